This design comes from an exercise in tuning for small area, a short achievable clock period and few clock cycles on the open sky130 flow, not from production work. In this exercise RTL edits were held to simulation tests only and were not proved equivalent to the original. Order is by start time. A run may have started before the one above it ended, and the first run may already hold edits. The series may have gaps, and a smaller design here may also do less where the tests do not look. Power and IR drop assume default switching activity.

## flow/config.mk

```make
export PLATFORM = sky130hd
export DESIGN_NAME = LASER
export DESIGN_NICKNAME = LASER
export VERILOG_FILES = /design/flow/design.v
export SDC_FILE = /design/flow/constraint.sdc
export NUM_CORES = 4
export LEC_CHECK = 0
export CAP_MARGIN = 20
export CORE_MARGIN = 2
export CORE_UTILIZATION = 40
export SLEW_MARGIN = 20
```

## flow/design.v

```verilog
module LASER (
    input CLK,
    input RST,
    input [3:0] X,
    input [3:0] Y,
    output reg [3:0] C1X,
    output reg [3:0] C1Y,
    output reg [3:0] C2X,
    output reg [3:0] C2Y,
    output reg DONE
);
    reg [3:0] target_x [0:39];  
    reg [3:0] target_y [0:39];
    reg [15:0] input_count;  
    parameter STATE_INPUT          = 4'd0,  
              STATE_INIT           = 4'd1,  
              STATE_ITER_C2_INIT   = 4'd2,  
              STATE_ITER_C2_CALC   = 4'd3,  
              STATE_ITER_C2_UPDATE = 4'd4,
              STATE_ITER_C2_DONE   = 4'd5,
              STATE_ITER_C1_INIT   = 4'd6,
              STATE_ITER_C1_CALC   = 4'd7,
              STATE_ITER_C1_UPDATE = 4'd8,
              STATE_ITER_C1_DONE   = 4'd9,
              STATE_CHECK          = 4'd10,
              STATE_OUTPUT         = 4'd11;
        reg [3:0] state;
        reg [3:0] bestC1X, bestC1Y;
        reg [3:0] bestC2X, bestC2Y; 
        reg [3:0] oldC1X, oldC1Y;
        reg [3:0] oldC2X, oldC2Y;
        reg [3:0] cand_x, cand_y;
        reg [5:0] targ_idx;  
        reg [5:0] temp_count;   
        reg [5:0] best_count;   
        reg [3:0] temp_bestX, temp_bestY;
        function automatic in_circle;  
            input [3:0] cx, cy;  
            input [3:0] tx, ty;  
            reg [3:0] dx, dy;  
            reg [8:0] distance;
            begin
                dx = (tx >= cx) ? (tx - cx) : (cx - tx);
                dy = (ty >= cy) ? (ty - cy) : (cy - ty);
                distance = dx * dx + dy * dy;
                in_circle = (distance <= 9'd16) ? 1'b1 : 1'b0 ;  
            end
        endfunction
        always @(posedge CLK) begin
            if (RST) begin
                state       <= STATE_INPUT;
                input_count <= 0;
                DONE        <= 0;
                C1X         <= 0;
                C1Y         <= 0;
                C2X         <= 0;
                C2Y         <= 0;
                bestC1X     <= 0;
                bestC1Y     <= 0;
                bestC2X     <= 0;
                bestC2Y     <= 0;
                oldC1X      <= 0;
                oldC1Y      <= 0;
                oldC2X      <= 0;
                oldC2Y      <= 0;
            end else begin
                case(state)
                STATE_INPUT: begin  
                    DONE <= 0;
                    target_x[input_count] <= X;
                    target_y[input_count] <= Y;
                    input_count <= input_count + 1;
                    if(input_count == 6'd39) begin
                        input_count <= 0;
                        state <= STATE_INIT;   
                    end
                end
                STATE_INIT: begin
                    bestC1X <= 4'd0; bestC1Y <= 4'd0;
                    bestC2X <= 4'd15; bestC2Y <= 4'd15;
                    oldC1X <= 4'd0; oldC1Y <= 4'd0;
                    oldC2X <= 4'd15; oldC2Y <= 4'd15;  
                    state <= STATE_ITER_C2_INIT;
                end
                STATE_ITER_C2_INIT: begin
                    cand_x <= 2;  
                    cand_y <= 2;
                    targ_idx <= 0;
                    best_count <= 0;
                    temp_count <= 0;
                    temp_bestX <= 0;
                    temp_bestY <= 0;
                    state <= STATE_ITER_C2_CALC;
                end
                STATE_ITER_C2_CALC: begin  
                    if(in_circle(bestC1X, bestC1Y, target_x[targ_idx], target_y[targ_idx]) ||
                       in_circle(cand_x, cand_y, target_x[targ_idx], target_y[targ_idx]))
                        temp_count <= temp_count + 1;
                    targ_idx <= targ_idx + 1;
                    if(targ_idx == 6'd39) state <= STATE_ITER_C2_UPDATE;
                end
                STATE_ITER_C2_UPDATE: begin  
                    if(temp_count > best_count)begin
                        best_count <= temp_count;
                        temp_bestX <= cand_x;
                        temp_bestY <= cand_y;
                    end
                    temp_count <= 0;
                    targ_idx <= 0;
                    if(cand_x < 4'd13) begin 
                        cand_x <= cand_x + 1;
                        state <= STATE_ITER_C2_CALC;
                    end
                    else begin
                        cand_x <= 2;
                        if (cand_y < 4'd13) begin 
                            cand_y <= cand_y + 1;
                            state <= STATE_ITER_C2_CALC;
                        end
                        else begin  
                            bestC2X <= (temp_count > best_count) ? cand_x : temp_bestX;  
                            bestC2Y <= (temp_count > best_count) ? cand_y : temp_bestY;
                            state <= STATE_ITER_C2_DONE;
                        end
                    end
                end
                STATE_ITER_C2_DONE: begin
                    state <= STATE_ITER_C1_INIT;  
                end
                STATE_ITER_C1_INIT: begin
                    cand_x   <= 2;
                    cand_y   <= 2;
                    targ_idx <= 0;
                    best_count <= 0;
                    temp_count <= 0;
                    temp_bestX <= 0;
                    temp_bestY <= 0;
                    state <= STATE_ITER_C1_CALC;
                end
                STATE_ITER_C1_CALC: begin
                    if (in_circle(cand_x, cand_y, target_x[targ_idx], target_y[targ_idx]) ||
                        in_circle(bestC2X, bestC2Y, target_x[targ_idx], target_y[targ_idx]) )
                        temp_count <= temp_count + 1;
                    targ_idx <= targ_idx + 1;
                    if(targ_idx == 6'd39) begin
                        state <= STATE_ITER_C1_UPDATE;
                    end
                end
                STATE_ITER_C1_UPDATE: begin
                    if(temp_count > best_count) begin
                        best_count <= temp_count;
                        temp_bestX <= cand_x;
                        temp_bestY <= cand_y;
                    end
                    temp_count <= 0;
                    targ_idx <= 0;
                    if(cand_x < 4'd13) begin
                        cand_x <= cand_x + 1;
                        state <= STATE_ITER_C1_CALC;
                    end
                    else begin
                        cand_x <= 2;
                        if(cand_y < 4'd13) begin
                            cand_y <= cand_y + 1;
                            state <= STATE_ITER_C1_CALC;
                        end
                        else begin
                            bestC1X <= (temp_count > best_count) ? cand_x : temp_bestX;  
                            bestC1Y <= (temp_count > best_count) ? cand_y : temp_bestY;
                            state <= STATE_ITER_C1_DONE;
                        end
                    end
                end
                STATE_ITER_C1_DONE: begin
                    state <= STATE_CHECK;
                end
                STATE_CHECK: begin
                    if((bestC1X != oldC1X) || (bestC1Y != oldC1Y) ||
                    (bestC2X != oldC2X) || (bestC2Y != oldC2Y)) begin
                        oldC1X <= bestC1X;
                        oldC1Y <= bestC1Y;
                        oldC2X <= bestC2X;
                        oldC2Y <= bestC2Y;
                        state <= STATE_ITER_C2_INIT;
                    end
                    else begin
                        state <= STATE_OUTPUT;
                    end
                end
                STATE_OUTPUT: begin
                    C1X  <= bestC1X;
                    C1Y  <= bestC1Y;
                    C2X  <= bestC2X;
                    C2Y  <= bestC2Y;
                    DONE <= 1;  
                    state <= STATE_INPUT;
                end        
                endcase
            end
        end
endmodule
```

## flow/constraint.sdc

```tcl
create_clock -name core_clock -period 10.0 [get_ports {CLK}]
set_input_delay 2.0000 -clock core_clock [delete_from_list [all_inputs] [get_ports {CLK}]]
set_output_delay 2.0000 -clock core_clock [all_outputs]
set_load 0.01 [all_outputs]
```

## flow/run.sh

```bash
#!/bin/bash
# synth_recipe.tcl (not shown) runs the flow's synth.tcl, then flattens the netlist and writes it again
# the make line also repeats each setting of config.mk as NAME=value (left out here)
make -C /OpenROAD-flow-scripts/flow DESIGN_CONFIG=/design/flow/config.mk WORK_HOME=/design/flow/orfs CLKGATE_MAP_FILE= SYNTH_SCRIPT=/design/flow/synth_recipe.tcl finish
```

==> impl_metrics.yaml, run 1 <==
power:
  power_switching_mw: 1.805
  clock_power_share_pct: 30.0
  power.internal_mw: 3.740
  p_comb_share_pct: 33.3
  ir_drop_uv: 212.4
  leakagePower_nw: 8.177
  seqPwrFrac_pct: 36.8
  p_per_area_nw_per_um2: 237.0
  switching_share_pct: 32.55
global_routing:
  grt-busiest-layer: "met2"
  grt.met3_usage_pct: 2.647
  grt_max_degree: 62
  grt_use_met2_pct: 29.62
  grt_pass1_vias: 12490
  grt.overflow.total: 0
  track_usage_pct: 17.19
  met1_usage_pct: 21.68
  antenna_found_initial: 1
  grt_pass1_wl_um: 70980
floorplanning:
  rows: 83
  io_pins: 27
  coreArea_um2: 51510
  die_area_um2: 54060
  die_w_um: 232.5
  start_util_pct: 40.55
  dieHeight_um: 232.5
finish:
  antenna-diode-count: 0
  fillers: 4619
  utilization_pct: 45.43
  nNetsFinal: 1706
  synthToLayoutAreaGrowth_pct: 12.03
  layout-drive-gt1-share_pct: 13.32
clock_network:
  clk_pin_slew_ns: 0.06
  post_cts_buffers: 0
  htreeDepth: 2
  clkLatencyLatePin_ns: 0.59
  cts_tree: "built"
  cts_hold_buf: 0
  clockBufferDepth: 3
  clock_sinks: 429
  ctsResizeCount: 0
  cts_made_buffers: 46
  cts_root_buf: "clkbuf_16"
placed_design:
  io_buffers: 26
  hpwl_um: 31450
  pre_cts_slack_ns: 0.9974
  place_congestion: 0.8750
critical_path:
  cp.arrival_ns: 9.20
  critPathMaxFanout: 33
  path_class: "register to register"
  cp_slowest_stage_delay_ns: 0.67
  crit_path_top_delay_cell: "dfxtp_4"
  end_kind: "register"
  crit_path_frequent_cell: "fa_1"
  crit_path_start_kind: "register"
  cp.required_ns: 10.26
timing:
  worst_pin_slew_ns: 0.9515
  finalSetupTns_ns: 0
  max_freq_mhz: 111.9
  rsz0062_at_grt: "no"
  maxSlewHeadroom_pct: 36.33
  finalSetupViolations: 0
  worst_slack_ns: 1.061
  finalHoldViolCount: 0
  period_share_pct: 89.39
  clock_skew_ns: 0.02310
  maxSlewViolCount: 0
  period_needed_ns: 8.939
synthesis:
  ys_warn_count: 1
  synth_area_um2: 20890
  synth_edf_count: 354
  syn_area_per_cell_um2: 13.87
  async_reset_ff_share_pct: 0
  synth_fp_nets: 1671
  ys.flop_type: "edfxtp_1"
  synth_top_cell_by_area: "edfxtp_1"
  syn_inst: 1506
  ys_seq_area_share_pct: 58.08
  ys_top_cells_by_area: "edfxtp_1, mux4_2, dfxtp_1"
  yosysTopAreaCellShare_pct: 50.89
  synth.distinct_cells: 63
  synth-seq-cells: 429
detailed_routing:
  ant_nets: 0
  vias: 12050
  vias_per_cell: 5.339
  drc: 0
  wl_per_cell_um: 20.09
  first_pass_iters: 5
  drt_iter0_markers: 819
  wl_um: 45320
job:
  drv_cap: 0
worst_hold_path:
  hold_path_class: "register to register"
run_status:
  status: "complete, no violations"
==> layer usage <==
metal  up-vias  part of all wire [%]  routed length [um]
met5         -                 0.029                  13
met4         2                   3.6                1628
met3        83                   4.3                1964
met2       242                    49               22340
met1      6092                    43               19370
li1       5626                     -                   -
==> power by group through the flow <==
stage	Combinational [mW]	Clock, mW	Sequential (mW)
after global routing	2.11	1.77	2.04
after detailed placement	1.87	0	2.08
after floorplan	1.44	0	2.04
after global placement	1.81	0	2.07
after CTS	1.88	1.70	2.04
final	1.84	1.66	2.04
==> cell usage in the layout, fill, tap and decap left out, types with 26 or more instances in the layout <==
cell / Yosys / routed
dfxtp_1: 75 / 72
a21oi_1: 80 / 80
edfxtp_1: 354 / 354
fa_1: 45 / 45
inv_1: 112 / 112
a22oi_1: 32 / 32
nor2_1: 141 / 141
xnor2_1: 36 / 36
mux2i_1: 26 / 26
nand2_1: 87 / 87
ha_1: 110 / 110
mux4_2: 80 / 80
clkbuf_16: 0 / 47
==> worst paths after layout <==
kind | depth (start not counted) | from | end | slack [ns]
setup / recovery | 29 | register | temp_count[2]$_SDFFCE_PN0P_ | 1.06
hold / removal | 2 | C1X[1]$_SDFFE_PP0P_ | C1X[1]$_SDFFE_PP0P_ | 0.45
setup reg to reg | 29 | register | temp_count[2]$_SDFFCE_PN0P_ | 1.06
hold reg to reg | 2 | C1X[1]$_SDFFE_PP0P_ | C1X[1]$_SDFFE_PP0P_ | 0.45
==> sequential cells by signal (all words and copies together), names as in the netlist, 6 cells and up, named ones only <==
signal       cells
target_y       160
target_x       160
input_count     16
targ_idx         6
temp_count       6
best_count       6
==> Yosys cell counts (4+ instances only) <==
cell      instances
inv_1           112
nor2b_1           7
o21bai_1          7
nor4_1            7
nand2_1          87
nand3_1          20
or3_1             5
a221oi_2          6
a21o_1           23
mux2i_1          26
a31oi_1           7
clkbuf_1         30
and3_1            4
o22ai_1           4
nor2_1          141
xnor2_1          36
a21oi_1          80
nand2b_1         11
ha_1            110
edfxtp_1        354
nand3b_1         17
nand4_1           6
mux4_2           80
and2_1            9
nor3_1           13
fa_1             45
buf_2            16
or2_2             9
a22oi_1          32
buf_1             9
a211oi_1         17
dfxtp_1          75
inv_2             7
mux2_2           12
o21ai_0          25
xor2_1           15
==> worst max-delay path, delay by kind of cell, from the launching register on <==
family | cells | cell delay, ns
adders and majority gates | 8 | 3.22
DFF | 1 | 0.67
xor gates and xnor gates | 1 | 0.22
muxes | 2 | 0.93
AOI/OAI and AO/OA | 11 | 2.67
buffers and inverters | 5 | 0.61
and+or+nand+nor | 2 | 0.28
==> layout make-up <==
| cell class | count | area (um2) | share of cell area [%] |
|---|---|---|---|
| clock buffer | 65 | 1254 | 5.358 |
| multi-input combinational | 897 | 8039 | 34.35 |
| tap | 680 | 850.8 | 3.636 |
| sequential | 429 | 12140 | 51.87 |
| timing repair buffer | 47 | 450.4 | 1.925 |
| clock inverter | 18 | 217.7 | 0.9304 |
| inverter | 120 | 450.4 | 1.925 |
==> per-stage QoR <==
| step | area [um2] | total power, mW | hold WS, ns | cells |
|---|---|---|---|---|
| after detailed placement | 21930 | 3.942 | 0.4484 | 2173 |
| after global routing | 23400 | 5.924 | 0.4858 | 2256 |
| final | 23400 | 5.545 | 0.4536 | 2256 |
| after global placement | 21930 | 3.880 | 0.4445 | 2173 |
| after CTS | 23400 | 5.619 | 0.4573 | 2256 |
| after floorplan | 20890 | 3.484 | 0.4695 | 1506 |
==> cell families (layout without fill, tap and decap cells) <==
group	Yosys count	after routing	synth area share, %
compound gates	220	220	6.925
xor+xnor	51	51	2.139
fa+ha+maj	155	155	10.90
buf+inv	180	250	3.456
flops	429	429	58.08
mux	118	118	10.52
simple gates	353	353	7.979
Testbench counts, summed over its fixed seeds: cycles 4,342,091.
==> run 2: changes to the inputs <==
==> flow/design.v (replaced) <==
module LASER (
    input CLK,
    input RST,
    input [3:0] X,
    input [3:0] Y,
    output reg [3:0] C1X,
    output reg [3:0] C1Y,
    output reg [3:0] C2X,
    output reg [3:0] C2Y,
    output reg DONE
);
    reg [3:0] px [0:39];
    reg [4:0] yr [0:39];      
    reg [39:0] pm;            
    reg       run;            
    reg [5:0] in_cnt;
    reg [4:0] cyc;            
    reg       par;            
    reg [5:0] b_cnt;
    reg [3:0] b_x, b_y;
    wire rowcyc = run & (cyc <= 5'd11);
    wire mcyc   = run & (cyc == 5'd16);
    wire ecyc   = run & (cyc == 5'd15);
    wire last_in = ~run & (in_cnt == 6'd39);
    wire same = par ? (b_x == C1X && b_y == C1Y) : (b_x == C2X && b_y == C2Y);
    reg [4:0] delta;
    always @* begin
        if (!run)
            delta = last_in ? 5'd2 : 5'd0;
        else if (cyc <= 5'd10)
            delta = 5'd1;
        else if (cyc == 5'd15)
            delta = {1'b0, b_y} - 5'd13;
        else if (cyc == 5'd16)
            delta = 5'd2 - {1'b0, b_y};
        else
            delta = 5'd0;
    end
    wire [11:0] colbit [0:39];
    wire [39:0] newmask;
    wire [11:0] bx_hot;
    genvar t, c;
    generate
        for (c = 0; c < 12; c = c + 1) begin : bh
            assign bx_hot[c] = (b_x == c + 2);
        end
        for (t = 0; t < 40; t = t + 1) begin : tg
            laser_tfun u_tf (.px(px[t]), .yr(yr[t]), .en(mcyc | ~pm[t]), .col(colbit[t]));
            assign newmask[t] = |(colbit[t] & bx_hot);
        end
    endgenerate
    reg [11-1:0] pa [0:11];
    reg [5:0] cnt [0:11];
    generate
        for (c = 0; c < 12; c = c + 1) begin : pc
            wire [39:0] bits;
            for (t = 0; t < 40; t = t + 1) begin : bb
                assign bits[t] = colbit[t][c];
            end
            wire [11-1:0] part;
            wire [5:0] sum;
            pc40_a u_a (.in(bits), .out(part));
            pc40_b u_b (.in(pa[c]), .out(sum));
            always @(posedge CLK) begin
                pa[c] <= part;
                cnt[c] <= sum;
            end
        end
    endgenerate
    reg [5:0] mc [0:2];
    reg [3:0] mx [0:2];
    generate
        for (c = 0; c < 3; c = c + 1) begin : am
            wire t0 = cnt[4*c+1] > cnt[4*c];
            wire [5:0] c0 = t0 ? cnt[4*c+1] : cnt[4*c];
            wire [1:0] x0 = t0 ? 2'd1 : 2'd0;
            wire t1 = cnt[4*c+3] > cnt[4*c+2];
            wire [5:0] c1 = t1 ? cnt[4*c+3] : cnt[4*c+2];
            wire [1:0] x1 = t1 ? 2'd3 : 2'd2;
            wire t2 = c1 > c0;
            always @(posedge CLK) begin
                mc[c] <= t2 ? c1 : c0;
                mx[c] <= (4*c + 2) + (t2 ? x1 : x0);
            end
        end
    endgenerate
    wire tk3 = mc[1] > mc[0];
    wire [5:0] m3c = tk3 ? mc[1] : mc[0];
    wire [3:0] m3x = tk3 ? mx[1] : mx[0];
    wire tk4 = mc[2] > m3c;
    wire [5:0] rmc = tk4 ? mc[2] : m3c;
    wire [3:0] rmx = tk4 ? mx[2] : m3x;
    reg vB, vC, vD, fB, fC, fD;
    reg [3:0] rB, rC, rD;
    wire take = vD & (fD | (rmc > b_cnt));
    wire m00 = (Y == 4'd0 && X <= 4'd4) || (Y <= 4'd2 && X <= 4'd3) ||
               (Y == 4'd3 && X <= 4'd2) || (Y == 4'd4 && X == 4'd0);
    integer i;
    always @(posedge CLK) begin
        px[0] <= run ? px[39] : X;
        yr[0] <= (run ? yr[39] : {1'b0, Y}) - delta;
        pm[0] <= run ? (mcyc ? newmask[39] : pm[39]) : m00;
        for (i = 1; i < 40; i = i + 1) begin
            px[i] <= px[i-1];
            yr[i] <= yr[i-1] - delta;
            pm[i] <= mcyc ? newmask[i-1] : pm[i-1];
        end
        vB <= rowcyc;
        fB <= (cyc == 5'd0);
        rB <= cyc[3:0] + 4'd2;
        vC <= vB; fC <= fB; rC <= rB;
        vD <= vC; fD <= fC; rD <= rC;
        if (take) begin
            b_cnt <= rmc;
            b_x <= rmx;
            b_y <= rD;
        end
        if (RST) begin
            run <= 1'b0;
            in_cnt <= 6'd0;
            DONE <= 1'b0;
        end else if (!run) begin
            DONE <= 1'b0;
            in_cnt <= in_cnt + 6'd1;
            if (last_in) begin
                in_cnt <= 6'd0;
                run <= 1'b1;
                cyc <= 5'd0;
                par <= 1'b0;
                C1X <= 4'd0;  C1Y <= 4'd0;
                C2X <= 4'd15; C2Y <= 4'd15;
            end
        end else begin
            cyc <= cyc + 5'd1;
            if (ecyc) begin
                par <= ~par;
                if (par) begin C1X <= b_x; C1Y <= b_y; end
                else     begin C2X <= b_x; C2Y <= b_y; end
                if (same) begin
                    DONE <= 1'b1;
                    run <= 1'b0;
                end
            end
            if (mcyc)
                cyc <= 5'd0;
        end
    end
endmodule
module laser_tfun(px, yr, en, col);
  input [3:0] px;
  wire [3:0] px;
  input [4:0] yr;
  wire [4:0] yr;
  input en;
  wire en;
  output [11:0] col;
  wire [11:0] col;
  wire _0_;
  wire _10_;
  wire _11_;
  wire _12_;
  wire _13_;
  wire _14_;
  wire _15_;
  wire _16_;
  wire _17_;
  wire _18_;
  wire _19_;
  wire _1_;
  wire _20_;
  wire _21_;
  wire _22_;
  wire _23_;
  wire _24_;
  wire _25_;
  wire _26_;
  wire _27_;
  wire _28_;
  wire _29_;
  wire _2_;
  wire _30_;
  wire _31_;
  wire _32_;
  wire _33_;
  wire _34_;
  wire _35_;
  wire _36_;
  wire _37_;
  wire _38_;
  wire _39_;
  wire _3_;
  wire _40_;
  wire _41_;
  wire _42_;
  wire _43_;
  wire _44_;
  wire _45_;
  wire _46_;
  wire _47_;
  wire _48_;
  wire _49_;
  wire _4_;
  wire _50_;
  wire _51_;
  wire _52_;
  wire _53_;
  wire _54_;
  wire _55_;
  wire _56_;
  wire _57_;
  wire _5_;
  wire _6_;
  wire _7_;
  wire _8_;
  wire _9_;
  assign _54_ = _27_ & ~(_55_);
  assign _53_ = _54_ | _30_;
  assign _52_ = _35_ ? _19_ : _9_;
  assign _51_ = _52_ | _53_;
  assign col[7] = ~((_56_ & px[2]) | _51_);
  assign _50_ = px[2] | px[3];
  assign _49_ = ~(px[2] & px[3]);
  assign _48_ = _49_ | ~(_29_);
  assign _47_ = ~(_48_ & _50_);
  assign _46_ = _4_ | ~(_17_);
  assign _45_ = _20_ & ~(_46_);
  assign _44_ = _45_ | _47_;
  assign col[6] = _26_ & ~(_44_);
  assign _43_ = ~((_50_ | _7_) & _49_);
  assign _42_ = _55_ | ~(_11_);
  assign _41_ = ~((_42_ | _13_) & _14_);
  assign col[5] = ~(_41_ | _43_);
  assign _40_ = ~((_57_ & _6_) | px[2]);
  assign _39_ = _49_ & _2_;
  assign col[4] = _39_ & ~(_40_);
  assign _38_ = ~((_19_ & _12_) | _35_);
  assign _37_ = ~((_56_ & _19_) | _53_);
  assign col[3] = _37_ & ~(_38_);
  assign _36_ = ~((_29_ | px[2]) & px[3]);
  assign col[2] = _36_ & _15_;
  assign col[1] = _35_ & ~(_10_);
  assign col[0] = _8_ & ~(_1_);
  assign col[11] = _37_ & ~(_36_);
  assign _35_ = ~px[3];
  assign _34_ = ~((yr[1] | yr[0]) & yr[2]);
  assign _33_ = ~(yr[4] | yr[3]);
  assign _32_ = yr[4] & yr[3];
  assign _31_ = ~((_32_ & yr[2]) | (_33_ & _34_));
  assign _30_ = _31_ | ~(en);
  assign _29_ = px[1] | px[0];
  assign _28_ = yr[1] | yr[0];
  assign _27_ = yr[2] & ~(_28_);
  assign _26_ = ~((_27_ & _29_) | _30_);
  assign _25_ = ~px[0];
  assign _24_ = ~(yr[1] | yr[0]);
  assign _23_ = _25_ & ~(_24_);
  assign _22_ = yr[0] & ~(yr[2]);
  assign _21_ = yr[1] ? _22_ : yr[2];
  assign _20_ = _21_ | _23_;
  assign _19_ = ~px[2];
  assign _18_ = ~(px[1] & px[0]);
  assign _17_ = _19_ ? px[1] : _18_;
  assign _16_ = _20_ & ~(_17_);
  assign _15_ = _26_ & ~(_16_);
  assign col[10] = _15_ & ~(_35_);
  assign _14_ = ~((_18_ & _27_) | _30_);
  assign _13_ = ~((_28_ & px[0]) | _21_);
  assign _12_ = ~px[1];
  assign _11_ = px[2] ? _12_ : _29_;
  assign _10_ = ~((_11_ | _13_) & _14_);
  assign _9_ = px[2] & px[1];
  assign _8_ = ~((_9_ & px[0]) | px[3]);
  assign col[9] = ~(_8_ | _10_);
  assign _7_ = ~_18_;
  assign _6_ = ~((_7_ & px[3]) | (_20_ & _29_));
  assign _5_ = en & ~(_31_);
  assign _4_ = px[1] & ~(px[0]);
  assign _3_ = _27_ & ~(_4_);
  assign _2_ = _5_ & ~(_3_);
  assign _1_ = ~((_6_ | _19_) & _2_);
  assign _0_ = _9_ | px[3];
  assign col[8] = _0_ & ~(_1_);
  assign _57_ = px[1] | px[3];
  assign _56_ = ~((_57_ | px[0]) & (_13_ | _7_));
  assign _55_ = px[0] & ~(px[1]);
endmodule
module pc40_a (input [39:0] in, output [10:0] out);
    wire a1, a2, a3, a4, a5, a6, a7, a8, a9, a10, a11, a12, a13, a14, a15, a16;
    wire a17, a18, a19, a20, a21, a22, a23, a24, a25, a26, a27, a28, a29, a30, a31, a32;
    wire a33, a34, a35, a36, a37, a38, a39, a40, a41, a42, a43, a44, a45, a46, a47, a48;
    wire a49, a50, a51, a52, a53, a54, a55, a56, a57, a58;
    assign a1 = in[0] ^ in[1] ^ in[2];
    assign a2 = (in[0] & in[1]) | (in[0] & in[2]) | (in[1] & in[2]);
    assign a3 = in[3] ^ in[4] ^ in[5];
    assign a4 = (in[3] & in[4]) | (in[3] & in[5]) | (in[4] & in[5]);
    assign a5 = in[6] ^ in[7] ^ in[8];
    assign a6 = (in[6] & in[7]) | (in[6] & in[8]) | (in[7] & in[8]);
    assign a7 = in[9] ^ in[10] ^ in[11];
    assign a8 = (in[9] & in[10]) | (in[9] & in[11]) | (in[10] & in[11]);
    assign a9 = in[12] ^ in[13] ^ in[14];
    assign a10 = (in[12] & in[13]) | (in[12] & in[14]) | (in[13] & in[14]);
    assign a11 = in[15] ^ in[16] ^ in[17];
    assign a12 = (in[15] & in[16]) | (in[15] & in[17]) | (in[16] & in[17]);
    assign a13 = in[18] ^ in[19] ^ in[20];
    assign a14 = (in[18] & in[19]) | (in[18] & in[20]) | (in[19] & in[20]);
    assign a15 = in[21] ^ in[22] ^ in[23];
    assign a16 = (in[21] & in[22]) | (in[21] & in[23]) | (in[22] & in[23]);
    assign a17 = in[24] ^ in[25] ^ in[26];
    assign a18 = (in[24] & in[25]) | (in[24] & in[26]) | (in[25] & in[26]);
    assign a19 = in[27] ^ in[28] ^ in[29];
    assign a20 = (in[27] & in[28]) | (in[27] & in[29]) | (in[28] & in[29]);
    assign a21 = in[30] ^ in[31] ^ in[32];
    assign a22 = (in[30] & in[31]) | (in[30] & in[32]) | (in[31] & in[32]);
    assign a23 = in[33] ^ in[34] ^ in[35];
    assign a24 = (in[33] & in[34]) | (in[33] & in[35]) | (in[34] & in[35]);
    assign a25 = in[36] ^ in[37] ^ in[38];
    assign a26 = (in[36] & in[37]) | (in[36] & in[38]) | (in[37] & in[38]);
    assign a27 = a1 ^ a3 ^ a5;
    assign a28 = (a1 & a3) | (a1 & a5) | (a3 & a5);
    assign a29 = a7 ^ a9 ^ a11;
    assign a30 = (a7 & a9) | (a7 & a11) | (a9 & a11);
    assign a31 = a13 ^ a15 ^ a17;
    assign a32 = (a13 & a15) | (a13 & a17) | (a15 & a17);
    assign a33 = a19 ^ a21 ^ a23;
    assign a34 = (a19 & a21) | (a19 & a23) | (a21 & a23);
    assign a35 = a2 ^ a4 ^ a6;
    assign a36 = (a2 & a4) | (a2 & a6) | (a4 & a6);
    assign a37 = a8 ^ a10 ^ a12;
    assign a38 = (a8 & a10) | (a8 & a12) | (a10 & a12);
    assign a39 = a14 ^ a16 ^ a18;
    assign a40 = (a14 & a16) | (a14 & a18) | (a16 & a18);
    assign a41 = a20 ^ a22 ^ a24;
    assign a42 = (a20 & a22) | (a20 & a24) | (a22 & a24);
    assign a43 = a27 ^ a29 ^ a31;
    assign a44 = (a27 & a29) | (a27 & a31) | (a29 & a31);
    assign a45 = a33 ^ a25 ^ in[39];
    assign a46 = (a33 & a25) | (a33 & in[39]) | (a25 & in[39]);
    assign a47 = a28 ^ a30 ^ a32;
    assign a48 = (a28 & a30) | (a28 & a32) | (a30 & a32);
    assign a49 = a34 ^ a35 ^ a37;
    assign a50 = (a34 & a35) | (a34 & a37) | (a35 & a37);
    assign a51 = a39 ^ a41 ^ a26;
    assign a52 = (a39 & a41) | (a39 & a26) | (a41 & a26);
    assign a53 = a36 ^ a38 ^ a40;
    assign a54 = (a36 & a38) | (a36 & a40) | (a38 & a40);
    assign a55 = a44 ^ a46 ^ a47;
    assign a56 = (a44 & a46) | (a44 & a47) | (a46 & a47);
    assign a57 = a48 ^ a50 ^ a52;
    assign a58 = (a48 & a50) | (a48 & a52) | (a50 & a52);
    assign out = {a54, a58, a42, a53, a57, a56, a51, a49, a55, a45, a43};
endmodule
module pc40_b (input [10:0] in, output [5:0] out);
    wire b1, b2, b3, b4, b5, b6, b7, b8, b9, b10, b11, b12, b13, b14, b15, b16;
    wire b17, b18;
    assign b1 = in[2] ^ in[3] ^ in[4];
    assign b2 = (in[2] & in[3]) | (in[2] & in[4]) | (in[3] & in[4]);
    assign b3 = in[5] ^ in[6] ^ in[7];
    assign b4 = (in[5] & in[6]) | (in[5] & in[7]) | (in[6] & in[7]);
    assign b5 = b2 ^ b3 ^ in[8];
    assign b6 = (b2 & b3) | (b2 & in[8]) | (b3 & in[8]);
    assign b7 = b4 ^ in[9] ^ in[10];
    assign b8 = (b4 & in[9]) | (b4 & in[10]) | (in[9] & in[10]);
    assign b9 = in[0] ^ in[1];
    assign b10 = in[0] & in[1];
    assign b11 = b1 ^ b10;
    assign b12 = b1 & b10;
    assign b13 = b5 ^ b12;
    assign b14 = b5 & b12;
    assign b15 = b6 ^ b7 ^ b14;
    assign b16 = (b6 & b7) | (b6 & b14) | (b7 & b14);
    assign b17 = b8 ^ b16;
    assign b18 = b8 & b16;
    assign out = {b18, b17, b15, b13, b11, b9};
endmodule
--- a/flow/config.mk
+++ b/flow/config.mk
@@ -7,3 +7,4 @@
 export LEC_CHECK = 0
-export CAP_MARGIN = 20
+export ABC_AREA = 1
+export CAP_MARGIN = 30
 export CORE_MARGIN = 2
==> run 2 against run 1 <==
Net effect: synthesized cell count grew to 5.1 times the previous value; fmax grew 70%; area after synthesis grew to 2.6 times the previous value; critical path type unchanged; critical endpoint is now pa[3][2]$_DFF_P_; highest routed layer unchanged.
==> impl_metrics.yaml, run 2 <==
critical_path:
  r2r-end: "pa[3][2]$_DFF_P_"
  path_class: "register to register"
  r2r_slack_ns: 4.74
  cp.required_ns: 10.57
  rr_startpoint: "cyc[1]$_SDFFCE_PP0P_"
  crit_path_start_kind: "register"
  r2r_cells: 15
  critPathMaxFanout: 23
  cp.arrival_ns: 5.83
  end_kind: "register"
timing:
  maxSlewViolCount: 0
  period_share_pct: 52.59
  clock_skew_ns: 0.03461
  max_freq_mhz: 190.2
  rsz0062_at_grt: "no"
  finalSetupTns_ns: 0
  finalHoldViolCount: 0
  maxSlewHeadroom_pct: 31.34
  finalSetupViolations: 0
  period_needed_ns: 5.259
  worst_pin_slew_ns: 1.030
synthesis:
  synth_top_cell_by_area: "dfxtp_1"
  ys_warn_count: 13
  synth_edf_count: 36
  synth-seq-cells: 693
  ys.flop_type: "dfxtp_1"
  ys_top_cells_by_area: "dfxtp_1, fa_1, nand2_1"
  yosysTopAreaCellShare_pct: 24.04
  async_reset_ff_share_pct: 0
  ys_seq_area_share_pct: 26.01
  syn_inst: 7721
  synth.distinct_cells: 51
  yosysMostFrequentCell: "nand2_1"
  synth_area_um2: 54720
  syn_area_per_cell_um2: 7.087
  synth_fp_nets: 8469
  netlist_top_cells_count: "nand2_1, inv_1, nor2_1"
placed_design:
  hpwl_um: 155900
  io_buffers: 26
  place_congestion: 0.9890
  dp.cells: 9428
detailed_routing:
  drc: 0
  drt_iter0_markers: 5018
  ant_nets: 0
  first_pass_iters: 7
  wl_per_cell_um: 20.67
  vias: 50680
  vias_per_cell: 5.284
  wl_um: 198300
job:
  drv_cap: 0
worst_hold_path:
  holdPathStages: 0
  min_to: "fC$_DFF_P_"
  min_from: "fB$_DFF_P_"
  hold_path_class: "register to register"
finish:
  synthToLayoutAreaGrowth_pct: 9.862
  layout-drive-gt1-share_pct: 3.611
  final_common_cell: "nand2_1"
  largest_reg_flops: 200
  top_register: "yr"
  nNetsFinal: 8484
  reg_top3: "yr x200, px x160, pa x132"
  fillers: 13810
  final_cell_mix: "nand2_1, inv_1, nor2_1"
  stdcell_count: 9591
power:
  p_per_area_nw_per_um2: 273.4
  ir_drop_uv: 276.4
  leakagePower_nw: 31.20
clock_network:
  htreeDepth: 3
  clkLatencyLatePin_ns: 0.72
  post_cts_buffers: 0
  ctsResizeCount: 0
  clk_pin_slew_ns: 0.06
  cts_made_buffers: 87
  cts_tree: "built"
  clock_sinks: 693
  cts_root_buf: "clkbuf_16"
  clockBufferDepth: 3
  cts_hold_buf: 0
floorplanning:
  die_area_um2: 139800
  die_w_um: 373.9
  coreArea_um2: 135600
  dieHeight_um: 373.9
  io_pins: 27
  start_util_pct: 40.34
  rows: 135
global_routing:
  grt_max_degree: 41
  grt_pass1_wl_um: 298500
  grt_pass1_vias: 49360
  antenna_found_initial: 9
  track_usage_pct: 28.13
  grt.overflow.total: 0
run_status:
  status: "complete, no violations"
## run 2: changes by cell type in the layout (fill, tap and decap cells not counted), sizes merged, moves of 216 or more
cell and delta:
nand2 +1897, o21ai +267, edfxtp -318, nor2 +793
a21oi +216, nand3 +766, dfxtp +582, inv +1125
fa +403
## run 2: layer usage
layer / vias up / part of all wire [%] / global-route usage [%]
li1: 24310 / - / -
met1: 23720 / 42 / 36.81
met2: 2199 / 45 / 45.89
met3: 452 / 8.3 / 4.717
met4: 4 / 4.4 / 11.77
met5: - / 0.016 / 0
## run 2: per-stage QoR
stage                     area (um2)  hold WS, ns  total power [mW]  worst slack [ns]  utilization, %
final                          60120       0.3139             16.44             4.741           44.32
after detailed placement       57030       0.3121             12.90             4.788           42.04
after global routing           60120       0.3131             17.64             4.370           44.32
after floorplan                54720       0.3096             9.599             5.473               -
after CTS                      60120       0.3198             16.36             4.784           44.32
after global placement         56940       0.3107             12.75             4.808           41.98
## run 2: worst max-delay path: stages (launching register included)
cell and delay [ns]:
edfxtp_1 0.46, inv_1 0.14, ha_1 0.25, nand4_4 0.68
buf_4 0.58, nand2_1 0.23, nand2_1 0.10, nor2_1 0.26
nand2_1 0.11, inv_1 0.08, nand2_1 0.07, fa_1 0.52
inv_1 0.07, fa_1 0.53, fa_1 0.55, fa_1 0.49
## run 2: cells by family after synthesis
group           synth area share, %
simple gates                  31.75
flops                         26.01
compound gates                6.199
buf+inv                       9.606
xor+xnor                      3.398
mux                         0.01829
fa+ha+maj                     23.02
## run 2: layout make-up
class	count	area (um2)	share of cell area (%)
well taps	1781	2228	3.707
diodes	1	2.502	0.004163
inverters	1245	4677	7.780
flip-flops and latches	693	14230	23.68
repair buffers	56	545.5	0.9074
clock inverters	47	684.4	1.138
clock buffers	115	2404	3.998
multi-input cells	5653	35340	58.79
## run 2: report_power, final
| group | internal, mW | total (mW) | switching, mW |
|---|---|---|---|
| sequential | 3.52 | 3.98 | 0.464 |
| clock | 2.03 | 3.41 | 1.39 |
| combinational | 3.15 | 9.04 | 5.89 |
| total | 8.69 | 16.4 | 7.74 |
## run 2: worst max-delay path by stage
stage / from / end / slack (ns) / cells after the start
after CTS: cyc[1]$_SDFFCE_PP0P_ / pa[4][2]$_DFF_P_ / 4.78 / 13
final: cyc[1]$_SDFFCE_PP0P_ / pa[3][2]$_DFF_P_ / 4.74 / 15
after floorplan: cyc[0]$_SDFFCE_PP0P_ / yr[11][4]$_DFF_P_ / 5.47 / 14
after global routing: mc[0][2]$_DFF_P_ / b_y[1]$_DFFE_PP_ / 4.37 / 23
after global placement: cyc[1]$_SDFFCE_PP0P_ / pa[3][2]$_DFF_P_ / 4.81 / 15
after detailed placement: cyc[1]$_SDFFCE_PP0P_ / pa[4][2]$_DFF_P_ / 4.79 / 13
Testbench counts for the RTL of run 2, summed over its fixed seeds: cycles 15,420.
==> run 3: changes to the inputs <==
--- a/flow/config.mk
+++ b/flow/config.mk
@@ -11,2 +11,3 @@
 export CORE_UTILIZATION = 40
+export SETUP_SLACK_MARGIN = 5
 export SLEW_MARGIN = 20
==> run 3 against run 2 <==
Net effect: still clean on timing, DRC and antenna; clock-buffer cell count stayed put; sequential cell count is the same; routed wire length grew 0.87%; global-route usage grew 0.18 points; clock power about the same; area after synthesis did not move; core utilization up 0.091 points; non-clock buffer count increased by 6; total power rose by 0.31%; design area is 0.21% higher.
==> impl_metrics.yaml, run 3 <==
run_status:
  status: "complete, no violations"
synthesis:
  ys_warn_count: 13
  synth_area_um2: 54720
  synth-seq-cells: 693
  ys_seq_area_share_pct: 26.01
  syn_inst: 7721
  netlist_top_cells_count: "nand2_1, inv_1, nor2_1"
  yosysTopAreaCellShare_pct: 24.04
  yosysMostFrequentCell: "nand2_1"
  syn_area_per_cell_um2: 7.087
  synth.distinct_cells: 51
  async_reset_ff_share_pct: 0
  ys_top_cells_by_area: "dfxtp_1, fa_1, nand2_1"
  ys.flop_type: "dfxtp_1"
  synth_fp_nets: 8469
  synth_edf_count: 36
  synth_top_cell_by_area: "dfxtp_1"
clock_network:
  cts_tree: "built"
  htreeDepth: 3
  clk_pin_slew_ns: 0.06
  cts_root_buf: "clkbuf_16"
  clockBufferDepth: 3
  cts_made_buffers: 87
  clock_sinks: 693
  clkLatencyLatePin_ns: 0.72
placed_design:
  place_congestion: 0.9890
  io_buffers: 26
  placedInstanceArea_um2: 57030
  hpwl_um: 155900
  dp.cells: 9428
timing:
  maxSlewHeadroom_pct: 30.75
  worst_pin_slew_ns: 1.039
  finalSetupViolations: 0
  holdWs_ns: 0.3136
  period_share_pct: 47.96
  max_freq_mhz: 208.5
  clock_skew_ns: 0.03767
  finalSetupTns_ns: 0
  finalHoldViolCount: 0
  period_needed_ns: 4.796
  maxSlewViolCount: 0
  rsz0062_at_grt: "yes"
floorplanning:
  start_util_pct: 40.34
  dieHeight_um: 373.9
  die_w_um: 373.9
  coreArea_um2: 135600
  die_area_um2: 139800
  rows: 135
  io_pins: 27
finish:
  final_area_um2: 60240
  largest_reg_flops: 200
  top_register: "yr"
  stdcell_count: 9598
  layout-drive-gt1-share_pct: 3.774
  nNetsFinal: 8492
  antenna-diode-count: 0
  utilization_pct: 44.41
  final_cell_mix: "nand2_1, inv_1, nor2_1"
  synthToLayoutAreaGrowth_pct: 10.09
  reg_top3: "yr x200, px x160, pa x132"
  final_common_cell: "nand2_1"
global_routing:
  grt_pass1_vias: 49430
  grt.overflow.total: 0
  grt_pass1_wl_um: 299800
  grt_max_degree: 41
  antenna_found_initial: 7
  track_usage_pct: 28.31
detailed_routing:
  vias_per_cell: 5.303
  wl_per_cell_um: 20.84
  first_pass_iters: 11
  drt_iter0_markers: 5057
  ant_nets: 0
  drc: 0
  wl_um: 200000
  vias: 50900
critical_path:
  cp.required_ns: 10.59
  critPathMaxFanout: 6
  crit_path_cell_trace: "nor2_2 -> nand4_4 -> buf_12 -> buf_4 -> nand2_1 -> nand3b_1 -> a21oi_1 -> nand2_1 -> fa_1 -> fa_1 -> inv_1 -> fa_1 -> fa_1"
  end_kind: "register"
  crit_path_frequent_cell: "fa_1"
  cp.arrival_ns: 5.38
  crit_path_start_kind: "register"
  cp_slowest_stage_delay_ns: 0.77
  crit_path_top_delay_cell: "fa_1"
  path_class: "register to register"
worst_hold_path:
  hold_path_class: "register to register"
power:
  ir_drop_uv: 277.4
  p_per_area_nw_per_um2: 273.7
  leakagePower_nw: 31.25
job:
  drv_cap: 0
[run 3: cell counts after synthesis]
Identical to the previous run, type by type.
[run 3: cells by family (layout without fill, tap and decap cells)]
| kind of cell | count (synthesis) | in the layout | synth area share [%] |
|---|---|---|---|
| buffers and inverters | 1375 | 1469 | 9.606 |
| flip-flops | 693 | 693 | 26.01 |
| AND/OR/NAND/NOR | 4089 | 4090 | 31.75 |
| AO/OA/AOI/OAI | 647 | 648 | 6.199 |
| adder cells (fa/ha/maj) | 738 | 738 | 23.02 |
| multiplexers | 1 | 1 | 0.01829 |
| XOR/XNOR | 178 | 178 | 3.398 |
[run 3: path summary, 6_finish.rpt]
path,endpoint,slack [ns],start,cells past startpoint
max,pa[8][2]$_DFF_P_,5.20,cyc[3]$_SDFFCE_PP0P_,13
min,fC$_DFF_P_,0.31,fB$_DFF_P_,0
max reg2reg,pa[8][2]$_DFF_P_,5.20,cyc[3]$_SDFFCE_PP0P_,13
min reg2reg,fC$_DFF_P_,0.31,fB$_DFF_P_,0
[run 3: final cells by class]
cell class | count | area (um2)
Multi-Input combinational cell | 5655 | 35400
Clock inverter | 47 | 684.4
Fill cell | 13800 | 75390
Sequential cell | 693 | 14230
Timing Repair Buffer | 62 | 615.6
Inverter | 1245 | 4677
Tap cell | 1781 | 2228
Clock buffer | 115 | 2404
[run 3: metal layers]
layer,routed length [um],GRT usage (%),vias up,part of all wire [%]
li1,-,-,24340,-
met1,83620,37.09,23920,42
met2,90780,46.08,2198,45
met3,17110,4.910,439,8.6
met4,8464,11.69,2,4.2
met5,13,0,-,0.0065
[run 3: through the flow]
stage	power, mW	setup WS (ns)
floorplan	9.599	5.473
global placement	12.75	4.808
detailed placement	12.90	4.788
CTS	16.36	4.921
global route	17.67	4.891
finish	16.49	5.204
[run 3: report_power, final]
group	internal, mW	switching [mW]
Sequential	3.52	0.468
Combinational	3.16	5.93
Clock	2.03	1.38
Total	8.70	7.79
[run 3: timing repair]
item | in CTS | in global routing
setup endpoints to repair | 28 | 39
hold buffers | 0 | 0
resized for setup | 1 | 10
buffers inserted | 3 | 3
pin swaps | 1 | 4
gates cloned | 1 | 1
[run 3: critical path, delay by kind of cell, from the launching register on]
kind	cells	cell delay, ns
flip-flops	1	0.48
adder cells (fa/ha/maj)	4	2.25
AND/OR/NAND/NOR	5	1.19
buffers and inverters	3	0.49
AO/OA/AOI/OAI	1	0.21
==> run 4: changes to the inputs <==
--- a/flow/design.v
+++ b/flow/design.v
@@ -23,2 +23,3 @@
     wire ecyc   = run & (cyc == 5'd15);
+    wire clr    = run & (cyc == 5'd12);    
     wire last_in = ~run & (in_cnt == 6'd39);
@@ -26,14 +27,19 @@
     reg [4:0] delta;
+    reg [4:0] delta_n;
+    wire [3:0] b_y_n;         
     always @* begin
-        if (!run)
-            delta = last_in ? 5'd2 : 5'd0;
-        else if (cyc <= 5'd10)
-            delta = 5'd1;
+        if (RST)
+            delta_n = 5'd0;
+        else if (!run)
+            delta_n = last_in ? 5'd1 : (in_cnt == 6'd38) ? 5'd2 : 5'd0;
+        else if (cyc <= 5'd9 || cyc == 5'd16)
+            delta_n = 5'd1;
+        else if (cyc == 5'd14)
+            delta_n = {1'b0, b_y_n} - 5'd13;
         else if (cyc == 5'd15)
-            delta = {1'b0, b_y} - 5'd13;
-        else if (cyc == 5'd16)
-            delta = 5'd2 - {1'b0, b_y};
+            delta_n = same ? 5'd0 : 5'd2 - {1'b0, b_y};
         else
-            delta = 5'd0;
+            delta_n = 5'd0;
     end
+    always @(posedge CLK) delta <= delta_n;
     wire [11:0] colbit [0:39];
@@ -47,3 +53,3 @@
         for (t = 0; t < 40; t = t + 1) begin : tg
-            laser_tfun u_tf (.px(px[t]), .yr(yr[t]), .en(mcyc | ~pm[t]), .col(colbit[t]));
+            laser_tfun u_tf (.px(px[t]), .yr(yr[t]), .en(~pm[t]), .col(colbit[t]));
             assign newmask[t] = |(colbit[t] & bx_hot);
@@ -51,3 +57,3 @@
     endgenerate
-    reg [11-1:0] pa [0:11];
+    reg [13-1:0] pa [0:11];
     reg [5:0] cnt [0:11];
@@ -59,3 +65,3 @@
             end
-            wire [11-1:0] part;
+            wire [13-1:0] part;
             wire [5:0] sum;
@@ -86,11 +92,14 @@
     endgenerate
-    wire tk3 = mc[1] > mc[0];
-    wire [5:0] m3c = tk3 ? mc[1] : mc[0];
-    wire [3:0] m3x = tk3 ? mx[1] : mx[0];
-    wire tk4 = mc[2] > m3c;
-    wire [5:0] rmc = tk4 ? mc[2] : m3c;
-    wire [3:0] rmx = tk4 ? mx[2] : m3x;
     reg vB, vC, vD, fB, fC, fD;
     reg [3:0] rB, rC, rD;
-    wire take = vD & (fD | (rmc > b_cnt));
+    wire g01 = mc[1] > mc[0];
+    wire g02 = mc[2] > mc[0];
+    wire g12 = mc[2] > mc[1];
+    wire w0 = (fD | (mc[0] > b_cnt)) & ~g01 & ~g02;
+    wire w1 = (fD | (mc[1] > b_cnt)) & g01 & ~g12;
+    wire w2 = (fD | (mc[2] > b_cnt)) & g02 & g12;
+    wire take = vD & (w0 | w1 | w2);
+    wire [5:0] rmc = w0 ? mc[0] : w1 ? mc[1] : mc[2];
+    wire [3:0] rmx = w0 ? mx[0] : w1 ? mx[1] : mx[2];
+    assign b_y_n = take ? rD : b_y;
     wire m00 = (Y == 4'd0 && X <= 4'd4) || (Y <= 4'd2 && X <= 4'd3) ||
@@ -101,3 +110,3 @@
         yr[0] <= (run ? yr[39] : {1'b0, Y}) - delta;
-        pm[0] <= run ? (mcyc ? newmask[39] : pm[39]) : m00;
+        pm[0] <= run ? (mcyc ? newmask[39] : pm[39] & ~clr) : m00;
         for (i = 1; i < 40; i = i + 1) begin
@@ -105,3 +114,3 @@
             yr[i] <= yr[i-1] - delta;
-            pm[i] <= mcyc ? newmask[i-1] : pm[i-1];
+            pm[i] <= mcyc ? newmask[i-1] : pm[i-1] & ~clr;
         end
@@ -286,3 +295,3 @@
 endmodule
-module pc40_a (input [39:0] in, output [10:0] out);
+module pc40_a (input [39:0] in, output [12:0] out);
     wire a1, a2, a3, a4, a5, a6, a7, a8, a9, a10, a11, a12, a13, a14, a15, a16;
@@ -290,3 +299,3 @@
     wire a33, a34, a35, a36, a37, a38, a39, a40, a41, a42, a43, a44, a45, a46, a47, a48;
-    wire a49, a50, a51, a52, a53, a54, a55, a56, a57, a58;
+    wire a49, a50, a51, a52, a53, a54;
     assign a1 = in[0] ^ in[1] ^ in[2];
@@ -345,30 +354,30 @@
     assign a54 = (a36 & a38) | (a36 & a40) | (a38 & a40);
-    assign a55 = a44 ^ a46 ^ a47;
-    assign a56 = (a44 & a46) | (a44 & a47) | (a46 & a47);
-    assign a57 = a48 ^ a50 ^ a52;
-    assign a58 = (a48 & a50) | (a48 & a52) | (a50 & a52);
-    assign out = {a54, a58, a42, a53, a57, a56, a51, a49, a55, a45, a43};
+    assign out = {a54, a42, a53, a52, a50, a48, a51, a49, a47, a46, a44, a45, a43};
 endmodule
-module pc40_b (input [10:0] in, output [5:0] out);
+module pc40_b (input [12:0] in, output [5:0] out);
     wire b1, b2, b3, b4, b5, b6, b7, b8, b9, b10, b11, b12, b13, b14, b15, b16;
-    wire b17, b18;
+    wire b17, b18, b19, b20, b21, b22;
     assign b1 = in[2] ^ in[3] ^ in[4];
     assign b2 = (in[2] & in[3]) | (in[2] & in[4]) | (in[3] & in[4]);
-    assign b3 = in[5] ^ in[6] ^ in[7];
-    assign b4 = (in[5] & in[6]) | (in[5] & in[7]) | (in[6] & in[7]);
-    assign b5 = b2 ^ b3 ^ in[8];
-    assign b6 = (b2 & b3) | (b2 & in[8]) | (b3 & in[8]);
-    assign b7 = b4 ^ in[9] ^ in[10];
-    assign b8 = (b4 & in[9]) | (b4 & in[10]) | (in[9] & in[10]);
-    assign b9 = in[0] ^ in[1];
-    assign b10 = in[0] & in[1];
-    assign b11 = b1 ^ b10;
-    assign b12 = b1 & b10;
-    assign b13 = b5 ^ b12;
-    assign b14 = b5 & b12;
-    assign b15 = b6 ^ b7 ^ b14;
-    assign b16 = (b6 & b7) | (b6 & b14) | (b7 & b14);
-    assign b17 = b8 ^ b16;
-    assign b18 = b8 & b16;
-    assign out = {b18, b17, b15, b13, b11, b9};
+    assign b3 = in[7] ^ in[8] ^ in[9];
+    assign b4 = (in[7] & in[8]) | (in[7] & in[9]) | (in[8] & in[9]);
+    assign b5 = b1 ^ in[5] ^ in[6];
+    assign b6 = (b1 & in[5]) | (b1 & in[6]) | (in[5] & in[6]);
+    assign b7 = b2 ^ b3 ^ in[10];
+    assign b8 = (b2 & b3) | (b2 & in[10]) | (b3 & in[10]);
+    assign b9 = b6 ^ b7 ^ in[11];
+    assign b10 = (b6 & b7) | (b6 & in[11]) | (b7 & in[11]);
+    assign b11 = b8 ^ b4 ^ in[12];
+    assign b12 = (b8 & b4) | (b8 & in[12]) | (b4 & in[12]);
+    assign b13 = in[0] ^ in[1];
+    assign b14 = in[0] & in[1];
+    assign b15 = b5 ^ b14;
+    assign b16 = b5 & b14;
+    assign b17 = b9 ^ b16;
+    assign b18 = b9 & b16;
+    assign b19 = b10 ^ b11 ^ b18;
+    assign b20 = (b10 & b11) | (b10 & b18) | (b11 & b18);
+    assign b21 = b12 ^ b20;
+    assign b22 = b12 & b20;
+    assign out = {b22, b21, b19, b17, b15, b13};
 endmodule
==> run 4 against run 3 <==
Net effect: still clean; via count fell by 6.0%; routed wire length fell by 7.2%; final cell count fell by 4.4%; core utilization fell by 0.14 points; worst hold slack improved by 0.0095 ns; sequential power rose by 4%; critical endpoint is now C2Y[1]$_SDFFCE_PN1P_; largest power group unchanged; highest routed layer unchanged.
==> impl_metrics.yaml, run 4 <==
detailed_routing:
  drc: 0
  wl_per_cell_um: 20.24
  wl_um: 185600
  first_pass_iters: 7
  vias_per_cell: 5.217
  vias: 47850
  ant_nets: 0
  drt_iter0_markers: 4806
synthesis:
  synth_area_um2: 54010
  synth_fp_nets: 8088
  synth.distinct_cells: 62
  syn_area_per_cell_um2: 7.379
  syn_inst: 7320
  ys_seq_area_share_pct: 27.35
  ys_warn_count: 13
  ys_top_cells_by_area: "dfxtp_1, fa_1, nand2_1"
  async_reset_ff_share_pct: 0
  netlist_top_cells_count: "nand2_1, inv_1, nor2_1"
  yosysTopAreaCellShare_pct: 25.57
  synth_edf_count: 32
  synth_top_cell_by_area: "dfxtp_1"
  ys.flop_type: "dfxtp_1"
  synth-seq-cells: 722
  yosysMostFrequentCell: "nand2_1"
clock_network:
  ctsResizeCount: 0
  clkLatencyLatePin_ns: 0.73
  clock_sinks: 722
  clockBufferDepth: 3
  cts_made_buffers: 88
  clk_pin_slew_ns: 0.06
  cts_root_buf: "clkbuf_16"
  htreeDepth: 3
  cts_tree: "built"
  post_cts_buffers: 0
  cts_hold_buf: 0
critical_path:
  crit_path_cell_trace: "clkdlybuf4s50_1 -> nor2_1 -> inv_1 -> a21oi_1 -> inv_1 -> a21oi_1"
  rr_startpoint: "cyc[0]$_SDFFCE_PP0P_"
  r2r_slack_ns: 6.36
  crit_path_top_delay_cell: "clkdlybuf4s50_1"
  r2r-end: "pm[7]$_DFF_P_"
  cp.required_ns: 10.34
  critPathMaxFanout: 9
  cp_slowest_stage_delay_ns: 0.60
  crit_path_start_kind: "input pin"
  path_class: "input pin to register"
  cp.arrival_ns: 4.07
  end_kind: "register"
  r2r_cells: 13
global_routing:
  grt_pass1_vias: 45850
  grt.overflow.total: 0
  grt_pass1_wl_um: 277700
  grt_max_degree: 45
  track_usage_pct: 26.74
  antenna_found_initial: 7
timing:
  period_share_pct: 37.25
  maxSlewViolCount: 0
  finalSetupTns_ns: 0
  period_needed_ns: 3.725
  worst_pin_slew_ns: 1.015
  max_freq_mhz: 268.4
  finalSetupViolations: 0
  clock_skew_ns: 0.06036
  finalHoldViolCount: 0
  rsz0062_at_grt: "no"
  maxSlewHeadroom_pct: 32.36
placed_design:
  hpwl_um: 144400
  dp.cells: 9007
  io_buffers: 26
  place_congestion: 0.9977
run_status:
  status: "complete, no violations"
worst_hold_path:
  min_from: "rB[3]$_DFF_P_"
  min_to: "rC[3]$_DFF_P_"
  holdPathStages: 0
  hold_path_class: "register to register"
job:
  drv_cap: 0
finish:
  synthToLayoutAreaGrowth_pct: 9.673
  top_register: "yr"
  layout-drive-gt1-share_pct: 3.998
  final_common_cell: "nand2_1"
  antenna-diode-count: 0
  final_cell_mix: "nand2_1, inv_1, nor2_1"
  reg_top3: "yr x200, px x160, pa x156"
  stdcell_count: 9172
  largest_reg_flops: 200
  nNetsFinal: 8100
  fillers: 13620
floorplanning:
  die_w_um: 371.5
  rows: 134
  dieHeight_um: 371.5
  die_area_um2: 138000
  io_pins: 27
  start_util_pct: 40.37
  coreArea_um2: 133800
power:
  clock_power_share_pct: 21.4
  seqPwrFrac_pct: 25.9
  power.internal_mw: 8.617
  power_switching_mw: 7.400
  p_comb_share_pct: 52.7
  ir_drop_uv: 217.6
  leakagePower_nw: 28.99
  switching_share_pct: 46.20
  p_per_area_nw_per_um2: 270.4
-- run 4: cell count changes in the layout (fill, tap and decap cells not counted), sizes merged, moves of 49 or more --
cell,before,now
o31ai,2,51
nor2,935,996
nand2,1984,1450
inv,1247,1364
and2,68,7
nand4,162,47
nand3,786,421
a21oi,296,513
-- run 4: stage by stage --
| step | util, % | power (mW) | setup WS, ns | hold WS, ns | instance area [um2] |
|---|---|---|---|---|---|
| finish | 44.28 | 16.02 | 6.275 | 0.3232 | 59240 |
| CTS | 44.27 | 15.96 | 6.238 | 0.3246 | 59220 |
| floorplan | - | 9.269 | 5.610 | 0.3096 | 54010 |
| global route | 44.28 | 17.22 | 6.066 | 0.3293 | 59240 |
| detailed placement | 41.95 | 12.48 | 5.531 | 0.3121 | 56130 |
| global placement | 41.90 | 12.29 | 5.557 | 0.3109 | 56060 |
-- run 4: worst max-delay path by stage --
stage / cells past startpoint / from / to
after detailed placement: 6 / RST / C2Y[1]$_SDFFCE_PN1P_
after global placement: 6 / RST / C2Y[0]$_SDFFCE_PN1P_
after CTS: 1 / C1Y[3]$_SDFFCE_PN0P_ / C1Y[3]
final: 6 / RST / C2Y[1]$_SDFFCE_PN1P_
after global routing: 6 / RST / C2Y[0]$_SDFFCE_PN1P_
after floorplan: 5 / delta[1]$_SDFF_PP0_ / yr[11][3]$_DFF_P_
-- run 4: cell families (layout without fill, tap and decap cells) --
group                    count (synthesis)  after routing  share of synthesized area [%]
XOR/XNOR                               169            169                          2.740
adder cells (fa/ha/maj)                758            758                          23.79
multiplexers                             1              1                        0.01853
AO/OA/AOI/OAI                         1082           1082                          11.55
buffers and inverters                 1505           1589                          10.74
flip-flops                             722            722                          27.35
AND/OR/NAND/NOR                       3083           3083                          23.81
-- run 4: critical path, delay by kind of cell --
| family | cells | cell delay (ns) |
|---|---|---|
| buffers and inverters | 3 | 0.83 |
| AO/OA/AOI/OAI | 2 | 0.78 |
| AND/OR/NAND/NOR | 1 | 0.45 |
-- run 4: area by class of cell --
type                            instances  area, um2  share of cell area [%]
Timing Repair Buffer                   56      518.0                  0.8744
Sequential cell                       722      14780                   24.95
Clock buffer                          121       2497                   4.216
Multi-Input combinational cell       5093      33480                   56.51
Clock inverter                         41      600.6                   1.014
Inverter                             1371       5151                   8.696
Tap cell                             1768       2212                   3.734
-- run 4: power groups by stage --
| stage | clock network, mW | registers [mW] | logic, mW |
|---|---|---|---|
| 6_report | 3.43 | 4.15 | 8.44 |
| 5_1_grt | 3.60 | 4.21 | 9.41 |
| 4_1_cts | 3.49 | 4.15 | 8.32 |
| 3_5_place_dp | 0 | 4.20 | 8.28 |
| 3_3_place_gp | 0 | 4.21 | 8.09 |
| 2_1_floorplan | 0 | 3.99 | 5.28 |
-- run 4: per-layer routing --
metal | global-route usage, % | vias up | wire length, um
li1 | - | 23040 | -
met1 | 35.31 | 22450 | 79260
met2 | 42.79 | 1938 | 82670
met3 | 4.620 | 411 | 14370
met4 | 11.96 | 6 | 9300
met5 | 0 | - | 40
Testbench counts for the RTL of run 4, summed over its fixed seeds: cycles 15,420.
==> run 5: changes to the inputs <==
--- a/flow/design.v
+++ b/flow/design.v
@@ -57,3 +57,3 @@
     endgenerate
-    reg [13-1:0] pa [0:11];
+    reg [11-1:0] pa [0:11];
     reg [5:0] cnt [0:11];
@@ -65,3 +65,3 @@
             end
-            wire [13-1:0] part;
+            wire [11-1:0] part;
             wire [5:0] sum;
@@ -295,3 +295,3 @@
 endmodule
-module pc40_a (input [39:0] in, output [12:0] out);
+module pc40_a (input [39:0] in, output [10:0] out);
     wire a1, a2, a3, a4, a5, a6, a7, a8, a9, a10, a11, a12, a13, a14, a15, a16;
@@ -299,3 +299,3 @@
     wire a33, a34, a35, a36, a37, a38, a39, a40, a41, a42, a43, a44, a45, a46, a47, a48;
-    wire a49, a50, a51, a52, a53, a54;
+    wire a49, a50, a51, a52, a53, a54, a55, a56, a57, a58;
     assign a1 = in[0] ^ in[1] ^ in[2];
@@ -354,30 +354,30 @@
     assign a54 = (a36 & a38) | (a36 & a40) | (a38 & a40);
-    assign out = {a54, a42, a53, a52, a50, a48, a51, a49, a47, a46, a44, a45, a43};
+    assign a55 = a44 ^ a46 ^ a47;
+    assign a56 = (a44 & a46) | (a44 & a47) | (a46 & a47);
+    assign a57 = a48 ^ a50 ^ a52;
+    assign a58 = (a48 & a50) | (a48 & a52) | (a50 & a52);
+    assign out = {a54, a58, a42, a53, a57, a56, a51, a49, a55, a45, a43};
 endmodule
-module pc40_b (input [12:0] in, output [5:0] out);
+module pc40_b (input [10:0] in, output [5:0] out);
     wire b1, b2, b3, b4, b5, b6, b7, b8, b9, b10, b11, b12, b13, b14, b15, b16;
-    wire b17, b18, b19, b20, b21, b22;
+    wire b17, b18;
     assign b1 = in[2] ^ in[3] ^ in[4];
     assign b2 = (in[2] & in[3]) | (in[2] & in[4]) | (in[3] & in[4]);
-    assign b3 = in[7] ^ in[8] ^ in[9];
-    assign b4 = (in[7] & in[8]) | (in[7] & in[9]) | (in[8] & in[9]);
-    assign b5 = b1 ^ in[5] ^ in[6];
-    assign b6 = (b1 & in[5]) | (b1 & in[6]) | (in[5] & in[6]);
-    assign b7 = b2 ^ b3 ^ in[10];
-    assign b8 = (b2 & b3) | (b2 & in[10]) | (b3 & in[10]);
-    assign b9 = b6 ^ b7 ^ in[11];
-    assign b10 = (b6 & b7) | (b6 & in[11]) | (b7 & in[11]);
-    assign b11 = b8 ^ b4 ^ in[12];
-    assign b12 = (b8 & b4) | (b8 & in[12]) | (b4 & in[12]);
-    assign b13 = in[0] ^ in[1];
-    assign b14 = in[0] & in[1];
-    assign b15 = b5 ^ b14;
-    assign b16 = b5 & b14;
-    assign b17 = b9 ^ b16;
-    assign b18 = b9 & b16;
-    assign b19 = b10 ^ b11 ^ b18;
-    assign b20 = (b10 & b11) | (b10 & b18) | (b11 & b18);
-    assign b21 = b12 ^ b20;
-    assign b22 = b12 & b20;
-    assign out = {b22, b21, b19, b17, b15, b13};
+    assign b3 = in[5] ^ in[6] ^ in[7];
+    assign b4 = (in[5] & in[6]) | (in[5] & in[7]) | (in[6] & in[7]);
+    assign b5 = b2 ^ b3 ^ in[8];
+    assign b6 = (b2 & b3) | (b2 & in[8]) | (b3 & in[8]);
+    assign b7 = b4 ^ in[9] ^ in[10];
+    assign b8 = (b4 & in[9]) | (b4 & in[10]) | (in[9] & in[10]);
+    assign b9 = in[0] ^ in[1];
+    assign b10 = in[0] & in[1];
+    assign b11 = b1 ^ b10;
+    assign b12 = b1 & b10;
+    assign b13 = b5 ^ b12;
+    assign b14 = b5 & b12;
+    assign b15 = b6 ^ b7 ^ b14;
+    assign b16 = (b6 & b7) | (b6 & b14) | (b7 & b14);
+    assign b17 = b8 ^ b16;
+    assign b18 = b8 & b16;
+    assign out = {b18, b17, b15, b13, b11, b9};
 endmodule
==> run 5 against run 4 <==
Net effect: routed wire length grew 0.44%; total power grew 0.50%; sequential cell count shrank 24; combinational power grew 5.1%; sequential share of layout area shrank 0.63 points; largest cell class unchanged; sequential power shrank 4%.
==> impl_metrics.yaml, run 5 <==
timing:
  clock_skew_ns: 0.08185
  finalSetupViolations: 0
  finalHoldViolCount: 0
  finalSetupTns_ns: 0
  max_freq_mhz: 253.4
  rsz0062_at_grt: "no"
  period_share_pct: 39.47
  period_needed_ns: 3.947
  worst_slack_ns: 6.053
  maxSlewViolCount: 0
  maxSlewHeadroom_pct: 32.41
  worst_pin_slew_ns: 1.013
synthesis:
  ys.flop_type: "dfxtp_1"
  synth-seq-cells: 698
  ys_top_cells_by_area: "dfxtp_1, fa_1, nand2_1"
  synth_fp_nets: 8191
  synth_edf_count: 32
  ys_seq_area_share_pct: 26.61
  yosysTopAreaCellShare_pct: 24.82
  synth_area_um2: 53720
  syn_area_per_cell_um2: 7.238
  async_reset_ff_share_pct: 0
  yosysMostFrequentCell: "nand2_1"
  synth.distinct_cells: 57
  ys_warn_count: 13
  syn_inst: 7423
  netlist_top_cells_count: "nand2_1, inv_1, nor2_1"
  synth_top_cell_by_area: "dfxtp_1"
critical_path:
  end_kind: "register"
  crit_path_top_delay_cell: "fa_1"
  path_buf_inv: 2
  crit_path_frequent_cell: "fa_1"
  r2r_slack_ns: 6.05
  cp.required_ns: 10.63
  crit_path_start_kind: "register"
  cp_slowest_stage_delay_ns: 0.68
  critPathMaxFanout: 7
  path_class: "register to register"
  cp.arrival_ns: 4.57
  crit_path_cell_trace: "inv_1 -> nand3_1 -> o21ai_0 -> a21oi_1 -> o21ai_0 -> nand2_1 -> nand3_1 -> fa_1 -> inv_1 -> fa_1 -> fa_1 -> fa_1"
  critPathTopFamily: "adder cells"
floorplanning:
  dieHeight_um: 370.5
  die_area_um2: 137300
  start_util_pct: 40.26
  io_pins: 27
  rows: 134
  die_w_um: 370.5
  coreArea_um2: 133500
detailed_routing:
  first_pass_iters: 6
  vias: 48550
  wl_per_cell_um: 20.16
  highest_layer: "met4"
  wl_um: 186500
  wl_met2_um: 82870
  ant_nets: 0
  met3_length_um: 14500
  drt_iter0_markers: 4700
  drc: 0
  vias_per_cell: 5.248
  drt-met1-wl_um: 80880
finish:
  synthToLayoutAreaGrowth_pct: 9.444
  layout-drive-gt1-share_pct: 3.635
  nNetsFinal: 8183
  reg_top3: "yr x200, px x160, pa x132"
  final_common_cell: "nand2_1"
  final_cell_mix: "nand2_1, inv_1, nor2_1"
  antenna-diode-count: 0
  largest_reg_flops: 200
  top_register: "yr"
power:
  p_per_area_nw_per_um2: 273.8
  ir_drop_uv: 366.9
  leakagePower_nw: 29.14
job:
  drv_cap: 0
clock_network:
  post_cts_buffers: 0
  clockBufferDepth: 3
  htreeDepth: 3
  clkLatencyLatePin_ns: 0.75
  ctsResizeCount: 0
  cts_hold_buf: 0
  cts_made_buffers: 87
  clk_pin_slew_ns: 0.06
  cts_tree: "built"
  cts_root_buf: "clkbuf_16"
  clock_sinks: 698
global_routing:
  grt_pass1_wl_um: 280500
  antenna_found_initial: 2
  grt_pass1_vias: 46630
  grt.overflow.total: 0
  track_usage_pct: 27.04
  grt_max_degree: 41
placed_design:
  pre_cts_slack_ns: 5.591
  hpwl_um: 144700
  io_buffers: 26
  place_congestion: 1.003
worst_hold_path:
  hold_path_class: "register to register"
run_status:
  status: "complete, no violations"
[run 5: changes by cell type after synthesis, moves of 24 or more]
cell,change
fa_1,-44
nor3_1,+46
dfxtp_1,-24
clkbuf_1,+27
o21ai_0,+68
nand2_1,+24
ha_1,+44
a21oi_1,-36
xor2_1,+33
nor2_1,-51
nand3_1,+29
[run 5: per-layer routing]
layer	global-route usage [%]	vias to the layer above
met4	11.30	0
met3	4.239	386
met1	36.40	22830
li1	-	23320
met2	43.11	2007
met5	0	-
[run 5: worst paths after layout]
path	start	to	cells past startpoint
min	rB[1]$_DFF_P_	rC[1]$_DFF_P_	0
max reg2reg	yr[0][2]$_DFF_P_	pa[7][2]$_DFF_P_	12
min reg2reg	rB[1]$_DFF_P_	rC[1]$_DFF_P_	0
max	yr[0][2]$_DFF_P_	pa[7][2]$_DFF_P_	12
[run 5: cell type report]
class,count,area [um2]
Fill cell,13630,74660
Multi-Input combinational cell,5191,33590
Sequential cell,698,14300
Inverter,1373,5154
Clock buffer,116,2447
Tap cell,1768,2212
Timing Repair Buffer,64,560.5
Clock inverter,41,528.0
[run 5: logic make-up (layout without fill, tap and decap cells)]
| family | Yosys count | in the layout | share of synthesized area, % |
|---|---|---|---|
| XOR/XNOR | 217 | 217 | 3.538 |
| buffers and inverters | 1534 | 1594 | 10.96 |
| flip-flops | 698 | 698 | 26.61 |
| AO/OA/AOI/OAI | 1112 | 1112 | 11.60 |
| AND/OR/NAND/NOR | 3103 | 3103 | 23.99 |
| adder cells (fa/ha/maj) | 758 | 758 | 23.30 |
| multiplexers | 1 | 1 | 0.01863 |
[run 5: power by group]
group          leakage, nW  switching (mW)  internal (mW)  total, mW
Clock                 1.45            1.38           1.88       3.25
Combinational         21.8            5.89           2.98       8.87
Sequential            5.84           0.452           3.53       3.98
[run 5: through the flow]
step / power, mW / instances / cell area, um2 / hold WS [ns] / utilization, %
final: 16.10 / 9251 / 58800 / 0.3252 / 44.06
after CTS: 16.00 / 9248 / 58770 / 0.3262 / 44.03
after global placement: 12.56 / 9088 / 55760 / 0.3098 / 41.78
after detailed placement: 12.68 / 9091 / 55790 / 0.3121 / 41.81
after global routing: 17.37 / 9251 / 58800 / 0.3302 / 44.06
after floorplan: 9.369 / 7423 / 53720 / 0.3096 / -
[run 5: worst reg2reg max path, delay by kind of cell (launching register included)]
kind	cells	cell delay (ns)
AO/OA/AOI/OAI	3	0.53
buffers and inverters	2	0.26
flip-flops	1	0.47
AND/OR/NAND/NOR	3	0.37
adder cells (fa/ha/maj)	4	2.19
Testbench counts for the RTL of run 5, summed over its fixed seeds: cycles 15,420.
==> run 6: changes to the inputs <==
--- a/flow/design.v
+++ b/flow/design.v
@@ -11,3 +11,3 @@
 );
-    reg [3:0] px [0:39];
+    reg [3:0] px [0:39];      
     reg [4:0] yr [0:39];      
@@ -26,3 +26,3 @@
     wire same = par ? (b_x == C1X && b_y == C1Y) : (b_x == C2X && b_y == C2Y);
-    reg [4:0] delta;
+    reg [4:0] ndelta;         
     reg [4:0] delta_n;
@@ -43,3 +43,11 @@
     end
-    always @(posedge CLK) delta <= delta_n;
+    always @(posedge CLK) ndelta <= -delta_n;
+    genvar t, c;
+    wire [4:0] yr_in [0:39];
+    generate
+        for (t = 0; t < 40; t = t + 1) begin : ys
+            wire [4:0] a = (t == 0) ? (run ? yr[39] : {1'b0, Y}) : yr[(t + 39) % 40];
+            laser_add5 u_add (.a(a), .b(ndelta), .s(yr_in[t]));
+        end
+    endgenerate
     wire [11:0] colbit [0:39];
@@ -47,3 +55,2 @@
     wire [11:0] bx_hot;
-    genvar t, c;
     generate
@@ -57,3 +64,3 @@
     endgenerate
-    reg [11-1:0] pa [0:11];
+    reg [13-1:0] pa [0:11];
     reg [5:0] cnt [0:11];
@@ -65,3 +72,3 @@
             end
-            wire [11-1:0] part;
+            wire [13-1:0] part;
             wire [5:0] sum;
@@ -108,4 +115,4 @@
     always @(posedge CLK) begin
-        px[0] <= run ? px[39] : X;
-        yr[0] <= (run ? yr[39] : {1'b0, Y}) - delta;
+        px[0] <= run ? px[39] : (X ^ {1'b0, X[3:1]});    
+        yr[0] <= yr_in[0];
         pm[0] <= run ? (mcyc ? newmask[39] : pm[39] & ~clr) : m00;
@@ -113,3 +120,3 @@
             px[i] <= px[i-1];
-            yr[i] <= yr[i-1] - delta;
+            yr[i] <= yr_in[i];
             pm[i] <= mcyc ? newmask[i-1] : pm[i-1] & ~clr;
@@ -132,13 +139,16 @@
             DONE <= 1'b0;
-            in_cnt <= in_cnt + 6'd1;
-            if (last_in) begin
-                in_cnt <= 6'd0;
+            in_cnt <= last_in ? 6'd0 : in_cnt + 6'd1;
+            if (last_in)
                 run <= 1'b1;
-                cyc <= 5'd0;
-                par <= 1'b0;
-                C1X <= 4'd0;  C1Y <= 4'd0;
-                C2X <= 4'd15; C2Y <= 4'd15;
-            end
+        end else if (ecyc && same) begin
+            DONE <= 1'b1;
+            run <= 1'b0;
+        end
+        if (last_in) begin
+            cyc <= 5'd0;
+            par <= 1'b0;
+            C1X <= 4'd0;  C1Y <= 4'd0;
+            C2X <= 4'd15; C2Y <= 4'd15;
         end else begin
-            cyc <= cyc + 5'd1;
+            cyc <= mcyc ? 5'd0 : cyc + 5'd1;
             if (ecyc) begin
@@ -147,9 +157,3 @@
                 else     begin C2X <= b_x; C2Y <= b_y; end
-                if (same) begin
-                    DONE <= 1'b1;
-                    run <= 1'b0;
-                end
             end
-            if (mcyc)
-                cyc <= 5'd0;
         end
@@ -205,16 +209,3 @@
   wire _44_;
-  wire _45_;
-  wire _46_;
-  wire _47_;
-  wire _48_;
-  wire _49_;
   wire _4_;
-  wire _50_;
-  wire _51_;
-  wire _52_;
-  wire _53_;
-  wire _54_;
-  wire _55_;
-  wire _56_;
-  wire _57_;
   wire _5_;
@@ -224,74 +215,68 @@
   wire _9_;
-  assign _54_ = _27_ & ~(_55_);
-  assign _53_ = _54_ | _30_;
-  assign _52_ = _35_ ? _19_ : _9_;
-  assign _51_ = _52_ | _53_;
-  assign col[7] = ~((_56_ & px[2]) | _51_);
-  assign _50_ = px[2] | px[3];
-  assign _49_ = ~(px[2] & px[3]);
-  assign _48_ = _49_ | ~(_29_);
-  assign _47_ = ~(_48_ & _50_);
-  assign _46_ = _4_ | ~(_17_);
-  assign _45_ = _20_ & ~(_46_);
-  assign _44_ = _45_ | _47_;
-  assign col[6] = _26_ & ~(_44_);
-  assign _43_ = ~((_50_ | _7_) & _49_);
-  assign _42_ = _55_ | ~(_11_);
-  assign _41_ = ~((_42_ | _13_) & _14_);
-  assign col[5] = ~(_41_ | _43_);
-  assign _40_ = ~((_57_ & _6_) | px[2]);
-  assign _39_ = _49_ & _2_;
-  assign col[4] = _39_ & ~(_40_);
-  assign _38_ = ~((_19_ & _12_) | _35_);
-  assign _37_ = ~((_56_ & _19_) | _53_);
-  assign col[3] = _37_ & ~(_38_);
-  assign _36_ = ~((_29_ | px[2]) & px[3]);
-  assign col[2] = _36_ & _15_;
-  assign col[1] = _35_ & ~(_10_);
-  assign col[0] = _8_ & ~(_1_);
-  assign col[11] = _37_ & ~(_36_);
-  assign _35_ = ~px[3];
-  assign _34_ = ~((yr[1] | yr[0]) & yr[2]);
-  assign _33_ = ~(yr[4] | yr[3]);
-  assign _32_ = yr[4] & yr[3];
-  assign _31_ = ~((_32_ & yr[2]) | (_33_ & _34_));
-  assign _30_ = _31_ | ~(en);
-  assign _29_ = px[1] | px[0];
-  assign _28_ = yr[1] | yr[0];
-  assign _27_ = yr[2] & ~(_28_);
-  assign _26_ = ~((_27_ & _29_) | _30_);
-  assign _25_ = ~px[0];
-  assign _24_ = ~(yr[1] | yr[0]);
-  assign _23_ = _25_ & ~(_24_);
-  assign _22_ = yr[0] & ~(yr[2]);
-  assign _21_ = yr[1] ? _22_ : yr[2];
-  assign _20_ = _21_ | _23_;
-  assign _19_ = ~px[2];
-  assign _18_ = ~(px[1] & px[0]);
-  assign _17_ = _19_ ? px[1] : _18_;
-  assign _16_ = _20_ & ~(_17_);
-  assign _15_ = _26_ & ~(_16_);
-  assign col[10] = _15_ & ~(_35_);
-  assign _14_ = ~((_18_ & _27_) | _30_);
-  assign _13_ = ~((_28_ & px[0]) | _21_);
+  assign col[0] = _1_ & ~(_23_);
+  assign col[11] = px[3] & ~(_23_);
+  assign _22_ = ~px[2];
+  assign _21_ = yr[1] | yr[0];
+  assign _20_ = yr[4] | yr[3];
+  assign _19_ = ~((_21_ & yr[2]) | _20_);
+  assign _18_ = ~(yr[3] & yr[2]);
+  assign _17_ = yr[4] & ~(_18_);
+  assign _16_ = ~((_17_ | _19_) & en);
+  assign _15_ = ~px[0];
+  assign _14_ = ~(yr[1] & yr[0]);
+  assign _13_ = yr[2] ? yr[1] : _14_;
   assign _12_ = ~px[1];
-  assign _11_ = px[2] ? _12_ : _29_;
-  assign _10_ = ~((_11_ | _13_) & _14_);
-  assign _9_ = px[2] & px[1];
-  assign _8_ = ~((_9_ & px[0]) | px[3]);
-  assign col[9] = ~(_8_ | _10_);
-  assign _7_ = ~_18_;
-  assign _6_ = ~((_7_ & px[3]) | (_20_ & _29_));
-  assign _5_ = en & ~(_31_);
-  assign _4_ = px[1] & ~(px[0]);
-  assign _3_ = _27_ & ~(_4_);
-  assign _2_ = _5_ & ~(_3_);
-  assign _1_ = ~((_6_ | _19_) & _2_);
-  assign _0_ = _9_ | px[3];
-  assign col[8] = _0_ & ~(_1_);
-  assign _57_ = px[1] | px[3];
-  assign _56_ = ~((_57_ | px[0]) & (_13_ | _7_));
-  assign _55_ = px[0] & ~(px[1]);
+  assign _11_ = ~((_21_ | _15_) & _12_);
+  assign _10_ = ~((_13_ | _15_) & _11_);
+  assign _9_ = _21_ & ~(_15_);
+  assign _8_ = ~(_9_ | _13_);
+  assign _7_ = ~((_8_ & _10_) | _16_);
+  assign _6_ = ~(yr[1] | yr[0]);
+  assign _5_ = ~((_6_ | px[0]) & _13_);
+  assign _4_ = yr[2] & ~(_21_);
+  assign _3_ = ~((_5_ & _12_) | _4_);
+  assign _2_ = ~((_3_ | _22_) & _7_);
+  assign col[10] = px[3] & ~(_2_);
+  assign _1_ = ~px[3];
+  assign _0_ = ~((_3_ | px[2]) & _7_);
+  assign _44_ = _15_ & ~(_21_);
+  assign _43_ = px[1] | ~(px[2]);
+  assign _42_ = _43_ | ~(_44_);
+  assign col[9] = ~((_42_ & _1_) | _0_);
+  assign _41_ = px[0] & ~(_13_);
+  assign _40_ = _11_ & ~(_41_);
+  assign _39_ = ~((_12_ | _15_) & _4_);
+  assign _38_ = _39_ & ~(_16_);
+  assign _37_ = ~((_40_ | px[2]) & _38_);
+  assign _36_ = _13_ & ~(_9_);
+  assign _35_ = _43_ | ~(_36_);
+  assign col[8] = ~((_35_ & _1_) | _37_);
+  assign _34_ = ~((px[1] | _15_) & _4_);
+  assign _33_ = ~((_34_ & px[2]) | (_36_ & px[1]));
+  assign _32_ = _33_ | _16_;
+  assign _31_ = px[0] & ~(_21_);
+  assign _30_ = px[2] & ~(_5_);
+  assign _29_ = ~((_30_ | _15_) & (_31_ | _12_));
+  assign col[7] = ~((_29_ & _1_) | _32_);
+  assign _28_ = ~((_21_ & _12_) | _30_);
+  assign _27_ = _8_ & _11_;
+  assign _26_ = ~((_44_ & px[1]) | px[2]);
+  assign _25_ = _26_ | _16_;
+  assign _24_ = _25_ | _27_;
+  assign col[6] = ~((_28_ & _1_) | _24_);
+  assign col[5] = ~((_28_ & px[3]) | _24_);
+  assign col[4] = ~((_29_ & px[3]) | _32_);
+  assign col[3] = ~((_35_ & px[3]) | _37_);
+  assign col[2] = ~((_42_ & px[3]) | _0_);
+  assign col[1] = _1_ & ~(_2_);
+  assign _23_ = ~((_40_ | _22_) & _38_);
+endmodule
+module laser_add5 (input [4:0] a, input [4:0] b, output [4:0] s);
+    wire c0 = a[0] & b[0];
+    wire c1 = (a[1] & b[1]) | (a[1] & c0) | (b[1] & c0);
+    wire c2 = (a[2] & b[2]) | (a[2] & c1) | (b[2] & c1);
+    wire c3 = (a[3] & b[3]) | (a[3] & c2) | (b[3] & c2);
+    assign s = {a[4] ^ b[4] ^ c3, a[3] ^ b[3] ^ c2, a[2] ^ b[2] ^ c1, a[1] ^ b[1] ^ c0, a[0] ^ b[0]};
 endmodule
-module pc40_a (input [39:0] in, output [10:0] out);
+module pc40_a (input [39:0] in, output [12:0] out);
     wire a1, a2, a3, a4, a5, a6, a7, a8, a9, a10, a11, a12, a13, a14, a15, a16;
@@ -299,3 +284,3 @@
     wire a33, a34, a35, a36, a37, a38, a39, a40, a41, a42, a43, a44, a45, a46, a47, a48;
-    wire a49, a50, a51, a52, a53, a54, a55, a56, a57, a58;
+    wire a49, a50, a51, a52, a53, a54;
     assign a1 = in[0] ^ in[1] ^ in[2];
@@ -354,30 +339,30 @@
     assign a54 = (a36 & a38) | (a36 & a40) | (a38 & a40);
-    assign a55 = a44 ^ a46 ^ a47;
-    assign a56 = (a44 & a46) | (a44 & a47) | (a46 & a47);
-    assign a57 = a48 ^ a50 ^ a52;
-    assign a58 = (a48 & a50) | (a48 & a52) | (a50 & a52);
-    assign out = {a54, a58, a42, a53, a57, a56, a51, a49, a55, a45, a43};
+    assign out = {a54, a42, a53, a52, a50, a48, a51, a49, a47, a46, a44, a45, a43};
 endmodule
-module pc40_b (input [10:0] in, output [5:0] out);
+module pc40_b (input [12:0] in, output [5:0] out);
     wire b1, b2, b3, b4, b5, b6, b7, b8, b9, b10, b11, b12, b13, b14, b15, b16;
-    wire b17, b18;
+    wire b17, b18, b19, b20, b21, b22;
     assign b1 = in[2] ^ in[3] ^ in[4];
     assign b2 = (in[2] & in[3]) | (in[2] & in[4]) | (in[3] & in[4]);
-    assign b3 = in[5] ^ in[6] ^ in[7];
-    assign b4 = (in[5] & in[6]) | (in[5] & in[7]) | (in[6] & in[7]);
-    assign b5 = b2 ^ b3 ^ in[8];
-    assign b6 = (b2 & b3) | (b2 & in[8]) | (b3 & in[8]);
-    assign b7 = b4 ^ in[9] ^ in[10];
-    assign b8 = (b4 & in[9]) | (b4 & in[10]) | (in[9] & in[10]);
-    assign b9 = in[0] ^ in[1];
-    assign b10 = in[0] & in[1];
-    assign b11 = b1 ^ b10;
-    assign b12 = b1 & b10;
-    assign b13 = b5 ^ b12;
-    assign b14 = b5 & b12;
-    assign b15 = b6 ^ b7 ^ b14;
-    assign b16 = (b6 & b7) | (b6 & b14) | (b7 & b14);
-    assign b17 = b8 ^ b16;
-    assign b18 = b8 & b16;
-    assign out = {b18, b17, b15, b13, b11, b9};
+    assign b3 = in[7] ^ in[8] ^ in[9];
+    assign b4 = (in[7] & in[8]) | (in[7] & in[9]) | (in[8] & in[9]);
+    assign b5 = b1 ^ in[5] ^ in[6];
+    assign b6 = (b1 & in[5]) | (b1 & in[6]) | (in[5] & in[6]);
+    assign b7 = b2 ^ b3 ^ in[10];
+    assign b8 = (b2 & b3) | (b2 & in[10]) | (b3 & in[10]);
+    assign b9 = b6 ^ b7 ^ in[11];
+    assign b10 = (b6 & b7) | (b6 & in[11]) | (b7 & in[11]);
+    assign b11 = b8 ^ b4 ^ in[12];
+    assign b12 = (b8 & b4) | (b8 & in[12]) | (b4 & in[12]);
+    assign b13 = in[0] ^ in[1];
+    assign b14 = in[0] & in[1];
+    assign b15 = b5 ^ b14;
+    assign b16 = b5 & b14;
+    assign b17 = b9 ^ b16;
+    assign b18 = b9 & b16;
+    assign b19 = b10 ^ b11 ^ b18;
+    assign b20 = (b10 & b11) | (b10 & b18) | (b11 & b18);
+    assign b21 = b12 ^ b20;
+    assign b22 = b12 & b20;
+    assign out = {b22, b21, b19, b17, b15, b13};
 endmodule
==> run 6 against run 5 <==
Net effect: area after synthesis down 8.4%; register-to-register slack better by 0.16 ns; final cell count down 14%; design area down 7.9%; still clean; clock power down 4%; critical path depth up 6.
==> impl_metrics.yaml, run 6 <==
run_status:
  status: "complete, no violations"
timing:
  worst_slack_ns: 6.209
  worst_pin_slew_ns: 1.033
  finalHoldViolCount: 0
  maxSlewHeadroom_pct: 30.91
  rsz0062_at_grt: "no"
  finalSetupViolations: 0
  holdWs_ns: 0.3270
  period_share_pct: 37.91
  max_freq_mhz: 263.8
  period_needed_ns: 3.791
  clock_skew_ns: 0.03895
  finalSetupTns_ns: 0
  maxSlewViolCount: 0
global_routing:
  grt_pass1_vias: 40160
  grt_max_degree: 41
  met1_usage_pct: 32.98
  antenna_found_initial: 1
  track_usage_pct: 24.59
  grt.overflow.total: 0
  grt-busiest-layer: "met2"
  grt.met3_usage_pct: 4.410
  grt_use_met2_pct: 39.42
  grt_pass1_wl_um: 237700
finish:
  final_common_cell: "nand2_1"
  reg_top3: "yr x200, px x160, pa x156"
  nNetsFinal: 6951
  top_register: "yr"
  final_cell_mix: "nand2_1, inv_1, dfxtp_1"
  fillers: 12080
  synthToLayoutAreaGrowth_pct: 9.970
  largest_reg_flops: 200
  stdcell_count: 7913
  layout-drive-gt1-share_pct: 5.361
detailed_routing:
  ant_nets: 0
  wl_um: 155000
  vias_per_cell: 5.199
  first_pass_iters: 8
  vias: 41140
  drc: 0
  drt_iter0_markers: 3922
  wl_per_cell_um: 19.59
clock_network:
  htreeDepth: 3
  clkLatencyLatePin_ns: 0.68
  clk_pin_slew_ns: 0.06
  clockBufferDepth: 3
  cts_hold_buf: 0
  post_cts_buffers: 0
  cts_tree: "built"
  cts_root_buf: "clkbuf_16"
  clock_sinks: 722
  ctsResizeCount: 0
  cts_made_buffers: 83
synthesis:
  synth_area_um2: 49230
  synth_top_cell_by_area: "dfxtp_1"
  ys_warn_count: 13
  synth_fp_nets: 6918
  yosysMostFrequentCell: "nand2_1"
  yosysTopAreaCellShare_pct: 28.95
  async_reset_ff_share_pct: 0
  ys.flop_type: "dfxtp_1"
  netlist_top_cells_count: "nand2_1, inv_1, dfxtp_1"
  synth-seq-cells: 722
  synth_edf_count: 10
  ys_top_cells_by_area: "dfxtp_1, fa_1, nand2_1"
  synth.distinct_cells: 61
  syn_area_per_cell_um2: 7.962
  syn_inst: 6184
  ys_seq_area_share_pct: 29.56
critical_path:
  end_kind: "register"
  path_class: "register to register"
  cp-startpoint: "cnt[4][5]$_DFF_P_"
  cp.arrival_ns: 4.34
  rr_startpoint: "cnt[4][5]$_DFF_P_"
  critPathMaxFanout: 12
  crit_path_start_kind: "register"
  cp.required_ns: 10.55
  r2r_slack_ns: 6.21
floorplanning:
  start_util_pct: 40.34
  rows: 128
  die_area_um2: 125900
  dieHeight_um: 354.8
  io_pins: 27
  die_w_um: 354.8
  coreArea_um2: 122000
worst_hold_path:
  min_from: "rB[3]$_DFF_P_"
  hold_path_class: "register to register"
power:
  leakagePower_nw: 25.49
  seqPwrFrac_pct: 33.4
  total_power_mw: 11.49
  power.internal_mw: 6.844
  power_switching_mw: 4.648
  clock_power_share_pct: 27.1
  p_per_area_nw_per_um2: 212.2
  ir_drop_uv: 221.6
  switching_share_pct: 40.44
  p_comb_share_pct: 39.6
placed_design:
  hpwl_um: 124600
  pre_cts_slack_ns: 5.768
  place_congestion: 0.9875
  io_buffers: 26
  dp.cells: 7754
job:
  drv_cap: 0
run 6: final cells by class:
class                   instances  area [um2]  share of cell area (%)
well taps                    1625        2033                   3.755
diodes                          2       5.005                0.009244
clock inverters                40       377.9                  0.6979
multi-input cells            4185       29890                   55.20
clock buffers                 114        2397                   4.428
flip-flops and latches        722       14570                   26.90
repair buffers                 55       483.0                  0.8920
inverters                    1170        4394                   8.116
run 6: logic make-up after synthesis:
family	share of synthesized area, %
xor gates and xnor gates	1.654
buffers and inverters	9.893
DFF	29.56
adders and majority gates	26.45
and+or+nand+nor	19.34
AOI/OAI and AO/OA	13.10
run 6: path summary, 6_finish.rpt:
kind                      endpoint  cells after the start
setup reg to reg  mx[1][0]$_DFF_P_                     18
hold / removal       rC[3]$_DFF_P_                      0
setup / recovery  mx[1][0]$_DFF_P_                     18
hold reg to reg      rC[3]$_DFF_P_                      0
run 6: worst max-delay path, cell delays in order, from the launching register on:
cell and delay [ns]:
dfxtp_1 0.31, inv_1 0.05, ha_1 0.30, nand2_1 0.07, nor2_1 0.13, o21ai_0 0.11
o211ai_1 0.13, nand2_1 0.27, o21ai_0 0.42, ha_1 0.23, inv_1 0.04, o21bai_1 0.12
a21o_1 0.12, a21oi_1 0.05, nor2_1 0.08, a211oi_1 0.05, a31oi_1 0.60, inv_1 0.23
o21ai_0 0.35
run 6: routing by layer:
metal	part of all wire [%]	vias up	routed length (um)
met3	6.9	258	10700
met4	4.0	0	6167
met5	0	-	0
li1	-	19750	-
met1	44	19590	67980
met2	45	1534	70160
run 6: power by group through the flow:
stage	clock, mW	sequential [mW]	combinational, mW
2_1_floorplan	0	3.73	3.14
6_report	3.11	3.84	4.55
3_3_place_gp	0	3.89	4.34
4_1_cts	3.17	3.83	4.48
3_5_place_dp	0	3.89	4.43
5_1_grt	3.29	3.88	5.23
run 6: per-stage QoR:
step                utilization, %  area [um2]
CTS                          44.35       54120
detailed placement           42.07       51350
finish                       44.37       54140
global placement             42.05       51320
global route                 44.36       54140
floorplan                        -       49230
Testbench counts for the RTL of run 6, summed over its fixed seeds: cycles 15,420.
==> run 7: changes to the inputs <==
--- a/flow/design.v
+++ b/flow/design.v
@@ -23,5 +23,5 @@
     wire ecyc   = run & (cyc == 5'd15);
+    wire dcyc   = run & (cyc == 5'd14);    
     wire clr    = run & (cyc == 5'd12);    
     wire last_in = ~run & (in_cnt == 6'd39);
-    wire same = par ? (b_x == C1X && b_y == C1Y) : (b_x == C2X && b_y == C2Y);
     reg [4:0] ndelta;         
@@ -37,5 +37,5 @@
         else if (cyc == 5'd14)
-            delta_n = {1'b0, b_y_n} - 5'd13;
+            delta_n = same ? 5'd0 : {1'b0, b_y_n} - 5'd13;
         else if (cyc == 5'd15)
-            delta_n = same ? 5'd0 : 5'd2 - {1'b0, b_y};
+            delta_n = 5'd2 - {1'b0, b_y};
         else
@@ -48,4 +48,10 @@
         for (t = 0; t < 40; t = t + 1) begin : ys
-            wire [4:0] a = (t == 0) ? (run ? yr[39] : {1'b0, Y}) : yr[(t + 39) % 40];
-            laser_add5 u_add (.a(a), .b(ndelta), .s(yr_in[t]));
+            wire [4:0] s;
+            laser_add5 u_add (.a(yr[(t + 39) % 40]), .b(ndelta), .s(s));
+            if (t == 0) begin : in0
+                wire [4:0] ny = last_in ? {1'b0, Y} - 5'd2 : {1'b0, Y};
+                assign yr_in[t] = run ? s : ny;
+            end else begin : nx
+                assign yr_in[t] = s;
+            end
         end
@@ -54,7 +60,4 @@
     wire [39:0] newmask;
-    wire [11:0] bx_hot;
+    reg [11:0] bx_hot;        
     generate
-        for (c = 0; c < 12; c = c + 1) begin : bh
-            assign bx_hot[c] = (b_x == c + 2);
-        end
         for (t = 0; t < 40; t = t + 1) begin : tg
@@ -86,12 +89,11 @@
         for (c = 0; c < 3; c = c + 1) begin : am
-            wire t0 = cnt[4*c+1] > cnt[4*c];
-            wire [5:0] c0 = t0 ? cnt[4*c+1] : cnt[4*c];
-            wire [1:0] x0 = t0 ? 2'd1 : 2'd0;
-            wire t1 = cnt[4*c+3] > cnt[4*c+2];
-            wire [5:0] c1 = t1 ? cnt[4*c+3] : cnt[4*c+2];
-            wire [1:0] x1 = t1 ? 2'd3 : 2'd2;
-            wire t2 = c1 > c0;
+            wire [5:0] v0 = cnt[4*c], v1 = cnt[4*c+1], v2 = cnt[4*c+2], v3 = cnt[4*c+3];
+            wire g01 = v1 > v0, g02 = v2 > v0, g03 = v3 > v0;
+            wire g12 = v2 > v1, g13 = v3 > v1, g23 = v3 > v2;
+            wire w0 = ~g01 & ~g02 & ~g03;
+            wire w1 = g01 & ~g12 & ~g13;
+            wire w2 = g02 & g12 & ~g23;
             always @(posedge CLK) begin
-                mc[c] <= t2 ? c1 : c0;
-                mx[c] <= (4*c + 2) + (t2 ? x1 : x0);
+                mc[c] <= w0 ? v0 : w1 ? v1 : w2 ? v2 : v3;
+                mx[c] <= w0 ? (4*c + 2) : w1 ? (4*c + 3) : w2 ? (4*c + 4) : (4*c + 5);
             end
@@ -111,2 +113,4 @@
     assign b_y_n = take ? rD : b_y;
+    wire [3:0] b_x_n = take ? rmx : b_x;
+    wire same = par ? (b_x_n == C1X && b_y_n == C1Y) : (b_x_n == C2X && b_y_n == C2Y);
     wire m00 = (Y == 4'd0 && X <= 4'd4) || (Y <= 4'd2 && X <= 4'd3) ||
@@ -131,2 +135,4 @@
             b_x <= rmx;
+            for (i = 0; i < 12; i = i + 1)
+                bx_hot[i] <= (rmx == i + 2);
             b_y <= rD;
@@ -142,3 +148,3 @@
                 run <= 1'b1;
-        end else if (ecyc && same) begin
+        end else if (dcyc && same) begin
             DONE <= 1'b1;
==> run 7 against run 6 <==
Net effect: area after synthesis is 1.8% higher; setup slack worse by 0.071 ns; highest routed layer is now met5; core utilization is 0.20 points higher; clock-buffer cell count is 5 higher; critical path type unchanged; fmax is 1.8% lower; first-iteration DRC count is 21% higher; clock skew is 0.0083 ns lower; total power is 0.74% lower; die area is 1.8% higher; largest cell class unchanged; non-clock buffer count is 3 higher; via count is 3.5% higher.
==> impl_metrics.yaml, run 7 <==
synthesis:
  syn_area_per_cell_um2: 8.173
  ys_top_cells_by_area: "dfxtp_1, fa_1, inv_1"
  synth_area_um2: 50120
  synth_edf_count: 18
  synth.distinct_cells: 57
  yosysTopAreaCellShare_pct: 28.60
  ys.flop_type: "dfxtp_1"
  ys_warn_count: 13
  netlist_top_cells_count: "inv_1, nand2_1, dfxtp_1"
  yosysMostFrequentCell: "inv_1"
  synth-seq-cells: 734
  async_reset_ff_share_pct: 0
  ys_seq_area_share_pct: 29.68
  syn_inst: 6132
  synth_top_cell_by_area: "dfxtp_1"
  synth_fp_nets: 6922
finish:
  nNetsFinal: 6957
  reg_top3: "yr x200, px x160, pa x156"
  fillers: 12200
  top_register: "yr"
  multi_input_area_um2: 30420
  final_cell_mix: "inv_1, nand2_1, dfxtp_1"
  register_area_um2: 14880
  synthToLayoutAreaGrowth_pct: 10.23
  layout-drive-gt1-share_pct: 3.640
  largest_reg_flops: 200
  final_area_um2: 55250
  final_common_cell: "inv_1"
detailed_routing:
  vias_per_cell: 5.405
  first_pass_iters: 8
  drt_iter0_markers: 4744
  vias: 42570
  drt-met1-wl_um: 75380
  wl_met2_um: 74720
  met3_length_um: 14080
  drc: 0
  wl_per_cell_um: 22.00
  ant_nets: 0
  highest_layer: "met5"
  wl_um: 173300
timing:
  holdWs_ns: 0.3192
  finalHoldViolCount: 0
  maxSlewHeadroom_pct: 28.68
  finalSetupViolations: 0
  worst_pin_slew_ns: 1.059
  period_needed_ns: 3.862
  max_freq_mhz: 258.9
  maxSlewViolCount: 0
  rsz0062_at_grt: "no"
  period_share_pct: 38.62
  finalSetupTns_ns: 0
  clock_skew_ns: 0.03066
clock_network:
  clk_pin_slew_ns: 0.06
  htreeDepth: 3
  post_cts_buffers: 0
  cts_made_buffers: 88
  ctsResizeCount: 0
  cts_tree: "built"
  clock_sinks: 734
  cts_root_buf: "clkbuf_16"
  cts_hold_buf: 0
  clockBufferDepth: 3
  clkLatencyLatePin_ns: 0.68
critical_path:
  cp-startpoint: "mc[1][5]$_DFF_P_"
  path_class: "register to register"
  crit_path_start_kind: "register"
  cp.required_ns: 10.57
  end_kind: "register"
  cp.arrival_ns: 4.43
  rr_startpoint: "mc[1][5]$_DFF_P_"
  r2r_slack_ns: 6.14
  critPathMaxFanout: 21
global_routing:
  grt.overflow.total: 0
  grt_max_degree: 41
  grt_pass1_wl_um: 260300
  grt_pass1_vias: 41580
  track_usage_pct: 27.14
  antenna_found_initial: 2
placed_design:
  placedInstanceArea_um2: 52250
  place_congestion: 1.014
  hpwl_um: 137900
  io_buffers: 26
worst_hold_path:
  min_from: "vC$_DFF_P_"
  hold_path_class: "register to register"
run_status:
  status: "complete, no violations"
job:
  drv_cap: 0
floorplanning:
  die_w_um: 358.0
  dieHeight_um: 358.0
  rows: 129
  io_pins: 27
  start_util_pct: 40.43
  die_area_um2: 128100
  coreArea_um2: 124000
power:
  leakagePower_nw: 25.90
  ir_drop_uv: 159.3
  p_per_area_nw_per_um2: 206.5
-- run 7: changes by cell type in the layout (fill, tap and decap cells not counted), moves of 28 or more --
cell and delta:
o211ai_1 +38, o21a_1 +30, nand3_1 +34, a21oi_1 -172, a221oi_1 +33, nand4_1 -80, o21ai_0 +131, ha_1 +56
nand2_1 -170, o21ai_1 -101, a31oi_1 +28, o22ai_1 +63, a21boi_0 +32
-- run 7: cells by family (layout without fill, tap and decap cells) --
logic type / count (synthesis) / count (layout) / synth area share, %
buffers and inverters: 1282 / 1387 / 9.632
other: 0 / 1 / 0
adders and majority gates: 780 / 780 / 27.38
DFF: 734 / 734 / 29.68
AOI/OAI and AO/OA: 1270 / 1270 / 15.23
and+or+nand+nor: 1979 / 1979 / 16.56
xor gates and xnor gates: 87 / 87 / 1.520
-- run 7: power breakdown --
group	internal (mW)	switching, mW	total [mW]	leakage [nW]
clock	1.94	1.40	3.34	1.44
sequential	3.45	0.428	3.88	6.13
combinational	1.50	2.69	4.19	18.3
total	6.89	4.52	11.4	25.9
-- run 7: stage by stage --
step / power, mW / instances / util [%] / setup WS, ns
after floorplan: 6.462 / 6132 / - / 6.613
after global placement: 7.960 / 7713 / 42.14 / 6.056
after detailed placement: 8.031 / 7714 / 42.15 / 6.043
after CTS: 11.40 / 7874 / 44.57 / 6.030
after global routing: 12.18 / 7874 / 44.57 / 5.597
final: 11.41 / 7875 / 44.57 / 6.138
-- run 7: area by class of cell --
cell class / count / share of cell area (%)
inverter: 1169 / 7.945
timing repair buffer: 58 / 0.9059
clock buffer: 119 / 4.561
antenna: 1 / 0.004530
sequential: 734 / 26.94
clock inverter: 41 / 0.8651
multi-input combinational: 4116 / 55.07
tap: 1637 / 3.707
-- run 7: worst paths after layout --
kind         cells after the start                 to
min                              0         vD$_DFF_P_
min reg2reg                      0         vD$_DFF_P_
max                             23  ndelta[4]$_DFF_P_
max reg2reg                     23  ndelta[4]$_DFF_P_
-- run 7: layer usage --
layer / up-vias / global-route usage (%)
met4: 4 / 12.78
li1: 19930 / -
met1: 20260 / 37.25
met5: - / 0.2963
met2: 1939 / 41.26
met3: 429 / 5.099
-- run 7: critical path, cell delays in order (launching register included) --
cell      delay (ns)
dfxtp_1         0.40
inv_1           0.08
ha_1            0.31
a21oi_1         0.21
nand3_1         0.11
nand2_1         0.13
nand3_4         0.23
nand3_4         0.21
nand2_4         0.19
inv_2           0.43
nand2_1         0.18
nand3b_1        0.12
nand2_1         0.05
nor2_1          0.13
nand3_2         0.14
nand3_1         0.11
nand2_1         0.06
nand2_1         0.05
nand2_1         0.05
nand2_1         0.10
ha_1            0.22
nand2_1         0.08
o21ai_1         0.12
nand2_1         0.07
Testbench counts for the RTL of run 7, summed over its fixed seeds: cycles 15,260.
==> run 8: changes to the inputs <==
==> flow/flow/run.sh (new file) <==
#!/bin/bash
# Own flow: the standard layout (standard.sh, unchanged synthesis), only
# with a larger setup repair margin, so that the resizer keeps shortening
# paths that already meet the 10 ns clock. Each tool's output goes to
# standard.log (make) in this folder; ORFS's own logs stay under orfs/logs.
set -euo pipefail
sed -e 's/SETUP_SLACK_MARGIN=[0-9.]*/SETUP_SLACK_MARGIN=6.6/' standard.sh > standard_margin.sh
bash standard_margin.sh > standard.log 2>&1
==> flow/standard.sh (new file) <==
#!/bin/bash
# synth_recipe.tcl (not shown) runs the flow's synth.tcl, then flattens the netlist and writes it again
# the make line also repeats each setting of config.mk as NAME=value (left out here)
make -C /OpenROAD-flow-scripts/flow DESIGN_CONFIG=/design/flow/config.mk WORK_HOME=/design/flow/orfs CLKGATE_MAP_FILE= SYNTH_SCRIPT=/design/flow/synth_recipe.tcl "${@:-finish}"
removed: flow/run.sh
==> run 8 against run 7 <==
Net effect: still clean on timing, DRC and antenna; combinational power is 7.2% higher; final cell count is 0.55% higher; clock skew is 0.0039 ns lower; die area stayed put; fmax is 15% higher; clock power hardly changed; first-iteration DRC count is 6.9% lower; sequential power hardly changed.
==> impl_metrics.yaml, run 8 <==
floorplanning:
  dieHeight_um: 358.0
  die_area_um2: 128100
  rows: 129
  coreArea_um2: 124000
  start_util_pct: 40.43
  io_pins: 27
  die_w_um: 358.0
finish:
  layout-drive-gt1-share_pct: 10.28
  synthToLayoutAreaGrowth_pct: 14.01
  final_cell_mix: "inv_1, nand2_1, dfxtp_1"
  reg_top3: "yr x200, px x160, pa x156"
  nNetsFinal: 7001
  top_register: "yr"
  antenna-diode-count: 0
  final_common_cell: "inv_1"
  fillers: 12090
  largest_reg_flops: 200
synthesis:
  ys_top_cells_by_area: "dfxtp_1, fa_1, inv_1"
  netlist_top_cells_count: "inv_1, nand2_1, dfxtp_1"
  synth-seq-cells: 734
  ys.flop_type: "dfxtp_1"
  synth_area_um2: 50120
  synth_top_cell_by_area: "dfxtp_1"
  yosysMostFrequentCell: "inv_1"
  ys_warn_count: 13
  synth.distinct_cells: 57
  synth_fp_nets: 6922
  yosysTopAreaCellShare_pct: 28.60
  syn_inst: 6132
  synth_edf_count: 18
  ys_seq_area_share_pct: 29.68
  async_reset_ff_share_pct: 0
  syn_area_per_cell_um2: 8.173
global_routing:
  track_usage_pct: 27.22
  grt_pass1_wl_um: 261400
  grt_pass1_vias: 41730
  grt_max_degree: 41
  grt.overflow.total: 0
  antenna_found_initial: 1
clock_network:
  clock_sinks: 734
  clockBufferDepth: 3
  cts_tree: "built"
  cts_root_buf: "clkbuf_16"
  clk_pin_slew_ns: 0.07
  cts_hold_buf: 0
  cts_made_buffers: 88
  htreeDepth: 3
  clkLatencyLatePin_ns: 0.68
critical_path:
  crit_path_top_delay_cell: "fa_1"
  critPathMaxFanout: 4
  crit_path_cell_trace: "nor2_2 -> inv_1 -> nor2_2 -> nor2_1 -> inv_1 -> o21ai_0 -> a31oi_1 -> o211ai_1 -> fa_1 -> fa_1 -> inv_1 -> fa_1"
  end_kind: "register"
  rr_startpoint: "yr[10][1]$_DFF_P_"
  crit_path_end: "pa[9][0]$_DFF_P_"
  r2r_cells: 12
  r2r_slack_ns: 6.64
  cp.required_ns: 10.56
  cp.arrival_ns: 3.92
  cp_slowest_stage_delay_ns: 0.61
  crit_path_start_kind: "register"
  path_class: "register to register"
  r2r-end: "pa[9][0]$_DFF_P_"
  cp-startpoint: "yr[10][1]$_DFF_P_"
placed_design:
  hpwl_um: 137900
  place_congestion: 1.014
  pre_cts_slack_ns: 6.043
  io_buffers: 26
power:
  power_switching_mw: 4.672
  clock_power_share_pct: 28.5
  p_comb_share_pct: 38.3
  leakagePower_nw: 26.33
  seqPwrFrac_pct: 33.2
  switching_share_pct: 39.82
  total_power_mw: 11.73
  power.internal_mw: 7.061
  ir_drop_uv: 160.0
  p_per_area_nw_per_um2: 205.3
timing:
  maxSlewHeadroom_pct: 30.84
  finalSetupTns_ns: 0
  period_needed_ns: 3.362
  clock_skew_ns: 0.02677
  maxSlewViolCount: 0
  rsz0062_at_grt: "yes"
  period_share_pct: 33.62
  finalHoldViolCount: 0
  worst_slack_ns: 6.638
  worst_pin_slew_ns: 1.036
  finalSetupViolations: 0
  max_freq_mhz: 297.4
detailed_routing:
  vias: 42920
  wl_um: 175400
  drc: 0
  ant_nets: 0
  wl_per_cell_um: 22.16
  drt_iter0_markers: 4417
  vias_per_cell: 5.420
  first_pass_iters: 8
worst_hold_path:
  hold_path_class: "register to register"
job:
  drv_cap: 0
run_status:
  status: "complete, no violations"
run 8: what timing repair did:
item | in CTS | in global routing
endpoints found under the setup margin | 144 | 154
buffers inserted | 5 | 38
pin swaps | 20 | 108
gates resized for setup | 189 | 409
hold endpoints to repair | 0 | 0
cloned | 0 | 1
run 8: worst max-delay path: cells and delay by family (launching register included):
kind	cells	cell delay, ns
adder cells (fa/ha/maj)	3	1.62
buffers and inverters	3	0.26
flip-flops	1	0.32
AND/OR/NAND/NOR	3	0.33
AO/OA/AOI/OAI	3	0.73
run 8: how the worst min path moves through the flow:
stage / startpoint / end / cells past startpoint
after floorplan: fB$_DFF_P_ / fC$_DFF_P_ / 0
after global placement: rC[3]$_DFF_P_ / rD[3]$_DFF_P_ / 0
after detailed placement: rB[2]$_DFF_P_ / rC[2]$_DFF_P_ / 0
after CTS: vC$_DFF_P_ / vD$_DFF_P_ / 0
after global routing: vC$_DFF_P_ / vD$_DFF_P_ / 0
final: vC$_DFF_P_ / vD$_DFF_P_ / 0
run 8: cell type report:
| class | count | area, um2 | area share (%) |
|---|---|---|---|
| inverter | 1169 | 4408 | 7.714 |
| tap | 1637 | 2048 | 3.585 |
| clock inverter | 41 | 478.0 | 0.8365 |
| sequential | 734 | 14950 | 26.17 |
| multi-input combinational | 4117 | 31900 | 55.82 |
| timing repair buffer | 101 | 834.6 | 1.461 |
| clock buffer | 119 | 2520 | 4.410 |
run 8: metal layers:
metal | up-vias | GRT usage [%] | share of wire (%)
met5 | - | 0.2963 | 0.029
met4 | 2 | 12.10 | 5.0
met3 | 432 | 5.293 | 8.0
met2 | 1800 | 41.75 | 44
met1 | 20630 | 37.23 | 43
li1 | 20050 | - | -
run 8: cell families (layout without fill, tap and decap cells):
logic type / after synthesis / in the layout / synth area share (%)
XOR/XNOR: 87 / 87 / 1.520
adder cells (fa/ha/maj): 780 / 780 / 27.38
AO/OA/AOI/OAI: 1270 / 1270 / 15.23
flip-flops: 734 / 734 / 29.68
AND/OR/NAND/NOR: 1979 / 1980 / 16.56
buffers and inverters: 1282 / 1430 / 9.632
run 8: power by group through the flow:
stage / sequential (mW) / combinational (mW) / clock [mW]
finish: 3.90 / 4.49 / 3.34
global route: 3.94 / 5.05 / 3.51
CTS: 3.87 / 4.20 / 3.39
detailed placement: 3.93 / 4.10 / 0
global placement: 3.93 / 4.03 / 0
floorplan: 3.73 / 2.74 / 0
run 8: through the flow:
stage                     hold slack [ns]  instance area [um2]  util [%]  std cells
final                              0.3215                57140     46.10       7918
after global routing               0.3290                57140     46.10       7918
after CTS                          0.3228                55620     44.87       7879
after detailed placement           0.3121                52250     42.15       7714
after global placement             0.3115                52240     42.14       7713
after floorplan                    0.3096                50120         -       6132
==> run 9: changes to the inputs <==
--- a/flow/design.v
+++ b/flow/design.v
@@ -20,26 +20,40 @@
     reg [3:0] b_x, b_y;
+    integer i;
+    reg vB, vC, fB, fC;       
+    reg [3:0] rB, rC;         
+    function gt6;
+        input [5:0] a, b;
+        integer k;
+        reg g;
+        begin
+            g = 1'b0;
+            for (k = 0; k < 6; k = k + 1)
+                g = (a[k] & ~b[k]) | ((a[k] | ~b[k]) & g);
+            gt6 = g;
+        end
+    endfunction
     wire rowcyc = run & (cyc <= 5'd11);
-    wire mcyc   = run & (cyc == 5'd16);
-    wire ecyc   = run & (cyc == 5'd15);
-    wire dcyc   = run & (cyc == 5'd14);    
+    wire mcyc   = run & (cyc == 5'd15);
+    wire ecyc   = run & (cyc == 5'd14);
+    wire dcyc   = run & (cyc == 5'd13);    
     wire clr    = run & (cyc == 5'd12);    
     wire last_in = ~run & (in_cnt == 6'd39);
-    reg [4:0] ndelta;         
-    reg [4:0] delta_n;
-    wire [3:0] b_y_n;         
+    reg [4:0] ndelta;
+    reg [4:0] nd_n;
+    wire take;
     always @* begin
         if (RST)
-            delta_n = 5'd0;
+            nd_n = 5'd0;
         else if (!run)
-            delta_n = last_in ? 5'd1 : (in_cnt == 6'd38) ? 5'd2 : 5'd0;
-        else if (cyc <= 5'd9 || cyc == 5'd16)
-            delta_n = 5'd1;
-        else if (cyc == 5'd14)
-            delta_n = same ? 5'd0 : {1'b0, b_y_n} - 5'd13;
-        else if (cyc == 5'd15)
-            delta_n = 5'd2 - {1'b0, b_y};
+            nd_n = last_in ? -5'd1 : (in_cnt == 6'd38) ? -5'd2 : 5'd0;
+        else if (cyc <= 5'd9 || cyc == 5'd15)
+            nd_n = -5'd1;
+        else if (cyc == 5'd13)       
+            nd_n = take ? 5'd13 - {1'b0, rC} : 5'd13 - {1'b0, b_y};
+        else if (cyc == 5'd14)       
+            nd_n = {1'b0, b_y} - 5'd2;
         else
-            delta_n = 5'd0;
+            nd_n = 5'd0;
     end
-    always @(posedge CLK) ndelta <= -delta_n;
+    always @(posedge CLK) ndelta <= nd_n;
     genvar t, c;
@@ -67,6 +81,7 @@
     endgenerate
-    reg [13-1:0] pa [0:11];
-    reg [5:0] cnt [0:11];
+    reg [11-1:0] pa [0:11];
+    reg [5:0] pc [0:5];       
+    reg       ph [0:5];       
     generate
-        for (c = 0; c < 12; c = c + 1) begin : pc
+        for (c = 0; c < 12; c = c + 1) begin : pcnt
             wire [39:0] bits;
@@ -75,3 +90,3 @@
             end
-            wire [13-1:0] part;
+            wire [11-1:0] part;
             wire [5:0] sum;
@@ -79,5 +94,10 @@
             pc40_b u_b (.in(pa[c]), .out(sum));
+            always @(posedge CLK) pa[c] <= part;
+        end
+        for (c = 0; c < 6; c = c + 1) begin : pair
+            wire [5:0] s0 = pcnt[2*c].sum, s1 = pcnt[2*c+1].sum;
+            wire hi = gt6(s1, s0);
             always @(posedge CLK) begin
-                pa[c] <= part;
-                cnt[c] <= sum;
+                pc[c] <= hi ? s1 : s0;
+                ph[c] <= hi;
             end
@@ -85,35 +105,44 @@
     endgenerate
-    reg [5:0] mc [0:2];
-    reg [3:0] mx [0:2];
+    wire [5:0] w;
     generate
-        for (c = 0; c < 3; c = c + 1) begin : am
-            wire [5:0] v0 = cnt[4*c], v1 = cnt[4*c+1], v2 = cnt[4*c+2], v3 = cnt[4*c+3];
-            wire g01 = v1 > v0, g02 = v2 > v0, g03 = v3 > v0;
-            wire g12 = v2 > v1, g13 = v3 > v1, g23 = v3 > v2;
-            wire w0 = ~g01 & ~g02 & ~g03;
-            wire w1 = g01 & ~g12 & ~g13;
-            wire w2 = g02 & g12 & ~g23;
-            always @(posedge CLK) begin
-                mc[c] <= w0 ? v0 : w1 ? v1 : w2 ? v2 : v3;
-                mx[c] <= w0 ? (4*c + 2) : w1 ? (4*c + 3) : w2 ? (4*c + 4) : (4*c + 5);
+        for (c = 0; c < 6; c = c + 1) begin : win
+            wire [5:0] beats_lo, beats_hi;
+            for (t = 0; t < 6; t = t + 1) begin : cmp
+                if (t < c) begin : lo
+                    assign beats_lo[t] = gt6(pc[c], pc[t]);
+                    assign beats_hi[t] = 1'b1;
+                end else if (t > c) begin : hi
+                    assign beats_lo[t] = 1'b1;
+                    assign beats_hi[t] = ~gt6(pc[t], pc[c]);
+                end else begin : eq
+                    assign beats_lo[t] = 1'b1;
+                    assign beats_hi[t] = 1'b1;
+                end
             end
+            assign w[c] = (fC | gt6(pc[c], b_cnt)) & (&beats_lo) & (&beats_hi);
         end
     endgenerate
-    reg vB, vC, vD, fB, fC, fD;
-    reg [3:0] rB, rC, rD;
-    wire g01 = mc[1] > mc[0];
-    wire g02 = mc[2] > mc[0];
-    wire g12 = mc[2] > mc[1];
-    wire w0 = (fD | (mc[0] > b_cnt)) & ~g01 & ~g02;
-    wire w1 = (fD | (mc[1] > b_cnt)) & g01 & ~g12;
-    wire w2 = (fD | (mc[2] > b_cnt)) & g02 & g12;
-    wire take = vD & (w0 | w1 | w2);
-    wire [5:0] rmc = w0 ? mc[0] : w1 ? mc[1] : mc[2];
-    wire [3:0] rmx = w0 ? mx[0] : w1 ? mx[1] : mx[2];
-    assign b_y_n = take ? rD : b_y;
-    wire [3:0] b_x_n = take ? rmx : b_x;
-    wire same = par ? (b_x_n == C1X && b_y_n == C1Y) : (b_x_n == C2X && b_y_n == C2Y);
+    assign take = vC & (|w);
+    reg [5:0] rmc;
+    reg [3:0] rmx;
+    always @* begin
+        rmc = 6'd0;
+        rmx = 4'd0;
+        for (i = 0; i < 6; i = i + 1)
+            if (w[i]) begin
+                rmc = rmc | pc[i];
+                rmx = rmx | (2 * i + 2 + ph[i]);
+            end
+    end
+    wire [3:0] ox = par ? C1X : C2X;
+    wire [3:0] oy = par ? C1Y : C2Y;
+    wire [5:0] same_w;
+    generate
+        for (c = 0; c < 6; c = c + 1) begin : sm
+            assign same_w[c] = w[c] & ((2 * c + 2 + ph[c]) == ox) & (rC == oy);
+        end
+    endgenerate
+    wire same = take ? (|same_w) : (b_x == ox && b_y == oy);
     wire m00 = (Y == 4'd0 && X <= 4'd4) || (Y <= 4'd2 && X <= 4'd3) ||
                (Y == 4'd3 && X <= 4'd2) || (Y == 4'd4 && X == 4'd0);
-    integer i;
     always @(posedge CLK) begin
@@ -131,3 +160,2 @@
         vC <= vB; fC <= fB; rC <= rB;
-        vD <= vC; fD <= fC; rD <= rC;
         if (take) begin
@@ -137,3 +165,3 @@
                 bx_hot[i] <= (rmx == i + 2);
-            b_y <= rD;
+            b_y <= rC;
         end
@@ -286,3 +314,3 @@
 endmodule
-module pc40_a (input [39:0] in, output [12:0] out);
+module pc40_a (input [39:0] in, output [10:0] out);
     wire a1, a2, a3, a4, a5, a6, a7, a8, a9, a10, a11, a12, a13, a14, a15, a16;
@@ -290,3 +318,3 @@
     wire a33, a34, a35, a36, a37, a38, a39, a40, a41, a42, a43, a44, a45, a46, a47, a48;
-    wire a49, a50, a51, a52, a53, a54;
+    wire a49, a50, a51, a52, a53, a54, a55, a56, a57, a58;
     assign a1 = in[0] ^ in[1] ^ in[2];
@@ -345,30 +373,30 @@
     assign a54 = (a36 & a38) | (a36 & a40) | (a38 & a40);
-    assign out = {a54, a42, a53, a52, a50, a48, a51, a49, a47, a46, a44, a45, a43};
+    assign a55 = a44 ^ a46 ^ a47;
+    assign a56 = (a44 & a46) | (a44 & a47) | (a46 & a47);
+    assign a57 = a48 ^ a50 ^ a52;
+    assign a58 = (a48 & a50) | (a48 & a52) | (a50 & a52);
+    assign out = {a54, a58, a42, a53, a57, a56, a51, a49, a55, a45, a43};
 endmodule
-module pc40_b (input [12:0] in, output [5:0] out);
+module pc40_b (input [10:0] in, output [5:0] out);
     wire b1, b2, b3, b4, b5, b6, b7, b8, b9, b10, b11, b12, b13, b14, b15, b16;
-    wire b17, b18, b19, b20, b21, b22;
+    wire b17, b18;
     assign b1 = in[2] ^ in[3] ^ in[4];
     assign b2 = (in[2] & in[3]) | (in[2] & in[4]) | (in[3] & in[4]);
-    assign b3 = in[7] ^ in[8] ^ in[9];
-    assign b4 = (in[7] & in[8]) | (in[7] & in[9]) | (in[8] & in[9]);
-    assign b5 = b1 ^ in[5] ^ in[6];
-    assign b6 = (b1 & in[5]) | (b1 & in[6]) | (in[5] & in[6]);
-    assign b7 = b2 ^ b3 ^ in[10];
-    assign b8 = (b2 & b3) | (b2 & in[10]) | (b3 & in[10]);
-    assign b9 = b6 ^ b7 ^ in[11];
-    assign b10 = (b6 & b7) | (b6 & in[11]) | (b7 & in[11]);
-    assign b11 = b8 ^ b4 ^ in[12];
-    assign b12 = (b8 & b4) | (b8 & in[12]) | (b4 & in[12]);
-    assign b13 = in[0] ^ in[1];
-    assign b14 = in[0] & in[1];
-    assign b15 = b5 ^ b14;
-    assign b16 = b5 & b14;
-    assign b17 = b9 ^ b16;
-    assign b18 = b9 & b16;
-    assign b19 = b10 ^ b11 ^ b18;
-    assign b20 = (b10 & b11) | (b10 & b18) | (b11 & b18);
-    assign b21 = b12 ^ b20;
-    assign b22 = b12 & b20;
-    assign out = {b22, b21, b19, b17, b15, b13};
+    assign b3 = in[5] ^ in[6] ^ in[7];
+    assign b4 = (in[5] & in[6]) | (in[5] & in[7]) | (in[6] & in[7]);
+    assign b5 = b2 ^ b3 ^ in[8];
+    assign b6 = (b2 & b3) | (b2 & in[8]) | (b3 & in[8]);
+    assign b7 = b4 ^ in[9] ^ in[10];
+    assign b8 = (b4 & in[9]) | (b4 & in[10]) | (in[9] & in[10]);
+    assign b9 = in[0] ^ in[1];
+    assign b10 = in[0] & in[1];
+    assign b11 = b1 ^ b10;
+    assign b12 = b1 & b10;
+    assign b13 = b5 ^ b12;
+    assign b14 = b5 & b12;
+    assign b15 = b6 ^ b7 ^ b14;
+    assign b16 = (b6 & b7) | (b6 & b14) | (b7 & b14);
+    assign b17 = b8 ^ b16;
+    assign b18 = b8 & b16;
+    assign out = {b18, b17, b15, b13, b11, b9};
 endmodule
==> run 9 against run 8 <==
Net effect: die area decreased by 5.8%; clock-buffer cell count decreased by 11; design area decreased by 0.71%; synthesized cell count decreased by 0.55%; sequential power decreased by 14%; fmax decreased by 7.9%; register-to-register slack got worse by 0.29 ns; first-iteration DRC count decreased by 13%; highest routed layer is now met4; routed wire length decreased by 4.5%; non-clock buffer count increased by 88; area after synthesis decreased by 5.9%.
==> impl_metrics.yaml, run 9 <==
run_status:
  status: "complete, no violations"
clock_network:
  clk_pin_slew_ns: 0.06
  cts_root_buf: "clkbuf_16"
  htreeDepth: 3
  clockBufferDepth: 3
  cts_made_buffers: 79
  clock_sinks: 647
  clkLatencyLatePin_ns: 0.70
  cts_tree: "built"
finish:
  largest_reg_flops: 200
  register_area_um2: 13400
  multi_input_area_um2: 32830
  stdcell_count: 7840
  reg_top3: "yr x200, px x160, pa x132"
  final_common_cell: "nand2_1"
  top_register: "yr"
  utilization_pct: 48.69
  final_cell_mix: "nand2_1, inv_1, dfxtp_1"
  nNetsFinal: 6896
  final_area_um2: 56730
  layout-drive-gt1-share_pct: 21.58
  synthToLayoutAreaGrowth_pct: 20.31
  fillers: 11010
floorplanning:
  dieHeight_um: 347.4
  die_w_um: 347.4
  io_pins: 27
  coreArea_um2: 116500
  rows: 125
  start_util_pct: 40.47
  die_area_um2: 120700
worst_hold_path:
  hold_path_class: "register to register"
  holdPathStages: 0
  min_from: "rB[2]$_DFF_P_"
  min_to: "rC[2]$_DFF_P_"
timing:
  period_share_pct: 36.50
  finalSetupViolations: 0
  clock_skew_ns: 0.05079
  holdWs_ns: 0.3078
  maxSlewHeadroom_pct: 31.61
  period_needed_ns: 3.650
  maxSlewViolCount: 0
  max_freq_mhz: 273.9
  finalSetupTns_ns: 0
  worst_slack_ns: 6.350
  rsz0062_at_grt: "yes"
  finalHoldViolCount: 0
  worst_pin_slew_ns: 1.026
synthesis:
  synth_edf_count: 26
  ys.flop_type: "dfxtp_1"
  async_reset_ff_share_pct: 0
  yosysTopAreaCellShare_pct: 26.36
  synth.distinct_cells: 61
  netlist_top_cells_count: "nand2_1, inv_1, dfxtp_1"
  synth_area_um2: 47160
  syn_inst: 6098
  ys_top_cells_by_area: "dfxtp_1, fa_1, nand2_1"
  synth-seq-cells: 647
  yosysMostFrequentCell: "nand2_1"
  ys_seq_area_share_pct: 28.02
  ys_warn_count: 11
  synth_top_cell_by_area: "dfxtp_1"
  synth_fp_nets: 6743
  syn_area_per_cell_um2: 7.733
critical_path:
  path_class: "register to register"
  r2r_slack_ns: 6.35
  rr_startpoint: "yr[5][0]$_DFF_P_"
  crit_path_frequent_cell: "fa_2"
  crit_path_cell_trace: "nor2_4 -> nor2_2 -> o31ai_2 -> nand2_1 -> or2_1 -> a21o_1 -> inv_2 -> nand2_2 -> fa_2 -> inv_2 -> fa_2 -> fa_2 -> fa_2"
  crit_path_start_kind: "register"
  cp.arrival_ns: 4.22
  r2r-end: "pa[0][2]$_DFF_P_"
  critPathMaxFanout: 3
  crit_path_top_delay_cell: "fa_2"
  cp.required_ns: 10.57
  cp_slowest_stage_delay_ns: 0.57
  r2r_cells: 13
  end_kind: "register"
detailed_routing:
  drt_iter0_markers: 3834
  wl_um: 167500
  ant_nets: 0
  drc: 0
  wl_per_cell_um: 21.37
  first_pass_iters: 6
  vias_per_cell: 5.432
  vias: 42580
power:
  leakagePower_nw: 25.32
  total_power_mw: 10.88
  p_per_area_nw_per_um2: 191.8
  ir_drop_uv: 150.2
placed_design:
  place_congestion: 0.9930
  hpwl_um: 128500
  dp.cells: 7562
  placedInstanceArea_um2: 49200
  io_buffers: 26
  pre_cts_slack_ns: 6.006
global_routing:
  grt_pass1_vias: 41650
  grt_max_degree: 41
  track_usage_pct: 27.42
  grt.overflow.total: 0
  antenna_found_initial: 0
  grt_pass1_wl_um: 252200
job:
  drv_cap: 0
## run 9: cell types whose count changed after synthesis, moves of 25 or more
cell      change
o22ai_1      +75
o21ai_0      -74
inv_1       -122
ha_1        -145
dfxtp_1      -95
nand3_1      +32
inv_2        +39
a21boi_0     -25
o21ai_1      +90
nand2_1     +338
a31oi_1      -30
o211ai_1     -35
nor2_1       -66
## run 9: area by class of cell
type	count	area share, %
Clock buffer	108	4.020
Multi-Input combinational cell	4240	57.87
Tap cell	1524	3.361
Inverter	1094	7.293
Antenna cell	1	0.004411
Timing Repair Buffer	189	2.810
Clock inverter	37	1.023
Sequential cell	647	23.62
## run 9: cells by family after synthesis
group | Yosys count | synth area share [%]
and+or+nand+nor | 2310 | 20.41
buffers and inverters | 1212 | 9.727
AOI/OAI and AO/OA | 1199 | 14.82
DFF | 647 | 28.02
adders and majority gates | 635 | 25.25
xor gates and xnor gates | 95 | 1.764
## run 9: how the worst max path moves through the flow
stage	from	to	slack, ns	depth (start not counted)
global placement	yr[1][2]$_DFF_P_	pa[6][2]$_DFF_P_	5.99	13
CTS	yr[13][1]$_DFF_P_	pa[3][2]$_DFF_P_	6.38	13
floorplan	yr[5][1]$_DFF_P_	pa[11][2]$_DFF_P_	6.58	13
global route	yr[26][1]$_DFF_P_	pa[10][2]$_DFF_P_	6.23	13
finish	yr[5][0]$_DFF_P_	pa[0][2]$_DFF_P_	6.35	13
detailed placement	yr[3][1]$_DFF_P_	pa[6][2]$_DFF_P_	6.01	11
## run 9: metal layers
metal | wire [um] | global-route usage [%]
met1 | 70410 | 36.22
met2 | 76210 | 44.28
met3 | 11980 | 4.259
met4 | 8924 | 12.49
met5 | 0 | 0
## run 9: power breakdown
part	switching [mW]	total (mW)	internal, mW
sequential	0.406	3.37	2.96
combinational	2.75	4.35	1.59
clock	1.26	3.17	1.90
total	4.42	10.9	6.46
## run 9: worst max-delay path, delay by kind of cell, from the launching register on
kind	cells	cell delay, ns
AND/OR/NAND/NOR	5	0.65
flip-flops	1	0.35
adder cells (fa/ha/maj)	4	1.96
buffers and inverters	2	0.13
AO/OA/AOI/OAI	2	0.44
## run 9: repair_timing
| item | 4_1_cts | 5_1_grt |
|---|---|---|
| pin swaps | 207 | 120 |
| hold buffers | 0 | 0 |
| gates resized for setup | 828 | 426 |
| gates cloned | 0 | 1 |
| buffers inserted | 97 | 33 |
| setup endpoints to repair | 95 | 105 |
Testbench counts for the RTL of run 9, summed over its fixed seeds: cycles 14,720.
==> run 10: changes to the inputs <==
--- a/flow/flow/run.sh
+++ b/flow/flow/run.sh
@@ -6,3 +6,3 @@
 set -euo pipefail
-sed -e 's/SETUP_SLACK_MARGIN=[0-9.]*/SETUP_SLACK_MARGIN=6.6/' standard.sh > standard_margin.sh
+sed -e 's/SETUP_SLACK_MARGIN=[0-9.]*/SETUP_SLACK_MARGIN=7.2/' standard.sh > standard_margin.sh
 bash standard_margin.sh > standard.log 2>&1
==> run 10 against run 9 <==
Net effect: still clean; global-route usage grew 0.21 points; non-clock buffer count grew 73; combinational power is 27% higher; register-to-register slack better by 0.03 ns; via count increased by 2.0%; first-iteration DRC count is 8.9% higher; final cell count grew 1.1%; total power rose by 10%; core utilization is 2.2 points higher; clock skew down 0.023 ns; die area unchanged; sequential share of layout area down 0.69 points; critical endpoint is now pa[9][2]$_DFF_P_; largest cell class unchanged; highest routed layer unchanged.
==> impl_metrics.yaml, run 10 <==
job:
  drv_cap: 0
synthesis:
  ys_top_cells_by_area: "dfxtp_1, fa_1, nand2_1"
  syn_inst: 6098
  ys.flop_type: "dfxtp_1"
  synth_edf_count: 26
  syn_area_per_cell_um2: 7.733
  synthAdderAreaFrac_pct: 25.25
  yosysTopAreaCellShare_pct: 26.36
  synth-xor-area-share_pct: 1.764
  yosysMostFrequentCell: "nand2_1"
  ys_seq_area_share_pct: 28.02
  synth_top_family_by_area: "adder cells"
  netlist_top_cells_count: "nand2_1, inv_1, dfxtp_1"
  synth_top_cell_by_area: "dfxtp_1"
  synthSimpleGateAreaFrac_pct: 20.41
  synth_fp_nets: 6743
  ys_warn_count: 11
  synth_area_um2: 47160
  synth_mux_area_share_pct: 0
  synth.distinct_cells: 61
  async_reset_ff_share_pct: 0
  synth_compound_area_share_pct: 14.82
  synth-seq-cells: 647
power:
  p_comb_share_pct: 46.2
  power.internal_mw: 7.013
  p_per_area_nw_per_um2: 202.4
  clock_power_share_pct: 25.5
  switching_share_pct: 41.56
  ir_drop_uv: 229.8
  seqPwrFrac_pct: 28.3
  leakagePower_nw: 25.75
  power_switching_mw: 4.988
finish:
  layout-drive-gt1-share_pct: 30.46
  fillers: 10710
  synthToLayoutAreaGrowth_pct: 25.75
  largest_reg_flops: 200
  reg_top3: "yr x200, px x160, pa x132"
  final_common_cell: "nand2_1"
  top_register: "yr"
  nNetsFinal: 6976
  final_cell_mix: "nand2_1, inv_1, dfxtp_1"
global_routing:
  grt_pass1_vias: 41970
  grt_pass1_wl_um: 254800
  antenna_found_initial: 2
  grt.overflow.total: 0
  track_usage_pct: 27.63
  grt_max_degree: 41
detailed_routing:
  highest_layer: "met4"
  wl_met2_um: 77570
  wl_um: 171500
  drt-met1-wl_um: 70640
  met3_length_um: 14220
  wl_per_cell_um: 21.65
  vias_per_cell: 5.484
  drc: 0
  drt_iter0_markers: 4177
  vias: 43450
  first_pass_iters: 6
  ant_nets: 0
floorplanning:
  die_area_um2: 120700
  dieHeight_um: 347.4
  rows: 125
  start_util_pct: 40.47
  io_pins: 27
  coreArea_um2: 116500
  die_w_um: 347.4
timing:
  maxSlewHeadroom_pct: 33.94
  finalSetupViolations: 0
  period_needed_ns: 3.625
  finalSetupTns_ns: 0
  period_share_pct: 36.25
  holdWs_ns: 0.3253
  worst_slack_ns: 6.375
  finalHoldViolCount: 0
  worst_pin_slew_ns: 0.9909
  rsz0062_at_grt: "yes"
  maxSlewViolCount: 0
  clock_skew_ns: 0.02822
  max_freq_mhz: 275.9
critical_path:
  end_kind: "register"
  crit_path_cell_trace: "nor2_4 -> nor2_2 -> o31ai_2 -> nand2_2 -> buf_4 -> a31oi_4 -> nand3_2 -> fa_2 -> fa_1 -> inv_1 -> fa_2 -> fa_2"
  r2r_cells: 12
  crit_path_start_kind: "register"
  cp-startpoint: "yr[3][0]$_DFF_P_"
  crit_path_frequent_cell: "fa_2"
  critPathMaxFanout: 4
  r2r-end: "pa[9][2]$_DFF_P_"
  rr_startpoint: "yr[3][0]$_DFF_P_"
  r2r_slack_ns: 6.38
  cp.required_ns: 10.63
  path_class: "register to register"
  cp_slowest_stage_delay_ns: 0.53
  cp.arrival_ns: 4.25
  crit_path_top_delay_cell: "fa_2"
worst_hold_path:
  min_to: "rC[3]$_DFF_P_"
  holdPathStages: 0
  min_from: "rB[3]$_DFF_P_"
  hold_path_class: "register to register"
placed_design:
  pre_cts_slack_ns: 6.100
  io_buffers: 26
  hpwl_um: 128500
  place_congestion: 0.9997
clock_network:
  cts_root_buf: "clkbuf_16"
  htreeDepth: 3
  clk_pin_slew_ns: 0.06
  clock_sinks: 647
  clkLatencyLatePin_ns: 0.68
  cts_made_buffers: 81
  clockBufferDepth: 3
  cts_tree: "built"
run_status:
  status: "complete, no violations"
==> run 10: stage by stage <==
stage               util (%)  instance area (um2)  total power [mW]  std cells
global placement       42.89                49970             7.122       7560
CTS                    48.56                56580             11.19       7845
detailed placement     42.96                50050             7.179       7563
global route           50.89                59290             12.66       7923
floorplan                  -                48060             5.944       6098
finish                 50.89                59300             12.00       7924
==> run 10: area by class of cell <==
cell class | count | area, um2 | area share [%]
Multi-Input combinational cell | 4244 | 34510 | 58.20
Clock buffer | 119 | 2402 | 4.051
Timing Repair Buffer | 262 | 2288 | 3.859
Antenna cell | 1 | 2.502 | 0.004220
Timing Repair inverter | 1 | 7.507 | 0.01266
Clock inverter | 32 | 367.9 | 0.6204
Tap cell | 1524 | 1907 | 3.216
Inverter | 1094 | 4212 | 7.102
Sequential cell | 647 | 13600 | 22.93
==> run 10: worst max path at each step <==
stage	to	slack, ns	cells past startpoint
6_report	pa[9][2]$_DFF_P_	6.38	12
5_1_grt	pa[9][2]$_DFF_P_	6.30	12
4_1_cts	pa[3][2]$_DFF_P_	6.44	12
3_5_place_dp	pa[6][2]$_DFF_P_	6.10	11
3_3_place_gp	pa[6][2]$_DFF_P_	6.13	11
2_1_floorplan	pa[3][2]$_DFF_P_	6.70	12
==> run 10: per-layer routing <==
layer  track usage (%)  vias to the layer above
met5                 0                        -
met4             12.71                        0
met3             5.525                      438
met2             43.81                     2028
met1             36.33                    20880
li1                  -                    20110
==> run 10: logic make-up (layout without fill, tap and decap cells) <==
family | Yosys count | after routing
compound gates | 1199 | 1204
xor+xnor | 95 | 95
fa+ha+maj | 635 | 635
buf+inv | 1212 | 1508
flops | 647 | 647
other cells | 0 | 1
simple gates | 2310 | 2310
==> run 10: critical path: cells and delay by family (launching register included) <==
kind,cells,cell delay (ns)
flops,1,0.35
simple gates,4,0.47
fa+ha+maj,4,1.93
buf+inv,2,0.34
compound gates,2,0.48
==> run 10: power groups by stage <==
stage               sequential [mW]  combinational, mW  clock [mW]
floorplan                      3.21               2.74           0
global placement               3.38               3.74           0
detailed placement             3.38               3.80           0
CTS                            3.35               4.74        3.11
global route                   3.43               6.01        3.22
finish                         3.40               5.54        3.06
==> run 10: repair_timing <==
item,4_1_cts,5_1_grt
gates cloned,5,2
setup buffers,126,75
endpoints found under the setup margin,296,183
pin swaps,218,217
resized for setup,1039,659
hold buffers,0,0
==> run 11: changes to the inputs <==
--- a/flow/design.v
+++ b/flow/design.v
@@ -16,3 +16,7 @@
     reg [5:0] in_cnt;
-    reg [4:0] cyc;            
+    reg [3:0] cyc;            
+    reg       tail;           
+    reg [1:0] rec;            
+    reg [3:0] sy;             
+    reg       bad;            
     reg       par;            
@@ -34,8 +38,9 @@
     endfunction
-    wire rowcyc = run & (cyc <= 5'd11);
-    wire mcyc   = run & (cyc == 5'd15);
-    wire ecyc   = run & (cyc == 5'd14);
-    wire dcyc   = run & (cyc == 5'd13);    
-    wire clr    = run & (cyc == 5'd12);    
+    wire norm   = run & (rec == 2'd0);
+    wire issue  = norm & (cyc <= 4'd11);           
+    wire mcyc   = norm & (cyc == 4'd12) | run & (rec == 2'd2);
+    wire clr    = norm & (cyc == 4'd11) | run & (rec == 2'd1);    
+    wire tcyc   = norm & tail;
     wire last_in = ~run & (in_cnt == 6'd39);
+    wire miss;                
     reg [4:0] ndelta;
@@ -48,10 +53,14 @@
             nd_n = last_in ? -5'd1 : (in_cnt == 6'd38) ? -5'd2 : 5'd0;
-        else if (cyc <= 5'd9 || cyc == 5'd15)
+        else if (rec == 2'd1)        
+            nd_n = {1'b0, b_y} - 5'd2;
+        else if (rec == 2'd2)
+            nd_n = -5'd1;
+        else if (tail && miss)       
+            nd_n = take ? 5'd3 - {1'b0, rC} : 5'd3 - {1'b0, b_y};
+        else if (cyc <= 4'd9 || cyc == 4'd12)
             nd_n = -5'd1;
-        else if (cyc == 5'd13)       
+        else if (cyc == 4'd10)       
             nd_n = take ? 5'd13 - {1'b0, rC} : 5'd13 - {1'b0, b_y};
-        else if (cyc == 5'd14)       
-            nd_n = {1'b0, b_y} - 5'd2;
-        else
-            nd_n = 5'd0;
+        else                         
+            nd_n = {1'b0, sy} - 5'd2;
     end
@@ -81,3 +90,3 @@
     endgenerate
-    reg [11-1:0] pa [0:11];
+    reg [13-1:0] pa [0:11];
     reg [5:0] pc [0:5];       
@@ -90,3 +99,3 @@
             end
-            wire [11-1:0] part;
+            wire [13-1:0] part;
             wire [5:0] sum;
@@ -145,2 +154,3 @@
     wire same = take ? (|same_w) : (b_x == ox && b_y == oy);
+    assign miss = bad | take;
     wire m00 = (Y == 4'd0 && X <= 4'd4) || (Y <= 4'd2 && X <= 4'd3) ||
@@ -156,6 +166,7 @@
         end
-        vB <= rowcyc;
-        fB <= (cyc == 5'd0);
-        rB <= cyc[3:0] + 4'd2;
-        vC <= vB; fC <= fB; rC <= rB;
+        vB <= issue;
+        fB <= (cyc == 4'd0);
+        rB <= cyc + 4'd2;
+        vC <= vB & ~(rec == 2'd1);    
+        fC <= fB; rC <= rB;
         if (take) begin
@@ -167,2 +178,8 @@
         end
+        if (cyc == 4'd10) begin
+            sy <= take ? rC : b_y;
+            bad <= 1'b0;
+        end else if (cyc == 4'd11 || cyc == 4'd12) begin
+            bad <= bad | take;
+        end
         if (RST) begin
@@ -176,3 +193,3 @@
                 run <= 1'b1;
-        end else if (dcyc && same) begin
+        end else if (tcyc && same) begin
             DONE <= 1'b1;
@@ -181,3 +198,5 @@
         if (last_in) begin
-            cyc <= 5'd0;
+            cyc <= 4'd0;
+            tail <= 1'b0;
+            rec <= 2'd0;
             par <= 1'b0;
@@ -186,7 +205,19 @@
         end else begin
-            cyc <= mcyc ? 5'd0 : cyc + 5'd1;
-            if (ecyc) begin
+            if (rec == 2'd1) begin
+                rec <= 2'd2;
+            end else if (rec == 2'd2) begin
+                rec <= 2'd0;
+                cyc <= 4'd0;
+                tail <= 1'b0;
+            end else if (tcyc && miss) begin
+                rec <= 2'd1;
+                tail <= 1'b0;
+            end else begin
+                cyc <= (cyc == 4'd12) ? 4'd0 : cyc + 4'd1;
+                tail <= (cyc == 4'd12);
+            end
+            if (tcyc) begin
                 par <= ~par;
-                if (par) begin C1X <= b_x; C1Y <= b_y; end
-                else     begin C2X <= b_x; C2Y <= b_y; end
+                if (par) begin C1X <= take ? rmx : b_x; C1Y <= take ? rC : b_y; end
+                else     begin C2X <= take ? rmx : b_x; C2Y <= take ? rC : b_y; end
             end
@@ -314,3 +345,3 @@
 endmodule
-module pc40_a (input [39:0] in, output [10:0] out);
+module pc40_a (input [39:0] in, output [12:0] out);
     wire a1, a2, a3, a4, a5, a6, a7, a8, a9, a10, a11, a12, a13, a14, a15, a16;
@@ -318,3 +349,3 @@
     wire a33, a34, a35, a36, a37, a38, a39, a40, a41, a42, a43, a44, a45, a46, a47, a48;
-    wire a49, a50, a51, a52, a53, a54, a55, a56, a57, a58;
+    wire a49, a50, a51, a52, a53, a54;
     assign a1 = in[0] ^ in[1] ^ in[2];
@@ -373,30 +404,30 @@
     assign a54 = (a36 & a38) | (a36 & a40) | (a38 & a40);
-    assign a55 = a44 ^ a46 ^ a47;
-    assign a56 = (a44 & a46) | (a44 & a47) | (a46 & a47);
-    assign a57 = a48 ^ a50 ^ a52;
-    assign a58 = (a48 & a50) | (a48 & a52) | (a50 & a52);
-    assign out = {a54, a58, a42, a53, a57, a56, a51, a49, a55, a45, a43};
+    assign out = {a54, a42, a53, a52, a50, a48, a51, a49, a47, a46, a44, a45, a43};
 endmodule
-module pc40_b (input [10:0] in, output [5:0] out);
+module pc40_b (input [12:0] in, output [5:0] out);
     wire b1, b2, b3, b4, b5, b6, b7, b8, b9, b10, b11, b12, b13, b14, b15, b16;
-    wire b17, b18;
+    wire b17, b18, b19, b20, b21, b22;
     assign b1 = in[2] ^ in[3] ^ in[4];
     assign b2 = (in[2] & in[3]) | (in[2] & in[4]) | (in[3] & in[4]);
-    assign b3 = in[5] ^ in[6] ^ in[7];
-    assign b4 = (in[5] & in[6]) | (in[5] & in[7]) | (in[6] & in[7]);
-    assign b5 = b2 ^ b3 ^ in[8];
-    assign b6 = (b2 & b3) | (b2 & in[8]) | (b3 & in[8]);
-    assign b7 = b4 ^ in[9] ^ in[10];
-    assign b8 = (b4 & in[9]) | (b4 & in[10]) | (in[9] & in[10]);
-    assign b9 = in[0] ^ in[1];
-    assign b10 = in[0] & in[1];
-    assign b11 = b1 ^ b10;
-    assign b12 = b1 & b10;
-    assign b13 = b5 ^ b12;
-    assign b14 = b5 & b12;
-    assign b15 = b6 ^ b7 ^ b14;
-    assign b16 = (b6 & b7) | (b6 & b14) | (b7 & b14);
-    assign b17 = b8 ^ b16;
-    assign b18 = b8 & b16;
-    assign out = {b18, b17, b15, b13, b11, b9};
+    assign b3 = in[7] ^ in[8] ^ in[9];
+    assign b4 = (in[7] & in[8]) | (in[7] & in[9]) | (in[8] & in[9]);
+    assign b5 = b1 ^ in[5] ^ in[6];
+    assign b6 = (b1 & in[5]) | (b1 & in[6]) | (in[5] & in[6]);
+    assign b7 = b2 ^ b3 ^ in[10];
+    assign b8 = (b2 & b3) | (b2 & in[10]) | (b3 & in[10]);
+    assign b9 = b6 ^ b7 ^ in[11];
+    assign b10 = (b6 & b7) | (b6 & in[11]) | (b7 & in[11]);
+    assign b11 = b8 ^ b4 ^ in[12];
+    assign b12 = (b8 & b4) | (b8 & in[12]) | (b4 & in[12]);
+    assign b13 = in[0] ^ in[1];
+    assign b14 = in[0] & in[1];
+    assign b15 = b5 ^ b14;
+    assign b16 = b5 & b14;
+    assign b17 = b9 ^ b16;
+    assign b18 = b9 & b16;
+    assign b19 = b10 ^ b11 ^ b18;
+    assign b20 = (b10 & b11) | (b10 & b18) | (b11 & b18);
+    assign b21 = b12 ^ b20;
+    assign b22 = b12 & b20;
+    assign out = {b22, b21, b19, b17, b15, b13};
 endmodule
--- a/flow/flow/run.sh
+++ b/flow/flow/run.sh
@@ -6,3 +6,3 @@
 set -euo pipefail
-sed -e 's/SETUP_SLACK_MARGIN=[0-9.]*/SETUP_SLACK_MARGIN=7.2/' standard.sh > standard_margin.sh
+sed -e 's/SETUP_SLACK_MARGIN=[0-9.]*/SETUP_SLACK_MARGIN=6.6/' standard.sh > standard_margin.sh
 bash standard_margin.sh > standard.log 2>&1
==> run 11 against run 10 <==
Net effect: now fails the layout checks on antenna violations; design area fell by 7.0%; critical path depth is the same; synthesized cell count increased by 0.59%; global-route usage down 1.0 points; non-clock buffer count is 181 lower; area after synthesis rose by 1.9%; routed wire length shrank 3.3%; clock-buffer cell count down 9; largest cell class unchanged.
==> impl_metrics.yaml, run 11 <==
clock_network:
  htreeDepth: 3
  clockBufferDepth: 3
  cts_hold_buf: 0
  cts_root_buf: "clkbuf_16"
  clk_pin_slew_ns: 0.07
  clock_sinks: 678
  cts_made_buffers: 82
  clkLatencyLatePin_ns: 0.70
  cts_tree: "built"
detailed_routing:
  ant_nets: 1
  drc: 0
  first_pass_iters: 6
  wl_um: 165900
  vias_per_cell: 5.463
  wl_per_cell_um: 21.10
  drt_iter0_markers: 4469
  vias: 42950
global_routing:
  grt_max_degree: 41
  antenna_found_initial: 3
  grt_pass1_wl_um: 246700
  grt_pass1_vias: 41260
  track_usage_pct: 26.62
  grt.overflow.total: 0
critical_path:
  crit_path_start_kind: "register"
  crit_path_frequent_cell: "fa_1"
  crit_path_top_delay_cell: "fa_1"
  path_class: "register to register"
  cp.required_ns: 10.59
  end_kind: "register"
  cp.arrival_ns: 4.07
  cp_slowest_stage_delay_ns: 0.55
  crit_path_cell_trace: "fa_1 -> fa_1 -> fa_1 -> ha_2 -> fa_2 -> inv_2 -> nor2_2 -> a21oi_2 -> a221oi_4 -> o22ai_4 -> nand2_1 -> o21ai_1"
  critPathMaxFanout: 6
timing:
  worst_slack_ns: 6.518
  maxSlewHeadroom_pct: 21.30
  period_share_pct: 34.82
  finalHoldViolCount: 0
  max_freq_mhz: 287.2
  finalSetupTns_ns: 0
  clock_skew_ns: 0.04422
  maxSlewViolCount: 0
  finalSetupViolations: 0
  worst_pin_slew_ns: 1.168
  rsz0062_at_grt: "yes"
  period_needed_ns: 3.482
placed_design:
  placedInstanceArea_um2: 50150
  io_buffers: 26
  dp.cells: 7675
  place_congestion: 1.034
  pre_cts_slack_ns: 6.237
  hpwl_um: 127700
floorplanning:
  die_area_um2: 122900
  start_util_pct: 40.20
  io_pins: 27
  rows: 127
  die_w_um: 350.5
  coreArea_um2: 119500
  dieHeight_um: 350.5
finish:
  nNetsFinal: 6826
  final_cell_mix: "nand2_1, inv_1, dfxtp_1"
  stdcell_count: 7862
  top_register: "yr"
  layout-drive-gt1-share_pct: 11.19
  reg_top3: "yr x200, px x160, pa x156"
  final_area_um2: 55170
  fillers: 11780
  final_common_cell: "nand2_1"
  synthToLayoutAreaGrowth_pct: 14.86
  largest_reg_flops: 200
power:
  leakagePower_nw: 25.13
  ir_drop_uv: 227.4
  p_per_area_nw_per_um2: 216.2
  total_power_mw: 11.93
synthesis:
  ys_seq_area_share_pct: 28.71
  netlist_top_cells_count: "nand2_1, inv_1, dfxtp_1"
  ys_top_cells_by_area: "dfxtp_1, fa_1, nand2_1"
  synth_top_cell_by_area: "dfxtp_1"
  synth-seq-cells: 678
  ys.flop_type: "dfxtp_1"
  synth_fp_nets: 6783
  yosysMostFrequentCell: "nand2_1"
  async_reset_ff_share_pct: 0
  synth.distinct_cells: 59
  synth_area_um2: 48040
  synth_edf_count: 22
  syn_inst: 6134
  ys_warn_count: 11
  yosysTopAreaCellShare_pct: 27.34
  syn_area_per_cell_um2: 7.831
run_status:
  status: "finished with violations"
  failed_checks: "antenna violations"
worst_hold_path:
  hold_path_class: "register to register"
job:
  drv_cap: 0
run 11: changes by cell type after synthesis, sizes merged, moves of 20 or more:
cell	before	now
a21oi	321	283
dfxtp	621	656
inv	1077	1187
nand2	1333	1229
nand4	44	18
nor2	460	409
o2111ai	9	39
o211ai	25	45
o21ai	445	472
run 11: metal layers:
layer	vias to the layer above	part of all wire, %	GRT usage, %
met1	20540	40	34.34
met5	-	0.0078	0
met4	2	5.4	13.09
met3	420	9.3	5.832
met2	2122	45	42.18
li1	19870	-	-
run 11: kinds of logic after synthesis:
family	share of synthesized area (%)
adder cells (fa/ha/maj)	24.90
AND/OR/NAND/NOR	18.24
AO/OA/AOI/OAI	15.86
XOR/XNOR	1.842
buffers and inverters	10.43
flip-flops	28.71
multiplexers	0.02084
run 11: worst paths after layout:
check	from	to	slack [ns]	cells after the start
worst max-delay path	pa[2][9]$_DFF_P_	pc[1][3]$_DFF_P_	6.52	12
worst min-delay path	rB[1]$_DFF_P_	rC[1]$_DFF_P_	0.32	0
worst max register to register	pa[2][9]$_DFF_P_	pc[1][3]$_DFF_P_	6.52	12
worst min register to register	rB[1]$_DFF_P_	rC[1]$_DFF_P_	0.32	0
run 11: worst max-delay path: cells and delay by family, from the launching register on:
family / cells / cell delay (ns)
compound gates: 4 / 0.61
fa+ha+maj: 5 / 2.18
buf+inv: 1 / 0.06
flops: 1 / 0.32
simple gates: 2 / 0.20
run 11: through the flow:
stage | hold WS (ns) | utilization (%)
6_report | 0.3198 | 46.17
3_5_place_dp | 0.3135 | 41.97
4_1_cts | 0.3228 | 45.10
2_1_floorplan | 0.3096 | -
3_3_place_gp | 0.3130 | 41.97
5_1_grt | 0.3295 | 46.16
run 11: power breakdown:
part | internal, mW | switching [mW] | leakage (nW) | total, mW
clock network | 1.89 | 1.30 | 1.44 | 3.19
registers | 3.12 | 0.427 | 5.66 | 3.55
logic | 2.09 | 3.10 | 18.0 | 5.19
run 11: cell type report:
cell class | count | area, um2 | share of cell area [%]
Timing Repair Buffer | 81 | 686.9 | 1.245
Multi-Input combinational cell | 4140 | 31170 | 56.50
Clock buffer | 110 | 2359 | 4.275
Tap cell | 1612 | 2017 | 3.656
Clock inverter | 41 | 563.0 | 1.020
Sequential cell | 678 | 13870 | 25.14
Inverter | 1194 | 4491 | 8.139
Antenna cell | 6 | 15.01 | 0.02721
run 11: what timing repair did:
action                     CTS  global route
gates cloned                 6             0
pin swaps                   80           114
setup endpoints to repair  157           161
resized for setup          254           425
setup buffers                9            13
Testbench counts for the RTL of run 11, summed over its fixed seeds: cycles 13,874.
==> run 12: changes to the inputs <==
--- a/flow/flow/run.sh
+++ b/flow/flow/run.sh
@@ -6,3 +6,3 @@
 set -euo pipefail
-sed -e 's/SETUP_SLACK_MARGIN=[0-9.]*/SETUP_SLACK_MARGIN=6.6/' standard.sh > standard_margin.sh
+sed -e 's/SETUP_SLACK_MARGIN=[0-9.]*/SETUP_SLACK_MARGIN=7.0/' standard.sh > standard_margin.sh
 bash standard_margin.sh > standard.log 2>&1
==> run 12 against run 11 <==
Net effect: combinational power up 7.9%; total power is 3.3% higher; routed wire length up 5.6%; now clean on timing, DRC and antenna; worst hold slack improved by 0.0077 ns; largest power group unchanged; largest cell class unchanged; global-route usage increased by 1.1 points; design area grew 10%; die area is the same.
==> impl_metrics.yaml, run 12 <==
global_routing:
  grt.overflow.total: 0
  track_usage_pct: 27.73
  antenna_found_initial: 0
  grt_pass1_wl_um: 259000
  grt_pass1_vias: 43190
  grt_max_degree: 41
synthesis:
  synth_area_um2: 48040
  ys_seq_area_share_pct: 28.71
  ys_top_cells_by_area: "dfxtp_1, fa_1, nand2_1"
  netlist_top_cells_count: "nand2_1, inv_1, dfxtp_1"
  yosysTopAreaCellShare_pct: 27.34
  synth_edf_count: 22
  syn_inst: 6134
  async_reset_ff_share_pct: 0
  ys_warn_count: 11
  synth.distinct_cells: 59
  syn_area_per_cell_um2: 7.831
  synth_fp_nets: 6783
  synth_top_cell_by_area: "dfxtp_1"
  ys.flop_type: "dfxtp_1"
  synth-seq-cells: 678
  yosysMostFrequentCell: "nand2_1"
critical_path:
  rr_startpoint: "pa[10][8]$_DFF_P_"
  r2r_cells: 13
  cp.arrival_ns: 4.10
  cp-startpoint: "pa[10][8]$_DFF_P_"
  critPathMaxFanout: 7
  path_buf_inv: 2
  end_kind: "register"
  cp_slowest_stage_delay_ns: 0.56
  cp.required_ns: 10.56
  r2r_slack_ns: 6.46
  path_class: "register to register"
  r2r-end: "pc[5][4]$_DFF_P_"
  crit_path_frequent_cell: "fa_1"
  crit_path_start_kind: "register"
  critPathTopFamily: "adder cells"
  crit_path_cell_trace: "fa_1 -> fa_1 -> fa_1 -> ha_2 -> fa_2 -> inv_4 -> nor2_4 -> a21oi_2 -> a221oi_4 -> o22ai_4 -> buf_6 -> nand2_2 -> o21ai_2"
  crit_path_top_delay_cell: "fa_1"
worst_hold_path:
  min_from: "rB[3]$_DFF_P_"
  holdPathStages: 0
  min_to: "rC[3]$_DFF_P_"
  hold_path_class: "register to register"
timing:
  period_share_pct: 35.41
  finalSetupTns_ns: 0
  worst_pin_slew_ns: 1.034
  maxSlewViolCount: 0
  max_freq_mhz: 282.4
  holdWs_ns: 0.3275
  period_needed_ns: 3.541
  worst_slack_ns: 6.459
  finalHoldViolCount: 0
  rsz0062_at_grt: "yes"
  maxSlewHeadroom_pct: 30.63
  clock_skew_ns: 0.02837
  finalSetupViolations: 0
detailed_routing:
  drc: 0
  wl_met2_um: 80360
  drt-met1-wl_um: 72310
  wl_um: 175200
  wl_per_cell_um: 21.69
  vias_per_cell: 5.474
  highest_layer: "met4"
  vias: 44230
  first_pass_iters: 7
  ant_nets: 0
  drt_iter0_markers: 4481
  met3_length_um: 13570
finish:
  reg_top3: "yr x200, px x160, pa x156"
  top_register: "yr"
  final_cell_mix: "nand2_1, inv_1, dfxtp_1"
  nNetsFinal: 7053
  layout-drive-gt1-share_pct: 29.23
  largest_reg_flops: 200
  final_area_um2: 60860
  synthToLayoutAreaGrowth_pct: 26.70
  final_common_cell: "nand2_1"
  utilization_pct: 50.93
  stdcell_count: 8079
power:
  p_comb_share_pct: 45.4
  ir_drop_uv: 162.3
  seqPwrFrac_pct: 29.3
  power.internal_mw: 7.280
  leakagePower_nw: 26.30
  switching_share_pct: 40.91
  p_per_area_nw_per_um2: 202.4
  power_switching_mw: 5.040
  clock_power_share_pct: 25.3
  total_power_mw: 12.32
placed_design:
  place_congestion: 1.004
  hpwl_um: 129200
  pre_cts_slack_ns: 6.222
  dp.cells: 7675
  io_buffers: 26
  placedInstanceArea_um2: 50260
floorplanning:
  coreArea_um2: 119500
  io_pins: 27
  start_util_pct: 40.20
  die_w_um: 350.5
  dieHeight_um: 350.5
  rows: 127
  die_area_um2: 122900
clock_network:
  clkLatencyLatePin_ns: 0.67
  clock_sinks: 678
  htreeDepth: 3
  clk_pin_slew_ns: 0.06
  cts_root_buf: "clkbuf_16"
  clockBufferDepth: 3
  cts_hold_buf: 0
  cts_tree: "built"
  cts_made_buffers: 81
run_status:
  status: "complete, no violations"
job:
  drv_cap: 0
## run 12: cell counts after synthesis
Identical to the previous run, type by type.
## run 12: how the worst max path moves through the flow
stage,endpoint,cells after the start
detailed placement,pc[4][3]$_DFF_P_,12
global placement,pc[4][3]$_DFF_P_,12
floorplan,pc[0][3]$_DFF_P_,13
CTS,ph[5]$_DFF_P_,11
global route,pc[5][4]$_DFF_P_,13
finish,pc[5][4]$_DFF_P_,13
## run 12: cell type report
type | instances | area, um2
Fill cell | 11110 | 58630
Multi-Input combinational cell | 4139 | 34740
Sequential cell | 678 | 14110
Inverter | 1194 | 4567
Timing Repair Buffer | 310 | 2668
Clock buffer | 114 | 2312
Tap cell | 1612 | 2017
Clock inverter | 30 | 447.9
Antenna cell | 2 | 5.005
## run 12: per-layer routing
metal / global-route usage (%) / vias to the layer above
met3: 4.665 / 489
li1: - / 20330
met1: 36.39 / 21460
met2: 44.97 / 1949
met4: 12.16 / 0
met5: 0 / -
## run 12: power by group through the flow
stage / Sequential [mW] / Combinational [mW] / Clock [mW]
2_1_floorplan: 3.36 / 3.12 / 0
6_report: 3.61 / 5.60 / 3.12
5_1_grt: 3.63 / 6.14 / 3.26
3_5_place_dp: 3.60 / 4.08 / 0
4_1_cts: 3.56 / 4.91 / 3.16
3_3_place_gp: 3.60 / 4.01 / 0
## run 12: repair_timing
item / CTS / global route
endpoints found under the setup margin: 259 / 234
resized for setup: 1302 / 736
gates cloned: 3 / 2
buffers inserted: 153 / 100
pin swaps: 292 / 322
## run 12: cell families after synthesis
| family | count (synthesis) | share of synthesized area (%) |
|---|---|---|
| AND/OR/NAND/NOR | 2121 | 18.24 |
| buffers and inverters | 1322 | 10.43 |
| AO/OA/AOI/OAI | 1272 | 15.86 |
| flip-flops | 678 | 28.71 |
| adder cells (fa/ha/maj) | 639 | 24.90 |
| XOR/XNOR | 101 | 1.842 |
| multiplexers | 1 | 0.02084 |
==> run 13: changes to the inputs <==
==> flow/run.sh (new file) <==
#!/bin/bash
# synth_recipe.tcl (not shown) runs the flow's synth.tcl, then flattens the netlist and writes it again
# the make line also repeats each setting of config.mk as NAME=value (left out here)
make -C /OpenROAD-flow-scripts/flow DESIGN_CONFIG=/design/flow/config.mk WORK_HOME=/design/flow/orfs CLKGATE_MAP_FILE= SYNTH_SCRIPT=/design/flow/synth_recipe.tcl finish
--- a/flow/config.mk
+++ b/flow/config.mk
@@ -11,2 +11,5 @@
 export CORE_UTILIZATION = 40
+export CTS_BUF_LIST = sky130_fd_sc_hd__clkbuf_8
+export CTS_CLUSTER_DIAMETER = 60
+export CTS_CLUSTER_SIZE = 24
 export SETUP_SLACK_MARGIN = 5
removed: flow/flow/run.sh
removed: flow/standard.sh
==> run 13 against run 12 <==
Net effect: still clean; via count shrank 4.9%; sequential power shrank 2%; final cell count shrank 3.2%; critical path depth shrank 3; area after synthesis is the same; worst hold slack gained 0.010 ns; critical path type unchanged; largest cell class unchanged; highest routed layer unchanged.
==> impl_metrics.yaml, run 13 <==
run_status:
  status: "complete, no violations"
clock_network:
  htreeDepth: 3
  ctsResizeCount: 0
  cts_tree: "built"
  cts_root_buf: "clkbuf_8"
  clkLatencyLatePin_ns: 0.81
  post_cts_buffers: 0
  cts_hold_buf: 0
  cts_made_buffers: 75
  clk_pin_slew_ns: 0.11
  clockBufferDepth: 3
  clock_sinks: 678
synthesis:
  yosysMostFrequentCell: "nand2_1"
  ys.flop_type: "dfxtp_1"
  ys_warn_count: 11
  synth_area_um2: 48040
  yosysTopAreaCellShare_pct: 27.34
  syn_inst: 6134
  synth_edf_count: 22
  syn_area_per_cell_um2: 7.831
  synth_fp_nets: 6783
  synth-seq-cells: 678
  ys_seq_area_share_pct: 28.71
  synth_top_cell_by_area: "dfxtp_1"
  ys_top_cells_by_area: "dfxtp_1, fa_1, nand2_1"
  netlist_top_cells_count: "nand2_1, inv_1, dfxtp_1"
  synth.distinct_cells: 59
  async_reset_ff_share_pct: 0
finish:
  largest_reg_flops: 200
  reg_top3: "yr x200, px x160, pa x156"
  top_register: "yr"
  final_common_cell: "nand2_1"
  final_area_um2: 51930
  utilization_pct: 43.46
  final_cell_mix: "nand2_1, inv_1, dfxtp_1"
  layout-drive-gt1-share_pct: 4.045
  synthToLayoutAreaGrowth_pct: 8.109
  nNetsFinal: 6793
  stdcell_count: 7819
worst_hold_path:
  hold_path_class: "register to register"
timing:
  finalSetupViolations: 0
  maxSlewHeadroom_pct: 28.92
  max_freq_mhz: 261.5
  period_needed_ns: 3.824
  period_share_pct: 38.24
  maxSlewViolCount: 0
  finalHoldViolCount: 0
  finalSetupTns_ns: 0
  worst_pin_slew_ns: 1.066
  clock_skew_ns: 0.08001
  rsz0062_at_grt: "no"
job:
  drv_cap: 0
power:
  ir_drop_uv: 171.5
  p_per_area_nw_per_um2: 187.9
  leakagePower_nw: 24.30
floorplanning:
  rows: 127
  start_util_pct: 40.20
  die_area_um2: 122900
  coreArea_um2: 119500
  die_w_um: 350.5
  dieHeight_um: 350.5
  io_pins: 27
critical_path:
  cp.arrival_ns: 4.47
  path_class: "register to register"
  cp.required_ns: 10.64
  critPathMaxFanout: 11
  crit_path_start_kind: "register"
  end_kind: "register"
placed_design:
  place_congestion: 0.9911
  placedInstanceArea_um2: 50080
  hpwl_um: 130800
  io_buffers: 26
  dp.cells: 7678
detailed_routing:
  vias_per_cell: 5.379
  vias: 42060
  ant_nets: 0
  wl_um: 164900
  drt_iter0_markers: 4719
  first_pass_iters: 10
  wl_per_cell_um: 21.09
  drc: 0
global_routing:
  grt.overflow.total: 0
  track_usage_pct: 26.64
  grt_max_degree: 41
  antenna_found_initial: 3
  grt_pass1_vias: 40120
  grt_pass1_wl_um: 245100
-- run 13: layout make-up --
cell class / count / area [um2]
tap: 1612 / 2017
timing repair buffer: 61 / 548.0
fill: 11950 / 67560
multi-input combinational: 4134 / 29250
antenna: 2 / 5.005
clock buffer: 77 / 1060
clock inverter: 61 / 764.5
sequential: 678 / 13810
inverter: 1194 / 4484
-- run 13: path summary, 6_finish.rpt --
kind / start / endpoint / slack [ns] / depth (start not counted)
worst min-delay path: rB[0]$_DFF_P_ / rC[0]$_DFF_P_ / 0.34 / 0
worst max register to register: pa[4][7]$_DFF_P_ / pc[2][2]$_DFF_P_ / 6.18 / 10
worst min register to register: rB[0]$_DFF_P_ / rC[0]$_DFF_P_ / 0.34 / 0
worst max-delay path: pa[4][7]$_DFF_P_ / pc[2][2]$_DFF_P_ / 6.18 / 10
-- run 13: cells by family after synthesis --
family	share of synthesized area [%]
and+or+nand+nor	18.24
DFF	28.71
muxes	0.02084
buffers and inverters	10.43
adders and majority gates	24.90
xor gates and xnor gates	1.842
AOI/OAI and AO/OA	15.86
-- run 13: layer usage --
layer	wire length [um]	vias up	part of all wire, %	track usage (%)
met1	68630	20000	42	35.07
met4	7912	0	4.8	11.94
met5	0	-	0	0
met2	72640	1943	44	41.60
li1	-	19740	-	-
met3	15720	376	9.5	6.245
-- run 13: worst max-delay path: stages, from the launching register on --
cell and delay [ns]:
dfxtp_1 0.33, fa_1 0.57, fa_1 0.45, fa_1 0.47
ha_1 0.21, fa_1 0.42, ha_1 0.31, inv_1 0.09
o22ai_1 0.08, o22ai_1 0.56, o21ai_0 0.16
-- run 13: metrics by stage --
stage | worst slack, ns | total power [mW] | hold slack [ns]
floorplan | 6.520 | 6.299 | 0.3096
global placement | 6.299 | 7.406 | 0.3123
detailed placement | 6.215 | 7.495 | 0.3135
global route | 5.912 | 10.48 | 0.3522
CTS | 6.169 | 9.752 | 0.3380
finish | 6.176 | 9.758 | 0.3379
-- run 13: power breakdown --
part	total, mW	leakage (nW)	switching [mW]	internal, mW
clock	2.24	0.911	1.30	0.940
sequential	3.52	5.65	0.412	3.11
combinational	4.00	17.7	2.56	1.44
total	9.76	24.3	4.27	5.49
==> run 14: changes to the inputs <==
==> flow/flow/run.sh (new file) <==
#!/bin/bash
# Own flow: the standard layout (standard.sh, unchanged synthesis), with
# a larger setup repair margin, so that the resizer keeps shortening paths
# that already meet the 10 ns clock, and more antenna repair rounds after
# detailed routing. If the final layout still has an antenna violation, the
# layout is made once more at 39% core utilization.
# Logs: standard.log (make, all tools), antenna.log; ORFS's own logs stay
# under orfs/logs.
set -euo pipefail
layout() {
  rm -rf orfs
  sed -e 's/SETUP_SLACK_MARGIN=[0-9.]*/SETUP_SLACK_MARGIN=6.2 MAX_REPAIR_ANTENNAS_ITER_DRT=10/' "$@" standard.sh > standard_margin.sh
  bash standard_margin.sh > standard.log 2>&1
}
layout
printf 'read_db orfs/results/%s/LASER/base/6_final.odb\nputs "ANTENNA [check_antennas]"\n' "$FLOW_PLATFORM" > antenna.tcl
n=$(openroad -no_init -exit antenna.tcl 2>&1 | tee antenna.log | sed -n 's/^ANTENNA //p')
if [ "$n" != "0" ]; then
  mv standard.log standard_first.log
  layout -e 's/CORE_UTILIZATION=40/CORE_UTILIZATION=39/'
fi
==> flow/standard.sh (new file) <==
#!/bin/bash
# synth_recipe.tcl (not shown) runs the flow's synth.tcl, then flattens the netlist and writes it again
# the make line also repeats each setting of config.mk as NAME=value (left out here)
make -C /OpenROAD-flow-scripts/flow DESIGN_CONFIG=/design/flow/config.mk WORK_HOME=/design/flow/orfs CLKGATE_MAP_FILE= SYNTH_SCRIPT=/design/flow/synth_recipe.tcl "${@:-finish}"
--- a/flow/config.mk
+++ b/flow/config.mk
@@ -11,5 +11,2 @@
 export CORE_UTILIZATION = 40
-export CTS_BUF_LIST = sky130_fd_sc_hd__clkbuf_8
-export CTS_CLUSTER_DIAMETER = 60
-export CTS_CLUSTER_SIZE = 24
 export SETUP_SLACK_MARGIN = 5
removed: flow/run.sh
==> run 14 against run 13 <==
Net effect: design area up 2.3%; final cell count up 0.22%; clock power up 41%; largest cell class unchanged; via count up 0.62%; combinational power up 5.8%; sequential share of layout area down 0.59 points; still clean; non-clock buffer count up 3; global-route usage up 0.096 points; core utilization up 0.99 points.
==> impl_metrics.yaml, run 14 <==
synthesis:
  yosysTopAreaCellShare_pct: 27.34
  synth_edf_count: 22
  synth_top_cell_by_area: "dfxtp_1"
  synth_area_um2: 48040
  netlist_top_cells_count: "nand2_1, inv_1, dfxtp_1"
  ys_top_cells_by_area: "dfxtp_1, fa_1, nand2_1"
  async_reset_ff_share_pct: 0
  ys_warn_count: 11
  synth_fp_nets: 6783
  ys_seq_area_share_pct: 28.71
  syn_inst: 6134
  syn_area_per_cell_um2: 7.831
  yosysMostFrequentCell: "nand2_1"
  synth-seq-cells: 678
  synth.distinct_cells: 59
  ys.flop_type: "dfxtp_1"
global_routing:
  grt.met3_usage_pct: 6.049
  grt_max_degree: 41
  grt_pass1_vias: 40240
  met1_usage_pct: 35.25
  grt_pass1_wl_um: 245900
  grt_use_met2_pct: 42.32
  track_usage_pct: 26.73
  antenna_found_initial: 2
  grt.overflow.total: 0
  grt-busiest-layer: "met2"
clock_network:
  clkLatencyLatePin_ns: 0.71
  cts_made_buffers: 80
  htreeDepth: 3
  cts_tree: "built"
  clock_sinks: 678
  clockBufferDepth: 3
  clk_pin_slew_ns: 0.06
  cts_hold_buf: 0
  cts_root_buf: "clkbuf_16"
timing:
  finalHoldViolCount: 0
  max_freq_mhz: 270.9
  maxSlewViolCount: 0
  rsz0062_at_grt: "yes"
  period_needed_ns: 3.691
  finalSetupViolations: 0
  worst_slack_ns: 6.309
  clock_skew_ns: 0.04844
  holdWs_ns: 0.3287
  finalSetupTns_ns: 0
  maxSlewHeadroom_pct: 28.44
  period_share_pct: 36.91
  worst_pin_slew_ns: 1.073
critical_path:
  cp_slowest_stage_delay_ns: 0.59
  end_kind: "register"
  crit_path_top_delay_cell: "fa_1"
  crit_path_cell_trace: "nor2_1 -> inv_1 -> nor2_1 -> nor2_1 -> inv_1 -> o21ai_0 -> a21oi_1 -> nand3_1 -> fa_1 -> inv_1 -> fa_1 -> fa_1"
  cp.arrival_ns: 4.23
  cp.required_ns: 10.54
  critPathMaxFanout: 5
  crit_path_start_kind: "register"
  path_class: "register to register"
finish:
  fillers: 11850
  nNetsFinal: 6803
  utilization_pct: 44.45
  synthToLayoutAreaGrowth_pct: 10.57
  final_common_cell: "nand2_1"
  largest_reg_flops: 200
  multi_input_area_um2: 29370
  final_area_um2: 53110
  top_register: "yr"
  layout-drive-gt1-share_pct: 4.372
  reg_top3: "yr x200, px x160, pa x156"
  register_area_um2: 13810
  final_cell_mix: "nand2_1, inv_1, dfxtp_1"
job:
  drv_cap: 0
run_status:
  status: "complete, no violations"
floorplanning:
  rows: 127
  die_w_um: 350.5
  die_area_um2: 122900
  coreArea_um2: 119500
  start_util_pct: 40.20
  io_pins: 27
  dieHeight_um: 350.5
worst_hold_path:
  hold_path_class: "register to register"
placed_design:
  io_buffers: 26
  hpwl_um: 130800
  placedInstanceArea_um2: 50080
  pre_cts_slack_ns: 6.215
  place_congestion: 0.9911
power:
  leakagePower_nw: 24.82
  ir_drop_uv: 148.9
  p_per_area_nw_per_um2: 205.6
detailed_routing:
  drt_iter0_markers: 4446
  vias_per_cell: 5.400
  wl_um: 166200
  drc: 0
  vias: 42320
  wl_per_cell_um: 21.21
  first_pass_iters: 7
  ant_nets: 0
[run 14: metal layers]
metal	wire length, um	share of wire, %
met1	69800	42
met3	15160	9.1
met4	7083	4.3
met2	74180	45
met5	0	0
[run 14: worst paths after layout]
check             cells past startpoint        startpoint          endpoint  slack (ns)
setup reg to reg                     12  yr[0][0]$_DFF_P_  pa[1][0]$_DFF_P_        6.31
setup / recovery                     12  yr[0][0]$_DFF_P_  pa[1][0]$_DFF_P_        6.31
hold / removal                        0     rB[3]$_DFF_P_     rC[3]$_DFF_P_        0.33
hold reg to reg                       0     rB[3]$_DFF_P_     rC[3]$_DFF_P_        0.33
[run 14: stage by stage]
step,power [mW],cells
floorplan,6.299,6134
detailed placement,7.495,7678
CTS,10.69,7828
global route,11.62,7834
finish,10.92,7836
global placement,7.406,7677
[run 14: where the power goes]
| part | switching, mW | total (mW) | leakage (nW) | internal [mW] |
|---|---|---|---|---|
| clock | 1.30 | 3.16 | 1.38 | 1.86 |
| combinational | 2.67 | 4.23 | 17.8 | 1.56 |
| sequential | 0.415 | 3.53 | 5.65 | 3.11 |
| total | 4.38 | 10.9 | 24.8 | 6.53 |
[run 14: critical path, delay by kind of cell (launching register included)]
kind,cells,cell delay [ns]
buf+inv,3,0.30
simple gates,4,0.78
compound gates,2,0.47
flops,1,0.46
fa+ha+maj,3,1.53
[run 14: logic make-up after synthesis]
| group | share of synthesized area (%) |
|---|---|
| AO/OA/AOI/OAI | 15.86 |
| XOR/XNOR | 1.842 |
| adder cells (fa/ha/maj) | 24.90 |
| buffers and inverters | 10.43 |
| flip-flops | 28.71 |
| multiplexers | 0.02084 |
| AND/OR/NAND/NOR | 18.24 |
[run 14: timing repair]
item                                    4_1_cts  5_1_grt
endpoints found under the setup margin        0       70
resized for setup                             0       34
buffers inserted                              0        3
[run 14: layout make-up]
class	instances	share of cell area (%)
multi-input combinational	4136	55.30
sequential	678	25.99
inverter	1194	8.443
clock buffer	107	4.188
tap	1612	3.797
clock inverter	43	1.204
timing repair buffer	64	1.069
antenna	2	0.009423
==> run 15: changes to the inputs <==
--- a/flow/design.v
+++ b/flow/design.v
@@ -49,5 +49,3 @@
     always @* begin
-        if (RST)
-            nd_n = 5'd0;
-        else if (!run)
+        if (!run)
             nd_n = last_in ? -5'd1 : (in_cnt == 6'd38) ? -5'd2 : 5'd0;
--- a/flow/flow/run.sh
+++ b/flow/flow/run.sh
@@ -11,3 +11,3 @@
   rm -rf orfs
-  sed -e 's/SETUP_SLACK_MARGIN=[0-9.]*/SETUP_SLACK_MARGIN=6.2 MAX_REPAIR_ANTENNAS_ITER_DRT=10/' "$@" standard.sh > standard_margin.sh
+  sed -e 's/SETUP_SLACK_MARGIN=[0-9.]*/SETUP_SLACK_MARGIN=6.4 MAX_REPAIR_ANTENNAS_ITER_DRT=10/' "$@" standard.sh > standard_margin.sh
   bash standard_margin.sh > standard.log 2>&1
--- a/flow/config.mk
+++ b/flow/config.mk
@@ -11,2 +11,5 @@
 export CORE_UTILIZATION = 40
+export CTS_BUF_LIST = sky130_fd_sc_hd__clkbuf_8
+export CTS_CLUSTER_DIAMETER = 60
+export CTS_CLUSTER_SIZE = 16
 export SETUP_SLACK_MARGIN = 5
==> run 15 against run 14 <==
Net effect: core utilization decreased by 0.28 points; final cell count about the same; clock skew increased by 0.021 ns; critical path depth decreased by 1; fmax increased by 3.7%; combinational power increased by 26%; worst hold slack got worse by 0.0077 ns; non-clock buffer count increased by 16; sequential cell count unchanged; highest routed layer is now met5.
==> impl_metrics.yaml, run 15 <==
timing:
  holdWs_ns: 0.3211
  finalSetupTns_ns: 0
  worst_slack_ns: 6.441
  finalSetupViolations: 0
  maxSlewHeadroom_pct: 31.69
  max_freq_mhz: 281.0
  period_needed_ns: 3.559
  rsz0062_at_grt: "yes"
  worst_pin_slew_ns: 1.025
  finalHoldViolCount: 0
  period_share_pct: 35.59
  clock_skew_ns: 0.06943
  maxSlewViolCount: 0
synthesis:
  yosysMostFrequentCell: "nand2_1"
  synth_compound_area_share_pct: 15.77
  synth_edf_count: 22
  ys_warn_count: 11
  netlist_top_cells_count: "nand2_1, inv_1, dfxtp_1"
  yosysTopAreaCellShare_pct: 27.35
  synth_mux_area_share_pct: 0.02085
  synth-seq-cells: 678
  synth_top_cell_by_area: "dfxtp_1"
  async_reset_ff_share_pct: 0
  synth-xor-area-share_pct: 1.769
  ys_top_cells_by_area: "dfxtp_1, fa_1, nand2_1"
  syn_area_per_cell_um2: 7.812
  synth.distinct_cells: 56
  syn_inst: 6146
  synth_area_um2: 48010
  ys.flop_type: "dfxtp_1"
  synthAdderAreaFrac_pct: 24.91
  synth_top_family_by_area: "adder cells"
  synthSimpleGateAreaFrac_pct: 18.36
  synth_fp_nets: 6795
  ys_seq_area_share_pct: 28.73
critical_path:
  path_buf_inv: 1
  cp_slowest_stage_delay_ns: 0.55
  cp-startpoint: "pa[10][9]$_DFF_P_"
  rr_startpoint: "pa[10][9]$_DFF_P_"
  r2r_slack_ns: 6.44
  crit_path_frequent_cell: "fa_1"
  cp.required_ns: 10.65
  crit_path_end: "pc[5][4]$_DFF_P_"
  crit_path_cell_trace: "fa_1 -> fa_1 -> fa_1 -> ha_2 -> fa_2 -> ha_4 -> inv_2 -> a221oi_4 -> o22ai_4 -> nand2_1 -> o21ai_1"
  r2r-end: "pc[5][4]$_DFF_P_"
  r2r_cells: 11
  end_kind: "register"
  crit_path_start_kind: "register"
  cp_num_cells: 11
  critPathTopFamily: "adder cells"
  critPathMaxFanout: 6
  cp.arrival_ns: 4.21
  path_class: "register to register"
  crit_path_top_delay_cell: "fa_1"
detailed_routing:
  wl_um: 167200
  first_pass_iters: 7
  wl_per_cell_um: 21.34
  drt_iter0_markers: 4435
  drc: 0
  vias_per_cell: 5.418
  vias: 42460
  ant_nets: 0
placed_design:
  io_buffers: 26
  hpwl_um: 132600
  pre_cts_slack_ns: 6.093
  place_congestion: 1.023
  dp.cells: 7686
  placedInstanceArea_um2: 50070
global_routing:
  grt_pass1_vias: 40950
  antenna_found_initial: 5
  grt_pass1_wl_um: 249600
  grt.overflow.total: 0
  track_usage_pct: 26.98
  grt_max_degree: 36
finish:
  stdcell_count: 7838
  final_common_cell: "nand2_1"
  synthToLayoutAreaGrowth_pct: 9.924
  nNetsFinal: 6818
  final_area_um2: 52780
  final_cell_mix: "nand2_1, inv_1, dfxtp_1"
  layout-drive-gt1-share_pct: 7.230
  reg_top3: "yr x200, px x160, pa x156"
  top_register: "yr"
  utilization_pct: 44.17
  fillers: 11960
  largest_reg_flops: 200
power:
  p_per_area_nw_per_um2: 208.0
  leakagePower_nw: 24.14
  ir_drop_uv: 213.7
  total_power_mw: 10.98
floorplanning:
  rows: 127
  io_pins: 27
  start_util_pct: 40.18
  dieHeight_um: 350.5
  coreArea_um2: 119500
  die_area_um2: 122800
  die_w_um: 350.5
clock_network:
  clock_sinks: 678
  clk_pin_slew_ns: 0.10
  cts_root_buf: "clkbuf_8"
  cts_made_buffers: 72
  clkLatencyLatePin_ns: 0.80
  cts_tree: "built"
  htreeDepth: 3
  clockBufferDepth: 3
  cts_hold_buf: 0
worst_hold_path:
  hold_path_class: "register to register"
run_status:
  status: "complete, no violations"
job:
  drv_cap: 0
run 15: cell types whose count changed after synthesis, moves of 8 or more:
cell and delta:
nand3_1 -28, nor2_1 +28, o31ai_1 +17, a21oi_1 +15, nand4_1 +15, o2111ai_1 -15, nand2_1 -14, inv_2 -13
a221oi_1 -10, clkbuf_1 +8, o221ai_1 +8
run 15: logic make-up after synthesis:
group | after synthesis
AO/OA/AOI/OAI | 1274
buffers and inverters | 1323
flip-flops | 678
AND/OR/NAND/NOR | 2134
multiplexers | 1
adder cells (fa/ha/maj) | 639
XOR/XNOR | 97
run 15: metal layers:
layer  global-route usage (%)  wire [um]
met1                    35.80      69850
met2                    43.00      75090
met3                    4.697      14150
met4                    12.20       8109
met5                        0         27
run 15: power breakdown:
| group | switching [mW] | internal, mW | total, mW |
|---|---|---|---|
| Clock | 1.20 | 0.884 | 2.08 |
| Sequential | 0.427 | 3.14 | 3.56 |
| Combinational | 3.20 | 2.13 | 5.33 |
run 15: how the worst min path moves through the flow:
stage | depth (start not counted) | from | end | slack [ns]
after CTS | 0 | rB[2]$_DFF_P_ | rC[2]$_DFF_P_ | 0.33
after detailed placement | 0 | rB[1]$_DFF_P_ | rC[1]$_DFF_P_ | 0.31
after global routing | 0 | fB$_DFF_P_ | fC$_DFF_P_ | 0.34
after floorplan | 0 | fB$_DFF_P_ | fC$_DFF_P_ | 0.31
after global placement | 0 | rB[1]$_DFF_P_ | rC[1]$_DFF_P_ | 0.31
final | 0 | rB[2]$_DFF_P_ | rC[2]$_DFF_P_ | 0.32
run 15: timing repair:
action                                  CTS  global route
gates resized for setup                  74           258
buffers inserted                          6            11
pin swaps                                14            64
endpoints found under the setup margin   92           163
cloned                                    3             1
run 15: final cells by class:
| class | instances | area [um2] | area share (%) |
|---|---|---|---|
| repair buffers | 80 | 696.9 | 1.320 |
| flip-flops and latches | 678 | 13820 | 26.19 |
| well taps | 1612 | 2017 | 3.822 |
| diodes | 2 | 5.005 | 0.009483 |
| clock buffers | 77 | 1060 | 2.008 |
| clock inverters | 52 | 551.8 | 1.045 |
| multi-input cells | 4149 | 30160 | 57.14 |
| inverters | 1188 | 4471 | 8.471 |
Testbench counts for the RTL of run 15, summed over its fixed seeds: cycles 13,874.
==> run 16: changes to the inputs <==
--- a/flow/flow/run.sh
+++ b/flow/flow/run.sh
@@ -5,3 +5,3 @@
 # detailed routing. If the final layout still has an antenna violation, the
-# layout is made once more at 39% core utilization.
+# layout is made once more at 48% core utilization.
 # Logs: standard.log (make, all tools), antenna.log; ORFS's own logs stay
@@ -19,3 +19,3 @@
   mv standard.log standard_first.log
-  layout -e 's/CORE_UTILIZATION=40/CORE_UTILIZATION=39/'
+  layout -e 's/CORE_UTILIZATION=50/CORE_UTILIZATION=48/'
 fi
--- a/flow/config.mk
+++ b/flow/config.mk
@@ -10,3 +10,3 @@
 export CORE_MARGIN = 2
-export CORE_UTILIZATION = 40
+export CORE_UTILIZATION = 50
 export CTS_BUF_LIST = sky130_fd_sc_hd__clkbuf_8
==> run 16 against run 15 <==
Net effect: sequential share of layout area grew 0.21 points; area after synthesis stayed put; critical path type unchanged; core utilization is 11 points higher; setup slack better by 0.036 ns; clock power increased by 13%; critical path depth is 2 higher; routed wire length is 2.5% higher; clock-buffer cell count is 13 higher; combinational power fell by 8.1%; register-to-register slack better by 0.04 ns; design area fell by 0.67%; die area decreased by 20%; highest routed layer unchanged.
==> impl_metrics.yaml, run 16 <==
global_routing:
  track_usage_pct: 34.47
  grt_pass1_vias: 40280
  grt.overflow.total: 0
  grt_max_degree: 41
  antenna_found_initial: 5
  grt_pass1_wl_um: 253100
synthesis:
  yosysMostFrequentCell: "nand2_1"
  ys_seq_area_share_pct: 28.73
  synth_top_cell_by_area: "dfxtp_1"
  syn_inst: 6146
  netlist_top_cells_count: "nand2_1, inv_1, dfxtp_1"
  synth_fp_nets: 6795
  synth_edf_count: 22
  synth.distinct_cells: 56
  async_reset_ff_share_pct: 0
  synth-seq-cells: 678
  ys_top_cells_by_area: "dfxtp_1, fa_1, nand2_1"
  ys.flop_type: "dfxtp_1"
  syn_area_per_cell_um2: 7.812
  synth-xor-area-share_pct: 1.769
  synth_area_um2: 48010
  synthAdderAreaFrac_pct: 24.91
  yosysTopAreaCellShare_pct: 27.35
  ys_warn_count: 11
  synth_compound_area_share_pct: 15.77
  synth_mux_area_share_pct: 0.02085
  synthSimpleGateAreaFrac_pct: 18.36
  synth_top_family_by_area: "adder cells"
power:
  switching_share_pct: 44.30
  ir_drop_uv: 175.7
  p_per_area_nw_per_um2: 207.0
  leakagePower_nw: 24.23
  p_comb_share_pct: 45.2
  total_power_mw: 10.85
  power_switching_mw: 4.807
  power.internal_mw: 6.043
  clock_power_share_pct: 21.6
  seqPwrFrac_pct: 33.3
floorplanning:
  die_area_um2: 98520
  dieHeight_um: 313.9
  coreArea_um2: 95150
  die_w_um: 313.9
  io_pins: 27
  start_util_pct: 50.46
  rows: 113
timing:
  maxSlewHeadroom_pct: 26.22
  maxSlewViolCount: 0
  worst_pin_slew_ns: 1.105
  clock_skew_ns: 0.04844
  period_share_pct: 35.23
  max_freq_mhz: 283.9
  finalHoldViolCount: 0
  rsz0062_at_grt: "yes"
  worst_slack_ns: 6.477
  finalSetupViolations: 0
  period_needed_ns: 3.523
  finalSetupTns_ns: 0
finish:
  reg_top3: "yr x200, px x160, pa x156"
  final_cell_mix: "nand2_1, inv_1, dfxtp_1"
  final_area_um2: 52420
  top_register: "yr"
  multi_input_area_um2: 30060
  final_common_cell: "nand2_1"
  layout-drive-gt1-share_pct: 7.224
  synthToLayoutAreaGrowth_pct: 9.189
  largest_reg_flops: 200
  fillers: 9068
  register_area_um2: 13840
  nNetsFinal: 6812
placed_design:
  pre_cts_slack_ns: 6.217
  io_buffers: 26
  hpwl_um: 132100
  placedInstanceArea_um2: 49590
  place_congestion: 1.038
detailed_routing:
  wl_um: 171300
  drt_iter0_markers: 4642
  vias_per_cell: 5.670
  vias: 42500
  first_pass_iters: 9
  wl_per_cell_um: 22.86
  ant_nets: 0
  drc: 0
clock_network:
  cts_tree: "built"
  cts_made_buffers: 81
  clk_pin_slew_ns: 0.11
  clockBufferDepth: 3
  clkLatencyLatePin_ns: 0.78
  cts_root_buf: "clkbuf_8"
  htreeDepth: 3
  clock_sinks: 678
critical_path:
  end_kind: "register"
  r2r_slack_ns: 6.48
  cp.required_ns: 10.68
  path_class: "register to register"
  crit_path_start_kind: "register"
  critPathMaxFanout: 5
  cp.arrival_ns: 4.20
job:
  drv_cap: 0
run_status:
  status: "complete, no violations"
worst_hold_path:
  hold_path_class: "register to register"
run 16: power groups by stage:
stage                     registers [mW]  logic [mW]  clock network, mW
after global routing                3.64        5.45               2.48
after CTS                           3.58        4.39               2.38
after global placement              3.64        4.11                  0
after detailed placement            3.64        4.16                  0
after floorplan                     3.39        3.11                  0
final                               3.61        4.90               2.34
run 16: path summary, 6_finish.rpt:
| kind | from | endpoint | cells after the start |
|---|---|---|---|
| worst max register to register | pa[4][2]$_DFF_P_ | pc[2][0]$_DFF_P_ | 13 |
| worst min-delay path | rB[1]$_DFF_P_ | rC[1]$_DFF_P_ | 0 |
| worst max-delay path | pa[4][2]$_DFF_P_ | pc[2][0]$_DFF_P_ | 13 |
| worst min register to register | rB[1]$_DFF_P_ | rC[1]$_DFF_P_ | 0 |
run 16: layout make-up:
cell class	count	share of cell area [%]
clock buffer	90	2.363
sequential	678	26.40
timing repair buffer	64	1.041
tap	1265	3.019
inverter	1188	8.520
antenna	2	0.009547
clock inverter	59	1.303
multi-input combinational	4150	57.35
run 16: logic make-up after synthesis:
group | after synthesis
compound gates | 1274
xor+xnor | 97
fa+ha+maj | 639
buf+inv | 1323
flops | 678
mux | 1
simple gates | 2134
run 16: worst max-delay path, cell delays in order, from the launching register on:
cell	delay, ns
dfxtp_2	0.35
fa_2	0.56
inv_1	0.05
fa_2	0.33
inv_2	0.06
fa_1	0.42
ha_2	0.21
fa_1	0.42
ha_1	0.29
inv_2	0.06
a221oi_4	0.34
o22ai_2	0.19
nand2_1	0.08
o21ai_0	0.07
run 16: repair_timing:
action	CTS	global route
setup buffers	3	3
pin swaps	8	59
gates cloned	2	3
hold buffers	0	0
gates resized for setup	47	267
endpoints found under the hold margin	0	0
endpoints found under the setup margin	79	159
run 16: layer usage:
| layer | vias to the layer above | wire length, um | global-route usage, % |
|---|---|---|---|
| li1 | 19820 | - | - |
| met1 | 20220 | 72770 | 46.85 |
| met2 | 2005 | 73860 | 52.31 |
| met3 | 458 | 14760 | 7.422 |
| met4 | 2 | 9955 | 16.76 |
| met5 | - | 13 | 0 |
run 16: stage by stage:
step / std cells / utilization (%) / hold WS, ns
after global routing: 7496 / 55.09 / 0.3403
after detailed placement: 7334 / 52.12 / 0.3121
after floorplan: 6146 / - / 0.3096
after global placement: 7333 / 52.09 / 0.3109
after CTS: 7488 / 54.27 / 0.3350
final: 7496 / 55.09 / 0.3336
==> run 17: changes to the inputs <==
--- a/flow/flow/run.sh
+++ b/flow/flow/run.sh
@@ -11,3 +11,3 @@
   rm -rf orfs
-  sed -e 's/SETUP_SLACK_MARGIN=[0-9.]*/SETUP_SLACK_MARGIN=6.4 MAX_REPAIR_ANTENNAS_ITER_DRT=10/' "$@" standard.sh > standard_margin.sh
+  sed -e 's/SETUP_SLACK_MARGIN=[0-9.]*/SETUP_SLACK_MARGIN=6.7 MAX_REPAIR_ANTENNAS_ITER_DRT=10/' "$@" standard.sh > standard_margin.sh
   bash standard_margin.sh > standard.log 2>&1
==> run 17 against run 16 <==
Net effect: final cell count rose by 1.2%; critical path type unchanged; still clean on timing, DRC and antenna; worst hold slack better by 0.0010 ns; synthesized cell count did not move.
==> impl_metrics.yaml, run 17 <==
run_status:
  status: "complete, no violations"
detailed_routing:
  highest_layer: "met4"
  drt_iter0_markers: 4271
  ant_nets: 0
  wl_per_cell_um: 23.27
  drt-met1-wl_um: 72890
  vias: 43450
  wl_um: 176500
  vias_per_cell: 5.728
  drc: 0
  wl_met2_um: 78700
  met3_length_um: 14520
  first_pass_iters: 8
global_routing:
  grt_pass1_wl_um: 260000
  grt_max_degree: 41
  antenna_found_initial: 4
  grt_pass1_vias: 41540
  track_usage_pct: 35.32
  grt.overflow.total: 0
clock_network:
  cts_made_buffers: 77
  clkLatencyLatePin_ns: 0.78
  clockBufferDepth: 3
  htreeDepth: 3
  cts_tree: "built"
  clock_sinks: 678
  cts_root_buf: "clkbuf_8"
  clk_pin_slew_ns: 0.10
finish:
  top_register: "yr"
  nNetsFinal: 6907
  synthToLayoutAreaGrowth_pct: 15.94
  final_common_cell: "nand2_1"
  fillers: 8808
  final_cell_mix: "nand2_1, inv_1, dfxtp_1"
  multi_input_area_um2: 32380
  register_area_um2: 14050
  largest_reg_flops: 200
  reg_top3: "yr x200, px x160, pa x156"
  layout-drive-gt1-share_pct: 18.29
worst_hold_path:
  hold_path_class: "register to register"
  holdPathStages: 0
timing:
  finalHoldViolCount: 0
  maxSlewHeadroom_pct: 28.67
  rsz0062_at_grt: "yes"
  maxSlewViolCount: 0
  period_needed_ns: 3.521
  max_freq_mhz: 284.0
  clock_skew_ns: 0.05628
  period_share_pct: 35.21
  finalSetupTns_ns: 0
  finalSetupViolations: 0
  worst_pin_slew_ns: 1.069
floorplanning:
  io_pins: 27
  coreArea_um2: 95150
  rows: 113
  die_w_um: 313.9
  dieHeight_um: 313.9
  start_util_pct: 50.46
  die_area_um2: 98520
job:
  drv_cap: 0
synthesis:
  syn_inst: 6146
  synth_edf_count: 22
  synth.distinct_cells: 56
  netlist_top_cells_count: "nand2_1, inv_1, dfxtp_1"
  yosysTopAreaCellShare_pct: 27.35
  async_reset_ff_share_pct: 0
  yosysMostFrequentCell: "nand2_1"
  synth_fp_nets: 6795
  ys_top_cells_by_area: "dfxtp_1, fa_1, nand2_1"
  syn_area_per_cell_um2: 7.812
  ys.flop_type: "dfxtp_1"
  synth_top_cell_by_area: "dfxtp_1"
  ys_warn_count: 11
  synth-seq-cells: 678
  ys_seq_area_share_pct: 28.73
  synth_area_um2: 48010
power:
  leakagePower_nw: 24.88
  ir_drop_uv: 300.1
  total_power_mw: 11.72
  p_per_area_nw_per_um2: 210.5
critical_path:
  cp.arrival_ns: 4.16
  critPathMaxFanout: 6
  crit_path_frequent_cell: "fa_1"
  cp_slowest_stage_delay_ns: 0.54
  cp.required_ns: 10.64
  crit_path_cell_trace: "fa_1 -> fa_1 -> fa_1 -> ha_2 -> fa_2 -> ha_4 -> inv_4 -> a221oi_4 -> o22ai_4 -> nand2_1 -> o21ai_1"
  path_class: "register to register"
  end_kind: "register"
  r2r_cells: 11
  crit_path_start_kind: "register"
  crit_path_top_delay_cell: "fa_1"
placed_design:
  hpwl_um: 136000
  io_buffers: 26
  place_congestion: 1.041
## run 17: cell counts after synthesis
Identical to the previous run, type by type.
## run 17: final timing paths
check                                         to  slack [ns]               from
worst max-delay path            pc[5][4]$_DFF_P_        6.48  pa[10][9]$_DFF_P_
worst max register to register  pc[5][4]$_DFF_P_        6.48  pa[10][9]$_DFF_P_
worst min register to register     rC[0]$_DFF_P_        0.33      rB[0]$_DFF_P_
worst min-delay path               rC[0]$_DFF_P_        0.33      rB[0]$_DFF_P_
## run 17: final cells by class
class                   instances  area share (%)
diodes                          4         0.01798
clock buffers                  83           2.052
clock inverters                54           1.218
inverters                    1188           8.076
multi-input cells            4149           58.17
flip-flops and latches        678           25.25
well taps                    1265           2.843
repair buffers                164           2.378
## run 17: per-stage QoR
| step | area [um2] | utilization, % | std cells | hold slack, ns | setup slack (ns) |
|---|---|---|---|---|---|
| 4_1_cts | 52990 | 55.69 | 7503 | 0.3353 | 6.514 |
| 6_report | 55660 | 58.50 | 7585 | 0.3346 | 6.479 |
| 2_1_floorplan | 48180 | - | 6146 | 0.3096 | 6.705 |
| 3_3_place_gp | 49710 | 52.24 | 7333 | 0.3129 | 6.239 |
| 3_5_place_dp | 49750 | 52.29 | 7335 | 0.3128 | 6.229 |
| 5_1_grt | 55660 | 58.49 | 7583 | 0.3418 | 6.393 |
## run 17: logic make-up after synthesis
kind of cell	Yosys count	synth area share [%]
AOI/OAI and AO/OA	1274	15.77
xor gates and xnor gates	97	1.769
buffers and inverters	1323	10.44
adders and majority gates	639	24.91
and+or+nand+nor	2134	18.36
DFF	678	28.73
muxes	1	0.02085
## run 17: layer usage
metal | vias to the layer above | track usage, %
li1 | 20020 | -
met5 | - | 0
met3 | 519 | 6.742
met2 | 2014 | 55.34
met4 | 0 | 17.04
met1 | 20890 | 47.12
## run 17: power breakdown
| part | internal [mW] | switching [mW] | leakage [nW] |
|---|---|---|---|
| Combinational | 2.35 | 3.46 | 18.3 |
| Clock | 1.00 | 1.26 | 0.905 |
| Sequential | 3.15 | 0.491 | 5.70 |
| Total | 6.51 | 5.21 | 24.9 |
## run 17: worst max-delay path: cells and delay by family, from the launching register on
kind	cells	cell delay, ns
flip-flops	1	0.33
AO/OA/AOI/OAI	3	0.58
AND/OR/NAND/NOR	1	0.09
adder cells (fa/ha/maj)	6	2.33
buffers and inverters	1	0.04
## run 17: what timing repair did
item,4_1_cts,5_1_grt
hold endpoints to repair,0,0
pin swaps,67,212
setup buffers,27,78
gates resized for setup,510,721
cloned,4,0
endpoints found under the setup margin,191,175
hold buffers,0,0
==> run 18: changes to the inputs <==
--- a/flow/flow/run.sh
+++ b/flow/flow/run.sh
@@ -5,3 +5,3 @@
 # detailed routing. If the final layout still has an antenna violation, the
-# layout is made once more at 48% core utilization.
+# layout is made once more at 57% core utilization.
 # Logs: standard.log (make, all tools), antenna.log; ORFS's own logs stay
@@ -11,3 +11,3 @@
   rm -rf orfs
-  sed -e 's/SETUP_SLACK_MARGIN=[0-9.]*/SETUP_SLACK_MARGIN=6.7 MAX_REPAIR_ANTENNAS_ITER_DRT=10/' "$@" standard.sh > standard_margin.sh
+  sed -e 's/SETUP_SLACK_MARGIN=[0-9.]*/SETUP_SLACK_MARGIN=6.5 MAX_REPAIR_ANTENNAS_ITER_DRT=10/' "$@" standard.sh > standard_margin.sh
   bash standard_margin.sh > standard.log 2>&1
@@ -19,3 +19,3 @@
   mv standard.log standard_first.log
-  layout -e 's/CORE_UTILIZATION=50/CORE_UTILIZATION=48/'
+  layout -e 's/CORE_UTILIZATION=60/CORE_UTILIZATION=57/'
 fi
--- a/flow/config.mk
+++ b/flow/config.mk
@@ -10,3 +10,3 @@
 export CORE_MARGIN = 2
-export CORE_UTILIZATION = 50
+export CORE_UTILIZATION = 60
 export CTS_BUF_LIST = sky130_fd_sc_hd__clkbuf_8
==> run 18 against run 17 <==
Net effect: critical path type unchanged; sequential cell count unchanged; core utilization up 7.6 points; clock power down 9%; total power down 7.5%; design area down 6.1%; setup slack better by 0.0061 ns; synthesized cell count unchanged; final cell count down 4.2%; sequential power down 1%.
==> impl_metrics.yaml, run 18 <==
run_status:
  status: "complete, no violations"
synthesis:
  synth_edf_count: 22
  ys_top_cells_by_area: "dfxtp_1, fa_1, nand2_1"
  synth-seq-cells: 678
  syn_inst: 6146
  ys_warn_count: 11
  synth_top_cell_by_area: "dfxtp_1"
  syn_area_per_cell_um2: 7.812
  ys.flop_type: "dfxtp_1"
  synth_area_um2: 48010
  yosysTopAreaCellShare_pct: 27.35
  ys_seq_area_share_pct: 28.73
  synth_fp_nets: 6795
  synth.distinct_cells: 56
  netlist_top_cells_count: "nand2_1, inv_1, dfxtp_1"
  yosysMostFrequentCell: "nand2_1"
  async_reset_ff_share_pct: 0
critical_path:
  crit_path_frequent_cell: "fa_1"
  crit_path_start_kind: "register"
  cp_slowest_stage_delay_ns: 0.58
  crit_path_cell_trace: "fa_1 -> fa_1 -> fa_1 -> ha_1 -> fa_2 -> ha_4 -> a221oi_4 -> o22ai_4 -> nand2_1 -> o21ai_1"
  cp.arrival_ns: 4.18
  end_kind: "register"
  cp.required_ns: 10.66
  critPathTopFamily: "adder cells"
  crit_path_top_delay_cell: "fa_1"
  path_class: "register to register"
  critPathMaxFanout: 6
  path_buf_inv: 0
power:
  leakagePower_nw: 24.17
  p_per_area_nw_per_um2: 207.2
  total_power_mw: 10.83
  ir_drop_uv: 226.1
clock_network:
  htreeDepth: 3
  cts_root_buf: "clkbuf_8"
  clockBufferDepth: 3
  cts_tree: "built"
  clkLatencyLatePin_ns: 0.77
  clock_sinks: 678
  cts_made_buffers: 71
  clk_pin_slew_ns: 0.10
timing:
  max_freq_mhz: 284.5
  maxSlewHeadroom_pct: 26.49
  period_needed_ns: 3.515
  maxSlewViolCount: 0
  worst_pin_slew_ns: 1.101
  finalSetupViolations: 0
  period_share_pct: 35.15
  rsz0062_at_grt: "yes"
  finalSetupTns_ns: 0
  clock_skew_ns: 0.05550
  finalHoldViolCount: 0
detailed_routing:
  vias: 43250
  ant_nets: 0
  drc: 0
  drt_iter0_markers: 5128
  first_pass_iters: 8
  wl_um: 166900
  wl_per_cell_um: 22.98
  vias_per_cell: 5.955
finish:
  final_common_cell: "nand2_1"
  final_cell_mix: "nand2_1, inv_1, dfxtp_1"
  layout-drive-gt1-share_pct: 8.404
  fillers: 6871
  largest_reg_flops: 200
  final_area_um2: 52270
  top_register: "yr"
  synthToLayoutAreaGrowth_pct: 8.871
  nNetsFinal: 6811
  reg_top3: "yr x200, px x160, pa x156"
global_routing:
  antenna_found_initial: 5
  grt_max_degree: 41
  track_usage_pct: 40.33
  grt_pass1_wl_um: 247500
  grt_pass1_vias: 40890
  grt.overflow.total: 0
floorplanning:
  io_pins: 27
  die_area_um2: 82300
  rows: 103
  die_w_um: 286.9
  start_util_pct: 60.68
  dieHeight_um: 286.9
  coreArea_um2: 79130
worst_hold_path:
  hold_path_class: "register to register"
placed_design:
  io_buffers: 26
  hpwl_um: 128200
  placedInstanceArea_um2: 49360
  place_congestion: 1.063
job:
  drv_cap: 0
[run 18: cell counts after synthesis]
Identical to the previous run, type by type.
[run 18: repair_timing]
item | in CTS | in global routing
cloned | 5 | 0
endpoints found under the setup margin | 130 | 190
buffers inserted | 3 | 11
pin swaps | 28 | 84
hold buffers | 0 | 0
gates resized for setup | 110 | 349
[run 18: where the power goes]
group | internal [mW] | switching, mW | leakage, nW
Combinational | 1.98 | 3.18 | 17.7
Sequential | 3.14 | 0.469 | 5.69
Clock | 0.872 | 1.19 | 0.797
Total | 5.99 | 4.84 | 24.2
[run 18: cell families (layout without fill, tap and decap cells)]
family | count (synthesis) | after routing | synth area share (%)
and+or+nand+nor | 2134 | 2134 | 18.36
buffers and inverters | 1323 | 1383 | 10.44
AOI/OAI and AO/OA | 1274 | 1279 | 15.77
DFF | 678 | 678 | 28.73
adders and majority gates | 639 | 639 | 24.91
xor gates and xnor gates | 97 | 97 | 1.769
muxes | 1 | 1 | 0.02085
other | 0 | 2 | 0
[run 18: path summary, 6_finish.rpt]
| kind | slack [ns] | startpoint | to | cells after the start |
|---|---|---|---|---|
| setup / recovery | 6.49 | pa[11][7]$_DFF_P_ | pc[5][2]$_DFF_P_ | 10 |
| hold / removal | 0.34 | rB[2]$_DFF_P_ | rC[2]$_DFF_P_ | 0 |
| setup reg to reg | 6.49 | pa[11][7]$_DFF_P_ | pc[5][2]$_DFF_P_ | 10 |
| hold reg to reg | 0.34 | rB[2]$_DFF_P_ | rC[2]$_DFF_P_ | 0 |
[run 18: cell type report]
cell class	count	area, um2	area share [%]
Clock inverter	46	520.5	0.9958
Tap cell	1050	1314	2.513
Timing Repair Buffer	73	670.6	1.283
Sequential cell	678	13860	26.52
Clock buffer	76	1046	2.001
Antenna cell	2	5.005	0.009575
Multi-Input combinational cell	4150	30370	58.11
Inverter	1188	4478	8.567
[run 18: routing by layer]
metal	GRT usage (%)	vias to the layer above	routed length, um
li1	-	19810	-
met1	52.75	20400	65540
met2	60.16	2464	71270
met3	10.95	584	18430
met4	23.71	4	11610
met5	0.2326	-	48
[run 18: through the flow]
step | util [%] | worst slack (ns) | instances | hold slack, ns
after floorplan | - | 6.520 | 6146 | 0.3096
after global placement | 62.28 | 6.229 | 7116 | 0.3120
after detailed placement | 62.38 | 6.229 | 7119 | 0.3121
after CTS | 64.80 | 6.482 | 7249 | 0.3364
after global routing | 66.06 | 6.337 | 7263 | 0.3454
final | 66.06 | 6.485 | 7263 | 0.3358
==> run 19: changes to the inputs <==
--- a/flow/flow/run.sh
+++ b/flow/flow/run.sh
@@ -5,3 +5,3 @@
 # detailed routing. If the final layout still has an antenna violation, the
-# layout is made once more at 57% core utilization.
+# layout is made once more at 48% core utilization.
 # Logs: standard.log (make, all tools), antenna.log; ORFS's own logs stay
@@ -11,3 +11,3 @@
   rm -rf orfs
-  sed -e 's/SETUP_SLACK_MARGIN=[0-9.]*/SETUP_SLACK_MARGIN=6.5 MAX_REPAIR_ANTENNAS_ITER_DRT=10/' "$@" standard.sh > standard_margin.sh
+  sed -e 's/SETUP_SLACK_MARGIN=[0-9.]*/SETUP_SLACK_MARGIN=6.4 MAX_REPAIR_ANTENNAS_ITER_DRT=10/' "$@" standard.sh > standard_margin.sh
   bash standard_margin.sh > standard.log 2>&1
@@ -19,3 +19,3 @@
   mv standard.log standard_first.log
-  layout -e 's/CORE_UTILIZATION=60/CORE_UTILIZATION=57/'
+  layout -e 's/CORE_UTILIZATION=50/CORE_UTILIZATION=48/'
 fi
--- a/flow/config.mk
+++ b/flow/config.mk
@@ -10,6 +10,6 @@
 export CORE_MARGIN = 2
-export CORE_UTILIZATION = 60
+export CORE_UTILIZATION = 50
 export CTS_BUF_LIST = sky130_fd_sc_hd__clkbuf_8
 export CTS_CLUSTER_DIAMETER = 60
-export CTS_CLUSTER_SIZE = 16
+export CTS_CLUSTER_SIZE = 20
 export SETUP_SLACK_MARGIN = 5
==> run 19 against run 18 <==
Net effect: sequential power about the same; combinational power down 4%; design area up 0.20%; non-clock buffer count down 9; clock skew down 0.018 ns; sequential share of layout area down 0.093 points; global-route usage down 6.0 points; critical path depth up 1; sequential cell count unchanged; critical path type unchanged; largest cell class unchanged; highest routed layer is now met4.
==> impl_metrics.yaml, run 19 <==
detailed_routing:
  vias: 42410
  ant_nets: 0
  drc: 0
  wl_um: 170800
  wl_per_cell_um: 22.79
  drt_iter0_markers: 4671
  first_pass_iters: 7
  vias_per_cell: 5.659
floorplanning:
  die_area_um2: 98520
  die_w_um: 313.9
  coreArea_um2: 95150
  dieHeight_um: 313.9
  rows: 113
  start_util_pct: 50.46
  io_pins: 27
finish:
  layout-drive-gt1-share_pct: 7.098
  stdcell_count: 7494
  final_area_um2: 52370
  fillers: 9049
  top_register: "yr"
  final_cell_mix: "nand2_1, inv_1, dfxtp_1"
  synthToLayoutAreaGrowth_pct: 9.085
  utilization_pct: 55.04
  largest_reg_flops: 200
  final_common_cell: "nand2_1"
  register_area_um2: 13840
  multi_input_area_um2: 30010
  reg_top3: "yr x200, px x160, pa x156"
  nNetsFinal: 6810
synthesis:
  syn_area_per_cell_um2: 7.812
  synth_mux_area_share_pct: 0.02085
  ys_top_cells_by_area: "dfxtp_1, fa_1, nand2_1"
  synth_top_cell_by_area: "dfxtp_1"
  synth_edf_count: 22
  netlist_top_cells_count: "nand2_1, inv_1, dfxtp_1"
  ys.flop_type: "dfxtp_1"
  synth.distinct_cells: 56
  synth_area_um2: 48010
  yosysTopAreaCellShare_pct: 27.35
  synth-xor-area-share_pct: 1.769
  ys_seq_area_share_pct: 28.73
  syn_inst: 6146
  synth_compound_area_share_pct: 15.77
  yosysMostFrequentCell: "nand2_1"
  synthAdderAreaFrac_pct: 24.91
  synth_top_family_by_area: "adder cells"
  async_reset_ff_share_pct: 0
  synth-seq-cells: 678
  synth_fp_nets: 6795
  ys_warn_count: 11
  synthSimpleGateAreaFrac_pct: 18.36
power:
  p_per_area_nw_per_um2: 208.1
  total_power_mw: 10.90
  ir_drop_uv: 204.2
  leakagePower_nw: 24.20
timing:
  period_share_pct: 35.15
  finalSetupViolations: 0
  period_needed_ns: 3.515
  max_freq_mhz: 284.5
  maxSlewHeadroom_pct: 26.10
  holdWs_ns: 0.3336
  worst_slack_ns: 6.485
  finalSetupTns_ns: 0
  clock_skew_ns: 0.03782
  rsz0062_at_grt: "yes"
  worst_pin_slew_ns: 1.107
  finalHoldViolCount: 0
  maxSlewViolCount: 0
critical_path:
  crit_path_top_delay_cell: "fa_1"
  cp_slowest_stage_delay_ns: 0.55
  path_class: "register to register"
  crit_path_frequent_cell: "fa_1"
  end_kind: "register"
  path_buf_inv: 3
  cp.arrival_ns: 4.19
  crit_path_start_kind: "register"
  crit_path_cell_trace: "fa_1 -> fa_1 -> fa_1 -> ha_2 -> fa_1 -> ha_1 -> inv_1 -> a221oi_2 -> o22ai_2 -> buf_1 -> buf_4"
  critPathMaxFanout: 5
  critPathTopFamily: "adder cells"
  cp.required_ns: 10.67
placed_design:
  pre_cts_slack_ns: 6.217
  io_buffers: 26
  placedInstanceArea_um2: 49590
  dp.cells: 7334
  hpwl_um: 132100
  place_congestion: 1.038
clock_network:
  cts_root_buf: "clkbuf_8"
  clockBufferDepth: 3
  clkLatencyLatePin_ns: 0.77
  clk_pin_slew_ns: 0.11
  cts_hold_buf: 0
  cts_tree: "built"
  htreeDepth: 3
  cts_made_buffers: 79
  clock_sinks: 678
job:
  drv_cap: 0
global_routing:
  grt_pass1_vias: 40180
  track_usage_pct: 34.37
  grt_pass1_wl_um: 252400
  grt_max_degree: 41
  antenna_found_initial: 3
  grt.overflow.total: 0
run_status:
  status: "complete, no violations"
worst_hold_path:
  hold_path_class: "register to register"
run 19: cell counts after synthesis:
No cell type changed its count.
run 19: layer usage:
| layer | up-vias | track usage (%) | wire length [um] |
|---|---|---|---|
| li1 | 19810 | - | - |
| met1 | 20180 | 46.88 | 72140 |
| met2 | 1993 | 52.34 | 73840 |
| met3 | 431 | 7.158 | 15200 |
| met4 | 0 | 16.31 | 9633 |
| met5 | - | 0 | 0 |
run 19: path summary, 6_finish.rpt:
path	startpoint	endpoint	slack (ns)	cells after the start
min reg2reg	rB[1]$_DFF_P_	rC[1]$_DFF_P_	0.33	0
max	pa[2][7]$_DFF_P_	ph[1]$_DFF_P_	6.48	11
max reg2reg	pa[2][7]$_DFF_P_	ph[1]$_DFF_P_	6.48	11
min	rB[1]$_DFF_P_	rC[1]$_DFF_P_	0.33	0
run 19: repair_timing:
item / CTS / global route
setup buffers: 3 / 3
pin swaps: 7 / 54
resized for setup: 49 / 256
gates cloned: 2 / 3
setup endpoints to repair: 74 / 159
run 19: worst reg2reg max path: stages (launching register included):
cell and delay [ns]:
dfxtp_1 0.32, fa_1 0.55, fa_1 0.43, fa_1 0.47, ha_2 0.20, fa_1 0.41
ha_1 0.29, inv_1 0.07, a221oi_2 0.26, o22ai_2 0.11, buf_1 0.17, buf_4 0.16
run 19: power by group:
part / internal, mW / switching, mW / leakage (nW)
Combinational: 1.89 / 3.07 / 17.6
Sequential: 3.14 / 0.468 / 5.68
Clock: 0.994 / 1.34 / 0.954
run 19: logic make-up after synthesis:
family                   after synthesis
adder cells (fa/ha/maj)              639
buffers and inverters               1323
AND/OR/NAND/NOR                     2134
XOR/XNOR                              97
multiplexers                           1
AO/OA/AOI/OAI                       1274
flip-flops                           678
run 19: cell type report:
cell class	count	share of cell area [%]
inverter	1188	8.529
clock inverter	64	1.486
multi-input combinational	4150	57.30
tap	1265	3.022
antenna	2	0.009556
timing repair buffer	64	1.039
sequential	678	26.43
clock buffer	83	2.181
==> run 20: changes to the inputs <==
--- a/flow/design.v
+++ b/flow/design.v
@@ -89,4 +89,3 @@
     reg [13-1:0] pa [0:11];
-    reg [5:0] pc [0:5];       
-    reg       ph [0:5];       
+    reg [5:0] cnt [0:11];
     generate
@@ -101,10 +100,5 @@
             pc40_b u_b (.in(pa[c]), .out(sum));
-            always @(posedge CLK) pa[c] <= part;
-        end
-        for (c = 0; c < 6; c = c + 1) begin : pair
-            wire [5:0] s0 = pcnt[2*c].sum, s1 = pcnt[2*c+1].sum;
-            wire hi = gt6(s1, s0);
             always @(posedge CLK) begin
-                pc[c] <= hi ? s1 : s0;
-                ph[c] <= hi;
+                pa[c] <= part;
+                cnt[c] <= sum;
             end
@@ -112,4 +106,10 @@
     endgenerate
+    wire [5:0] pc [0:5];
+    wire       ph [0:5];      
     wire [5:0] w;
     generate
+        for (c = 0; c < 6; c = c + 1) begin : pair
+            assign ph[c] = gt6(cnt[2*c+1], cnt[2*c]);
+            assign pc[c] = ph[c] ? cnt[2*c+1] : cnt[2*c];
+        end
         for (c = 0; c < 6; c = c + 1) begin : win
--- a/flow/flow/run.sh
+++ b/flow/flow/run.sh
@@ -11,3 +11,3 @@
   rm -rf orfs
-  sed -e 's/SETUP_SLACK_MARGIN=[0-9.]*/SETUP_SLACK_MARGIN=6.4 MAX_REPAIR_ANTENNAS_ITER_DRT=10/' "$@" standard.sh > standard_margin.sh
+  sed -e 's/SETUP_SLACK_MARGIN=[0-9.]*/SETUP_SLACK_MARGIN=6.5 MAX_REPAIR_ANTENNAS_ITER_DRT=10/' "$@" standard.sh > standard_margin.sh
   bash standard_margin.sh > standard.log 2>&1
--- a/flow/config.mk
+++ b/flow/config.mk
@@ -13,3 +13,3 @@
 export CTS_CLUSTER_DIAMETER = 60
-export CTS_CLUSTER_SIZE = 20
+export CTS_CLUSTER_SIZE = 16
 export SETUP_SLACK_MARGIN = 5
==> run 20 against run 19 <==
Net effect: design area increased by 4.7%; via count increased by 2.5%; clock power decreased by 6%; non-clock buffer count increased by 75; die area increased by 2.3%; clock-buffer cell count decreased by 3.
==> impl_metrics.yaml, run 20 <==
clock_network:
  cts_tree: "built"
  clockBufferDepth: 3
  clk_pin_slew_ns: 0.10
  cts_root_buf: "clkbuf_8"
  clock_sinks: 708
  clkLatencyLatePin_ns: 0.78
  htreeDepth: 3
  cts_made_buffers: 76
worst_hold_path:
  hold_path_class: "register to register"
  min_from: "rB[3]$_DFF_P_"
global_routing:
  grt.overflow.total: 0
  grt_pass1_wl_um: 257400
  antenna_found_initial: 8
  track_usage_pct: 33.82
  grt_pass1_vias: 41460
  grt_max_degree: 41
critical_path:
  path_buf_inv: 3
  r2r_cells: 11
  crit_path_start_kind: "register"
  cp_slowest_stage_delay_ns: 0.65
  crit_path_top_delay_cell: "fa_1"
  r2r_slack_ns: 6.53
  end_kind: "register"
  cp-startpoint: "yr[26][3]$_DFF_P_"
  cp_num_cells: 11
  path_class: "register to register"
  critPathTopFamily: "adder cells"
  cp.required_ns: 10.65
  critPathMaxFanout: 3
  cp.arrival_ns: 4.12
  rr_startpoint: "yr[26][3]$_DFF_P_"
  crit_path_cell_trace: "nand3_1 -> a21oi_1 -> inv_1 -> a21oi_1 -> inv_1 -> a21oi_1 -> nand2_1 -> fa_1 -> fa_1 -> inv_1 -> fa_1"
  crit_path_end: "pa[0][2]$_DFF_P_"
  r2r-end: "pa[0][2]$_DFF_P_"
synthesis:
  synth-xor-area-share_pct: 1.712
  synth_compound_area_share_pct: 15.48
  synthAdderAreaFrac_pct: 24.35
  async_reset_ff_share_pct: 0
  ys_seq_area_share_pct: 29.30
  syn_area_per_cell_um2: 7.851
  synth_edf_count: 22
  synth_mux_area_share_pct: 0.02038
  yosysMostFrequentCell: "nand2_1"
  synth_top_cell_by_area: "dfxtp_1"
  ys_warn_count: 9
  yosysTopAreaCellShare_pct: 27.96
  ys.flop_type: "dfxtp_1"
  synth_fp_nets: 6906
  synth.distinct_cells: 71
  ys_top_cells_by_area: "dfxtp_1, fa_1, nand2_1"
  synth_area_um2: 49120
  synth_top_family_by_area: "adder cells"
  synth-seq-cells: 708
  synthSimpleGateAreaFrac_pct: 18.94
  netlist_top_cells_count: "nand2_1, inv_1, dfxtp_1"
  syn_inst: 6257
power:
  leakagePower_nw: 25.85
  p_per_area_nw_per_um2: 214.1
  ir_drop_uv: 122.1
detailed_routing:
  vias: 43480
  vias_per_cell: 5.653
  drt_iter0_markers: 4607
  wl_per_cell_um: 22.57
  drc: 0
  first_pass_iters: 7
  wl_um: 173600
  ant_nets: 0
floorplanning:
  die_area_um2: 100800
  die_w_um: 317.4
  start_util_pct: 50.64
  rows: 114
  io_pins: 27
  dieHeight_um: 317.4
  coreArea_um2: 96990
placed_design:
  place_congestion: 1.007
  hpwl_um: 134200
  pre_cts_slack_ns: 5.795
  io_buffers: 26
finish:
  final_cell_mix: "nand2_1, inv_1, dfxtp_1"
  reg_top3: "yr x200, px x160, pa x156"
  top_register: "yr"
  nNetsFinal: 7006
  largest_reg_flops: 200
  synthToLayoutAreaGrowth_pct: 11.60
  layout-drive-gt1-share_pct: 10.70
  final_common_cell: "nand2_1"
job:
  drv_cap: 0
timing:
  period_needed_ns: 3.473
  maxSlewViolCount: 0
  maxSlewHeadroom_pct: 29.93
  holdWs_ns: 0.3208
  worst_pin_slew_ns: 1.050
  period_share_pct: 34.73
  worst_slack_ns: 6.527
  rsz0062_at_grt: "yes"
  finalHoldViolCount: 0
  max_freq_mhz: 288.0
  finalSetupTns_ns: 0
  finalSetupViolations: 0
  clock_skew_ns: 0.05597
run_status:
  status: "complete, no violations"
-- run 20: changes by cell type after synthesis, sizes merged, moves of 16 or more --
cell     previous run  this run
o22ai             152       111
a2111oi             4        20
nor2              435       419
nand3             343       324
o31ai              37        10
inv              1177      1195
nand2            1217      1337
dfxtp             656       686
a21oi             295       312
-- run 20: stage by stage --
stage	util, %	std cells	total power [mW]	area (um2)
floorplan	-	6257	6.863	49120
global placement	52.32	7466	8.700	50740
detailed placement	52.38	7470	8.714	50800
CTS	54.85	7633	11.23	53200
global route	56.52	7691	12.47	54820
finish	56.52	7691	11.74	54820
-- run 20: kinds of logic after synthesis --
| logic type | Yosys count |
|---|---|
| compound gates | 1258 |
| xor+xnor | 96 |
| fa+ha+maj | 639 |
| buf+inv | 1323 |
| flops | 708 |
| mux | 1 |
| simple gates | 2232 |
-- run 20: repair_timing --
| action | 4_1_cts | 5_1_grt |
|---|---|---|
| setup buffers | 27 | 52 |
| endpoints found under the setup margin | 153 | 157 |
| pin swaps | 21 | 89 |
| hold buffers | 0 | 0 |
| cloned | 1 | 5 |
| gates resized for setup | 195 | 375 |
-- run 20: where the power goes --
part	internal [mW]	total, mW	switching (mW)
registers	3.29	3.70	0.413
logic	2.06	5.84	3.77
clock network	0.929	2.20	1.27
total	6.28	11.7	5.45
-- run 20: how the worst min path moves through the flow --
stage / end / depth (start not counted)
after global routing: rC[3]$_DFF_P_ / 0
after floorplan: fC$_DFF_P_ / 0
after detailed placement: rC[0]$_DFF_P_ / 0
after CTS: rC[3]$_DFF_P_ / 0
final: rC[3]$_DFF_P_ / 0
after global placement: rC[0]$_DFF_P_ / 0
-- run 20: area by class of cell --
type                       count  area, um2
fill                        9126      42170
multi-input combinational   4232      31310
sequential                   708      14470
inverter                    1200       4536
tap                         1276       1597
timing repair buffer         139       1196
clock buffer                  80       1101
clock inverter                55      610.6
antenna                        1      2.502
-- run 20: layer usage --
layer	wire (um)	part of all wire [%]	GRT usage, %	up-vias
li1	-	-	-	20280
met3	14220	8.2	5.231	414
met1	72840	42	46.58	20800
met5	31	0.018	0	-
met4	8472	4.9	14.12	4
met2	78000	45	53.28	1987
Testbench counts for the RTL of run 20, summed over its fixed seeds: cycles 13,874.
==> run 21: changes to the inputs <==
--- a/flow/flow/run.sh
+++ b/flow/flow/run.sh
@@ -11,3 +11,3 @@
   rm -rf orfs
-  sed -e 's/SETUP_SLACK_MARGIN=[0-9.]*/SETUP_SLACK_MARGIN=6.5 MAX_REPAIR_ANTENNAS_ITER_DRT=10/' "$@" standard.sh > standard_margin.sh
+  sed -e 's/SETUP_SLACK_MARGIN=[0-9.]*/SETUP_SLACK_MARGIN=6.8 MAX_REPAIR_ANTENNAS_ITER_DRT=10/' "$@" standard.sh > standard_margin.sh
   bash standard_margin.sh > standard.log 2>&1
==> run 21 against run 20 <==
Net effect: register-to-register slack improved by 0.03 ns; still clean; worst hold slack improved by 0.014 ns; design area increased by 9.5%; core utilization increased by 5.4 points; largest cell class unchanged; via count increased by 4.0%; clock power decreased by 4%; clock-buffer cell count decreased by 4; highest routed layer unchanged.
==> impl_metrics.yaml, run 21 <==
timing:
  worst_pin_slew_ns: 0.9095
  clock_skew_ns: 0.04335
  period_needed_ns: 3.440
  maxSlewHeadroom_pct: 37.80
  max_freq_mhz: 290.7
  maxSlewViolCount: 0
  finalHoldViolCount: 0
  period_share_pct: 34.40
  finalSetupTns_ns: 0
  worst_slack_ns: 6.560
  rsz0062_at_grt: "yes"
  finalSetupViolations: 0
  holdWs_ns: 0.3348
synthesis:
  synth_top_cell_by_area: "dfxtp_1"
  async_reset_ff_share_pct: 0
  ys.flop_type: "dfxtp_1"
  ys_seq_area_share_pct: 29.30
  ys_top_cells_by_area: "dfxtp_1, fa_1, nand2_1"
  synth-seq-cells: 708
  netlist_top_cells_count: "nand2_1, inv_1, dfxtp_1"
  synth.distinct_cells: 71
  ys_warn_count: 9
  syn_area_per_cell_um2: 7.851
  synth_fp_nets: 6906
  yosysMostFrequentCell: "nand2_1"
  yosysTopAreaCellShare_pct: 27.96
  syn_inst: 6257
  synth_area_um2: 49120
  synth_edf_count: 22
finish:
  utilization_pct: 61.87
  reg_top3: "yr x200, px x160, pa x156"
  layout-drive-gt1-share_pct: 26.88
  synthToLayoutAreaGrowth_pct: 22.17
  multi_input_area_um2: 34520
  final_cell_mix: "nand2_1, inv_1, dfxtp_1"
  final_common_cell: "nand2_1"
  top_register: "yr"
  register_area_um2: 14760
  nNetsFinal: 7216
  final_area_um2: 60010
  largest_reg_flops: 200
  fillers: 8603
critical_path:
  rr_startpoint: "cnt[0][1]$_DFF_P_"
  r2r_slack_ns: 6.56
  cp-startpoint: "cnt[0][1]$_DFF_P_"
  critPathTopFamily: "simple AND/OR/NAND/NOR gates"
  end_kind: "register"
  path_class: "register to register"
  r2r_cells: 31
  critPathMaxFanout: 8
  cp_slowest_stage_delay_ns: 0.36
  crit_path_end: "ndelta[2]$_DFF_P_"
  cp.arrival_ns: 4.08
  crit_path_top_delay_cell: "dfxtp_4"
  crit_path_start_kind: "register"
  path_buf_inv: 6
  r2r-end: "ndelta[2]$_DFF_P_"
  crit_path_frequent_cell: "nand2_1"
  cp.required_ns: 10.64
  cp_num_cells: 31
clock_network:
  clock_sinks: 708
  cts_root_buf: "clkbuf_8"
  cts_made_buffers: 70
  clk_pin_slew_ns: 0.10
  clockBufferDepth: 3
  clkLatencyLatePin_ns: 0.77
  cts_tree: "built"
  htreeDepth: 3
  cts_hold_buf: 0
detailed_routing:
  highest_layer: "met5"
  drc: 0
  ant_nets: 0
  vias_per_cell: 5.724
  wl_met2_um: 80880
  drt-met1-wl_um: 74350
  first_pass_iters: 6
  wl_um: 179200
  met3_length_um: 14020
  vias: 45210
  drt_iter0_markers: 4260
  wl_per_cell_um: 22.69
placed_design:
  hpwl_um: 134800
  io_buffers: 26
  pre_cts_slack_ns: 5.798
  place_congestion: 0.9963
  placedInstanceArea_um2: 50800
power:
  leakagePower_nw: 27.14
  ir_drop_uv: 152.4
  p_per_area_nw_per_um2: 206.0
worst_hold_path:
  hold_path_class: "register to register"
  holdPathStages: 0
global_routing:
  grt_max_degree: 41
  track_usage_pct: 34.11
  grt_pass1_vias: 42430
  grt_pass1_wl_um: 261300
  grt.overflow.total: 0
  antenna_found_initial: 7
floorplanning:
  coreArea_um2: 96990
  dieHeight_um: 317.4
  start_util_pct: 50.64
  rows: 114
  die_w_um: 317.4
  io_pins: 27
  die_area_um2: 100800
job:
  drv_cap: 0
run_status:
  status: "complete, no violations"
-- run 21: how the worst min path moves through the flow --
stage / startpoint / end / slack (ns)
3_3_place_gp: rB[3]$_DFF_P_ / rC[3]$_DFF_P_ / 0.31
2_1_floorplan: fB$_DFF_P_ / fC$_DFF_P_ / 0.31
3_5_place_dp: rB[3]$_DFF_P_ / rC[3]$_DFF_P_ / 0.31
6_report: rB[2]$_DFF_P_ / rC[2]$_DFF_P_ / 0.33
5_1_grt: rB[3]$_DFF_P_ / rC[3]$_DFF_P_ / 0.35
4_1_cts: rB[3]$_DFF_P_ / rC[3]$_DFF_P_ / 0.34
-- run 21: report_power, final --
group / switching, mW / internal (mW)
Sequential: 0.419 / 3.29
Combinational: 4.09 / 2.45
Clock: 1.20 / 0.912
-- run 21: layer usage --
layer,up-vias,track usage [%]
li1,20740,-
met1,21870,46.34
met2,2085,53.46
met3,509,5.753
met4,4,15.65
met5,-,0
-- run 21: logic make-up after synthesis --
kind of cell    count (synthesis)  share of synthesized area (%)
xor+xnor                       96                          1.712
buf+inv                      1323                          10.20
fa+ha+maj                     639                          24.35
compound gates               1258                          15.48
flops                         708                          29.30
mux                             1                        0.02038
simple gates                 2232                          18.94
-- run 21: per-stage QoR --
stage	total power, mW	std cells
6_report	12.36	7898
5_1_grt	13.08	7897
4_1_cts	11.45	7733
3_5_place_dp	8.698	7472
3_3_place_gp	8.707	7471
2_1_floorplan	6.863	6257
-- run 21: timing repair --
action                                 CTS  global route
endpoints found under the hold margin    0             0
resized for setup                      824          1089
pin swaps                              241           396
setup endpoints to repair              228           218
setup buffers                          133           157
cloned                                   5             4
-- run 21: worst register-to-register path: cells and delay by family (launching register included) --
kind            cells  cell delay, ns
flops               1            0.36
simple gates       18            1.62
buf+inv             6            0.55
mux                 1            0.06
fa+ha+maj           1            0.25
compound gates      5            0.50
-- run 21: layout make-up --
class / instances / area share, %
multi-input cells: 4234 / 57.52
well taps: 1276 / 2.660
repair buffers: 353 / 4.923
inverters: 1200 / 7.656
clock inverters: 47 / 0.8882
diodes: 4 / 0.01668
clock buffers: 76 / 1.743
flip-flops and latches: 708 / 24.59

==> static timing again, ports no longer ideal <==
The flow's constraints put no driver on any port. The routed layouts listed below were extracted and timed again, unchanged, in two steps.
Step 1, drivers: a clkbuf_16 drives CLK and a buf_2 each remaining input, both assumed.
Step 2 times the ports against the registers' clock, not the clock port: input delays grow and output delays shrink by t, the midpoint of the rising clock arrivals with the driver on.
a / b / c = ideal / step 1 / step 2; a / b = the first two.
run | t, ns | setup slack, ns | worst hold slack (ns) | worst setup path at the end | slew at the worst register clock pin (ns)
run 1 | 0.631 | 1.061 / 1.061 / 1.061 | 0.454 / 0.454 / 0.454 | register to register | 0.06 / 0.06
run 2 | 0.786 | 4.741 / 4.741 / 4.741 | 0.314 / 0.314 / 0.314 | register to register | 0.07 / 0.07
run 3 | 0.784 | 5.204 / 5.204 / 5.204 | 0.314 / 0.314 / 0.314 | register to register | 0.07 / 0.07
run 4 | 0.770 | 6.275 / 6.224 / 5.495 | 0.323 / 0.323 / 0.323 | input to register | 0.07 / 0.07
run 5 | 0.783 | 6.053 / 6.053 / 5.605 | 0.325 / 0.325 / 0.325 | input to register | 0.06 / 0.06
run 6 | 0.736 | 6.209 / 6.209 / 5.736 | 0.327 / 0.327 / 0.327 | input to register | 0.07 / 0.07
run 7 | 0.744 | 6.138 / 6.138 / 6.138 | 0.319 / 0.319 / 0.319 | register to register | 0.07 / 0.07
run 8 | 0.744 | 6.638 / 6.580 / 6.196 | 0.321 / 0.321 / 0.321 | input to register | 0.07 / 0.07
run 9 | 0.747 | 6.350 / 6.350 / 6.247 | 0.308 / 0.308 / 0.308 | input to register | 0.07 / 0.07
run 10 | 0.750 | 6.375 / 6.375 / 6.375 | 0.325 / 0.325 / 0.325 | register to register | 0.06 / 0.06
run 11 | 0.748 | 6.518 / 6.518 / 6.264 | 0.320 / 0.320 / 0.320 | input to register | 0.07 / 0.07
run 12 | 0.726 | 6.459 / 6.459 / 6.436 | 0.327 / 0.327 / 0.327 | input to register | 0.07 / 0.07
run 13 | 0.840 | 6.176 / 6.147 / 6.176 | 0.338 / 0.338 / 0.338 | register to register | 0.12 / 0.12
run 14 | 0.760 | 6.309 / 6.263 / 6.214 | 0.329 / 0.329 / 0.329 | input to register | 0.07 / 0.07
run 15 | 0.842 | 6.441 / 6.441 / 6.441 | 0.321 / 0.321 / 0.321 | register to register | 0.11 / 0.11
run 16 | 0.825 | 6.477 / 6.477 / 6.428 | 0.334 / 0.334 / 0.334 | input to register | 0.11 / 0.11
run 17 | 0.836 | 6.479 / 6.479 / 6.405 | 0.335 / 0.335 / 0.335 | input to register | 0.11 / 0.11
run 18 | 0.815 | 6.485 / 6.485 / 6.400 | 0.336 / 0.336 / 0.336 | input to register | 0.11 / 0.11
run 19 | 0.822 | 6.485 / 6.485 / 6.413 | 0.334 / 0.334 / 0.334 | input to register | 0.12 / 0.12
run 20 | 0.823 | 6.527 / 6.492 / 6.137 | 0.321 / 0.321 / 0.321 | input to register | 0.10 / 0.10
run 21 | 0.819 | 6.560 / 6.560 / 6.262 | 0.335 / 0.335 / 0.335 | input to register | 0.11 / 0.11
For run 4, which loses most, drivers alone change the setup slack by -0.051 ns; drivers and shift together by -0.780 ns.
